Source: an optimization exercise on an open RTL-to-GDS flow (aim: small area). Production flows keep margins and buffers that such runs may drop. Only simulation tests tie the RTL to the original design; equivalence was not proved. The runs stand in the order in which they began. Some may have run side by side, so a run need not build on the results above it, and the first need not be the original design. Some runs may be left out. An edit can pass the tests and still lose a function that they never use. The clock cells of runs 5 to 17 come from the design's own scripts or RTL, not from TritonCTS. No driver is modelled on the clock port, so clock power and skew are understated where the tree is cut down; a real chip needs a root buffer or a tree. Power is estimated from default activity; no workload was simulated.

===== run.sh =====
#!/bin/bash
# synth_recipe.tcl (not shown) runs the flow's synth.tcl, then flattens the netlist and writes it again
# the make line also repeats each setting of config.mk as NAME=value (left out here)
make -C /OpenROAD-flow-scripts/flow DESIGN_CONFIG=/design/flow/config.mk WORK_HOME=/design/flow/orfs CLKGATE_MAP_FILE= SYNTH_SCRIPT=/design/flow/synth_recipe.tcl finish

===== config.mk =====
export PLATFORM = sky130hd
export DESIGN_NAME = topmodule
export DESIGN_NICKNAME = topmodule
export VERILOG_FILES = /design/flow/design.v
export SDC_FILE = /design/flow/constraint.sdc
export NUM_CORES = 4
export LEC_CHECK = 0
export CAP_MARGIN = 20
export CORE_MARGIN = 2
export CORE_UTILIZATION = 40
export SLEW_MARGIN = 20

===== constraint.sdc =====
create_clock -name core_clock -period 10.0 [get_ports {CLK100MHZ}]
set_input_delay 2.0000 -clock core_clock [delete_from_list [all_inputs] [get_ports {CLK100MHZ}]]
set_output_delay 2.0000 -clock core_clock [all_outputs]
set_load 0.01 [all_outputs]

===== design.v =====
`timescale 1ns / 1ps
module segment7(
    input [3:0] bcd,
    output [6:0] seg
    );
    logic [6:0] cathodes;
    assign seg[6:0] = cathodes[6:0]; 
    always_comb begin
        case (bcd[3:0])
            4'd0:
                cathodes = 7'b0000001;
            4'd1:        
                cathodes = 7'b1001111;
            4'd2:       
                cathodes = 7'b0010010;
            4'd3:        
                cathodes = 7'b0000110;
            4'd4:        
                cathodes = 7'b1001100;
            4'd5:        
                cathodes = 7'b0100100;
            4'd6:        
                cathodes = 7'b0100000;
            4'd7:        
                cathodes = 7'b0001111;
            4'd8:        
                cathodes = 7'b0000000;
            4'd9:        
                cathodes = 7'b0000100;
            default :
                cathodes = 7'b1111110;  
        endcase
    end
endmodule
`timescale 1ns / 1ps
module clock_divider #(parameter d = 2)(
    input clk_in,
    input reset,
    output clk_out,
    output clk_rise      
    );
    logic next_clk, clk;
    logic [27:0] next_counter, counter;
    assign clk_out = clk;
    assign clk_rise = ( counter == (d/2 - 1) ) && ( clk == 1'b0 );
    always_ff @ (posedge clk_in) begin
        if (reset == 1'b1) begin
            clk <= 1'b0;
            counter[27:0] <= 28'b0;
        end
        else begin
            clk <= next_clk;
            counter[27:0] <= next_counter[27:0];
        end
    end
    always_comb begin
        if ( counter == (d/2 - 1) ) begin
            next_clk = ~clk;
            next_counter[27:0] = 28'b0; 
        end
        else begin
            next_clk = clk;
            next_counter[27:0] = counter[27:0] + 1;
        end
    end
endmodule
`timescale 1ns / 1ps
`timescale 1ns / 1ps
module posedge_detector ( 
    input clk,
    input reset,
    input in_signal,
    output signal_edges
    );
    logic DFF1, DFF2;
    logic in_edge;
    assign in_edge = (DFF1 & ~DFF2) ;  
    assign signal_edges = in_edge; 
    always_ff @(posedge clk) begin
        if ( reset == 1'b1) begin
            DFF1 <= 1'b0;
            DFF2 <= 1'b0;
        end
        else begin
            DFF1 <= in_signal;
            DFF2 <= DFF1;
        end
    end
endmodule
`timescale 1ns / 1ps
module debouncer #(parameter N = 11)(
    input clk,
    input reset,
    input in_btn,
    output out_btn
    );
	reg [N-1 : 0] count, next_count;	                        
	reg DFF1, DFF2, DFF3;            						    
	reg out, next_out;                                          
	wire count_flag;										    
	wire in_edge;                                               
	assign in_edge = (DFF1  ^ DFF2);		 
	assign count_flag = count[N-1];			 
	assign out_btn = out;
	always_ff @ ( posedge clk ) begin
    	if(reset ==  1'b1) begin
        	DFF1 <= 1'b0;
        	DFF2 <= 1'b0;
        	DFF3 <= 1'b0;
        end
    	else begin
    		DFF1 <= in_btn;
    		DFF2 <= DFF1;
    		DFF3 <= DFF2;
    	end
    end
    always_comb begin                           
        case ( { in_edge , count_flag } )               
            2'b00:                                       
                next_count = count + 1;
            2'b01:                                       
                next_count = count;
            default:                                     
                next_count = { {(N - 1){1'b0}}, 1'b1 };
        endcase
    end
    always_ff @ ( posedge clk ) begin            
        if (reset == 1'b1)
		    count <= { N {1'b0} };
        else
            count <= next_count;
    end
    always_comb begin
        if ( count_flag == 1'b1 )                        
            next_out = DFF3;
        else                                             
            next_out = out;
    end
    always_ff @ ( posedge clk ) begin
        if ( reset == 1'b1 )
            out <= 1'b0;
        else
            out <= next_out;
    end
endmodule
`timescale 1ns / 1ps
module mode12_24(
    input reset,                     
    input mod12_24,                  
    input [19:0] in_disp_time,       
    output led0,                     
    output [19:0] out_disp_time      
);
    logic [5:0] hour12_24;
    logic pm;
    assign out_disp_time[19:0] = {hour12_24[5:0] , in_disp_time[13:0]};
    assign led0 = pm;
    always_comb begin
        if (mod12_24 == 1'b1) begin
            case (in_disp_time[19:14])
                {2'd2, 4'd3}: begin
                    hour12_24[5:0] = {2'd1, 4'd1};
                    pm = 1'd1;
                end
                {2'd2, 4'd2}: begin
                    hour12_24[5:0] = {2'd1, 4'd0};
                    pm = 1'd1;
                end
                {2'd2, 4'd1}: begin
                    hour12_24[5:0] = {2'd0, 4'd9};
                    pm = 1'd1;
                end
                {2'd2, 4'd0}: begin
                    hour12_24[5:0] = {2'd0, 4'd8};
                    pm = 1'd1;
                end
                {2'd1, 4'd9}: begin
                    hour12_24[5:0] = {2'd0, 4'd7};
                    pm = 1'd1;
                end
                {2'd1, 4'd8}: begin
                    hour12_24[5:0] = {2'd0, 4'd6};
                    pm = 1'd1;
                end
                {2'd1, 4'd7}: begin
                    hour12_24[5:0] = {2'd0, 4'd5};
                    pm = 1'd1;
                end
                {2'd1, 4'd6}: begin
                    hour12_24[5:0] = {2'd0, 4'd4};
                    pm = 1'd1;
                end
                {2'd1, 4'd5}: begin
                    hour12_24[5:0] = {2'd0, 4'd3};
                    pm = 1'd1;
                end
                {2'd1, 4'd4}: begin
                    hour12_24[5:0] = {2'd0, 4'd2};
                    pm = 1'd1;
                end
                {2'd1, 4'd3}: begin
                    hour12_24[5:0] = {2'd0, 4'd1};
                    pm = 1'd1;
                end
                default: begin
                    hour12_24[5:0] = in_disp_time[19:14];
                    pm = 1'b0;
                 end
            endcase
        end
        else begin
            hour12_24[5:0] = in_disp_time[19:14];
            pm = 1'b0;
        end
    end 
endmodule
`timescale 1ns / 1ps
module display_ctrl(
    input clk,                     
    input reset,                   
    input [19:0] disp_time,        
    output [15:0] seg7s            
);
    logic [1:0][3:0] hours, minutes, seconds;
    logic [5:0] anode, next_anode;
    logic [6:0] cathodes;            
    logic DP;
    logic [3:0] digit;
    logic sec_clk, sec_rise;
    assign seg7s[15:0] = { cathodes[6:0], DP , anode[5:0], 2'b11 };
    assign hours[1] = {2'b00, disp_time[19:18]};
    assign hours[0] = {disp_time[17:14]};
    assign minutes[1] = {1'b0, disp_time[13:11]};
    assign minutes[0] = disp_time[10:7];
    assign seconds[1] = {1'b0, disp_time[6:4]};
    assign seconds[0] = disp_time[3:0];
    always_ff @( posedge clk ) begin
        if ( reset == 1'b1 )   
            anode[5:0] <= 6'b111110;
        else if ( sec_rise == 1'b1 )
            anode[5:0] <= next_anode[5:0];
    end
    always_comb begin
        next_anode[5:0] = {anode[4:0], anode[5]};
        case ( anode[5:0] )            
            6'b111110: begin
                digit = seconds[0];
                DP = 1'b1;
            end
            6'b111101: begin
                digit = seconds[1];
                DP = 1'b1;
            end 
            6'b111011: begin
                digit = minutes[0];
                DP = 1'b0;
            end
            6'b110111: begin
                digit = minutes[1];
                DP = 1'b1;
            end
            6'b101111: begin
                digit = hours[0];
                DP = 1'b1;
            end
            6'b011111: begin
                digit = hours[1];
                DP = 1'b1;
            end
            default: begin
                digit = 4'b1111;
                DP = 1'b0;
            end
        endcase
    end    
    segment7 bcd_to_7seg(
        .bcd(digit[3:0]),
        .seg(cathodes[6:0])
    );
    clock_divider #(.d (10)) seg7freq ( 
        .clk_in(clk),
        .reset(reset),
        .clk_out(sec_clk),
        .clk_rise(sec_rise)
    );
endmodule
`timescale 1ns / 1ps
module led_alarm(
    input clk,                
    input reset,              
    input alarm,              
    output led0_mux,          
    output [7:0] leds         
    );
    logic state, next_state;
    logic[5:0] counter;
    logic[7:0] out, shift;
    logic div_clk, div_rise;
    assign leds[7:0] = out;
    assign led0_mux = state;
    always_ff @ (posedge clk) begin
        if (reset == 1'b1)
            state <= 1'b0;
        else
            state <= next_state;    
    end
    always_ff @ (posedge clk) begin
        if (reset == 1'b1 || (div_rise == 1'b1 && state == 1'b0)) begin
            shift[7:0] <= 8'b00000001;
            counter[5:0] <= 6'b0;
        end
        else if (div_rise == 1'b1) begin
            shift[7:0] <= {shift[6:0], shift[7]};
            counter[5:0] <= counter[5:0] + 6'd1;
        end
    end
    always_comb begin
        if (alarm == 1'b1)
            next_state = 1'b1;
        else begin
            if (counter == 6'd63)
                next_state = 1'b0;
            else
                next_state = state;
        end   
        if (state == 1'b1)
            out[7:0] = shift[7:0];
        else
            out[7:0] = 8'b0;
    end
    clock_divider #(.d (100)) instance_name(
        .clk_in(clk),
        .reset(reset),
        .clk_out(div_clk),
        .clk_rise(div_rise)
    );
endmodule
`timescale 1ns / 1ps
module display(
    input clk,               
    input reset,             
    input mod12_24,          
    input alarm,             
    input [19:0] disp_time,  
    output [15:0] seg7s,     
    output [7:0] leds        
);
    logic led0_mux;
    logic [19:0] out_disp_time;
    logic out_led0, led_AM_PM;
    logic [7:0] alarm_leds;
    assign leds[7:0] = { alarm_leds[7:1], out_led0 };
    always_comb begin
        if ( led0_mux == 1'b1 )
            out_led0 = alarm_leds[0];
        else
            out_led0 = led_AM_PM;  
    end
    mode12_24 mode12_24_instance (
        .reset(reset),                   
        .mod12_24(mod12_24),             
        .in_disp_time(disp_time[19:0]),        
        .led0(led_AM_PM),                
        .out_disp_time(out_disp_time[19:0])    
    );
     display_ctrl disp_ctrl_instance (
        .clk(clk),                       
        .reset(reset),                   
        .disp_time(out_disp_time[19:0]),       
        .seg7s(seg7s)                    
    );   
    led_alarm leds_instance (
        .clk(clk),                       
        .reset(reset),                   
        .alarm(alarm),                   
        .led0_mux(led0_mux),             
        .leds(alarm_leds)                
    );    
endmodule
`timescale 1ns / 1ps
module watch(
    input clk,                       
    input reset,                     
    input [1:0] edit_btns,           
    output [19:0] current_time       
    );
    logic [19:0] clock_time, next_time;
    logic [19:0] edit_time;
    logic secs_clk;
    logic secs;
    assign current_time = clock_time;
    always_ff @ (posedge clk) begin
        if ( reset == 1'b1)
            clock_time[19:0] <= 20'd0;
        else
            clock_time[19:0] <= next_time[19:0];   
    end
    always_comb begin
        if (secs == 1'b1) begin
            if ( edit_time[3:0] == 4'd9 ) begin                      
                if ( edit_time[6:4] == 3'd5 ) begin                  
                    if ( edit_time[10:7] == 4'd9 ) begin             
                        if ( edit_time[13:11] == 3'd5 ) begin        
                            if ( edit_time[19:14] == {2'd2, 4'd3} )  
                                next_time[19:0] = 20'd0;
                            else begin                             
                                if (edit_time[17:14] == 4'd9 )       
                                    next_time[19:0] = {edit_time[19:18] + 2'd1, 18'd0};
                                else
                                    next_time[19:0] = {edit_time[19:18], edit_time[17:14] + 4'd1, 14'd0};
                            end
                        end
                        else
                            next_time[19:0] = {edit_time[19:14], edit_time[13:11] + 3'd1, 11'd0};
                    end
                    else
                        next_time[19:0] = {edit_time[19:11], edit_time[10:7] + 4'd1, 7'd0};
                end
                else
                    next_time[19:0] = {edit_time[19:7], edit_time[6:4] + 3'd1, 4'd0};
            end
            else
                next_time[19:0] = {edit_time[19:4], edit_time[3:0] + 4'd1};
        end
        else
            next_time[19:0] = edit_time[19:0];
    end
    always_comb begin    
        if ( edit_btns[1] == 1'b1 ) begin
            if ( clock_time[19:14] == {2'd2, 4'd3} )                      
                edit_time[19:14] = 6'd0;
            else begin
                if ( clock_time[17:14] == 4'd9 )                          
                    edit_time[19:14] = {clock_time[19:18] + 2'd1, 4'd0};
                else
                    edit_time[19:14] = {clock_time[19:18], clock_time[17:14] + 4'd1};
            end
        end
        else
            edit_time[19:14] = clock_time[19:14];
        if ( edit_btns[0] == 1'b1 ) begin
            if ( clock_time[13:7] == {3'd5, 4'd9} )                   
                edit_time[13:7] = 7'b0;
            else begin
                if ( clock_time[10:7] == 4'd9 )                       
                    edit_time[13:7] = {clock_time[13:11] + 3'd1, 4'd0};
                else
                    edit_time[13:7] = {clock_time[13:11], clock_time[10:7] + 4'd1};
            end
        end
        else
            edit_time[13:7] = clock_time[13:7];
        edit_time[6:0] = clock_time[6:0];
    end
    clock_divider #(.d (1000)) seconds_clk(
        .clk_in(clk),
        .reset(reset),
        .clk_out(secs_clk),
        .clk_rise()
    );
    posedge_detector instance_name (
        .clk(clk),              
        .reset(reset),            
        .in_signal(secs_clk),        
        .signal_edges(secs)      
    );
endmodule
`timescale 1ns / 1ps
module alarm(
    input clk,                       
    input reset,                     
    input [1:0] edit_btns,           
    output [19:0] alarm_time         
);
    logic [12:0] a_time, next_time;                  
    assign alarm_time = { a_time , 7'b0 };           
    always_ff @( posedge clk ) begin
        if ( reset == 1'b1 ) begin
            a_time <= 13'd1 ;
        end
        else begin
            a_time <= next_time;
        end
    end
    always_comb begin
        if (edit_btns[1] == 1'b1) begin
            if ( a_time[12:7] == {2'd2, 4'd3} )                      
                next_time[12:7] = 6'd0;
            else begin
                if ( a_time[10:7] == 4'd9 )                          
                    next_time[12:7] = {a_time[12:11] + 2'd1, 4'd0};
                else
                    next_time[12:7] = {a_time[12:11], a_time[10:7] + 4'd1};
            end
        end
        else 
            next_time[12:7] = a_time[12:7];
        if (edit_btns[0] == 1'b1) begin
            if ( a_time[6:0] == {3'd5, 4'd9} )                   
                next_time[6:0] = 7'b0;
            else begin
                if ( a_time[3:0] == 4'd9 )                       
                    next_time[6:0] = {a_time[6:4] + 3'd1, 4'd0};
                else
                    next_time[6:0] = {a_time[6:4], a_time[3:0] + 4'd1};
            end
        end
        else
            next_time[6:0] = a_time[6:0];
    end
endmodule
`timescale 1ns / 1ps
module clock_mode(
    input clk,
    input reset,
    input mode,
    input [1:0] in_edit_btns,
    input [19:0] current_time,
    input [19:0] alarm_time,
    output [1:0] clock_edit_btns,
    output [1:0] alarm_edit_btns,
    output [19:0] display_time,     
    output alarm                           
    );
    logic [1:0] edit_btns_edges;
    logic [1:0] clock_btns, alarm_btns;
    logic [19:0] display;
    logic alarm_trigger, next_trigger;
    assign clock_edit_btns = clock_btns;
    assign alarm_edit_btns = alarm_btns;
    assign display_time = display; 
    assign alarm = alarm_trigger;
    always_ff @( posedge clk )begin
        if ( reset == 1'b1 )
            alarm_trigger <= 1'b0;
        else
            alarm_trigger <= next_trigger;
    end
    always_comb begin
        if ( mode == 1'b0 ) begin            
            clock_btns[1:0] = edit_btns_edges;
            alarm_btns[1:0] = 2'b0;
            display[19:0] = current_time[19:0];
        end
        else begin                               
            clock_btns[1:0] = 2'b0;
            alarm_btns[1:0] = edit_btns_edges[1:0];
            display[19:0] = alarm_time[19:0];
        end
        if ( alarm_time[19:0] == current_time[19:0] && mode == 1'b0 )        
            next_trigger = 1'b1;
        else
            next_trigger = 1'b0;       
    end
    posedge_detector posedge_detector_left ( 
        .clk(clk),              
        .reset(reset),            
        .in_signal(in_edit_btns[1]),        
        .signal_edges(edit_btns_edges[1])      
    );
    posedge_detector posedge_detector_right ( 
        .clk(clk),              
        .reset(reset),            
        .in_signal(in_edit_btns[0]),        
        .signal_edges(edit_btns_edges[0])      
    );
endmodule
`timescale 1ns / 1ps
module reloj(
    input clk,               
    input reset,             
    input mode,              
    input [1:0] edit_btns,   
    output alarm,            
    output [19:0] disp_time  
);
    logic [1:0] clock_btns_edges, alarm_btns_edges;
    logic [19:0] current_time, alarm_time;
    watch watch_instance (
        .clk(clk),              
        .reset(reset),            
        .edit_btns(clock_btns_edges),          
        .current_time(current_time)        
    );
    clock_mode mode_instance (
        .clk(clk),              
        .reset(reset),            
        .mode(mode),             
        .in_edit_btns(edit_btns),     
        .current_time(current_time),     
        .alarm_time(alarm_time),       
        .clock_edit_btns(clock_btns_edges),  
        .alarm_edit_btns(alarm_btns_edges),  
        .display_time(disp_time),
        .alarm(alarm)               
    );
    alarm alarm_instance (
        .clk(clk),              
        .reset(reset),            
        .edit_btns(alarm_btns_edges),        
        .alarm_time(alarm_time)       
    );
endmodule
`timescale 1ns / 1ps
module topmodule(
    input CLK100MHZ,
    input CPU_RESETN,
    input [1:0]SW,
    input BTNL, BTNR,
    output CA, CB, CC, CD, CE, CF, CG, DP,
    output [7:0]AN,
    output [7:0]LED
);
    logic debouced_left, debounced_right;
    logic [19:0] disp_time;
    logic alarm_trigger;
    logic [15:0] seg7output;
    assign { CA, CB, CC, CD, CE, CF, CG, DP } =  seg7output[15:8];
    assign AN[7:0] = seg7output[7:0];
    debouncer #(.N(6)) debounce_right ( 
        .clk(CLK100MHZ),                  
        .reset(~CPU_RESETN),             
        .in_btn(BTNR),                   
        .out_btn(debounced_right)        
    );
    debouncer #(.N(6)) debounce_left (  
        .clk(CLK100MHZ),                  
        .reset(~CPU_RESETN),             
        .in_btn(BTNL),                   
        .out_btn(debouced_left)          
    );
    reloj reloj_instance (
        .clk(CLK100MHZ),                  
        .reset(~CPU_RESETN),             
        .mode(SW[1]),                    
        .edit_btns({debouced_left, debounced_right}),        
        .alarm(alarm_trigger),           
        .disp_time(disp_time)            
    );
    display display_instance (
        .clk(CLK100MHZ),                  
        .reset(~CPU_RESETN),             
        .mod12_24(SW[0]),                
        .alarm(alarm_trigger),           
        .disp_time(disp_time),           
        .seg7s(seg7output[15:0]),        
        .leds(LED[7:0])                  
    );
endmodule

==> impl_results.md, run 1 <==
- Status: timing/DRC/antenna clean
- Top-area cell type share of the netlist area: 38.1%
- Slowest-stage cell, CP: nor4_1
- # port buffers: 27
- Remaining Overflow, GRT: 0
- WL final: 17400 um
- Top Ports: 30
- Total number of vias: 6968
- Cells along the critical path: clkdlybuf4s50_1 > buf_4 > mux2_2 > or4_1 > a21oi_1 > nor4b_1 > nor4_1 > inv_1 > ha_1 > and2_1 > o21a_1 > clkdlybuf4s50_1
- Adder-cell share of the synthesized area: under 10%
- CTS tree: yes
- Sequential cell area: 0.00336 mm2
- Synth area leader: dfxtp_1
- Max transition margin: between 30% and 40%
- Iteration-0 DRC Markers: between 200 and 300
- Max Slew Vio Count: 0
- Die area: approximately 0.023 mm2
- Cell family with most CP delay: buffers and inverters
- Slew of the pin with the lowest slew margin: between 1 and 1.5 ns
- Vias in the first global route: 6409
- Resize count post-CTS: 0
- Worst-Skew Late Latency: roughly 0.43 ns
- Mapped Cells: roughly 1000
- Area contributors post-synth: dfxtp_1 (38%), xor2_1 (6.2%), nor2_1 (5.4%)
- Critical Path Sink Type: output port
- Core ar.: about 0.022 mm2
- Initial DRT Pass Iterations: 4
- CP required: 8.00 ns
- Post-layout nets: between 1000 and 1500
- DP HPWL: roughly 12000 um
- Asr flop ratio synth: 0%
- Layout cell share with drive strength beyond 1: under 10%
- Distinct cells, synth: 69
- Number of antenna violations at the first check in global routing: 0
- Vias per inst: 5.20
- Mapped cell area: ~0.009 mm2
- Worst-path maximum fanout: 14
- Synthesis-stage register bit count: ~170
- Unrepaired setup endpoints after global routing: false
- Most Frequent Cell on Critical Path: clkdlybuf4s50_1
- Clk buf depth: 2
- H-tree levels: 4
- Placed cells: ~1300
- Post-route minimum period: approximately 8.3 ns
- Leakage power: around 3.5 nW
- Num rows: between 50 and 60
- Die height: 152 um
- Wire length per cell after detailed routing: between 10 and 15 um
- Drt drc: 0
- Ys flop type: dfxtp_1
- Synth top cells by count: dfxtp_1 (168), nor2_1 (127), nand2_1 (86)
- Ys Warns: 13
- Clock buffer count from CTS: 17
- First-pass GRT wire length: approximately 31000 um
- Startpoint Class: input pin
- Clock tree sinks: roughly 170
- Largest family of logic cells by synthesized area: simple AND/OR/NAND/NOR gates
- Area occupied by multi-input gates: ~0.0052 mm2
- Area growth, synth to finish: 12.0%
- Max Freq: around 120 MHz
- All-Layer GR Usage: about 15%
- Slowest stage delay, CP: between 0.8 and 0.9 ns
- Hold Buf Count CTS: 0
- Simple-gate share of the synthesized area: 29.3%
- Worst path bufs/invs: 4
- Diode count: 0
- Sequential fraction of the synthesis area: about two fifths
- Clock Skew: approximately 0.012 ns
- Final Hold Fails: 0
- Clk slew on worst S/H paths: around 0.060 ns
- Filler Cell Count: 2180
- Starting Density: 40.5%
- Syn Area/Cell: 8.42 um2
- Die width: 152 um
- Setup bufs post-CTS: 0
- Hold Path Class: reg2reg
- Largest net degree at the start of global routing: a little under 80
- Most frequent cell after synthesis: dfxtp_1
- Mux contribution to synthesized area: under 10%
- Final setup violation count: 0
- Root Buffer: clkbuf_16
- Worst EP arrival: between 6 and 7 ns
- Final Wtd Congestion: between 0.7 and 0.8
- Worst setup path category: in2out
- Synth Area in Compound Gates: between 10 and 15%
- Antenna viol nets, final: 0
- Xor/xnor share of the synthesized area: a little over a tenth
- VDD IR max: around 0.10 mV
- PD cells: ~150 mW/mm2
- Setup_tns: 0 ns
- Post-synth EDFFs: 0
- MaxCap Viol Count: 0
- Final worst path period share: between 80% and 90%
- Fin cells: around 1300
- Final total power: between 1 and 1.5 mW
==> worst paths after layout <==
path / from / to / slack (ns) / cells past startpoint
hold reg to reg: reloj_instance.mode_instance.alarm_trigger$_SDFF_PN0_ / display_instance.leds_instance.state$_SDFFE_PN0P_ / 0.44 / 1
hold / removal: reloj_instance.mode_instance.alarm_trigger$_SDFF_PN0_ / display_instance.leds_instance.state$_SDFFE_PN0P_ / 0.44 / 1
setup / recovery: SW[1] / CG / 1.66 / 12
setup reg to reg: flop / reloj_instance.watch_instance.clock_time[17]$_SDFF_PN0_ / 7.01 / 7
==> where the power goes <==
| part | switching [mW] | total (mW) | leakage, nW | internal, mW |
|---|---|---|---|---|
| logic | 0.0453 | 0.0859 | 1.91 | 0.0406 |
| registers | 0.00865 | 0.685 | 1.36 | 0.677 |
| clock network | 0.288 | 0.668 | 0.286 | 0.380 |
| total | 0.342 | 1.44 | 3.55 | 1.10 |
==> state kept, by name, indices dropped and copies added, names as in the netlist, 6 cells and up <==
signal / count
display_instance.disp_ctrl_instance.seg7freq.counter: 28
debounce_left.count: 6
reloj_instance.alarm_instance.a_time: 13
debounce_right.count: 6
display_instance.disp_ctrl_instance.anode: 6
reloj_instance.watch_instance.clock_time: 20
reloj_instance.watch_instance.seconds_clk.counter: 28
display_instance.leds_instance.counter: 6
display_instance.leds_instance.shift: 8
display_instance.leds_instance.instance_name.counter: 28
==> routing by layer <==
metal | vias up | global-route usage [%] | share of wire [%]
met5 | - | 0 | 0
met4 | 0 | 4.72 | 1.4
met3 | 21 | 3.13 | 2.9
met2 | 85 | 23.5 | 43
met1 | 3219 | 22.1 | 52
li1 | 3643 | - | -
==> final cells by class <==
cell class	instances	area share [%]
Multi-Input combinational cell	801	52.2
Clock inverter	14	1.62
Timing Repair Buffer	31	2.99
Sequential cell	168	34.1
Clock buffer	18	4.45
Inverter	29	1.10
Tap cell	280	3.55
==> layout by cell type (no fill, tap or decap), types with 4 or more instances in the layout <==
cell,n
nand2b_1,18
xor2_1,62
o211ai_1,8
nor2b_1,24
inv_6,5
o21a_1,14
or3_1,8
nand3_1,42
and2_1,39
nor4b_1,6
o21ai_0,24
xnor2_1,43
nor3_1,31
mux2i_1,24
nand4_1,31
a22oi_1,8
and4_1,12
and3_1,16
dfxtp_1,168
a21boi_0,14
o22ai_1,4
nor2_1,127
and4b_1,4
buf_4,4
nand2_1,86
mux2_2,4
clkbuf_16,17
a21oi_1,34
inv_1,29
ha_1,29
nand4b_1,4
a21boi_1,5
nor4_1,15
nand3b_1,6
clkdlybuf4s50_1,26
nor3b_1,8
==> kinds of logic after synthesis <==
| family | after synthesis |
|---|---|
| flops | 168 |
| fa+ha+maj | 29 |
| simple gates | 493 |
| buf+inv | 79 |
| compound gates | 144 |
| xor+xnor | 105 |
| other cells | 1 |
| mux | 28 |
==> through the flow <==
step	hold WS [ns]	cell area (um2)	util, %	setup WS, ns
finish	0.443	9870	45.4	1.66
global route	0.460	9870	45.4	1.40
CTS	0.450	9860	45.3	1.65
global placement	0.425	9260	42.6	1.77
floorplan	0.418	8820	-	3.36
detailed placement	0.436	9260	42.6	1.67
==> run 2: changes to the inputs <==
==> design.v (replaced) <==
`timescale 1ns / 1ps
module topmodule(
    input CLK100MHZ,
    input CPU_RESETN,
    input [1:0]SW,
    input BTNL, BTNR,
    output CA, CB, CC, CD, CE, CF, CG, DP,
    output [7:0]AN,
    output [7:0]LED
);
    wire clk = CLK100MHZ;
    wire rst = ~CPU_RESETN;
    function automatic [3:0] inc10(input [3:0] d);    
        inc10 = (d[3] & d[0]) ? 4'd0 : d + 4'd1;
    endfunction
    function automatic [6:0] inc60(input [6:0] m);    
        if (m[3] & m[0])
            inc60 = {((m[6] & m[4]) ? 3'd0 : m[6:4] + 3'd1), 4'd0};
        else
            inc60 = {m[6:4], m[3:0] + 4'd1};
    endfunction
    function automatic [5:0] inc24(input [5:0] h);    
        if (h[5] & h[1] & h[0])                       
            inc24 = 6'd0;
        else if (h[3] & h[0])                         
            inc24 = {h[5:4] + 2'd1, 4'd0};
        else
            inc24 = {h[5:4], h[3:0] + 4'd1};
    endfunction
    logic [3:0] c0, c1, c2;
    wire c0_9 = c0[3] & c0[0];
    wire c1_9 = c1[3] & c1[0];
    always_ff @(posedge clk) begin
        if (rst) begin
            c0 <= 4'd0; c1 <= 4'd0; c2 <= 4'd0;
        end else begin
            c0 <= inc10(c0);
            if (c0_9) c1 <= inc10(c1);
            if (c0_9 & c1_9) c2 <= inc10(c2);
        end
    end
    wire scan_en = c0[2] & ~c0[1] & ~c0[0];                        
    wire led_en  = c0_9 & c1[2] & ~c1[1] & ~c1[0];                 
    wire tick    = c2[2] & c2[0] & ~c2[1] & ~c1[3] & ~c1[2] & ~c1[1] & ~c1[0]
                   & ~c0[3] & ~c0[2] & ~c0[1] & c0[0];             
    logic [1:0] d1, d2, outb, p1, p2;
    logic [5:0] cntL, cntR;
    wire [1:0] in_b = {BTNL, BTNR};
    wire [1:0] flag = {cntL[5], cntR[5]};
    wire [1:0] edg  = d1 ^ d2;
    always_ff @(posedge clk) begin
        d2 <= d1;        
        p2 <= p1;        
        if (rst) begin
            d1 <= 2'b0;
            outb <= 2'b0;
            p1 <= 2'b0;
            cntL <= 6'd0;
            cntR <= 6'd0;
        end else begin
            d1 <= in_b;
            outb <= (flag & d2) | (~flag & outb);
            p1 <= outb;
            if (edg[1]) cntL <= 6'd1; else if (!flag[1]) cntL <= cntL + 6'd1;
            if (edg[0]) cntR <= 6'd1; else if (!flag[0]) cntR <= cntR + 6'd1;
        end
    end
    wire [1:0] pulse = p1 & ~p2;           
    logic [5:0] ch, ah;                    
    logic [6:0] cm, am;                    
    logic [6:0] cs;                        
    wire amode = SW[1];
    wire [5:0] dh = amode ? ah : ch;       
    wire [6:0] dm = amode ? am : cm;
    wire [6:0] ds = amode ? 7'd0 : cs;
    wire [5:0] dh_inc = inc24(dh);         
    wire [6:0] dm_inc = inc60(dm);
    wire [5:0] ch_e = (pulse[1] & ~amode) ? dh_inc : ch;
    wire [6:0] cm_e = (pulse[0] & ~amode) ? dm_inc : cm;
    wire s59  = cs[6] & cs[4] & cs[3] & cs[0];
    wire m59  = cm_e[6] & cm_e[4] & cm_e[3] & cm_e[0];
    always_ff @(posedge clk) begin
        if (rst) begin
            cs <= 7'd0; cm <= 7'd0; ch <= 6'd0;
            am <= 7'd1; ah <= 6'd0;
        end else begin
            cs <= tick ? inc60(cs) : cs;
            cm <= (tick & s59) ? inc60(cm_e) : cm_e;
            ch <= (tick & s59 & m59) ? inc24(ch_e) : ch_e;
            if (pulse[1] & amode) ah <= dh_inc;
            if (pulse[0] & amode) am <= dm_inc;
        end
    end
    logic alarm_q;
    always_ff @(posedge clk) begin
        if (rst) alarm_q <= 1'b0;
        else     alarm_q <= ~amode & (ch == ah) & (cm == am) & (cs == 7'd0);
    end
    wire h_ge13 = dh[5] | (dh[4] & (dh[3] | (dh[1] & dh[0]) | dh[2]));
    wire pm = SW[0] & h_ge13;
    logic [5:0] hd;
    always_comb begin
        if (pm) begin
            if (dh[5])       
                hd = {1'b0, dh[1], ~dh[1], 2'b0, dh[0]};
            else             
                hd = {2'b00, dh[3:0] - 4'd2};
        end else
            hd = dh;
    end
    logic [2:0] j;
    always_ff @(posedge clk) begin
        if (rst)          j <= 3'b000;
        else if (scan_en) j <= {j[1:0], ~j[2]};
    end
    wire [5:0] sel;
    assign sel[0] = ~j[2] & ~j[0];
    assign sel[1] = j[0] & ~j[1];
    assign sel[2] = j[1] & ~j[2];
    assign sel[3] = j[2] & j[0];
    assign sel[4] = j[1] & ~j[0];
    assign sel[5] = j[2] & ~j[1];
    wire [3:0] digit = ({4{sel[0]}} & ds[3:0])
                     | ({4{sel[1]}} & {1'b0, ds[6:4]})
                     | ({4{sel[2]}} & dm[3:0])
                     | ({4{sel[3]}} & {1'b0, dm[6:4]})
                     | ({4{sel[4]}} & hd[3:0])
                     | ({4{sel[5]}} & {2'b0, hd[5:4]});
    wire b3 = digit[3], b2 = digit[2], b1 = digit[1], b0 = digit[0];
    wire sa = b3 | b1 | ~(b2 ^ b0);
    wire sb = ~b2 | ~(b1 ^ b0);
    wire sc = b2 | ~b1 | b0;
    wire sd = b3 | (~b2 & ~b0) | (b1 & ~b0) | (~b2 & b1) | (b2 & ~b1 & b0);
    wire se = (~b2 & ~b0) | (b1 & ~b0);
    wire sf = b3 | (~b1 & ~b0) | (b2 & ~b1) | (b2 & ~b0);
    wire sg = b3 | (b2 ^ b1) | (b1 & ~b0);
    assign {CA, CB, CC, CD, CE, CF, CG} = ~{sa, sb, sc, sd, se, sf, sg};
    assign DP = ~sel[2];
    assign AN = {~sel, 2'b11};
    logic lstate;
    logic [5:0] lcnt;
    always_ff @(posedge clk) begin
        if (rst) lstate <= 1'b0;
        else     lstate <= alarm_q | (lstate & ~(&lcnt));
        if (rst | (led_en & ~lstate)) lcnt <= 6'd0;
        else if (led_en)              lcnt <= lcnt + 6'd1;
    end
    wire [7:0] shift = 8'd1 << lcnt[2:0];
    assign LED[7:1] = lstate ? shift[7:1] : 7'd0;
    assign LED[0]   = lstate ? shift[0] : pm;
endmodule
==> impl_results.md, run 2 <==
- Top Ports: 30 (unchanged)
- Ys Warns: 1 (was 13)
- Die area: 0.0127 mm2 (was 0.0232 mm2)
- DP HPWL: 8280 um (was 12100 um)
- Number of antenna violations at the first check in global routing: 0 (unchanged)
- Area occupied by multi-input gates: 0.00293 mm2 (was 0.00516 mm2)
- Most common cell after layout, fill and taps aside: dfxtp_1 (unchanged)
- Synthesis-stage register bit count: 78 (was 168)
- Startpoint Class: input pin (unchanged)
- MaxCap Viol Count: 0 (unchanged)
- Layout cell share with drive strength beyond 1: 5.53% (was 5.00%)
- Metal-1 WL: 5210 um (was 9130 um)
- Drt drc: 0 (unchanged)
- Die height: 113 um (was 152 um)
- Worst-Skew Late Latency: 0.34 ns (was 0.43 ns)
- Leakage power: 2.09 nW (was 3.55 nW)
- Starting Density: 41.1% (was 40.5%)
- Max layer used: met4 (unchanged)
- H-tree levels: 3 (was 4)
- CP required: 8.00 ns (about the same)
- Vias in the first global route: 3821 (was 6409)
- Slowest-stage cell, CP: clkdlybuf4s50_1 (was nor4_1)
- Synth area leader: dfxtp_1 (unchanged)
- Num rows: 39 (was 54)
- Cell family with most CP delay: buffers and inverters (unchanged)
- First-pass GRT wire length: 18500 um (was 30600 um)
- Max transition margin: 39.5% (was 30.7%)
- Mapped cell area: 0.00472 mm2 (was 0.00882 mm2)
- Final Wtd Congestion: 0.904 (was 0.792)
- Sequential cell area: 0.00156 mm2 (was 0.00336 mm2)
- Iteration-0 DRC Markers: 221 (was 265)
- Hold Path Class: reg2reg (unchanged)
- Slew of the pin with the lowest slew margin: 0.905 ns (was 1.04 ns)
- Diode count: 0 (unchanged)
- Total number of vias: 4032 (was 6968)
- Antenna viol nets, final: 0 (unchanged)
- All-Layer GR Usage: 18.1% (was 15.4%)
- Final total power: 0.658 mW (was 1.44 mW)
- Worst-path maximum fanout: 22 (was 14)
- Slowest stage delay, CP: 0.99 ns (was 0.83 ns)
- Top-area cell type share of the netlist area: 33.1% (was 38.1%)
- Final setup violation count: 0 (unchanged)
- Mapped Cells: 577 (was 1047)
- Vias per inst: 5.45 (was 5.20)
- Ys flop type: dfxtp_1 (unchanged)
- Biggest registers after layout: am (7), cm (7), cs (7) (was display_instance.disp_ctrl_instance.seg7freq.counter (28), display_instance.leds_instance.instance_name.counter (28), reloj_instance.watch_instance.seconds_clk.counter (28))
- Post-route minimum period: 8.41 ns (was 8.34 ns)
- Setup_tns: 0 ns (unchanged)
- Die width: 113 um (was 152 um)
- Worst setup path category: in2out (unchanged)
- VDD IR max: 0.0916 mV (was 0.104 mV)
- Met2 routed WL: 4980 um (was 7550 um)
- Root Buffer: clkbuf_16 (unchanged)
- Met3 wire len: 552 um (was 509 um)
- Filler Cell Count: 1107 (was 2180)
- Worst path bufs/invs: 4 (unchanged)
- CTS tree: yes (unchanged)
- Post-layout nets: 629 (was 1083)
- Asr flop ratio synth: 0% (unchanged)
- Max Freq: 119 MHz (was 120 MHz)
- Sequential fraction of the synthesis area: 33.1% (was 38.1%)
- Final core occ: 46.7% (was 45.4%)
- Clk buf depth: 2 (unchanged)
- Clock Skew: 0.00338 ns (was 0.0116 ns)
- Clk slew on worst S/H paths: 0.06 ns (about the same)
- Area contributors post-synth: dfxtp_1 (33%), ha_1 (7.7%), nor2_1 (5.3%) (was dfxtp_1 (38%), xor2_1 (6.2%), nor2_1 (5.4%))
- Remaining Overflow, GRT: 0 (unchanged)
- Most frequent cell after synthesis: dfxtp_1 (unchanged)
- Resize count post-CTS: 0 (unchanged)
- Largest net degree at the start of global routing: 44 (was 78)
- Final Hold Fails: 0 (unchanged)
- PD cells: 123 mW/mm2 (was 146 mW/mm2)
- Area growth, synth to finish: 13.5% (was 12.0%)
- Synth top cells by count: dfxtp_1 (78), nor2_1 (66), nand2_1 (63) (was dfxtp_1 (168), nor2_1 (127), nand2_1 (86))
- Post-synth EDFFs: 0 (unchanged)
- # port buffers: 27 (unchanged)
- Clock tree sinks: 78 (was 168)
- Commonest cells after routing, fill and taps aside: dfxtp_1 (78), nor2_1 (66), nand2_1 (63), a21oi_1 (32), inv_1 (31) (was dfxtp_1 (168), nor2_1 (127), nand2_1 (86), xor2_1 (62), xnor2_1 (43))
- Core ar.: 0.0115 mm2 (was 0.0218 mm2)
- Setup bufs post-CTS: 0 (unchanged)
- WL final: 11000 um (was 17400 um)
- Unrepaired setup endpoints after global routing: false (unchanged)
- Syn Area/Cell: 8.18 um2 (was 8.42 um2)
- Max Slew Vio Count: 0 (unchanged)
- Worst EP arrival: 6.41 ns (was 6.34 ns)
- Clock buffer count from CTS: 9 (was 17)
- Wire length per cell after detailed routing: 14.8 um (was 13.0 um)
- Status: timing/DRC/antenna clean (unchanged)
- Critical Path Sink Type: output port (unchanged)
- Distinct cells, synth: 67 (was 69)
- Final worst path period share: 84.1% (was 83.4%)
- Hold Buf Count CTS: 0 (unchanged)
- Initial DRT Pass Iterations: 4 (unchanged)
- Cells along the critical path: clkdlybuf4s50_1 > mux2i_1 > inv_1 > ha_1 > o21bai_1 > and2_1 > mux2i_1 > a2111oi_1 > inv_1 > ha_1 > nor2_1 > nand2_1 > a211oi_1 > clkdlybuf4s50_1 (was clkdlybuf4s50_1 > buf_4 > mux2_2 > or4_1 > a21oi_1 > nor4b_1 > nor4_1 > inv_1 > ha_1 > and2_1 > o21a_1 > clkdlybuf4s50_1)
-- run 2: changes by cell type after synthesis, sizes merged, moves of 21 or more --
| cell | before | now |
|---|---|---|
| and2 | 39 | 15 |
| dfxtp | 168 | 78 |
| nand2 | 86 | 63 |
| nand3 | 43 | 17 |
| nand4 | 31 | 8 |
| nor2 | 127 | 66 |
| nor3 | 32 | 11 |
| xor2 | 62 | 16 |
-- run 2: worst paths after layout --
| check | startpoint | to | slack [ns] | cells after the start |
|---|---|---|---|---|
| max | SW[1] | CD | 1.59 | 14 |
| min | d1[1]$_SDFF_PN0_ | d2[1]$_DFF_P_ | 0.37 | 0 |
| max reg2reg | cm[0]$_SDFF_PN0_ | ch[4]$_SDFF_PN0_ | 7.39 | 6 |
| min reg2reg | d1[1]$_SDFF_PN0_ | d2[1]$_DFF_P_ | 0.37 | 0 |
-- run 2: routing by layer --
metal / vias to the layer above / GRT usage, %
met4: 0 / 6.83
met1: 1893 / 24.6
met3: 17 / 4.00
met5: - / 0
met2: 79 / 28.0
li1: 2043 / -
-- run 2: cell families (layout without fill, tap and decap cells) --
group                      Yosys count  in the layout  share of synthesized area, %
DFF                                 78             78                          33.1
and+or+nand+nor                    239            239                          25.2
muxes                               27             27                          5.89
buffers and inverters               57             76                          5.04
other                                1              2                        0.0795
AOI/OAI and AO/OA                  105            105                          15.4
xor gates and xnor gates            41             41                          7.61
adders and majority gates           29             29                          7.69
-- run 2: layout make-up --
cell class	instances	share of cell area, %
sequential	78	29.2
inverter	32	2.24
clock buffer	9	4.20
tap	143	3.34
multi-input combinational	443	54.6
clock inverter	5	0.981
timing repair buffer	30	5.47
-- run 2: through the flow --
step	cells	worst slack (ns)	cell area, um2	hold WS [ns]
finish	740	1.59	5360	0.368
global route	740	1.13	5360	0.376
floorplan	578	2.88	4720	0.347
detailed placement	726	1.42	5080	0.363
CTS	740	1.42	5350	0.371
global placement	726	1.55	5080	0.355
-- run 2: report_power, final --
part / leakage, nW / total [mW] / switching (mW) / internal, mW
clock network: 0.137 / 0.311 / 0.122 / 0.189
logic: 1.32 / 0.0279 / 0.0169 / 0.0110
registers: 0.631 / 0.319 / 0.00405 / 0.315
==> run 3: changes to the inputs <==
==> design.v (replaced) <==
`timescale 1ns / 1ps
module ac_timebase(
    input clk, input rst,
    output scan_en, output led_en, output tick
);
    logic [3:0] c0, c1, c2;
    wire c0_9 = c0[3] & c0[0];
    wire c1_9 = c1[3] & c1[0];
    always_ff @(posedge clk) begin
        if (rst) begin
            c0 <= 4'd0; c1 <= 4'd0; c2 <= 4'd0;
        end else begin
            c0 <= c0_9 ? 4'd0 : c0 + 4'd1;
            if (c0_9) c1 <= c1_9 ? 4'd0 : c1 + 4'd1;
            if (c0_9 & c1_9) c2 <= (c2[3] & c2[0]) ? 4'd0 : c2 + 4'd1;
        end
    end
    assign scan_en = c0[2] & ~c0[1] & ~c0[0];                        
    assign led_en  = c0_9 & c1[2] & ~c1[1] & ~c1[0];                 
    assign tick    = c2[2] & c2[0] & ~c2[1] & ~c1[3] & ~c1[2] & ~c1[1] & ~c1[0]
                     & ~c0[3] & ~c0[2] & ~c0[1] & c0[0];             
endmodule
module ac_debounce(
    input clk, input rst, input in_btn, output pulse
);
    logic d1, d2, outb, p1, p2, flag;
    logic [4:0] cnt;
    wire edg = d1 ^ d2;
    always_ff @(posedge clk) begin
        d2 <= d1;        
        p2 <= p1;        
        if (rst) begin
            d1 <= 1'b0; outb <= 1'b0; p1 <= 1'b0; flag <= 1'b0; cnt <= 5'd0;
        end else begin
            d1 <= in_btn;
            outb <= flag ? d2 : outb;
            p1 <= outb;
            flag <= ~edg & (flag | (&cnt));
            cnt <= edg ? 5'd1 : cnt + 5'd1;
        end
    end
    assign pulse = p1 & ~p2;
endmodule
module ac_time(
    input clk, input rst, input amode, input [1:0] pulse, input tick,
    output [5:0] dh, output [6:0] dm, output [6:0] ds, output logic alarm_q
);
    function automatic [6:0] cinc60(input [6:0] m, input ci);    
        logic cu;
        cu = ci & m[3] & m[0];                                   
        cinc60[3:0] = cu ? 4'd0 : m[3:0] + {3'd0, ci};
        cinc60[6:4] = (cu & m[6] & m[4]) ? 3'd0 : m[6:4] + {2'd0, cu};
    endfunction
    function automatic [5:0] cinc24(input [5:0] h, input ci);    
        logic w, cu;
        w  = ci & h[5] & h[1] & h[0];                            
        cu = ci & h[3] & h[0];                                   
        cinc24[3:0] = (cu | w) ? 4'd0 : h[3:0] + {3'd0, ci};
        cinc24[5:4] = w ? 2'd0 : h[5:4] + {1'b0, cu};
    endfunction
    logic [5:0] ch, ah;
    logic [6:0] cm, am, cs;
    assign dh = amode ? ah : ch;
    assign dm = amode ? am : cm;
    assign ds = amode ? 7'd0 : cs;
    wire [5:0] ch_e = cinc24(ch, pulse[1] & ~amode);
    wire [6:0] cm_e = cinc60(cm, pulse[0] & ~amode);
    wire s59  = cs[6] & cs[4] & cs[3] & cs[0];
    wire m59  = cm_e[6] & cm_e[4] & cm_e[3] & cm_e[0];
    always_ff @(posedge clk) begin
        if (rst) begin
            cs <= 7'd0; cm <= 7'd0; ch <= 6'd0;
            am <= 7'd1; ah <= 6'd0;
            alarm_q <= 1'b0;
        end else begin
            cs <= cinc60(cs, tick);
            cm <= cinc60(cm_e, tick & s59);
            ch <= cinc24(ch_e, tick & s59 & m59);
            ah <= cinc24(ah, pulse[1] & amode);
            am <= cinc60(am, pulse[0] & amode);
            alarm_q <= ~amode & (ch == ah) & (cm == am) & (cs == 7'd0);
        end
    end
endmodule
module ac_display(
    input clk, input rst, input scan_en, input mode12,
    input [5:0] dh, input [6:0] dm, input [6:0] ds,
    output [6:0] seg, output dp, output [5:0] an, output pm
);
    wire h_ge13 = dh[5] | (dh[4] & (dh[3] | (dh[1] & dh[0]) | dh[2]));
    assign pm = mode12 & h_ge13;
    logic [5:0] hd;
    always_comb begin
        if (pm) begin
            if (dh[5])       
                hd = {1'b0, dh[1], ~dh[1], 2'b0, dh[0]};
            else             
                hd = {2'b00, dh[3:0] - 4'd2};
        end else
            hd = dh;
    end
    logic [2:0] j;
    always_ff @(posedge clk) begin
        if (rst)          j <= 3'b000;
        else if (scan_en) j <= {j[1:0], ~j[2]};
    end
    wire [5:0] sel;
    assign sel[0] = ~j[2] & ~j[0];
    assign sel[1] = j[0] & ~j[1];
    assign sel[2] = j[1] & ~j[2];
    assign sel[3] = j[2] & j[0];
    assign sel[4] = j[1] & ~j[0];
    assign sel[5] = j[2] & ~j[1];
    wire [3:0] digit = ({4{sel[0]}} & ds[3:0])
                     | ({4{sel[1]}} & {1'b0, ds[6:4]})
                     | ({4{sel[2]}} & dm[3:0])
                     | ({4{sel[3]}} & {1'b0, dm[6:4]})
                     | ({4{sel[4]}} & hd[3:0])
                     | ({4{sel[5]}} & {2'b0, hd[5:4]});
    wire b3 = digit[3], b2 = digit[2], b1 = digit[1], b0 = digit[0];
    wire sa = b3 | b1 | ~(b2 ^ b0);
    wire sb = ~b2 | ~(b1 ^ b0);
    wire sc = b2 | ~b1 | b0;
    wire sd = b3 | (~b2 & ~b0) | (b1 & ~b0) | (~b2 & b1) | (b2 & ~b1 & b0);
    wire se = (~b2 & ~b0) | (b1 & ~b0);
    wire sf = b3 | (~b1 & ~b0) | (b2 & ~b1) | (b2 & ~b0);
    wire sg = b3 | (b2 ^ b1) | (b1 & ~b0);
    assign seg = ~{sa, sb, sc, sd, se, sf, sg};
    assign dp = ~sel[2];
    assign an = ~sel;
endmodule
module ac_led(
    input clk, input rst, input alarm, input led_en, input pm, output [7:0] led
);
    logic lstate;
    logic [5:0] lcnt;
    always_ff @(posedge clk) begin
        if (rst) lstate <= 1'b0;
        else     lstate <= alarm | (lstate & ~(&lcnt));
        if (rst | (led_en & ~lstate)) lcnt <= 6'd0;
        else if (led_en)              lcnt <= lcnt + 6'd1;
    end
    wire [7:0] shift = 8'd1 << lcnt[2:0];
    assign led[7:1] = lstate ? shift[7:1] : 7'd0;
    assign led[0]   = lstate ? shift[0] : pm;
endmodule
module topmodule(
    input CLK100MHZ,
    input CPU_RESETN,
    input [1:0]SW,
    input BTNL, BTNR,
    output CA, CB, CC, CD, CE, CF, CG, DP,
    output [7:0]AN,
    output [7:0]LED
);
    wire clk = CLK100MHZ;
    wire rst = ~CPU_RESETN;
    wire scan_en, led_en, tick, alarm_q, pm;
    wire [1:0] pulse;
    wire [5:0] dh;
    wire [6:0] dm, ds;
    wire [5:0] an;
    ac_timebase u_tb(.clk(clk), .rst(rst), .scan_en(scan_en), .led_en(led_en), .tick(tick));
    ac_debounce u_dl(.clk(clk), .rst(rst), .in_btn(BTNL), .pulse(pulse[1]));
    ac_debounce u_dr(.clk(clk), .rst(rst), .in_btn(BTNR), .pulse(pulse[0]));
    ac_time u_time(.clk(clk), .rst(rst), .amode(SW[1]), .pulse(pulse), .tick(tick),
                   .dh(dh), .dm(dm), .ds(ds), .alarm_q(alarm_q));
    ac_display u_disp(.clk(clk), .rst(rst), .scan_en(scan_en), .mode12(SW[0]),
                      .dh(dh), .dm(dm), .ds(ds),
                      .seg({CA, CB, CC, CD, CE, CF, CG}), .dp(DP), .an(an), .pm(pm));
    assign AN = {an, 2'b11};
    ac_led u_led(.clk(clk), .rst(rst), .alarm(alarm_q), .led_en(led_en), .pm(pm), .led(LED));
endmodule
==> flow/run.sh (new file) <==
#!/bin/bash
# Own layout flow: the standard flow, with three changes.
#  1. After the standard synthesis, the combinational logic between the
#     (untouched) flip-flops is re-mapped by ABC with an area-oriented script
#     (deepsyn + area mapping). Flip-flop instances, names and cell types stay
#     exactly as the standard synthesis made them.
#  2. Port buffers are the smallest buffer (buf_1) instead of clkdlybuf4s50_1.
#  3. CTS without dummy loads, with a small buffer list.
# Each tool's output goes to a log file of its own in the work folder.
set -euo pipefail
W=$(pwd)
R=$W/orfs/results/${FLOW_PLATFORM}/topmodule/base
LIB=$FLOW_HOME/platforms/sky130hd/lib/sky130_fd_sc_hd__tt_025C_1v80.lib

bash standard.sh synth > $W/log_1_synth.txt 2>&1

cp $R/1_2_yosys.v $W/synth_standard.v
DU=$(sed -n '/^export DONT_USE_CELLS/,/^$/p' $FLOW_HOME/platforms/sky130hd/config.mk \
     | grep -oE 'sky130_fd_sc_hd__[a-z0-9_]+' | sort -u | sed 's/^/-dont_use /' | tr '\n' ' ')
sed -e "s#@LIB@#$LIB#g" -e "s#@DU@#$DU#g" -e "s#@IN@#$W/synth_standard.v#g" \
    -e "s#@OUT@#$W/synth_reabc.v#g" -e "s#@SCRIPT@#$W/flow/abc_area.script#g" \
    $W/flow/reabc.ys > $W/reabc.ys
yosys -s $W/reabc.ys > $W/log_reabc.txt 2>&1
cp $W/synth_reabc.v $R/1_2_yosys.v
rm -f $R/1_synth.odb $R/1_synth.sdc

bash standard.sh \
    BUFFER_PORTS_ARGS="-buffer_cell sky130_fd_sc_hd__buf_1" \
    CTS_ARGS="${CTS_ARGS_OVERRIDE:--sink_clustering_enable -repair_clock_nets -dont_use_dummy_load -buf_list sky130_fd_sc_hd__clkbuf_8}" \
    finish > $W/log_2_layout.txt 2>&1
==> flow/abc_area.script (new file) <==
strash
&get -n
&deepsyn -T 60 -S 1
&put
strash
&get -n
&dch -f
&nf -R 1000
&put
mfs2
strash
&get -n
&dch -f
&nf -R 1000
&put
topo
==> flow/reabc.ys (new file) <==
# Re-map the combinational logic of the standard synthesis netlist.
read_liberty -ignore_miss_func @LIB@
read_verilog @IN@
hierarchy -top topmodule
# keep flip-flops and tie cells as they are
blackbox sky130_fd_sc_hd__dfxtp_* sky130_fd_sc_hd__dfrtp_* sky130_fd_sc_hd__dfstp_* sky130_fd_sc_hd__dfbbp_* sky130_fd_sc_hd__dfrbp_* sky130_fd_sc_hd__dfsbp_* sky130_fd_sc_hd__dfxbp_* sky130_fd_sc_hd__edfxtp_* sky130_fd_sc_hd__conb_1
# private names for the combinational cells, so that flattening keeps the
# standard netlist's net names
rename -hide t:sky130_fd_sc_hd__* t:sky130_fd_sc_hd__df* %d t:sky130_fd_sc_hd__conb_1 %d
flatten
opt_clean
tee -o @OUT@.stat_before.txt stat -liberty @LIB@
abc -liberty @LIB@ @DU@ -script @SCRIPT@
opt_clean -purge
splitnets
opt_clean -purge
hilomap -singleton -hicell sky130_fd_sc_hd__conb_1 HI -locell sky130_fd_sc_hd__conb_1 LO
insbuf -buf sky130_fd_sc_hd__buf_1 A X
write_verilog -noattr -nohex -nodec -selected @OUT@.tmp.v
design -reset
read_liberty -lib @LIB@
read_verilog @OUT@.tmp.v
hierarchy -check -top topmodule
tee -o @OUT@.stat_after.txt stat -liberty @LIB@
check -assert -mapped
write_verilog -noattr -nohex -nodec @OUT@
==> standard.sh (new file) <==
#!/bin/bash
# synth_recipe.tcl (not shown) runs the flow's synth.tcl, then flattens the netlist and writes it again
# the make line also repeats each setting of config.mk as NAME=value (left out here)
make -C /OpenROAD-flow-scripts/flow DESIGN_CONFIG=/design/flow/config.mk WORK_HOME=/design/flow/orfs CLKGATE_MAP_FILE= SYNTH_SCRIPT=/design/flow/synth_recipe.tcl "${@:-finish}"
removed: run.sh
==> impl_results.md, run 3 <==
- Setup_tns: 0 ns (unchanged)
- Hold WS: 0.332 ns (was 0.368 ns)
- Worst setup path category: in2out (unchanged)
- PD cells: 143 mW/mm2 (was 123 mW/mm2)
- Mapped Cells: 417 (was 577)
- Die height: 96.7 um (was 113 um)
- Num rows: 33 (was 39)
- Antenna viol nets, final: 0 (unchanged)
- CP required: 8.00 ns (about the same)
- Clock tree sinks: 78 (unchanged)
- Commonest cells after routing, fill and taps aside: dfxtp_1 (78), nor2_1 (61), nand2_1 (39), a21oi_1 (31), buf_1 (27) (was dfxtp_1 (78), nor2_1 (66), nand2_1 (63), a21oi_1 (32), inv_1 (31))
- Status: timing/DRC/antenna clean (unchanged)
- Die width: 96.7 um (was 113 um)
- Remaining Overflow, GRT: 0 (unchanged)
- Worst reg2reg startpoint: u_tb.c0[2]$_SDFF_PP0_ (was cm[0]$_SDFF_PN0_)
- Worst setup startpoint: SW[1] (unchanged)
- Worst-Skew Late Latency: 0.35 ns (was 0.34 ns)
- Clock buffer count from CTS: 9 (unchanged)
- Clk buf depth: 2 (unchanged)
- Met3 Use GR: 4.70% (was 4.00%)
- # port buffers: 27 (unchanged)
- Wire length per cell after detailed routing: 13.2 um (was 14.8 um)
- Slew of the pin with the lowest slew margin: 0.643 ns (was 0.905 ns)
- Vias per inst: 5.33 (was 5.45)
- Die area: 0.00934 mm2 (was 0.0127 mm2)
- Diode count: 0 (unchanged)
- First-pass GRT wire length: 12400 um (was 18500 um)
- Clk slew on worst S/H paths: 0.09 ns (was 0.06 ns)
- Gr busiest metal: met2 (unchanged)
- Worst Hold Launch: u_dr.p1$_SDFF_PN0_ (was d1[1]$_SDFF_PN0_)
- Final Hold Fails: 0 (unchanged)
- Largest net degree at the start of global routing: 44 (unchanged)
- Hold Buf Count CTS: 0 (unchanged)
- Startpoint Class: input pin (unchanged)
- MaxCap Viol Count: 0 (unchanged)
- Final worst path period share: 69.4% (was 84.1%)
- Met2 Use GR: 24.1% (was 28.0%)
- Routing usage on met1: 22.0% (was 24.6%)
- Worst EP arrival: 4.94 ns (was 6.41 ns)
- All-Layer GR Usage: 16.0% (was 18.1%)
- Max transition margin: 56.7% (was 39.5%)
- Critical Path Sink Type: output port (unchanged)
- Layout cell share with drive strength beyond 1: 2.43% (was 5.53%)
- Vias in the first global route: 2660 (was 3821)
- Ys Warns: 5 (was 1)
- Biggest registers after layout: u_time.am (7), u_time.cm (7), u_time.cs (7) (was am (7), cm (7), cs (7))
- CTS tree: yes (unchanged)
- Unrepaired setup endpoints after global routing: false (unchanged)
- Max Freq: 144 MHz (was 119 MHz)
- Syn Area/Cell: 8.24 um2 (was 8.18 um2)
- Area growth, synth to finish: 10.6% (was 13.5%)
- DP HPWL: 5340 um (was 8280 um)
- Root Buffer: clkbuf_8 (was clkbuf_16)
- Final core occ: 46.0% (was 46.7%)
- WL final: 7360 um (was 11000 um)
- Max Slew Vio Count: 0 (unchanged)
- Leakage power: 1.36 nW (was 2.09 nW)
- Initial DRT Pass Iterations: 5 (was 4)
- Final total power: 0.543 mW (was 0.658 mW)
- H-tree levels: 3 (unchanged)
- Mapped cell area: 0.00343 mm2 (was 0.00472 mm2)
- Top Ports: 30 (unchanged)
- Core ar.: 0.00826 mm2 (was 0.0115 mm2)
- Worst-path maximum fanout: 21 (was 22)
- Starting Density: 41.6% (was 41.1%)
- Post-layout nets: 461 (was 629)
- Post-route minimum period: 6.94 ns (was 8.41 ns)
- Total number of vias: 2972 (was 4032)
- Setup bufs post-CTS: 0 (unchanged)
- VDD IR max: 0.0595 mV (was 0.0916 mV)
- Hold Path Class: reg2reg (unchanged)
- Final setup violation count: 0 (unchanged)
- Number of antenna violations at the first check in global routing: 0 (unchanged)
- Clock Skew: 0.0282 ns (was 0.00338 ns)
- Iteration-0 DRC Markers: 181 (was 221)
- Final Wtd Congestion: 0.876 (was 0.904)
- Drt drc: 0 (unchanged)
- Most common cell after layout, fill and taps aside: dfxtp_1 (unchanged)
- Resize count post-CTS: 0 (unchanged)
run 3: report_power, final:
part | switching, mW | internal (mW)
logic | 0.0234 | 0.0156
clock network | 0.0987 | 0.0804
registers | 0.00675 | 0.318
total | 0.129 | 0.414
run 3: final timing paths:
| check | slack, ns | to | cells after the start |
|---|---|---|---|
| max | 3.06 | CA | 13 |
| max reg2reg | 6.89 | u_time.ch[5]$_SDFF_PP0_ | 15 |
| min | 0.33 | u_dr.p2$_DFF_P_ | 0 |
| min reg2reg | 0.33 | u_dr.p2$_DFF_P_ | 0 |
run 3: layout make-up:
class	count	area (um2)
fillers	814	4460
multi-input cells	314	1780
flip-flops and latches	78	1560
well taps	105	131
clock buffers	9	124
repair buffers	29	116
inverters	23	86.3
run 3: metrics by stage:
| stage | worst slack, ns | instance area (um2) | instances |
|---|---|---|---|
| after floorplan | 3.65 | 3440 | 418 |
| after global placement | 3.30 | 3670 | 549 |
| after detailed placement | 3.11 | 3670 | 549 |
| after CTS | 3.10 | 3800 | 558 |
| after global routing | 2.73 | 3800 | 558 |
| final | 3.06 | 3800 | 558 |
run 3: per-layer routing:
metal	vias up	wire length, um
met2	74	3210
li1	1534	-
met5	-	0
met3	5	446
met4	0	78
met1	1359	3620
run 3: worst max-delay path, stage by stage:
cell	delay [ns]
buf_1	0.07
buf_4	0.24
mux2i_1	0.32
nand2_1	0.08
nor4_1	0.48
and2_0	0.27
xnor2_1	0.09
a221oi_1	0.50
a21oi_1	0.14
nor2b_1	0.19
nor3b_1	0.24
nor2b_1	0.16
buf_1	0.15
==> run 4: changes to the inputs <==
==> design.v (replaced) <==
`timescale 1ns / 1ps
module ac_dig10(input [3:0] q, input ci, output [3:0] n, output co);
    assign n[0] = q[0] ^ ci;
    assign n[1] = q[1] ^ (ci & q[0] & ~q[3]);
    assign n[2] = q[2] ^ (ci & q[0] & q[1]);
    assign n[3] = q[3] ^ (ci & q[0] & (q[3] | (q[2] & q[1])));
    assign co   = ci & q[3] & q[0];
endmodule
module ac_dig6(input [2:0] q, input ci, output [2:0] n, output co);
    assign n[0] = q[0] ^ ci;
    assign n[1] = q[1] ^ (ci & q[0] & ~q[2]);
    assign n[2] = q[2] ^ (ci & q[0] & (q[1] | q[2]));
    assign co   = ci & q[2] & q[0];
endmodule
module ac_inc60(input [6:0] q, input ci, output [6:0] n, output co);
    wire cu;
    ac_dig10 u_u(.q(q[3:0]), .ci(ci), .n(n[3:0]), .co(cu));
    ac_dig6  u_t(.q(q[6:4]), .ci(cu), .n(n[6:4]), .co(co));
endmodule
module ac_inc24(input [5:0] q, input ci, output [5:0] n);
    wire w  = ci & q[5] & q[1] & q[0];               
    wire cu = ci & q[3] & q[0];                      
    assign n[0] = q[0] ^ ci;
    assign n[1] = q[1] ^ (ci & q[0] & ~q[3]);
    assign n[2] = q[2] ^ (ci & q[0] & q[1] & ~q[5]);
    assign n[3] = q[3] ^ (ci & q[0] & (q[3] | (q[2] & q[1])));
    assign n[4] = q[4] ^ cu;
    assign n[5] = (q[5] & ~w) | (cu & q[4]);
endmodule
module ac_timebase(
    input clk, input rst,
    output scan_en, output led_en, output tick
);
    logic [3:0] c0, c1, c2;
    wire [3:0] n0, n1, n2;
    wire k0, k1, k2;
    ac_dig10 u_d0(.q(c0), .ci(1'b1), .n(n0), .co(k0));
    ac_dig10 u_d1(.q(c1), .ci(k0),   .n(n1), .co(k1));
    ac_dig10 u_d2(.q(c2), .ci(k1),   .n(n2), .co(k2));
    always_ff @(posedge clk) begin
        if (rst) begin
            c0 <= 4'd0; c1 <= 4'd0; c2 <= 4'd0;
        end else begin
            c0 <= n0; c1 <= n1; c2 <= n2;
        end
    end
    assign scan_en = c0[2] & ~c0[1] & ~c0[0];                          
    assign led_en  = c0[3] & c0[0] & c1[2] & ~c1[1] & ~c1[0];          
    assign tick    = c2[2] & c2[0] & ~c2[1] & ~c1[3] & ~c1[2] & ~c1[1] & ~c1[0]
                     & ~c0[3] & ~c0[2] & ~c0[1] & c0[0];               
endmodule
module ac_debounce(
    input clk, input rst, input in_btn, output pulse
);
    logic d1, d2, outb, p1, p2, flag;
    logic [4:0] lf;
    wire edg = d1 ^ d2;
    wire last = ~lf[4] & lf[3] & lf[2] & lf[1] & lf[0];
    always_ff @(posedge clk) begin
        p2 <= p1;        
        lf <= edg ? 5'b11111 : {lf[3:0], lf[4] ^ lf[2]};
        if (rst) begin
            d1 <= 1'b0; d2 <= 1'b1; outb <= 1'b0; p1 <= 1'b0; flag <= 1'b0;
        end else begin
            d1 <= in_btn;
            d2 <= d1;
            outb <= flag ? d2 : outb;
            p1 <= outb;
            flag <= ~edg & (flag | last);
        end
    end
    assign pulse = p1 & ~p2;
endmodule
module ac_time(
    input clk, input rst, input amode, input [1:0] pulse, input tick,
    output [5:0] dh, output logic [6:0] cm, output logic [6:0] am, output logic [6:0] cs,
    output logic alarm_q
);
    logic [5:0] ch, ah;
    assign dh = amode ? ah : ch;
    wire [6:0] cs_n, cm_e, cm_n, am_n;
    wire [5:0] ch_e, ch_n, ah_n;
    wire cs_c, cm_c, x1, x2;
    ac_inc60 u_cs (.q(cs),   .ci(tick),               .n(cs_n), .co(cs_c));
    ac_inc60 u_cme(.q(cm),   .ci(pulse[0] & ~amode),  .n(cm_e), .co(x1));
    ac_inc60 u_cmn(.q(cm_e), .ci(cs_c),               .n(cm_n), .co(cm_c));
    ac_inc24 u_che(.q(ch),   .ci(pulse[1] & ~amode),  .n(ch_e));
    ac_inc24 u_chn(.q(ch_e), .ci(cm_c),               .n(ch_n));
    ac_inc60 u_am (.q(am),   .ci(pulse[0] & amode),   .n(am_n), .co(x2));
    ac_inc24 u_ah (.q(ah),   .ci(pulse[1] & amode),   .n(ah_n));
    always_ff @(posedge clk) begin
        if (rst) begin
            cs <= 7'd0; cm <= 7'd0; ch <= 6'd0;
            am <= 7'd1; ah <= 6'd0;
            alarm_q <= 1'b0;
        end else begin
            cs <= cs_n;
            cm <= cm_n;
            ch <= ch_n;
            am <= am_n;
            ah <= ah_n;
            alarm_q <= ~amode & (ch == ah) & (cm == am) & (cs == 7'd0);
        end
    end
endmodule
module ac_display(
    input clk, input rst, input scan_en, input mode12, input amode,
    input [5:0] dh, input [6:0] cm, input [6:0] am, input [6:0] cs,
    output [6:0] seg, output dp, output [5:0] an, output pm
);
    wire h_ge13 = dh[5] | (dh[4] & (dh[3] | dh[2] | (dh[1] & dh[0])));
    assign pm = mode12 & h_ge13;
    wire [5:0] hd = ~pm   ? dh :
                    dh[5] ? {1'b0, dh[1], ~dh[1], 2'b00, dh[0]} :
                            {2'b00, 1'b0, dh[3] | (dh[2] & dh[1]), ~dh[1], dh[0]};
    logic [2:0] j;
    always_ff @(posedge clk) begin
        if (rst)          j <= 3'b000;
        else if (scan_en) j <= {j[1:0], ~j[2]};
    end
    wire [5:0] sel;
    assign sel[0] = ~j[2] & ~j[0];
    assign sel[1] = j[0] & ~j[1];
    assign sel[2] = j[1] & ~j[2];
    assign sel[3] = j[2] & j[0];
    assign sel[4] = j[1] & ~j[0];
    assign sel[5] = j[2] & ~j[1];
    wire [3:0] digit = ({4{sel[0] & ~amode}} & cs[3:0])
                     | ({4{sel[1] & ~amode}} & {1'b0, cs[6:4]})
                     | ({4{sel[2] & ~amode}} & cm[3:0])
                     | ({4{sel[2] &  amode}} & am[3:0])
                     | ({4{sel[3] & ~amode}} & {1'b0, cm[6:4]})
                     | ({4{sel[3] &  amode}} & {1'b0, am[6:4]})
                     | ({4{sel[4]}} & hd[3:0])
                     | ({4{sel[5]}} & {2'b0, hd[5:4]});
    wire b3 = digit[3], b2 = digit[2], b1 = digit[1], b0 = digit[0];
    wire sa = b3 | b1 | ~(b2 ^ b0);
    wire sb = ~b2 | ~(b1 ^ b0);
    wire sc = b2 | ~b1 | b0;
    wire sd = b3 | (~b2 & ~b0) | (b1 & ~b0) | (~b2 & b1) | (b2 & ~b1 & b0);
    wire se = (~b2 & ~b0) | (b1 & ~b0);
    wire sf = b3 | (~b1 & ~b0) | (b2 & ~b1) | (b2 & ~b0);
    wire sg = b3 | (b2 ^ b1) | (b1 & ~b0);
    assign seg = ~{sa, sb, sc, sd, se, sf, sg};
    assign dp = ~sel[2];
    assign an = ~sel;
endmodule
module ac_led(
    input clk, input rst, input alarm, input led_en, input pm, output [7:0] led
);
    logic lstate;
    logic [5:0] lcnt;
    always_ff @(posedge clk) begin
        if (rst) lstate <= 1'b0;
        else     lstate <= alarm | (lstate & ~(&lcnt));
        if (rst | (led_en & ~lstate)) lcnt <= 6'd0;
        else if (led_en)              lcnt <= lcnt + 6'd1;
    end
    wire [7:0] shift = 8'd1 << lcnt[2:0];
    assign led[7:1] = lstate ? shift[7:1] : 7'd0;
    assign led[0]   = lstate ? shift[0] : pm;
endmodule
module topmodule(
    input CLK100MHZ,
    input CPU_RESETN,
    input [1:0]SW,
    input BTNL, BTNR,
    output CA, CB, CC, CD, CE, CF, CG, DP,
    output [7:0]AN,
    output [7:0]LED
);
    wire clk = CLK100MHZ;
    wire rst = ~CPU_RESETN;
    wire scan_en, led_en, tick, alarm_q, pm;
    wire [1:0] pulse;
    wire [5:0] dh;
    wire [6:0] cm, am, cs;
    wire [5:0] an;
    ac_timebase u_tb(.clk(clk), .rst(rst), .scan_en(scan_en), .led_en(led_en), .tick(tick));
    ac_debounce u_dl(.clk(clk), .rst(rst), .in_btn(BTNL), .pulse(pulse[1]));
    ac_debounce u_dr(.clk(clk), .rst(rst), .in_btn(BTNR), .pulse(pulse[0]));
    ac_time u_time(.clk(clk), .rst(rst), .amode(SW[1]), .pulse(pulse), .tick(tick),
                   .dh(dh), .cm(cm), .am(am), .cs(cs), .alarm_q(alarm_q));
    ac_display u_disp(.clk(clk), .rst(rst), .scan_en(scan_en), .mode12(SW[0]), .amode(SW[1]),
                      .dh(dh), .cm(cm), .am(am), .cs(cs),
                      .seg({CA, CB, CC, CD, CE, CF, CG}), .dp(DP), .an(an), .pm(pm));
    assign AN = {an, 2'b11};
    ac_led u_led(.clk(clk), .rst(rst), .alarm(alarm_q), .led_en(led_en), .pm(pm), .led(LED));
endmodule
==> flow/run.sh (replaced) <==
#!/bin/bash
# Own layout flow: the standard flow, with these changes.
#  1. After the standard synthesis (bash standard.sh synth, unchanged), the
#     combinational logic between the flip-flops is re-mapped by ABC with an
#     area-oriented script (deepsyn + area mapping), four seeds in parallel,
#     keeping the smallest result. Flip-flop instances, their names and cell
#     types stay exactly as the standard synthesis made them.
#  2. Port buffers are the smallest buffer (buf_1) instead of clkdlybuf4s50_1.
#  3. CTS without dummy loads, clkbuf_8 only.
# Each tool's output goes to a log file of its own in the work folder.
set -euo pipefail
W=$(pwd)
R=$W/orfs/results/${FLOW_PLATFORM}/topmodule/base
LIB=$FLOW_HOME/platforms/sky130hd/lib/sky130_fd_sc_hd__tt_025C_1v80.lib

bash standard.sh synth > $W/log_1_synth.txt 2>&1

cp $R/1_2_yosys.v $W/synth_standard.v
DU=$(sed -n '/^export DONT_USE_CELLS/,/^$/p' $FLOW_HOME/platforms/sky130hd/config.mk \
     | grep -oE 'sky130_fd_sc_hd__[a-z0-9_]+' | sort -u | sed 's/^/-dont_use /' | tr '\n' ' ')
for s in 1 2 3 4; do
  sed -e "s#SEED#$s#" $W/flow/abc_area.script > $W/abc_area_$s.script
  sed -e "s#@LIB@#$LIB#g" -e "s#@DU@#$DU#g" -e "s#@IN@#$W/synth_standard.v#g" \
      -e "s#@OUT@#$W/synth_reabc_$s.v#g" -e "s#@SCRIPT@#$W/abc_area_$s.script#g" \
      $W/flow/reabc.ys > $W/reabc_$s.ys
  yosys -s $W/reabc_$s.ys > $W/log_reabc_$s.txt 2>&1 &
done
wait
best=""; besta=""
for s in 1 2 3 4; do
  a=$(grep 'Chip area for module' $W/synth_reabc_$s.v.stat_after.txt | awk '{print $NF}')
  echo "seed $s: $a" >> $W/log_reabc_pick.txt
  if [[ -z "$best" ]] || awk -v a="$a" -v b="$besta" 'BEGIN{exit !(a < b)}'; then best=$s; besta=$a; fi
done
echo "picked seed $best ($besta)" >> $W/log_reabc_pick.txt
cp $W/synth_reabc_$best.v $R/1_2_yosys.v
rm -f $R/1_synth.odb $R/1_synth.sdc

bash standard.sh \
    BUFFER_PORTS_ARGS="-buffer_cell sky130_fd_sc_hd__buf_1" \
    CTS_ARGS="-sink_clustering_enable -repair_clock_nets -dont_use_dummy_load -buf_list sky130_fd_sc_hd__clkbuf_8" \
    finish > $W/log_2_layout.txt 2>&1
==> flow/abc_area.script (replaced) <==
strash
&get -n
&deepsyn -T 60 -S SEED
&put
strash
&get -n
&dch -f
&nf -R 1000
&put
mfs2
strash
&get -n
&dch -f
&nf -R 1000
&put
topo
==> impl_results.md, run 4 <==
- Top Ports: 30 (unchanged)
- VDD IR max: 0.0916 mV (was 0.0595 mV)
- Setup bufs post-CTS: 0 (unchanged)
- All-Layer GR Usage: 17.0% (was 16.0%)
- Iteration-0 DRC Markers: 132 (was 181)
- Final total power: 0.516 mW (was 0.543 mW)
- Worst-Skew Late Latency: 0.35 ns (about the same)
- Final worst path period share: 67.0% (was 69.4%)
- MaxCap Viol Count: 0 (unchanged)
- # port buffers: 27 (unchanged)
- Max Freq: 149 MHz (was 144 MHz)
- Fin cells: 553 (was 558)
- Mapped Cells: 413 (was 417)
- Starting Density: 41.1% (was 41.6%)
- Hold Buf Count CTS: 0 (unchanged)
- Critical Path Sink Type: output port (unchanged)
- Wire length per cell after detailed routing: 13.0 um (was 13.2 um)
- Clock tree sinks: 78 (unchanged)
- Remaining Overflow, GRT: 0 (unchanged)
- Core ar.: 0.00818 mm2 (was 0.00826 mm2)
- Biggest registers after layout: u_time.am (7), u_time.cm (7), u_time.cs (7) (unchanged)
- CP required: 8.00 ns (about the same)
- Antenna viol nets, final: 0 (unchanged)
- Ys Warns: 5 (unchanged)
- Syn Area/Cell: 8.14 um2 (was 8.24 um2)
- Diode count: 0 (unchanged)
- DP HPWL: 5270 um (was 5340 um)
- WL final: 7180 um (was 7360 um)
- Initial DRT Pass Iterations: 4 (was 5)
- Slew of the pin with the lowest slew margin: 0.975 ns (was 0.643 ns)
- Clk buf depth: 2 (unchanged)
- Hold Path Class: reg2reg (unchanged)
- Post-layout nets: 456 (was 461)
- Vias per inst: 5.32 (was 5.33)
- Clk slew on worst S/H paths: 0.09 ns (about the same)
- Number of antenna violations at the first check in global routing: 0 (unchanged)
- Most common cell after layout, fill and taps aside: dfxtp_1 (unchanged)
- Leakage power: 1.35 nW (was 1.36 nW)
- H-tree levels: 3 (unchanged)
- Worst setup path category: in2out (unchanged)
- Resize count post-CTS: 0 (unchanged)
- Die width: 95.7 um (was 96.7 um)
- Setup_tns: 0 ns (unchanged)
- Drt drc: 0 (unchanged)
- Commonest cells after routing, fill and taps aside: dfxtp_1 (78), nor2_1 (55), a21oi_1 (40), nand2_1 (37), buf_1 (27) (was dfxtp_1 (78), nor2_1 (61), nand2_1 (39), a21oi_1 (31), buf_1 (27))
- Worst EP arrival: 4.70 ns (was 4.94 ns)
- Placed cells: 544 (was 549)
- Clock buffer count from CTS: 9 (unchanged)
- Final Wtd Congestion: 0.875 (was 0.876)
- PD cells: 139 mW/mm2 (was 143 mW/mm2)
- First-pass GRT wire length: 12200 um (was 12400 um)
- Num rows: 33 (unchanged)
- Post-route minimum period: 6.70 ns (was 6.94 ns)
- Unrepaired setup endpoints after global routing: false (unchanged)
- Area growth, synth to finish: 10.6% (about the same)
- Max transition margin: 35.0% (was 56.7%)
- Layout cell share with drive strength beyond 1: 2.23% (was 2.43%)
- Worst-path maximum fanout: 20 (was 21)
- CTS tree: yes (unchanged)
- Vias in the first global route: 2660 (unchanged)
- Final Hold Fails: 0 (unchanged)
- Root Buffer: clkbuf_8 (unchanged)
- Final setup violation count: 0 (unchanged)
- Clock Skew: 0.0315 ns (was 0.0282 ns)
- Status: timing/DRC/antenna clean (unchanged)
- Largest net degree at the start of global routing: 42 (was 44)
- Mapped cell area: 0.00336 mm2 (was 0.00343 mm2)
- Die height: 95.7 um (was 96.7 um)
- Max Slew Vio Count: 0 (unchanged)
- Total number of vias: 2940 (was 2972)
- Startpoint Class: input pin (unchanged)
- Die area: 0.00916 mm2 (was 0.00934 mm2)
run 4: path summary, 6_finish.rpt:
kind	startpoint	to	slack (ns)	depth (start not counted)
setup / recovery	SW[1]	CA	3.30	11
hold reg to reg	u_dr.p1$_SDFF_PN0_	u_dr.p2$_DFF_P_	0.35	0
hold / removal	u_dr.p1$_SDFF_PN0_	u_dr.p2$_DFF_P_	0.35	0
setup reg to reg	u_tb.c0[2]$_SDFF_PN0_	u_time.ch[4]$_SDFF_PN0_	6.39	13
run 4: area by class of cell:
type                       instances  area, um2
inverter                          26       97.6
clock buffer                       9        124
multi-input combinational        307       1700
sequential                        78       1560
timing repair buffer              28        109
tap                              105        131
fill                             847       4460
run 4: power by group:
| group | internal [mW] | switching, mW |
|---|---|---|
| clock network | 0.0802 | 0.0913 |
| logic | 0.00868 | 0.0150 |
| registers | 0.316 | 0.00413 |
run 4: through the flow:
step | hold slack [ns] | setup slack [ns] | util, % | area (um2)
after floorplan | 0.324 | 4.23 | - | 3370
after global placement | 0.334 | 3.49 | 44.0 | 3600
after detailed placement | 0.338 | 3.34 | 44.0 | 3600
after CTS | 0.356 | 3.32 | 45.5 | 3720
after global routing | 0.365 | 2.94 | 45.5 | 3720
final | 0.352 | 3.30 | 45.5 | 3720
run 4: worst max-delay path: stages:
cell and delay [ns]:
buf_1 0.71, nand2_1 0.18, o22ai_1 0.25, nand2_1 0.15, xor2_1 0.18, a221oi_1 0.31, o31ai_1 0.20, a21oi_1 0.25
nor2b_1 0.23, nor4_1 0.08, buf_1 0.15
run 4: per-layer routing:
metal  routed length [um]  track usage, %
met1                 3450            22.5
met2                 3240            26.6
met3                  370            4.93
met4                  119            5.95
met5                    0               0
==> run 5: changes to the inputs <==
--- a/flow/run.sh
+++ b/flow/run.sh
@@ -6,7 +6,8 @@
 #     keeping the smallest result. Flip-flop instances, their names and cell
 #     types stay exactly as the standard synthesis made them.
 #  2. Port buffers are the smallest buffer (buf_1) instead of clkdlybuf4s50_1.
-#  3. CTS without dummy loads, clkbuf_8 only.
+#  3. Clock buffering by hand (flow/mycts.tcl): the clock port drives four
+#     clkbuf_16, each driving a k-means cluster of flip-flops.
 # Each tool's output goes to a log file of its own in the work folder.
 set -euo pipefail
 W=$(pwd)
@@ -38,5 +39,5 @@
 
 bash standard.sh \
     BUFFER_PORTS_ARGS="-buffer_cell sky130_fd_sc_hd__buf_1" \
-    CTS_ARGS="-sink_clustering_enable -repair_clock_nets -dont_use_dummy_load -buf_list sky130_fd_sc_hd__clkbuf_8" \
+    PRE_CTS_TCL="$W/flow/mycts_hook.tcl" \
     finish > $W/log_2_layout.txt 2>&1
==> flow/mycts.tcl (new file) <==
# Clock buffering for a small design: the clock port drives K clock buffers
# directly, each buffer drives one cluster of flip-flops (k-means on the
# placed flip-flop locations). Used in place of TritonCTS's tree.
proc mycts_build {K master_name} {
  set db [ord::get_db]
  set block [ord::get_db_block]
  set master [$db findMaster $master_name]
  set clk_port_net ""
  foreach bt [$block getBTerms] {
    if {[$bt getName] == "CLK100MHZ"} { set clk_port_net [$bt getNet] }
  }
  set sinks {}
  foreach it [$clk_port_net getITerms] { lappend sinks $it }
  set n [llength $sinks]
  set xs {}; set ys {}
  foreach it $sinks {
    set box [[$it getInst] getBBox]
    lappend xs [expr {([$box xMin] + [$box xMax]) / 2.0}]
    lappend ys [expr {([$box yMin] + [$box yMax]) / 2.0}]
  }
  # k-means, seeded with sinks spread along the sorted x order
  set order [lsort -real -indices $xs]
  set cx {}; set cy {}
  for {set k 0} {$k < $K} {incr k} {
    set i [lindex $order [expr {int(($k + 0.5) * $n / $K)}]]
    lappend cx [lindex $xs $i]; lappend cy [lindex $ys $i]
  }
  set asg [lrepeat $n 0]
  for {set iter 0} {$iter < 50} {incr iter} {
    for {set i 0} {$i < $n} {incr i} {
      set best 0; set bd 1e30
      for {set k 0} {$k < $K} {incr k} {
        set d [expr {abs([lindex $xs $i] - [lindex $cx $k]) + abs([lindex $ys $i] - [lindex $cy $k])}]
        if {$d < $bd} { set bd $d; set best $k }
      }
      lset asg $i $best
    }
    for {set k 0} {$k < $K} {incr k} {
      set sx 0; set sy 0; set c 0
      for {set i 0} {$i < $n} {incr i} {
        if {[lindex $asg $i] == $k} { set sx [expr {$sx + [lindex $xs $i]}]; set sy [expr {$sy + [lindex $ys $i]}]; incr c }
      }
      if {$c > 0} { lset cx $k [expr {$sx / $c}]; lset cy $k [expr {$sy / $c}] }
    }
  }
  for {set k 0} {$k < $K} {incr k} {
    set inst [odb::dbInst_create $block $master "clkbuf_my_$k"]
    set net [odb::dbNet_create $block "clknet_my_$k"]
    $net setSigType CLOCK
    [$inst findITerm A] connect $clk_port_net
    [$inst findITerm X] connect $net
    for {set i 0} {$i < $n} {incr i} {
      if {[lindex $asg $i] == $k} {
        set it [lindex $sinks $i]
        $it disconnect
        $it connect $net
      }
    }
    $inst setLocation [expr {int([lindex $cx $k])}] [expr {int([lindex $cy $k])}]
    $inst setPlacementStatus PLACED
    puts "mycts: buffer $k at [lindex $cx $k] [lindex $cy $k]"
  }
}
==> flow/mycts_hook.tcl (new file) <==
# PRE_CTS hook: the clock port drives four clkbuf_16 directly, each driving one
# k-means cluster of flip-flops; TritonCTS is then skipped.
source [file join [file dirname [info script]] mycts.tcl]
mycts_build 4 sky130_fd_sc_hd__clkbuf_16
set_propagated_clock [all_clocks]
proc clock_tree_synthesis {args} { puts "clock_tree_synthesis skipped: clock buffered by mycts" }
==> impl_results.md, run 5 <==
- Cells along the critical path: buf_1 > nand2_1 > o22ai_1 > nand2_1 > xor2_1 > a221oi_1 > o31ai_1 > a21oi_1 > nor2b_1 > nor4_1 > buf_1 (unchanged)
- Hold Path Class: reg2reg (unchanged)
- WL final: 7280 um (was 7180 um)
- Number of antenna violations at the first check in global routing: 0 (unchanged)
- Filler Cell Count: 850 (was 847)
- Hold WS: 0.351 ns (was 0.352 ns)
- Mapped cell area: 0.00336 mm2 (unchanged)
- Worst path bufs/invs: 2 (unchanged)
- PD cells: 134 mW/mm2 (was 139 mW/mm2)
- MaxCap Viol Count: 0 (unchanged)
- Final Hold Fails: 0 (unchanged)
- Sequential cell area: 0.00156 mm2 (unchanged)
- Core ar.: 0.00818 mm2 (unchanged)
- Worst-Skew Late Latency: 0.16 ns (was 0.35 ns)
- Ys Warns: 5 (unchanged)
- Max transition margin: 35.2% (was 35.0%)
- Startpoint Class: input pin (unchanged)
- Vias per inst: 5.34 (was 5.32)
- All-Layer GR Usage: 16.0% (was 17.0%)
- Slew of the pin with the lowest slew margin: 0.971 ns (was 0.975 ns)
- Clock Skew: 0.0360 ns (was 0.0315 ns)
- Final Wtd Congestion: 0.875 (unchanged)
- Drt drc: 0 (unchanged)
- Leakage power: 1.33 nW (was 1.35 nW)
- Worst-path maximum fanout: 20 (unchanged)
- Area occupied by multi-input gates: 0.00170 mm2 (unchanged)
- Syn Area/Cell: 8.14 um2 (unchanged)
- Setup bufs post-CTS: 0 (unchanged)
- # port buffers: 27 (unchanged)
- Die height: 95.7 um (unchanged)
- Unrepaired setup endpoints after global routing: false (unchanged)
- Initial DRT Pass Iterations: 4 (unchanged)
- Wire length per cell after detailed routing: 13.3 um (was 13.0 um)
- Die area: 0.00916 mm2 (unchanged)
- Biggest registers after layout: u_time.am (7), u_time.cm (7), u_time.cs (7) (unchanged)
- Area growth, synth to finish: 9.90% (was 10.6%)
- Resize count post-CTS: 0 (unchanged)
- Cell family with most CP delay: compound AO/OA/AOI/OAI gates (unchanged)
- Post-layout nets: 451 (was 456)
- Die width: 95.7 um (unchanged)
- CP required: 8.00 ns (about the same)
- DP HPWL: 5270 um (unchanged)
- Post-Place Setup Slack: 3.34 ns (unchanged)
- Starting Density: 41.1% (unchanged)
- Setup_tns: 0 ns (unchanged)
- Layout cell share with drive strength beyond 1: 1.13% (was 2.23%)
- Slowest-stage cell, CP: buf_1 (unchanged)
- Hold Buf Count CTS: 0 (unchanged)
- Max Freq: 150 MHz (was 149 MHz)
- Final setup violation count: 0 (unchanged)
- Post-route minimum period: 6.69 ns (was 6.70 ns)
- Clk slew on worst S/H paths: 0.08 ns (was 0.09 ns)
- Worst EP arrival: 4.69 ns (was 4.70 ns)
- First-pass GRT wire length: 12200 um (about the same)
- VDD IR max: 0.0949 mV (was 0.0916 mV)
- Fin worst setup slack: 3.31 ns (was 3.30 ns)
- Antenna viol nets, final: 0 (unchanged)
- Total number of vias: 2928 (was 2940)
- Critical Path Sink Type: output port (unchanged)
- Num rows: 33 (unchanged)
- Top Ports: 30 (unchanged)
- Status: timing/DRC/antenna clean (unchanged)
- Vias in the first global route: 2666 (was 2660)
- Slowest stage delay, CP: 0.70 ns (was 0.71 ns)
- Diode count: 0 (unchanged)
- Mapped Cells: 413 (unchanged)
- Most common cell after layout, fill and taps aside: dfxtp_1 (unchanged)
- Iteration-0 DRC Markers: 150 (was 132)
- Remaining Overflow, GRT: 0 (unchanged)
- Final worst path period share: 66.9% (was 67.0%)
- Largest net degree at the start of global routing: 42 (unchanged)
- Commonest cells after routing, fill and taps aside: dfxtp_1 (78), nor2_1 (55), a21oi_1 (40), nand2_1 (37), buf_1 (27) (unchanged)
- Worst setup path category: in2out (unchanged)
- Max Slew Vio Count: 0 (unchanged)
## run 5: worst paths after layout
kind,endpoint,slack (ns),start,cells after the start
setup / recovery,CA,3.31,SW[1],11
hold / removal,u_dr.p2$_DFF_P_,0.35,u_dr.p1$_SDFF_PN0_,0
hold reg to reg,u_dr.p2$_DFF_P_,0.35,u_dr.p1$_SDFF_PN0_,0
setup reg to reg,u_time.ch[4]$_SDFF_PN0_,6.34,u_tb.c0[0]$_SDFF_PN0_,13
## run 5: report_power, final
part           switching [mW]  total, mW  internal [mW]
logic                  0.0151     0.0238        0.00868
registers             0.00416      0.320          0.316
clock network          0.0773      0.150         0.0726
## run 5: metrics by stage
stage                     instance area [um2]  util (%)  cells  total power, mW
after floorplan                          3370         -    414            0.342
after global routing                     3700      45.2    548            0.513
after detailed placement                 3600      44.0    544            0.351
after CTS                                3700      45.2    548            0.498
final                                    3700      45.2    548            0.494
after global placement                   3600      44.0    544            0.351
## run 5: metal layers
metal,wire length [um],share of wire [%],vias up,global-route usage [%]
li1,-,-,1509,-
met1,3580,49,1359,22.8
met2,3270,45,51,26.7
met3,337,4.6,9,1.72
met4,93,1.3,0,2.50
met5,0,0,-,0
## run 5: area by class of cell
class | instances | area share, %
multi-input combinational | 307 | 45.9
sequential | 78 | 42.2
tap | 105 | 3.55
timing repair buffer | 28 | 2.95
buffer | 4 | 2.71
inverter | 26 | 2.64
==> run 6: changes to the inputs <==
--- a/design.v
+++ b/design.v
@@ -39,15 +39,14 @@
     ac_dig10 u_d2(.q(c2), .ci(k1),   .n(n2), .co(k2));
     always_ff @(posedge clk) begin
         if (rst) begin
-            c0 <= 4'd0; c1 <= 4'd0; c2 <= 4'd0;
+            c0 <= 4'd8; c1 <= 4'd9; c2 <= 4'd4;
         end else begin
             c0 <= n0; c1 <= n1; c2 <= n2;
         end
     end
-    assign scan_en = c0[2] & ~c0[1] & ~c0[0];                          
-    assign led_en  = c0[3] & c0[0] & c1[2] & ~c1[1] & ~c1[0];          
-    assign tick    = c2[2] & c2[0] & ~c2[1] & ~c1[3] & ~c1[2] & ~c1[1] & ~c1[0]
-                     & ~c0[3] & ~c0[2] & ~c0[1] & c0[0];               
+    assign scan_en = ~c0[2] & c0[1] & ~c0[0];                          
+    assign led_en  = c1[2] & ~c1[1] & ~c1[0] & c0[2] & c0[1] & c0[0];   
+    assign tick    = k2;                                               
 endmodule
 module ac_debounce(
     input clk, input rst, input in_btn, output pulse
@@ -55,10 +54,10 @@
     logic d1, d2, outb, p1, p2, flag;
     logic [4:0] lf;
     wire edg = d1 ^ d2;
-    wire last = ~lf[4] & lf[3] & lf[2] & lf[1] & lf[0];
+    wire last = ~lf[3] & ~lf[2] & ~lf[1] & ~lf[0];
     always_ff @(posedge clk) begin
         p2 <= p1;        
-        lf <= edg ? 5'b11111 : {lf[3:0], lf[4] ^ lf[2]};
+        lf <= edg ? 5'b00001 : {lf[3:0], lf[4] ^ lf[2]};
         if (rst) begin
             d1 <= 1'b0; d2 <= 1'b1; outb <= 1'b0; p1 <= 1'b0; flag <= 1'b0;
         end else begin
==> flow/mycts_hook.tcl (replaced) <==
# PRE_CTS hook: the clock port drives four clkbuf_16 directly, each driving one
# k-means cluster of flip-flops; TritonCTS is then skipped.
source [file join [file dirname [info script]] mycts.tcl]
mycts_build 3 sky130_fd_sc_hd__clkbuf_16
set_propagated_clock [all_clocks]
proc clock_tree_synthesis {args} { puts "clock_tree_synthesis skipped: clock buffered by mycts" }
--- a/config.mk
+++ b/config.mk
@@ -7,5 +7,5 @@
 export LEC_CHECK = 0
 export CAP_MARGIN = 20
 export CORE_MARGIN = 2
-export CORE_UTILIZATION = 40
+export CORE_UTILIZATION = 60
 export SLEW_MARGIN = 20
==> impl_results.md, run 6 <==
- Cells along the critical path: buf_1 > clkinv_1 > a2111oi_0 > nor3_1 > xnor2_1 > a31oi_1 > o31ai_1 > nand2b_1 > xnor2_1 > and2_0 > nor3b_1 > buf_1 (was buf_1 > nand2_1 > o22ai_1 > nand2_1 > xor2_1 > a221oi_1 > o31ai_1 > a21oi_1 > nor2b_1 > nor4_1 > buf_1)
- Biggest registers after layout: u_time.am (7), u_time.cm (7), u_time.cs (7) (unchanged)
- Layout cell share with drive strength beyond 1: 1.16% (was 1.13%)
- Max Slew Vio Count: 0 (unchanged)
- Capturing point of the worst reg2reg path: u_time.ch[2]$_SDFF_PN0_ (was u_time.ch[4]$_SDFF_PN0_)
- Filler Cell Count: 481 (was 850)
- Largest net degree at the start of global routing: 55 (was 42)
- Worst Hold Launch: u_dr.p1$_SDFF_PN0_ (unchanged)
- Final Hold Fails: 0 (unchanged)
- Die area: 0.00618 mm2 (was 0.00916 mm2)
- R2R depth: 11 (was 13)
- # port buffers: 27 (unchanged)
- Flop pwr share: 67.3% (was 64.8%)
- Comb pwr share: 6.3% (was 4.8%)
- Min-Delay Endpoint: u_dr.p2$_DFF_P_ (unchanged)
- Fin cells: 504 (was 548)
- Mapped Cells: 403 (was 413)
- Startpoint Class: input pin (unchanged)
- Diode count: 0 (unchanged)
- Wire length per cell after detailed routing: 14.1 um (was 13.3 um)
- Slowest-stage cell, CP: buf_1 (unchanged)
- Post-route minimum period: 7.19 ns (was 6.69 ns)
- Area growth, synth to finish: 8.02% (was 9.90%)
- Worst-path maximum fanout: 19 (was 20)
- Antenna viol nets, final: 0 (unchanged)
- Critical Path Sink Type: output port (unchanged)
- Clk slew on worst S/H paths: 0.12 ns (was 0.08 ns)
- Initial DRT Pass Iterations: 5 (was 4)
- Cell family with most CP delay: buffers and inverters (was compound AO/OA/AOI/OAI gates)
- Worst setup startpoint: SW[1] (unchanged)
- Die height: 78.6 um (was 95.7 um)
- Slowest stage delay, CP: 0.61 ns (was 0.70 ns)
- WL final: 7100 um (was 7280 um)
- Max Freq: 139 MHz (was 150 MHz)
- Worst reg2reg startpoint: u_tb.c0[0]$_SDFF_PN0_ (unchanged)
- Top Ports: 30 (unchanged)
- Resize count post-CTS: 0 (unchanged)
- Core ar.: 0.00544 mm2 (was 0.00818 mm2)
- Worst EP arrival: 5.19 ns (was 4.69 ns)
- Unrepaired setup endpoints after global routing: false (unchanged)
- Syn Area/Cell: 8.29 um2 (was 8.14 um2)
- Worst-Skew Late Latency: 0.18 ns (was 0.16 ns)
- Hold Path Depth: 0 (unchanged)
- Iteration-0 DRC Markers: 191 (was 150)
- First-pass GRT wire length: 12200 um (about the same)
- Worst R2R Setup Slack: 7.11 ns (was 6.34 ns)
- Most common cell after layout, fill and taps aside: dfxtp_1 (unchanged)
- Max transition margin: 44.7% (was 35.2%)
- Sequential cell area: 0.00156 mm2 (unchanged)
- Remaining Overflow, GRT: 0 (unchanged)
- Final setup violation count: 0 (unchanged)
- VDD IR max: 0.123 mV (was 0.0949 mV)
- Slew of the pin with the lowest slew margin: 0.829 ns (was 0.971 ns)
- Worst setup path category: in2out (unchanged)
- Worst path bufs/invs: 3 (was 2)
- Vias in the first global route: 2672 (was 2666)
- Clock share of power: 26.4% (was 30.3%)
- Commonest cells after routing, fill and taps aside: dfxtp_1 (78), a21oi_1 (42), nor2_1 (41), o21ai_0 (32), nand2_1 (28) (was dfxtp_1 (78), nor2_1 (55), a21oi_1 (40), nand2_1 (37), buf_1 (27))
- Final Wtd Congestion: 0.919 (was 0.875)
- CP required: 8.00 ns (about the same)
- Number of antenna violations at the first check in global routing: 0 (unchanged)
- Internal power: 0.388 mW (was 0.397 mW)
- Critical path depth: 12 (was 11)
- Hold Buf Count CTS: 0 (unchanged)
- Die width: 78.6 um (was 95.7 um)
- Clock Skew: 0.0444 ns (was 0.0360 ns)
- Setup_tns: 0 ns (unchanged)
- Vias per inst: 5.76 (was 5.34)
- Switching share of power: 20.4% (was 19.6%)
- Psw: 0.0993 mW (was 0.0965 mW)
- Area occupied by multi-input gates: 0.00167 mm2 (was 0.00170 mm2)
- PD cells: 135 mW/mm2 (was 134 mW/mm2)
- MaxCap Viol Count: 0 (unchanged)
- Post-layout nets: 440 (was 451)
- Final total power: 0.487 mW (was 0.494 mW)
- All-Layer GR Usage: 23.3% (was 16.0%)
- Total number of vias: 2904 (was 2928)
- DP HPWL: 5190 um (was 5270 um)
- Num rows: 27 (was 33)
- Ys Warns: 5 (unchanged)
- Drt drc: 0 (unchanged)
- Placed cells: 501 (was 544)
- Leakage power: 1.29 nW (was 1.33 nW)
- Mapped cell area: 0.00334 mm2 (was 0.00336 mm2)
- Setup bufs post-CTS: 0 (unchanged)
- Status: timing/DRC/antenna clean (unchanged)
- Hold Path Class: reg2reg (unchanged)
- Final worst path period share: 71.9% (was 66.9%)
- Starting Density: 61.4% (was 41.1%)
## run 6: cell type report
| class | count | share of cell area (%) |
|---|---|---|
| buffer | 3 | 2.08 |
| inverter | 27 | 2.81 |
| multi-input combinational | 296 | 46.3 |
| sequential | 78 | 43.3 |
| tap | 72 | 2.50 |
| timing repair buffer | 28 | 3.05 |
## run 6: worst register-to-register path, cell delays in order (launching register included)
cell and delay, ns:
dfxtp_1 0.45, and3_1 0.29, and3_1 0.30, and3_1 0.24, and2_0 0.26, nand4_1 0.24
nor3_1 0.29, a31oi_1 0.14, nand2b_1 0.23, nor2_1 0.09, o21ai_0 0.08, a31oi_1 0.18
## run 6: routing by layer
metal / GRT usage [%] / share of wire (%) / vias up
li1: - / - / 1489
met1: 32.5 / 47 / 1322
met2: 40.9 / 47 / 85
met3: 1.38 / 4.5 / 8
met4: 3.16 / 1.2 / 0
met5: 0 / 0 / -
## run 6: stage by stage
stage | hold WS [ns] | instance area, um2 | util (%) | setup WS (ns)
floorplan | 0.324 | 3340 | - | 4.01
global placement | 0.326 | 3530 | 64.9 | 3.12
detailed placement | 0.332 | 3530 | 64.9 | 2.96
CTS | 0.375 | 3610 | 66.3 | 2.91
global route | 0.390 | 3610 | 66.3 | 2.52
finish | 0.368 | 3610 | 66.3 | 2.81
## run 6: power by group through the flow
stage | combinational [mW] | sequential [mW] | clock (mW)
floorplan | 0.0206 | 0.333 | 0
global placement | 0.0296 | 0.335 | 0
detailed placement | 0.0302 | 0.335 | 0
CTS | 0.0304 | 0.328 | 0.133
global route | 0.0351 | 0.330 | 0.144
finish | 0.0305 | 0.328 | 0.129
## run 6: worst max-delay path by stage
stage	slack, ns	to
3_3_place_gp	3.12	CG
6_report	2.81	CG
2_1_floorplan	4.01	CG
3_5_place_dp	2.96	CG
5_1_grt	2.52	CG
4_1_cts	2.91	CG
==> run 7: changes to the inputs <==
==> flow/mycts_hook.tcl (replaced) <==
# PRE_CTS hook: the clock port drives four clkbuf_16 directly, each driving one
# k-means cluster of flip-flops; TritonCTS is then skipped.
source [file join [file dirname [info script]] mycts.tcl]
mycts_build 4 sky130_fd_sc_hd__clkbuf_8
set_propagated_clock [all_clocks]
proc clock_tree_synthesis {args} { puts "clock_tree_synthesis skipped: clock buffered by mycts" }
--- a/config.mk
+++ b/config.mk
@@ -8,4 +8,5 @@
 export CAP_MARGIN = 20
 export CORE_MARGIN = 2
 export CORE_UTILIZATION = 60
+export PLACE_DENSITY = 0.85
 export SLEW_MARGIN = 20
==> impl_results.md, run 7 <==
- Switching share of power: 21.3% (was 20.4%)
- Slew of the pin with the lowest slew margin: 0.905 ns (was 0.829 ns)
- Layout cell share with drive strength beyond 1: 1.16% (unchanged)
- Post-layout nets: 440 (unchanged)
- Die width: 78.6 um (unchanged)
- Setup_tns: 0 ns (unchanged)
- Max Freq: 138 MHz (was 139 MHz)
- Worst-Skew Late Latency: 0.17 ns (was 0.18 ns)
- CP required: 8.00 ns (about the same)
- Max transition margin: 39.7% (was 44.7%)
- VDD IR max: 0.116 mV (was 0.123 mV)
- Mapped cell area: 0.00334 mm2 (unchanged)
- Max Slew Vio Count: 0 (unchanged)
- Flop pwr share: 69.8% (was 67.3%)
- Biggest registers after layout: u_time.am (7), u_time.cm (7), u_time.cs (7) (unchanged)
- Syn Area/Cell: 8.29 um2 (unchanged)
- R2R depth: 11 (unchanged)
- Core ar.: 0.00544 mm2 (unchanged)
- Critical Path Sink Type: output port (unchanged)
- Comb pwr share: 6.5% (was 6.3%)
- Starting Density: 61.4% (unchanged)
- Ys Warns: 5 (unchanged)
- Diode count: 0 (unchanged)
- Vias in the first global route: 2649 (was 2672)
- All-Layer GR Usage: 24.0% (was 23.3%)
- Hold Path Class: reg2reg (unchanged)
- Clock share of power: 23.7% (was 26.4%)
- Iteration-0 DRC Markers: 239 (was 191)
- Final Wtd Congestion: 0.951 (was 0.919)
- Status: timing/DRC/antenna clean (unchanged)
- Total number of vias: 2940 (was 2904)
- Largest net degree at the start of global routing: 55 (unchanged)
- Clk slew on worst S/H paths: 0.12 ns (about the same)
- PD cells: 131 mW/mm2 (was 135 mW/mm2)
- Wire length per cell after detailed routing: 14.5 um (was 14.1 um)
- MaxCap Viol Count: 0 (unchanged)
- Met2 Use GR: 42.1% (was 40.9%)
- Cell family with most CP delay: buffers and inverters (unchanged)
- Worst-path maximum fanout: 19 (unchanged)
- Setup bufs post-CTS: 0 (unchanged)
- Commonest cells after routing, fill and taps aside: dfxtp_1 (78), a21oi_1 (42), nor2_1 (41), o21ai_0 (32), nand2_1 (28) (unchanged)
- Most common cell after layout, fill and taps aside: dfxtp_1 (unchanged)
- Worst setup startpoint: SW[1] (unchanged)
- Startpoint Class: input pin (unchanged)
- Initial DRT Pass Iterations: 7 (was 5)
- Cells along the critical path: buf_1 > clkinv_1 > a2111oi_0 > nor3_1 > xnor2_1 > a31oi_1 > o31ai_1 > nand2b_1 > xnor2_1 > and2_0 > nor3b_1 > buf_1 (unchanged)
- Drt drc: 0 (unchanged)
- Unrepaired setup endpoints after global routing: false (unchanged)
- Antenna viol nets, final: 0 (unchanged)
- Met3 Use GR: 0.920% (was 1.38%)
- Remaining Overflow, GRT: 0 (unchanged)
- Gr busiest metal: met2 (unchanged)
- # port buffers: 27 (unchanged)
- Placement Cell Area: 0.00352 mm2 (was 0.00353 mm2)
- Placed cells: 500 (was 501)
- Critical Path End: CG (unchanged)
- Worst R2R Setup Slack: 7.05 ns (was 7.11 ns)
- First-pass GRT wire length: 12300 um (was 12200 um)
- Final Hold Fails: 0 (unchanged)
- Worst setup path category: in2out (unchanged)
- Clock Skew: 0.0173 ns (was 0.0444 ns)
- DP HPWL: 5410 um (was 5190 um)
- Mapped Cells: 403 (unchanged)
- Top Ports: 30 (unchanged)
- Post-route minimum period: 7.27 ns (was 7.19 ns)
- Slowest stage delay, CP: 0.64 ns (was 0.61 ns)
- Worst path bufs/invs: 3 (unchanged)
- Number of antenna violations at the first check in global routing: 0 (unchanged)
- Num rows: 27 (unchanged)
- WL final: 7290 um (was 7100 um)
- Resize count post-CTS: 0 (unchanged)
- Final worst path period share: 72.7% (was 71.9%)
- Capturing point of the worst reg2reg path: u_time.ch[2]$_SDFF_PN0_ (unchanged)
- Fin cells: 504 (unchanged)
- Routing usage on met1: 33.1% (was 32.5%)
- Final core occ: 65.8% (was 66.3%)
- Leakage power: 1.28 nW (was 1.29 nW)
- Vias per inst: 5.83 (was 5.76)
- Critical path depth: 12 (unchanged)
- Die area: 0.00618 mm2 (unchanged)
- Worst reg2reg startpoint: u_tb.c0[0]$_SDFF_PN0_ (unchanged)
- Area growth, synth to finish: 7.19% (was 8.02%)
- Psw: 0.100 mW (was 0.0993 mW)
- Slowest-stage cell, CP: buf_1 (unchanged)
- Hold Buf Count CTS: 0 (unchanged)
- Internal power: 0.370 mW (was 0.388 mW)
- Worst EP arrival: 5.27 ns (was 5.19 ns)
- Die height: 78.6 um (unchanged)
- Final setup violation count: 0 (unchanged)
- Final Instance Area: 0.00358 mm2 (was 0.00361 mm2)
-- run 7: how the worst min path moves through the flow --
stage                       start         endpoint  slack (ns)  cells past startpoint
2_1_floorplan  u_dr.p1$_SDFF_PN0_  u_dr.p2$_DFF_P_        0.32                      0
3_3_place_gp   u_dr.p1$_SDFF_PN0_  u_dr.p2$_DFF_P_        0.33                      0
3_5_place_dp   u_dr.p1$_SDFF_PN0_  u_dr.p2$_DFF_P_        0.33                      0
4_1_cts        u_dr.p1$_SDFF_PN0_  u_dr.p2$_DFF_P_        0.36                      0
5_1_grt        u_dr.p1$_SDFF_PN0_  u_dr.p2$_DFF_P_        0.36                      0
6_report       u_dr.p1$_SDFF_PN0_  u_dr.p2$_DFF_P_        0.36                      0
-- run 7: through the flow --
step                      hold WS [ns]  setup WS (ns)  power, mW
final                            0.355           2.73      0.470
after global routing             0.361           2.46      0.491
after CTS                        0.357           2.84      0.473
after detailed placement         0.332           2.87      0.366
after global placement           0.327           3.08      0.363
after floorplan                  0.324           4.01      0.354
-- run 7: final cells by class --
class                      count  area (um2)
timing repair buffer          27         103
tap                           72        90.1
inverter                      27         101
sequential                    78        1560
buffer                         4        55.1
fill                         485        1860
multi-input combinational    296        1670
-- run 7: layer usage --
layer  wire, um  share of wire [%]  vias up
met5          0                  0        -
met4        174                2.4        0
met3        313                4.3       16
met2       3520                 48       85
met1       3280                 45     1337
li1           -                  -     1502
-- run 7: power by group through the flow --
stage / clock [mW] / combinational (mW) / sequential [mW]
2_1_floorplan: 0 / 0.0206 / 0.333
6_report: 0.111 / 0.0304 / 0.328
5_1_grt: 0.126 / 0.0351 / 0.330
3_3_place_gp: 0 / 0.0289 / 0.335
3_5_place_dp: 0 / 0.0304 / 0.335
4_1_cts: 0.114 / 0.0306 / 0.328
==> run 8: changes to the inputs <==
==> flow/run.sh (replaced) <==
#!/bin/bash
# Own layout flow: the standard flow, with these changes.
#  1. After the standard synthesis (bash standard.sh synth, unchanged), the
#     combinational logic between the flip-flops is re-mapped by ABC with an
#     area-oriented script (deepsyn + area mapping), eight seeds, keeping the
#     smallest result. Flip-flop instances, their names and cell types stay
#     exactly as the standard synthesis made them (flow/reabc.ys).
#  2. Port buffers are the smallest buffer (buf_1) instead of clkdlybuf4s50_1.
#  3. Clock buffering by hand instead of TritonCTS (flow/mycts_hook.tcl, run
#     as the CTS step's PRE_CTS_TCL hook): the clock port drives a few clock
#     buffers directly, each driving one k-means cluster of flip-flops.
# Each tool's output goes to a log file of its own in the work folder.
set -euo pipefail
W=$(pwd)
R=$W/orfs/results/${FLOW_PLATFORM}/topmodule/base
LIB=$FLOW_HOME/platforms/sky130hd/lib/sky130_fd_sc_hd__tt_025C_1v80.lib

bash standard.sh synth > $W/log_1_synth.txt 2>&1

cp $R/1_2_yosys.v $W/synth_standard.v
DU=$(sed -n '/^export DONT_USE_CELLS/,/^$/p' $FLOW_HOME/platforms/sky130hd/config.mk \
     | grep -oE 'sky130_fd_sc_hd__[a-z0-9_]+' | sort -u | sed 's/^/-dont_use /' | tr '\n' ' ')
run_seed() {
  local s=$1
  sed -e "s#SEED#$s#" $W/flow/abc_area.script > $W/abc_area_$s.script
  sed -e "s#@LIB@#$LIB#g" -e "s#@DU@#$DU#g" -e "s#@IN@#$W/synth_standard.v#g" \
      -e "s#@OUT@#$W/synth_reabc_$s.v#g" -e "s#@SCRIPT@#$W/abc_area_$s.script#g" \
      $W/flow/reabc.ys > $W/reabc_$s.ys
  yosys -s $W/reabc_$s.ys > $W/log_reabc_$s.txt 2>&1 || true
}
for s in 1 2 3 4; do run_seed $s & done; wait
for s in 5 6 7 8; do run_seed $s & done; wait
best=""; besta=""
for s in 1 2 3 4 5 6 7 8; do
  f=$W/synth_reabc_$s.v.stat_after.txt
  [[ -s $W/synth_reabc_$s.v && -s $f ]] || { echo "seed $s: failed" >> $W/log_reabc_pick.txt; continue; }
  a=$(grep 'Chip area for module' $f | awk '{print $NF}')
  echo "seed $s: $a" >> $W/log_reabc_pick.txt
  if [[ -z "$best" ]] || awk -v a="$a" -v b="$besta" 'BEGIN{exit !(a < b)}'; then best=$s; besta=$a; fi
done
if [[ -n "$best" ]]; then
  echo "picked seed $best ($besta)" >> $W/log_reabc_pick.txt
  cp $W/synth_reabc_$best.v $R/1_2_yosys.v
  rm -f $R/1_synth.odb $R/1_synth.sdc
else
  echo "no re-mapped netlist; keeping the standard one" >> $W/log_reabc_pick.txt
fi

bash standard.sh \
    BUFFER_PORTS_ARGS="-buffer_cell sky130_fd_sc_hd__buf_1" \
    PRE_CTS_TCL="$W/flow/mycts_hook.tcl" \
    finish > $W/log_2_layout.txt 2>&1
--- a/flow/mycts.tcl
+++ b/flow/mycts.tcl
@@ -61,3 +61,25 @@
     puts "mycts: buffer $k at [lindex $cx $k] [lindex $cy $k]"
   }
 }
+
+# Size each clock buffer made by mycts_build: the smallest of the given cells
+# whose flip-flop clock pins all have an estimated slew below limit_ns.
+proc mycts_size {K cells limit_ns} {
+  set db [ord::get_db]
+  set block [ord::get_db_block]
+  for {set k 0} {$k < $K} {incr k} {
+    set inst [$block findInst "clkbuf_my_$k"]
+    foreach c $cells {
+      $inst swapMaster [$db findMaster $c]
+      estimate_parasitics -placement
+      set worst 0
+      foreach pin [get_pins -of_objects [get_nets "clknet_my_$k"]] {
+        if {[get_property $pin direction] != "input"} { continue }
+        set s [get_property $pin slew_max]
+        if {$s > $worst} { set worst $s }
+      }
+      puts "mycts: clkbuf_my_$k $c worst sink slew $worst"
+      if {$worst < $limit_ns} { break }
+    }
+  }
+}
==> flow/mycts_hook.tcl (replaced) <==
source [file join [file dirname [info script]] mycts.tcl]
mycts_build 4 sky130_fd_sc_hd__clkbuf_8
set_propagated_clock [all_clocks]
mycts_size 4 {sky130_fd_sc_hd__clkbuf_4 sky130_fd_sc_hd__clkbuf_8 sky130_fd_sc_hd__clkbuf_16} 0.124
proc clock_tree_synthesis {args} { puts "clock_tree_synthesis skipped: clock buffered by mycts" }
==> impl_results.md, run 8 <==
- Top Ports: 30 (unchanged)
- Clk slew on worst S/H paths: 0.09 ns (was 0.12 ns)
- Placement Cell Area: 0.00353 mm2 (was 0.00352 mm2)
- Fin cells: 508 (was 504)
- Mapped cell area: 0.00333 mm2 (was 0.00334 mm2)
- DP HPWL: 4870 um (was 5410 um)
- Die area: 0.00617 mm2 (was 0.00618 mm2)
- Mapped Cells: 405 (was 403)
- Final Instance Area: 0.00360 mm2 (was 0.00358 mm2)
- Unrepaired setup endpoints after global routing: false (unchanged)
- Starting Density: 61.3% (was 61.4%)
- All-Layer GR Usage: 21.9% (was 24.0%)
- Slew of the pin with the lowest slew margin: 0.706 ns (was 0.905 ns)
- Slowest-stage cell, CP: a31oi_1 (was buf_1)
- Setup_tns: 0 ns (unchanged)
- Core ar.: 0.00544 mm2 (unchanged)
- Startpoint Class: input pin (unchanged)
- Slowest stage delay, CP: 0.27 ns (was 0.64 ns)
- Vias per inst: 5.67 (was 5.83)
- Total number of vias: 2880 (was 2940)
- Post-layout nets: 444 (was 440)
- Syn Area/Cell: 8.23 um2 (was 8.29 um2)
- Cells along the critical path: buf_1 > buf_4 > nand2b_1 > o22ai_1 > nand2_1 > o22ai_1 > o22ai_1 > nand3_1 > nand2_1 > a31oi_1 > a21oi_1 > nor2b_1 > nor4_1 > buf_1 (was buf_1 > clkinv_1 > a2111oi_0 > nor3_1 > xnor2_1 > a31oi_1 > o31ai_1 > nand2b_1 > xnor2_1 > and2_0 > nor3b_1 > buf_1)
- Area growth, synth to finish: 7.96% (was 7.19%)
- Iteration-0 DRC Markers: 183 (was 239)
- Vias in the first global route: 2559 (was 2649)
- Placed cells: 504 (was 500)
- Commonest cells after routing, fill and taps aside: dfxtp_1 (78), nor2_1 (51), a21oi_1 (39), nand2_1 (30) (was dfxtp_1 (78), a21oi_1 (42), nor2_1 (41), o21ai_0 (32), nand2_1 (28))
- Cell family with most CP delay: simple AND/OR/NAND/NOR gates (was buffers and inverters)
- Drt drc: 0 (unchanged)
- Worst reg2reg startpoint: u_tb.c0[0]$_SDFF_PN0_ (unchanged)
- First-pass GRT wire length: 11400 um (was 12300 um)
- Number of antenna violations at the first check in global routing: 0 (unchanged)
- Num rows: 27 (unchanged)
- Final total power: 0.481 mW (was 0.470 mW)
- Initial DRT Pass Iterations: 4 (was 7)
- Hold Buf Count CTS: 0 (unchanged)
- Worst setup startpoint: SW[1] (unchanged)
- Most Frequent Cell on Critical Path: o22ai_1
- Worst-path maximum fanout: 25 (was 19)
- Die height: 78.5 um (was 78.6 um)
- Worst path bufs/invs: 3 (unchanged)
- Max Freq: 160 MHz (was 138 MHz)
- WL final: 6810 um (was 7290 um)
- Status: timing/DRC/antenna clean (unchanged)
- Worst-Skew Late Latency: 0.17 ns (about the same)
- Most common cell after layout, fill and taps aside: dfxtp_1 (unchanged)
- MaxCap Viol Count: 0 (unchanged)
- Leakage power: 1.29 nW (was 1.28 nW)
- Final Wtd Congestion: 0.909 (was 0.951)
- Largest net degree at the start of global routing: 41 (was 55)
- VDD IR max: 0.145 mV (was 0.116 mV)
- # port buffers: 27 (unchanged)
- Filler Cell Count: 470 (was 485)
- Worst setup path category: in2out (unchanged)
- Remaining Overflow, GRT: 0 (unchanged)
- Final Hold Fails: 0 (unchanged)
- Max Slew Vio Count: 0 (unchanged)
- Hold WS: 0.352 ns (was 0.355 ns)
- Layout cell share with drive strength beyond 1: 1.38% (was 1.16%)
- Resize count post-CTS: 0 (unchanged)
- Die width: 78.5 um (was 78.6 um)
- CP required: 8.00 ns (about the same)
- Clock Skew: 0.0220 ns (was 0.0173 ns)
- Post-route minimum period: 6.26 ns (was 7.27 ns)
- Diode count: 0 (unchanged)
- Wire length per cell after detailed routing: 13.4 um (was 14.5 um)
- Final worst path period share: 62.6% (was 72.7%)
- Hold Path Class: reg2reg (unchanged)
- PD cells: 134 mW/mm2 (was 131 mW/mm2)
- Ys Warns: 5 (unchanged)
- Worst R2R Setup Slack: 6.62 ns (was 7.05 ns)
- Worst EP arrival: 4.26 ns (was 5.27 ns)
- Critical Path Sink Type: output port (unchanged)
- Critical Path End: CA (was CG)
- Final setup violation count: 0 (unchanged)
- Biggest registers after layout: u_time.am (7), u_time.cm (7), u_time.cs (7) (unchanged)
- Antenna viol nets, final: 0 (unchanged)
- R2R depth: 12 (was 11)
- Capturing point of the worst reg2reg path: u_time.ch[4]$_SDFF_PN0_ (was u_time.ch[2]$_SDFF_PN0_)
- Critical path depth: 14 (was 12)
- Max transition margin: 52.6% (was 39.7%)
- Setup bufs post-CTS: 0 (unchanged)
## run 8: report_power, final
group | switching [mW] | internal, mW
sequential | 0.00759 | 0.321
combinational | 0.0193 | 0.0127
clock | 0.0740 | 0.0462
total | 0.101 | 0.380
## run 8: worst min path at each step
stage | start | endpoint | slack (ns) | depth (start not counted)
2_1_floorplan | u_dr.p1$_SDFF_PN0_ | u_dr.p2$_DFF_P_ | 0.32 | 0
3_3_place_gp | u_dr.p1$_SDFF_PN0_ | u_dr.p2$_DFF_P_ | 0.33 | 0
4_1_cts | u_dr.p1$_SDFF_PN0_ | u_dr.p2$_DFF_P_ | 0.35 | 0
5_1_grt | u_dr.p1$_SDFF_PN0_ | u_dr.p2$_DFF_P_ | 0.37 | 0
3_5_place_dp | u_dr.p1$_SDFF_PN0_ | u_dr.p2$_DFF_P_ | 0.34 | 0
6_report | u_dr.p1$_SDFF_PN0_ | u_dr.p2$_DFF_P_ | 0.35 | 0
## run 8: layer usage
layer	up-vias	global-route usage (%)	wire length, um
met1	1302	29.8	3210
met5	-	0	0
met2	69	38.7	3150
met3	8	1.95	368
met4	0	2.81	80
li1	1501	-	-
## run 8: final cells by class
type	instances	area, um2	share of cell area (%)
inverters	23	86.3	2.40
repair buffers	29	116	3.23
flip-flops and latches	78	1560	43.4
plain buffers	4	66.3	1.84
well taps	72	90.1	2.50
multi-input cells	302	1680	46.6
## run 8: stage by stage
stage                     util (%)  setup slack (ns)
after floorplan                  -              4.30
after global placement        64.9              3.98
after detailed placement      64.9              3.81
after CTS                     66.1              3.77
after global routing          66.1              3.52
final                         66.1              3.74
==> run 9: changes to the inputs <==
--- a/flow/run.sh
+++ b/flow/run.sh
@@ -2,7 +2,7 @@
 # Own layout flow: the standard flow, with these changes.
 #  1. After the standard synthesis (bash standard.sh synth, unchanged), the
 #     combinational logic between the flip-flops is re-mapped by ABC with an
-#     area-oriented script (deepsyn + area mapping), eight seeds, keeping the
+#     area-oriented script (deepsyn + area mapping), twelve seeds, keeping the
 #     smallest result. Flip-flop instances, their names and cell types stay
 #     exactly as the standard synthesis made them (flow/reabc.ys).
 #  2. Port buffers are the smallest buffer (buf_1) instead of clkdlybuf4s50_1.
@@ -30,8 +30,9 @@
 }
 for s in 1 2 3 4; do run_seed $s & done; wait
 for s in 5 6 7 8; do run_seed $s & done; wait
+for s in 9 10 11 12; do run_seed $s & done; wait
 best=""; besta=""
-for s in 1 2 3 4 5 6 7 8; do
+for s in 1 2 3 4 5 6 7 8 9 10 11 12; do
   f=$W/synth_reabc_$s.v.stat_after.txt
   [[ -s $W/synth_reabc_$s.v && -s $f ]] || { echo "seed $s: failed" >> $W/log_reabc_pick.txt; continue; }
   a=$(grep 'Chip area for module' $f | awk '{print $NF}')
==> flow/mycts.tcl (replaced) <==
# Clock buffering by hand for a small design: the clock port drives K clock
# buffers directly, each driving one cluster of flip-flops. Used in place of
# TritonCTS's tree (see mycts_hook.tcl).

# Manhattan minimum spanning tree length of the points (idx into xs/ys).
proc mycts_mst {xs ys idx} {
  set n [llength $idx]
  if {$n < 2} { return 0.0 }
  set in [lrepeat $n 0]
  set d [lrepeat $n 1e30]
  lset d 0 0.0
  set total 0.0
  for {set step 0} {$step < $n} {incr step} {
    set best -1; set bd 1e30
    for {set i 0} {$i < $n} {incr i} {
      if {![lindex $in $i] && [lindex $d $i] < $bd} { set bd [lindex $d $i]; set best $i }
    }
    lset in $best 1
    set total [expr {$total + $bd}]
    set bx [lindex $xs [lindex $idx $best]]; set by [lindex $ys [lindex $idx $best]]
    for {set i 0} {$i < $n} {incr i} {
      if {[lindex $in $i]} { continue }
      set dd [expr {abs([lindex $xs [lindex $idx $i]] - $bx) + abs([lindex $ys [lindex $idx $i]] - $by)}]
      if {$dd < [lindex $d $i]} { lset d $i $dd }
    }
  }
  return $total
}

# k-means (Manhattan assignment) from the given initial centres; returns the
# assignment list.
proc mycts_kmeans {xs ys K cx cy} {
  set n [llength $xs]
  set asg [lrepeat $n 0]
  for {set iter 0} {$iter < 40} {incr iter} {
    for {set i 0} {$i < $n} {incr i} {
      set best 0; set bd 1e30
      for {set k 0} {$k < $K} {incr k} {
        set d [expr {abs([lindex $xs $i] - [lindex $cx $k]) + abs([lindex $ys $i] - [lindex $cy $k])}]
        if {$d < $bd} { set bd $d; set best $k }
      }
      lset asg $i $best
    }
    for {set k 0} {$k < $K} {incr k} {
      set sx 0; set sy 0; set c 0
      for {set i 0} {$i < $n} {incr i} {
        if {[lindex $asg $i] == $k} { set sx [expr {$sx + [lindex $xs $i]}]; set sy [expr {$sy + [lindex $ys $i]}]; incr c }
      }
      if {$c > 0} { lset cx $k [expr {$sx / $c}]; lset cy $k [expr {$sy / $c}] }
    }
  }
  return $asg
}

proc mycts_build {K master_name} {
  set db [ord::get_db]
  set block [ord::get_db_block]
  set dbu [$block getDbUnitsPerMicron]
  set master [$db findMaster $master_name]
  set clk_port_net ""
  foreach bt [$block getBTerms] {
    if {[$bt getName] == "CLK100MHZ"} { set clk_port_net [$bt getNet] }
  }
  set sinks {}
  foreach it [$clk_port_net getITerms] { lappend sinks $it }
  set n [llength $sinks]
  set xs {}; set ys {}
  foreach it $sinks {
    set box [[$it getInst] getBBox]
    lappend xs [expr {([$box xMin] + [$box xMax]) / 2.0 / $dbu}]
    lappend ys [expr {([$box yMin] + [$box yMax]) / 2.0 / $dbu}]
  }
  # multi-start k-means; keep the clustering whose largest cluster load
  # (pins plus an MST wire estimate) is smallest
  set best_cost 1e30; set best_asg {}
  set lcg 12345
  for {set trial 0} {$trial < 30} {incr trial} {
    set cx {}; set cy {}
    for {set k 0} {$k < $K} {incr k} {
      set lcg [expr {($lcg * 1103515245 + 12345) % 2147483648}]
      set i [expr {$lcg % $n}]
      lappend cx [lindex $xs $i]; lappend cy [lindex $ys $i]
    }
    set asg [mycts_kmeans $xs $ys $K $cx $cy]
    set worst 0.0
    for {set k 0} {$k < $K} {incr k} {
      set idx {}
      for {set i 0} {$i < $n} {incr i} { if {[lindex $asg $i] == $k} { lappend idx $i } }
      set cost [expr {[llength $idx] * 1.8 + 0.2 * [mycts_mst $xs $ys $idx]}]
      if {$cost > $worst} { set worst $cost }
    }
    if {$worst < $best_cost} { set best_cost $worst; set best_asg $asg }
  }
  puts "mycts: best clustering, largest cluster load estimate $best_cost fF"
  for {set k 0} {$k < $K} {incr k} {
    set inst [odb::dbInst_create $block $master "clkbuf_my_$k"]
    set net [odb::dbNet_create $block "clknet_my_$k"]
    $net setSigType CLOCK
    [$inst findITerm A] connect $clk_port_net
    [$inst findITerm X] connect $net
    set sx 0; set sy 0; set c 0
    for {set i 0} {$i < $n} {incr i} {
      if {[lindex $best_asg $i] == $k} {
        set it [lindex $sinks $i]
        $it disconnect
        $it connect $net
        set sx [expr {$sx + [lindex $xs $i]}]; set sy [expr {$sy + [lindex $ys $i]}]; incr c
      }
    }
    set px [expr {int($sx / $c * $dbu)}]; set py [expr {int($sy / $c * $dbu)}]
    $inst setLocation $px $py
    $inst setPlacementStatus PLACED
    puts "mycts: buffer $k drives $c flip-flops, at $px $py"
  }
}
# Size each clock buffer made by mycts_build: the smallest of the given cells
# whose flip-flop clock pins all have an estimated slew below limit_ns.
proc mycts_size {K cells limit_ns} {
  set db [ord::get_db]
  set block [ord::get_db_block]
  for {set k 0} {$k < $K} {incr k} {
    set inst [$block findInst "clkbuf_my_$k"]
    foreach c $cells {
      $inst swapMaster [$db findMaster $c]
      estimate_parasitics -placement
      set worst 0
      foreach pin [get_pins -of_objects [get_nets "clknet_my_$k"]] {
        if {[get_property $pin direction] != "input"} { continue }
        set s [get_property $pin slew_max]
        if {$s > $worst} { set worst $s }
      }
      puts "mycts: clkbuf_my_$k $c worst sink slew $worst"
      if {$worst < $limit_ns} { break }
    }
  }
}
==> flow/mycts_hook.tcl (replaced) <==
source [file join [file dirname [info script]] mycts.tcl]
mycts_build 4 sky130_fd_sc_hd__clkbuf_8
set_propagated_clock [all_clocks]
detailed_placement
mycts_size 4 {sky130_fd_sc_hd__clkbuf_4 sky130_fd_sc_hd__clkbuf_8 sky130_fd_sc_hd__clkbuf_16} 0.125
proc clock_tree_synthesis {args} { puts "clock_tree_synthesis skipped: clock buffered by mycts" }
==> impl_results.md, run 9 <==
- Status: timing/DRC/antenna clean (unchanged)
- Worst-path maximum fanout: 26 (was 25)
- Startpoint Class: input pin (unchanged)
- MaxCap Viol Count: 0 (unchanged)
- Max Slew Vio Count: 0 (unchanged)
- Diode count: 0 (unchanged)
- CP required: 8.00 ns (about the same)
- First-pass GRT wire length: 12100 um (was 11400 um)
- Area growth, synth to finish: 8.45% (was 7.96%)
- VDD IR max: 0.124 mV (was 0.145 mV)
- Post-route minimum period: 6.56 ns (was 6.26 ns)
- Iteration-0 DRC Markers: 315 (was 183)
- Flop pwr share: 66.3% (was 68.3%)
- Remaining Overflow, GRT: 0 (unchanged)
- Critical Path Sink Type: output port (unchanged)
- Wire length per cell after detailed routing: 13.6 um (was 13.4 um)
- Final setup violation count: 0 (unchanged)
- Syn Area/Cell: 8.20 um2 (was 8.23 um2)
- Psw: 0.103 mW (was 0.101 mW)
- Layout cell share with drive strength beyond 1: 1.37% (was 1.38%)
- Setup bufs post-CTS: 0 (unchanged)
- Clock share of power: 27.1% (was 25.0%)
- Worst EP arrival: 4.56 ns (was 4.26 ns)
- Vias in the first global route: 2787 (was 2559)
- Worst-Skew Late Latency: 0.17 ns (about the same)
- Mapped Cells: 406 (was 405)
- Setup_tns: 0 ns (unchanged)
- Ys Warns: 5 (unchanged)
- Comb pwr share: 6.6% (about the same)
- Max Freq: 152 MHz (was 160 MHz)
- Leakage power: 1.31 nW (was 1.29 nW)
- Clock Skew: 0.0232 ns (was 0.0220 ns)
- Most common cell after layout, fill and taps aside: dfxtp_1 (unchanged)
- # port buffers: 27 (unchanged)
- Commonest cells after routing, fill and taps aside: dfxtp_1 (78), nor2_1 (45), a21oi_1 (44), clkinv_1 (34) (was dfxtp_1 (78), nor2_1 (51), a21oi_1 (39), nand2_1 (30))
- Die area: 0.00616 mm2 (was 0.00617 mm2)
- Hold Buf Count CTS: 0 (unchanged)
- Die height: 78.5 um (about the same)
- DP HPWL: 4970 um (was 4870 um)
- Worst setup path category: in2out (unchanged)
- Max transition margin: 45.6% (was 52.6%)
- Biggest registers after layout: u_time.am (7), u_time.cm (7), u_time.cs (7) (unchanged)
- Internal power: 0.394 mW (was 0.380 mW)
- Final Wtd Congestion: 0.901 (was 0.909)
- Final total power: 0.497 mW (was 0.481 mW)
- Drt drc: 0 (unchanged)
- Num rows: 27 (unchanged)
- Starting Density: 61.2% (was 61.3%)
- Top Ports: 30 (unchanged)
- Mapped cell area: 0.00333 mm2 (about the same)
- Largest net degree at the start of global routing: 40 (was 41)
- Clk slew on worst S/H paths: 0.09 ns (about the same)
- Hold Path Class: reg2reg (unchanged)
- Slew of the pin with the lowest slew margin: 0.805 ns (was 0.706 ns)
- All-Layer GR Usage: 23.1% (was 21.9%)
- Switching share of power: 20.7% (was 21.0%)
- Final Hold Fails: 0 (unchanged)
- Total number of vias: 2994 (was 2880)
- Number of antenna violations at the first check in global routing: 0 (unchanged)
- Initial DRT Pass Iterations: 6 (was 4)
- WL final: 6920 um (was 6810 um)
- Post-layout nets: 445 (was 444)
- Resize count post-CTS: 0 (unchanged)
- Die width: 78.5 um (about the same)
- Core ar.: 0.00544 mm2 (unchanged)
- Vias per inst: 5.88 (was 5.67)
- Final worst path period share: 65.6% (was 62.6%)
- Antenna viol nets, final: 0 (unchanged)
- Unrepaired setup endpoints after global routing: false (unchanged)
- PD cells: 137 mW/mm2 (was 134 mW/mm2)
==> run 9: stage by stage <==
step,cell area [um2],cells,hold WS (ns),utilization [%],setup slack (ns)
final,3610,509,0.352,66.4,3.44
after CTS,3610,509,0.352,66.4,3.49
after global placement,3530,505,0.330,64.9,3.58
after global routing,3610,509,0.366,66.4,3.03
after detailed placement,3530,505,0.333,64.9,3.47
after floorplan,3330,407,0.324,-,4.05
==> run 9: worst max-delay path, stage by stage <==
cell and delay [ns]:
buf_1 0.07, buf_4 0.26, a2111oi_0 0.10, nor4b_1 0.74, a21oi_1 0.13, a21oi_1 0.16
o31ai_1 0.08, a31oi_1 0.28, a21oi_1 0.12, o21ai_0 0.13, and3_1 0.21, nor2b_1 0.12
buf_1 0.16
==> run 9: layout make-up <==
type,count,area [um2]
Buffer,4,82.6
Tap cell,72,90.1
Inverter,34,128
Sequential cell,78,1560
Multi-Input combinational cell,292,1630
Fill cell,450,1830
Timing Repair Buffer,29,116
==> run 9: path summary, 6_finish.rpt <==
kind | start | endpoint | slack, ns | depth (start not counted)
worst max-delay path | SW[1] | CA | 3.44 | 13
worst min-delay path | u_dr.p1$_SDFF_PN0_ | u_dr.p2$_DFF_P_ | 0.35 | 0
worst max register to register | u_tb.c0[0]$_SDFF_PN0_ | u_time.ch[3]$_SDFF_PN0_ | 6.78 | 14
worst min register to register | u_dr.p1$_SDFF_PN0_ | u_dr.p2$_DFF_P_ | 0.35 | 0
==> run 9: layer usage <==
layer  vias to the layer above  routed length [um]  global-route usage [%]
met1                      1379                3260                    31.0
met2                        98                3230                    41.8
met4                         0                 104                    2.63
met3                        10                 327                    1.72
met5                         -                   0                       0
li1                       1507                   -                       -
==> run 9: power by group through the flow <==
stage	logic [mW]	clock network (mW)	registers, mW
global placement	0.0317	0	0.336
global route	0.0375	0.148	0.331
CTS	0.0329	0.136	0.329
floorplan	0.0226	0	0.334
detailed placement	0.0326	0	0.336
finish	0.0329	0.134	0.329
==> run 10: changes to the inputs <==
--- a/design.v
+++ b/design.v
@@ -152,8 +152,8 @@
     always_ff @(posedge clk) begin
         if (rst) lstate <= 1'b0;
         else     lstate <= alarm | (lstate & ~(&lcnt));
-        if (rst | (led_en & ~lstate)) lcnt <= 6'd0;
-        else if (led_en)              lcnt <= lcnt + 6'd1;
+        if (!lstate)     lcnt <= 6'd0;
+        else if (led_en) lcnt <= lcnt + 6'd1;
     end
     wire [7:0] shift = 8'd1 << lcnt[2:0];
     assign led[7:1] = lstate ? shift[7:1] : 7'd0;
==> impl_results.md, run 10 <==
- Die height: 78.2 um (was 78.5 um)
- Clk slew on worst S/H paths: 0.09 ns (about the same)
- Top Ports: 30 (unchanged)
- Placement Cell Area: 0.00349 mm2 (was 0.00353 mm2)
- Final total power: 0.482 mW (was 0.497 mW)
- Setup bufs post-CTS: 0 (unchanged)
- Area growth, synth to finish: 7.96% (was 8.45%)
- WL final: 7240 um (was 6920 um)
- Initial DRT Pass Iterations: 5 (was 6)
- PD cells: 135 mW/mm2 (was 137 mW/mm2)
- VDD IR max: 0.124 mV (about the same)
- Wire length per cell after detailed routing: 14.5 um (was 13.6 um)
- Max Slew Vio Count: 0 (unchanged)
- Slew of the pin with the lowest slew margin: 0.925 ns (was 0.805 ns)
- Worst-Skew Late Latency: 0.17 ns (about the same)
- Final setup violation count: 0 (unchanged)
- Core ar.: 0.00541 mm2 (was 0.00544 mm2)
- Die width: 78.2 um (was 78.5 um)
- Max Freq: 145 MHz (was 152 MHz)
- Total number of vias: 2955 (was 2994)
- Switching share of power: 20.7% (about the same)
- Mapped cell area: 0.00330 mm2 (was 0.00333 mm2)
- Flop pwr share: 68.0% (was 66.3%)
- Resize count post-CTS: 0 (unchanged)
- First-pass GRT wire length: 12200 um (was 12100 um)
- Antenna viol nets, final: 0 (unchanged)
- Final Wtd Congestion: 0.949 (was 0.901)
- Sequential cell area: 0.00156 mm2 (unchanged)
- Iteration-0 DRC Markers: 271 (was 315)
- Startpoint Class: input pin (unchanged)
- MaxCap Viol Count: 0 (unchanged)
- Unrepaired setup endpoints after global routing: false (unchanged)
- Diode count: 0 (unchanged)
- Final Hold Fails: 0 (unchanged)
- Vias per inst: 5.91 (was 5.88)
- Biggest registers after layout: u_time.am (7), u_time.cm (7), u_time.cs (7) (unchanged)
- Most common cell after layout, fill and taps aside: dfxtp_1 (unchanged)
- Die area: 0.00611 mm2 (was 0.00616 mm2)
- # port buffers: 27 (unchanged)
- Critical Path Sink Type: output port (unchanged)
- Num rows: 27 (unchanged)
- Remaining Overflow, GRT: 0 (unchanged)
- Filler Cell Count: 479 (was 450)
- Vias in the first global route: 2681 (was 2787)
- Starting Density: 61.1% (was 61.2%)
- Setup_tns: 0 ns (unchanged)
- Clock Skew: 0.0254 ns (was 0.0232 ns)
- Syn Area/Cell: 8.29 um2 (was 8.20 um2)
- Final Instance Area: 0.00356 mm2 (was 0.00361 mm2)
- Mapped Cells: 398 (was 406)
- Commonest cells after routing, fill and taps aside: dfxtp_1 (78), a21oi_1 (51), o21ai_0 (38), nor2_1 (35), clkinv_1 (28) (was dfxtp_1 (78), nor2_1 (45), a21oi_1 (44), clkinv_1 (34))
- Ys Warns: 5 (unchanged)
- Hold Buf Count CTS: 0 (unchanged)
- Layout cell share with drive strength beyond 1: 1.17% (was 1.37%)
- Comb pwr share: 6.1% (was 6.6%)
- All-Layer GR Usage: 23.7% (was 23.1%)
- Area occupied by multi-input gates: 0.00163 mm2 (about the same)
- Post-route minimum period: 6.89 ns (was 6.56 ns)
- Hold Path Class: reg2reg (unchanged)
- Largest net degree at the start of global routing: 44 (was 40)
- Status: timing/DRC/antenna clean (unchanged)
- CP required: 8.00 ns (about the same)
- Clock share of power: 25.9% (was 27.1%)
- Post-layout nets: 436 (was 445)
- Max transition margin: 37.6% (was 45.6%)
- DP HPWL: 5320 um (was 4970 um)
- Final core occ: 65.9% (was 66.4%)
- Worst setup path category: in2out (unchanged)
- Drt drc: 0 (unchanged)
- Internal power: 0.383 mW (was 0.394 mW)
- Worst EP arrival: 4.89 ns (was 4.56 ns)
- Leakage power: 1.26 nW (was 1.31 nW)
- Number of antenna violations at the first check in global routing: 0 (unchanged)
- Final worst path period share: 68.9% (was 65.6%)
- Psw: 0.0996 mW (was 0.103 mW)
- Worst-path maximum fanout: 20 (was 26)
## run 10: area by class of cell
cell class / instances / area share (%)
inverter: 28 / 2.95
sequential: 78 / 43.8
buffer: 4 / 2.00
timing repair buffer: 28 / 3.05
multi-input combinational: 290 / 45.6
tap: 72 / 2.53
## run 10: path summary, 6_finish.rpt
check	from	to	slack, ns	cells after the start
worst max register to register	u_tb.c0[0]$_SDFF_PN0_	u_time.ch[2]$_SDFF_PN0_	6.48	14
worst min-delay path	u_dr.p1$_SDFF_PN0_	u_dr.p2$_DFF_P_	0.36	0
worst min register to register	u_dr.p1$_SDFF_PN0_	u_dr.p2$_DFF_P_	0.36	0
worst max-delay path	SW[1]	CA	3.11	12
## run 10: power groups by stage
stage | clock [mW] | sequential, mW | combinational [mW]
after floorplan | 0 | 0.333 | 0.0202
after global placement | 0 | 0.334 | 0.0281
after detailed placement | 0 | 0.335 | 0.0291
after CTS | 0.128 | 0.328 | 0.0293
after global routing | 0.138 | 0.330 | 0.0334
final | 0.125 | 0.328 | 0.0293
## run 10: routing by layer
| metal | GRT usage [%] | share of wire, % | up-vias |
|---|---|---|---|
| li1 | - | - | 1488 |
| met1 | 32.0 | 45 | 1359 |
| met2 | 42.6 | 47 | 93 |
| met3 | 1.72 | 5.6 | 15 |
| met4 | 4.04 | 2.5 | 0 |
| met5 | 0 | 0 | - |
## run 10: critical path, cell delays in order
cell and delay (ns):
buf_1 0.64, clkinv_1 0.45, nand2_1 0.20, o22ai_1 0.10
nand2_1 0.15, xnor2_1 0.09, a32oi_1 0.16, o311ai_0 0.32
a21oi_1 0.30, nor2b_1 0.24, nor3_1 0.07, buf_1 0.16
## run 10: stage by stage
step | hold slack (ns) | instances | worst slack (ns)
2_1_floorplan | 0.324 | 399 | 4.34
3_3_place_gp | 0.331 | 496 | 3.40
3_5_place_dp | 0.345 | 496 | 3.24
4_1_cts | 0.361 | 500 | 3.23
5_1_grt | 0.366 | 500 | 2.73
6_report | 0.361 | 500 | 3.11
==> run 11: changes to the inputs <==
==> flow/mycts.tcl (replaced) <==
# Clock buffering by hand for a small design: the clock port drives K clock
# buffers directly, each driving one cluster of flip-flops. Used in place of
# TritonCTS's tree (see mycts_hook.tcl).

# Manhattan minimum spanning tree length of the points (idx into xs/ys).
proc mycts_mst {xs ys idx} {
  set n [llength $idx]
  if {$n < 2} { return 0.0 }
  set in [lrepeat $n 0]
  set d [lrepeat $n 1e30]
  lset d 0 0.0
  set total 0.0
  for {set step 0} {$step < $n} {incr step} {
    set best -1; set bd 1e30
    for {set i 0} {$i < $n} {incr i} {
      if {![lindex $in $i] && [lindex $d $i] < $bd} { set bd [lindex $d $i]; set best $i }
    }
    lset in $best 1
    set total [expr {$total + $bd}]
    set bx [lindex $xs [lindex $idx $best]]; set by [lindex $ys [lindex $idx $best]]
    for {set i 0} {$i < $n} {incr i} {
      if {[lindex $in $i]} { continue }
      set dd [expr {abs([lindex $xs [lindex $idx $i]] - $bx) + abs([lindex $ys [lindex $idx $i]] - $by)}]
      if {$dd < [lindex $d $i]} { lset d $i $dd }
    }
  }
  return $total
}

# k-means (Manhattan assignment) from the given initial centres; returns the
# assignment list.
proc mycts_kmeans {xs ys K cx cy} {
  set n [llength $xs]
  set asg [lrepeat $n 0]
  for {set iter 0} {$iter < 40} {incr iter} {
    for {set i 0} {$i < $n} {incr i} {
      set best 0; set bd 1e30
      for {set k 0} {$k < $K} {incr k} {
        set d [expr {abs([lindex $xs $i] - [lindex $cx $k]) + abs([lindex $ys $i] - [lindex $cy $k])}]
        if {$d < $bd} { set bd $d; set best $k }
      }
      lset asg $i $best
    }
    for {set k 0} {$k < $K} {incr k} {
      set sx 0; set sy 0; set c 0
      for {set i 0} {$i < $n} {incr i} {
        if {[lindex $asg $i] == $k} { set sx [expr {$sx + [lindex $xs $i]}]; set sy [expr {$sy + [lindex $ys $i]}]; incr c }
      }
      if {$c > 0} { lset cx $k [expr {$sx / $c}]; lset cy $k [expr {$sy / $c}] }
    }
  }
  return $asg
}

# Connect sink i to clock buffer asg(i) and put each buffer at its sinks'
# centre.
proc mycts_apply {sinks xs ys K asg} {
  set block [ord::get_db_block]
  set dbu [$block getDbUnitsPerMicron]
  set n [llength $sinks]
  for {set k 0} {$k < $K} {incr k} {
    set net [$block findNet "clknet_my_$k"]
    set sx 0; set sy 0; set c 0
    for {set i 0} {$i < $n} {incr i} {
      if {[lindex $asg $i] == $k} {
        set it [lindex $sinks $i]
        if {[$it getNet] != $net} { $it disconnect; $it connect $net }
        set sx [expr {$sx + [lindex $xs $i]}]; set sy [expr {$sy + [lindex $ys $i]}]; incr c
      }
    }
    set inst [$block findInst "clkbuf_my_$k"]
    if {$c > 0} {
      $inst setLocation [expr {int($sx / $c * $dbu)}] [expr {int($sy / $c * $dbu)}]
    }
    $inst setPlacementStatus PLACED
  }
}

# Size each clock buffer: the smallest of cells whose flip-flop clock pins all
# have an estimated slew below limit_ns. Returns {total area, worst slew}.
proc mycts_size {K cells limit_ns} {
  set db [ord::get_db]
  set block [ord::get_db_block]
  set dbu [$block getDbUnitsPerMicron]
  set area 0.0; set worst_all 0.0
  for {set k 0} {$k < $K} {incr k} {
    set inst [$block findInst "clkbuf_my_$k"]
    foreach c $cells {
      set m [$db findMaster $c]
      $inst swapMaster $m
      estimate_parasitics -placement
      set worst 0
      foreach pin [get_pins -of_objects [get_nets "clknet_my_$k"]] {
        if {[get_property $pin direction] != "input"} { continue }
        set s [get_property $pin slew_max]
        if {$s > $worst} { set worst $s }
      }
      if {$worst < $limit_ns} { break }
    }
    set area [expr {$area + [$m getWidth] * [$m getHeight] / double($dbu * $dbu)}]
    if {$worst > $worst_all} { set worst_all $worst }
  }
  return [list $area $worst_all]
}

proc mycts_build {K cells limit_ns} {
  set db [ord::get_db]
  set block [ord::get_db_block]
  set dbu [$block getDbUnitsPerMicron]
  set clk_port_net ""
  foreach bt [$block getBTerms] {
    if {[$bt getName] == "CLK100MHZ"} { set clk_port_net [$bt getNet] }
  }
  set sinks {}
  foreach it [$clk_port_net getITerms] { lappend sinks $it }
  set n [llength $sinks]
  set xs {}; set ys {}
  foreach it $sinks {
    set box [[$it getInst] getBBox]
    lappend xs [expr {([$box xMin] + [$box xMax]) / 2.0 / $dbu}]
    lappend ys [expr {([$box yMin] + [$box yMax]) / 2.0 / $dbu}]
  }
  set master [$db findMaster [lindex $cells 0]]
  for {set k 0} {$k < $K} {incr k} {
    set inst [odb::dbInst_create $block $master "clkbuf_my_$k"]
    set net [odb::dbNet_create $block "clknet_my_$k"]
    $net setSigType CLOCK
    [$inst findITerm A] connect $clk_port_net
    [$inst findITerm X] connect $net
  }
  # multi-start k-means; each clustering is sized, and the one with the
  # smallest buffer area (then the smallest worst slew) is kept
  set best {}; set best_area 1e30; set best_slew 1e30
  set lcg 12345
  set seen {}
  set xorder [lsort -real -indices $xs]
  set yorder [lsort -real -indices $ys]
  for {set trial 0} {$trial < 26} {incr trial} {
    set cx {}; set cy {}
    for {set k 0} {$k < $K} {incr k} {
      if {$trial == 0} {
        set i [lindex $xorder [expr {int(($k + 0.5) * $n / $K)}]]
      } elseif {$trial == 1} {
        set i [lindex $yorder [expr {int(($k + 0.5) * $n / $K)}]]
      } else {
        set lcg [expr {($lcg * 1103515245 + 12345) % 2147483648}]
        set i [expr {($lcg >> 8) % $n}]
      }
      lappend cx [lindex $xs $i]; lappend cy [lindex $ys $i]
    }
    set asg [mycts_kmeans $xs $ys $K $cx $cy]
    set used [lsort -unique $asg]
    if {[llength $used] < $K} { continue }
    if {[lsearch -exact $seen $asg] >= 0} { continue }
    lappend seen $asg
    mycts_apply $sinks $xs $ys $K $asg
    lassign [mycts_size $K $cells $limit_ns] area slew
    puts "mycts: trial $trial buffer area $area worst slew $slew"
    if {$area < $best_area - 1e-6 || ($area < $best_area + 1e-6 && $slew < $best_slew)} {
      set best $asg; set best_area $area; set best_slew $slew
    }
  }
  mycts_apply $sinks $xs $ys $K $best
  for {set k 0} {$k < $K} {incr k} {
    set c 0
    foreach a $best { if {$a == $k} { incr c } }
    puts "mycts: buffer $k drives $c flip-flops"
  }
}
==> flow/mycts_hook.tcl (replaced) <==
source [file join [file dirname [info script]] mycts.tcl]
set mycts_cells {sky130_fd_sc_hd__clkbuf_4 sky130_fd_sc_hd__clkbuf_8 sky130_fd_sc_hd__clkbuf_16}
mycts_build 4 $mycts_cells 0.125
set_propagated_clock [all_clocks]
detailed_placement
lassign [mycts_size 4 $mycts_cells 0.125] mycts_area mycts_slew
puts "mycts: final buffer area $mycts_area, worst estimated clock slew $mycts_slew"
proc clock_tree_synthesis {args} { puts "clock_tree_synthesis skipped: clock buffered by mycts" }
==> impl_results.md, run 11 <==
- Status: timing/DRC/antenna clean (unchanged)
- Startpoint Class: input pin (unchanged)
- Total number of vias: 2931 (was 2955)
- Max Slew Vio Count: 0 (unchanged)
- Die area: 0.00611 mm2 (unchanged)
- CP required: 8.00 ns (about the same)
- Max transition margin: 41.0% (was 37.6%)
- Iteration-0 DRC Markers: 177 (was 271)
- First-pass GRT wire length: 12300 um (was 12200 um)
- Resize count post-CTS: 0 (unchanged)
- DP HPWL: 5320 um (unchanged)
- Wire length per cell after detailed routing: 14.5 um (about the same)
- VDD IR max: 0.148 mV (was 0.124 mV)
- Drt drc: 0 (unchanged)
- Biggest registers after layout: u_time.am (7), u_time.cm (7), u_time.cs (7) (unchanged)
- Area growth, synth to finish: 7.81% (was 7.96%)
- Top Ports: 30 (unchanged)
- Vias per inst: 5.86 (was 5.91)
- Final setup violation count: 0 (unchanged)
- Mapped cell area: 0.00330 mm2 (unchanged)
- Final Instance Area: 0.00356 mm2 (about the same)
- # port buffers: 27 (unchanged)
- Final Hold Fails: 0 (unchanged)
- Post-layout nets: 436 (unchanged)
- Max Freq: 146 MHz (was 145 MHz)
- Final Wtd Congestion: 0.949 (unchanged)
- Largest net degree at the start of global routing: 44 (unchanged)
- Placement Cell Area: 0.00349 mm2 (unchanged)
- Number of antenna violations at the first check in global routing: 0 (unchanged)
- Die height: 78.2 um (unchanged)
- Vias in the first global route: 2717 (was 2681)
- Critical Path Sink Type: output port (unchanged)
- Worst setup path category: in2out (unchanged)
- Leakage power: 1.25 nW (was 1.26 nW)
- MaxCap Viol Count: 0 (unchanged)
- WL final: 7250 um (was 7240 um)
- Most common cell after layout, fill and taps aside: dfxtp_1 (unchanged)
- Ys Warns: 5 (unchanged)
- Layout cell share with drive strength beyond 1: 1.17% (unchanged)
- Unrepaired setup endpoints after global routing: false (unchanged)
- Slew of the pin with the lowest slew margin: 0.873 ns (was 0.925 ns)
- Diode count: 0 (unchanged)
- Starting Density: 61.1% (unchanged)
- Antenna viol nets, final: 0 (unchanged)
- Hold Buf Count CTS: 0 (unchanged)
- Post-route minimum period: 6.87 ns (was 6.89 ns)
- Syn Area/Cell: 8.29 um2 (unchanged)
- Setup_tns: 0 ns (unchanged)
- Final core occ: 65.8% (was 65.9%)
- Worst-path maximum fanout: 20 (unchanged)
- Hold Path Class: reg2reg (unchanged)
- Num rows: 27 (unchanged)
- Final worst path period share: 68.7% (was 68.9%)
- Clk slew on worst S/H paths: 0.11 ns (was 0.09 ns)
- Setup bufs post-CTS: 0 (unchanged)
- Clock Skew: 0.0196 ns (was 0.0254 ns)
- Die width: 78.2 um (unchanged)
- Commonest cells after routing, fill and taps aside: dfxtp_1 (78), a21oi_1 (51), o21ai_0 (38), nor2_1 (35), clkinv_1 (28) (unchanged)
- Initial DRT Pass Iterations: 4 (was 5)
- PD cells: 135 mW/mm2 (about the same)
- All-Layer GR Usage: 23.9% (was 23.7%)
- Remaining Overflow, GRT: 0 (unchanged)
- Worst-Skew Late Latency: 0.16 ns (was 0.17 ns)
- Worst EP arrival: 4.87 ns (was 4.89 ns)
- Mapped Cells: 398 (unchanged)
- Core ar.: 0.00541 mm2 (unchanged)
-- run 11: layout make-up --
cell class                      count  area (um2)
Buffer                              4        66.3
Sequential cell                    78        1560
Fill cell                         475        1850
Timing Repair Buffer               28         109
Tap cell                           72        90.1
Inverter                           28         105
Multi-Input combinational cell    290        1630
-- run 11: worst max-delay path: stages --
cell      delay (ns)
buf_1           0.63
clkinv_1        0.45
nand2_1         0.20
o22ai_1         0.10
nand2_1         0.15
a21boi_0        0.12
o32ai_1         0.49
a21oi_1         0.18
nor2b_1         0.22
nor3_1          0.17
buf_1           0.17
-- run 11: where the power goes --
part	internal [mW]	total, mW	switching (mW)
Sequential	0.321	0.328	0.00749
Combinational	0.0114	0.0293	0.0178
Clock	0.0463	0.123	0.0765
Total	0.378	0.480	0.102
-- run 11: worst paths after layout --
check                        start                      end  slack, ns  cells after the start
max reg2reg  u_tb.c0[0]$_SDFF_PN0_  u_time.ch[2]$_SDFF_PN0_       6.51                     14
min             u_dr.p1$_SDFF_PN0_          u_dr.p2$_DFF_P_       0.36                      0
min reg2reg     u_dr.p1$_SDFF_PN0_          u_dr.p2$_DFF_P_       0.36                      0
max                          SW[1]                       CA       3.13                     11
-- run 11: through the flow --
stage | std cells | power, mW | setup slack, ns | hold WS [ns]
final | 500 | 0.480 | 3.13 | 0.364
after global routing | 500 | 0.498 | 2.73 | 0.369
after CTS | 500 | 0.482 | 3.23 | 0.364
after detailed placement | 496 | 0.364 | 3.24 | 0.345
after global placement | 496 | 0.363 | 3.40 | 0.331
after floorplan | 399 | 0.353 | 4.34 | 0.324
-- run 11: routing by layer --
metal,routed length (um),track usage (%),up-vias
li1,-,-,1492
met1,3350,31.8,1359
met2,3450,43.1,69
met3,307,1.61,11
met4,142,4.91,0
met5,0,0,-
==> run 12: changes to the inputs <==
--- a/flow/run.sh
+++ b/flow/run.sh
@@ -2,7 +2,7 @@
 # Own layout flow: the standard flow, with these changes.
 #  1. After the standard synthesis (bash standard.sh synth, unchanged), the
 #     combinational logic between the flip-flops is re-mapped by ABC with an
-#     area-oriented script (deepsyn + area mapping), twelve seeds, keeping the
+#     area-oriented script (deepsyn + area mapping), 24 seeds, keeping the
 #     smallest result. Flip-flop instances, their names and cell types stay
 #     exactly as the standard synthesis made them (flow/reabc.ys).
 #  2. Port buffers are the smallest buffer (buf_1) instead of clkdlybuf4s50_1.
@@ -28,11 +28,13 @@
       $W/flow/reabc.ys > $W/reabc_$s.ys
   yosys -s $W/reabc_$s.ys > $W/log_reabc_$s.txt 2>&1 || true
 }
-for s in 1 2 3 4; do run_seed $s & done; wait
-for s in 5 6 7 8; do run_seed $s & done; wait
-for s in 9 10 11 12; do run_seed $s & done; wait
+SEEDS=$(seq 1 24)
+for b in 0 1 2 3 4 5; do
+  for i in 1 2 3 4; do run_seed $((b * 4 + i)) & done
+  wait
+done
 best=""; besta=""
-for s in 1 2 3 4 5 6 7 8 9 10 11 12; do
+for s in $SEEDS; do
   f=$W/synth_reabc_$s.v.stat_after.txt
   [[ -s $W/synth_reabc_$s.v && -s $f ]] || { echo "seed $s: failed" >> $W/log_reabc_pick.txt; continue; }
   a=$(grep 'Chip area for module' $f | awk '{print $NF}')
==> impl_results.md, run 12 <==
- Diode count: 0 (unchanged)
- Vias in the first global route: 2717 (unchanged)
- Worst reg2reg startpoint: u_tb.c0[0]$_SDFF_PN0_ (unchanged)
- Mapped Cells: 398 (unchanged)
- Max Freq: 146 MHz (unchanged)
- Core ar.: 0.00541 mm2 (unchanged)
- Final worst path period share: 68.7% (unchanged)
- MaxCap Viol Count: 0 (unchanged)
- CP required: 8.00 ns (about the same)
- Min-Delay Endpoint: u_dr.p2$_DFF_P_ (unchanged)
- Remaining Overflow, GRT: 0 (unchanged)
- Largest net degree at the start of global routing: 44 (unchanged)
- Number of antenna violations at the first check in global routing: 0 (unchanged)
- Cells along the critical path: buf_1 > clkinv_1 > nand2_1 > o22ai_1 > nand2_1 > a21boi_0 > o32ai_1 > a21oi_1 > nor2b_1 > nor3_1 > buf_1 (unchanged)
- Worst-path maximum fanout: 20 (unchanged)
- # port buffers: 27 (unchanged)
- Worst R2R Setup Slack: 6.51 ns (about the same)
- Initial DRT Pass Iterations: 4 (unchanged)
- Final total power: 0.480 mW (unchanged)
- Final setup violation count: 0 (unchanged)
- Final Wtd Congestion: 0.949 (unchanged)
- Setup bufs post-CTS: 0 (unchanged)
- Num rows: 27 (unchanged)
- Post-Place Setup Slack: 3.24 ns (unchanged)
- Die area: 0.00611 mm2 (unchanged)
- Capturing point of the worst reg2reg path: u_time.ch[2]$_SDFF_PN0_ (unchanged)
- Slew of the pin with the lowest slew margin: 0.873 ns (unchanged)
- Slowest-stage cell, CP: buf_1 (unchanged)
- Hold Path Depth: 0 (unchanged)
- Final Instance Area: 0.00356 mm2 (unchanged)
- Final Hold Fails: 0 (unchanged)
- Fin cells: 500 (unchanged)
- Resize count post-CTS: 0 (unchanged)
- Clk slew on worst S/H paths: 0.11 ns (about the same)
- Max transition margin: 41.0% (unchanged)
- Ys Warns: 5 (unchanged)
- Worst setup startpoint: SW[1] (unchanged)
- Mapped cell area: 0.00330 mm2 (unchanged)
- Iteration-0 DRC Markers: 177 (unchanged)
- Most common cell after layout, fill and taps aside: dfxtp_1 (unchanged)
- Die height: 78.2 um (unchanged)
- Syn Area/Cell: 8.29 um2 (unchanged)
- Total number of vias: 2931 (unchanged)
- Drt drc: 0 (unchanged)
- Worst-Skew Late Latency: 0.16 ns (about the same)
- Die width: 78.2 um (unchanged)
- WL final: 7250 um (unchanged)
- Leakage power: 1.25 nW (unchanged)
- Clock Skew: 0.0196 ns (unchanged)
- Commonest cells after routing, fill and taps aside: dfxtp_1 (78), a21oi_1 (51), o21ai_0 (38), nor2_1 (35), clkinv_1 (28) (unchanged)
- Area growth, synth to finish: 7.81% (unchanged)
- Startpoint Class: input pin (unchanged)
- DP HPWL: 5320 um (unchanged)
- VDD IR max: 0.148 mV (unchanged)
- Hold Path Class: reg2reg (unchanged)
- Worst setup path category: in2out (unchanged)
- Placed cells: 496 (unchanged)
- Wire length per cell after detailed routing: 14.5 um (unchanged)
- Setup_tns: 0 ns (unchanged)
- First-pass GRT wire length: 12300 um (unchanged)
- Worst path bufs/invs: 3 (unchanged)
- All-Layer GR Usage: 23.9% (unchanged)
- R2R depth: 14 (unchanged)
- Starting Density: 61.1% (unchanged)
- Post-layout nets: 436 (unchanged)
- Max Slew Vio Count: 0 (unchanged)
- Layout cell share with drive strength beyond 1: 1.17% (unchanged)
- Slowest stage delay, CP: 0.63 ns (about the same)
- Post-route minimum period: 6.87 ns (unchanged)
- Placement Cell Area: 0.00349 mm2 (unchanged)
- Final core occ: 65.8% (unchanged)
- Status: timing/DRC/antenna clean (unchanged)
- Top Ports: 30 (unchanged)
- PD cells: 135 mW/mm2 (unchanged)
- Worst EP arrival: 4.87 ns (about the same)
- Fin worst setup slack: 3.13 ns (unchanged)
- Hold WS: 0.364 ns (unchanged)
- Biggest registers after layout: u_time.am (7), u_time.cm (7), u_time.cs (7) (unchanged)
- Vias per inst: 5.86 (unchanged)
- Hold Buf Count CTS: 0 (unchanged)
- Unrepaired setup endpoints after global routing: false (unchanged)
- Cell family with most CP delay: buffers and inverters (unchanged)
- Critical Path Sink Type: output port (unchanged)
- Worst Hold Launch: u_dr.p1$_SDFF_PN0_ (unchanged)
- Antenna viol nets, final: 0 (unchanged)
[run 12: worst max path at each step]
stage	end	cells after the start
final	CA	11
after global placement	CA	11
after global routing	CA	12
after floorplan	CA	10
after CTS	CA	12
after detailed placement	CA	11
[run 12: layer usage]
metal  wire length [um]  GRT usage, %
met4                142          4.91
met3                307          1.61
met5                  0             0
met2               3450          43.1
met1               3350          31.8
[run 12: cell type report]
type / count / area [um2]
buffer: 4 / 66.3
fill: 475 / 1850
inverter: 28 / 105
multi-input combinational: 290 / 1630
sequential: 78 / 1560
tap: 72 / 90.1
timing repair buffer: 28 / 109
[run 12: report_power, final]
group | switching (mW) | internal, mW
Combinational | 0.0178 | 0.0114
Clock | 0.0765 | 0.0463
Sequential | 0.00749 | 0.321
Total | 0.102 | 0.378
==> run 13: changes to the inputs <==
--- a/flow/run.sh
+++ b/flow/run.sh
@@ -2,7 +2,7 @@
 # Own layout flow: the standard flow, with these changes.
 #  1. After the standard synthesis (bash standard.sh synth, unchanged), the
 #     combinational logic between the flip-flops is re-mapped by ABC with an
-#     area-oriented script (deepsyn + area mapping), 24 seeds, keeping the
+#     area-oriented script (deepsyn + area mapping), twelve seeds, keeping the
 #     smallest result. Flip-flop instances, their names and cell types stay
 #     exactly as the standard synthesis made them (flow/reabc.ys).
 #  2. Port buffers are the smallest buffer (buf_1) instead of clkdlybuf4s50_1.
@@ -28,13 +28,11 @@
       $W/flow/reabc.ys > $W/reabc_$s.ys
   yosys -s $W/reabc_$s.ys > $W/log_reabc_$s.txt 2>&1 || true
 }
-SEEDS=$(seq 1 24)
-for b in 0 1 2 3 4 5; do
-  for i in 1 2 3 4; do run_seed $((b * 4 + i)) & done
-  wait
-done
+for s in 1 2 3 4; do run_seed $s & done; wait
+for s in 5 6 7 8; do run_seed $s & done; wait
+for s in 9 10 11 12; do run_seed $s & done; wait
 best=""; besta=""
-for s in $SEEDS; do
+for s in 1 2 3 4 5 6 7 8 9 10 11 12; do
   f=$W/synth_reabc_$s.v.stat_after.txt
   [[ -s $W/synth_reabc_$s.v && -s $f ]] || { echo "seed $s: failed" >> $W/log_reabc_pick.txt; continue; }
   a=$(grep 'Chip area for module' $f | awk '{print $NF}')
--- a/config.mk
+++ b/config.mk
@@ -8,5 +8,5 @@
 export CAP_MARGIN = 20
 export CORE_MARGIN = 2
 export CORE_UTILIZATION = 60
-export PLACE_DENSITY = 0.85
+export PLACE_DENSITY = 0.95
 export SLEW_MARGIN = 20
==> impl_results.md, run 13 <==
- Mapped cell area: 0.00331 mm2 (was 0.00330 mm2)
- Placed cells: 498 (was 496)
- Ys Warns: 5 (unchanged)
- Post-layout nets: 438 (was 436)
- Capturing point of the worst reg2reg path: u_time.ch[2]$_SDFF_PN0_ (unchanged)
- Worst reg2reg startpoint: u_tb.c0[0]$_SDFF_PN0_ (unchanged)
- Layout cell share with drive strength beyond 1: 1.16% (was 1.17%)
- First-pass GRT wire length: 12500 um (was 12300 um)
- Final worst path period share: 68.2% (was 68.7%)
- Most common cell after layout, fill and taps aside: dfxtp_1 (unchanged)
- Drt drc: 0 (unchanged)
- Vias per inst: 5.95 (was 5.86)
- Final Wtd Congestion: 0.970 (was 0.949)
- WL final: 7190 um (was 7250 um)
- Hold Path Depth: 0 (unchanged)
- Total number of vias: 2989 (was 2931)
- Core ar.: 0.00541 mm2 (unchanged)
- Die width: 78.3 um (was 78.2 um)
- Die height: 78.3 um (was 78.2 um)
- Die area: 0.00612 mm2 (was 0.00611 mm2)
- Max Slew Vio Count: 0 (unchanged)
- Antenna viol nets, final: 0 (unchanged)
- Clock Skew: 0.00554 ns (was 0.0196 ns)
- Wire length per cell after detailed routing: 14.3 um (was 14.5 um)
- Worst-Skew Late Latency: 0.17 ns (was 0.16 ns)
- Worst setup path category: in2out (unchanged)
- Leakage power: 1.29 nW (was 1.25 nW)
- Setup bufs post-CTS: 0 (unchanged)
- Hold Path Class: reg2reg (unchanged)
- Biggest registers after layout: u_time.am (7), u_time.cm (7), u_time.cs (7) (unchanged)
- Final Hold Fails: 0 (unchanged)
- Worst setup startpoint: SW[1] (unchanged)
- Worst Hold Launch: u_dr.p1$_SDFF_PN0_ (unchanged)
- Post-route minimum period: 6.82 ns (was 6.87 ns)
- Commonest cells after routing, fill and taps aside: dfxtp_1 (78), nor2_1 (45), a21oi_1 (43), nand2_1 (33), buf_1 (27) (was dfxtp_1 (78), a21oi_1 (51), o21ai_0 (38), nor2_1 (35), clkinv_1 (28))
- Starting Density: 61.2% (was 61.1%)
- Largest net degree at the start of global routing: 39 (was 44)
- Top Ports: 30 (unchanged)
- Critical Path Sink Type: output port (unchanged)
- Area growth, synth to finish: 7.45% (was 7.81%)
- Number of antenna violations at the first check in global routing: 0 (unchanged)
- Diode count: 0 (unchanged)
- Initial DRT Pass Iterations: 5 (was 4)
- PD cells: 132 mW/mm2 (was 135 mW/mm2)
- Remaining Overflow, GRT: 0 (unchanged)
- DP HPWL: 5340 um (was 5320 um)
- Mapped Cells: 400 (was 398)
- Worst EP arrival: 4.82 ns (was 4.87 ns)
- Max transition margin: 33.4% (was 41.0%)
- Fin cells: 502 (was 500)
- VDD IR max: 0.126 mV (was 0.148 mV)
- Resize count post-CTS: 0 (unchanged)
- Num rows: 27 (unchanged)
- # port buffers: 27 (unchanged)
- Iteration-0 DRC Markers: 217 (was 177)
- Setup_tns: 0 ns (unchanged)
- Worst R2R Setup Slack: 6.87 ns (was 6.51 ns)
- Worst-path maximum fanout: 24 (was 20)
- Min-Delay Endpoint: u_dr.p2$_DFF_P_ (unchanged)
- Vias in the first global route: 2869 (was 2717)
- Max Freq: 147 MHz (was 146 MHz)
- All-Layer GR Usage: 24.2% (was 23.9%)
- Status: timing/DRC/antenna clean (unchanged)
- Startpoint Class: input pin (unchanged)
- Unrepaired setup endpoints after global routing: false (unchanged)
- Slew of the pin with the lowest slew margin: 0.999 ns (was 0.873 ns)
- MaxCap Viol Count: 0 (unchanged)
- Hold Buf Count CTS: 0 (unchanged)
- Final setup violation count: 0 (unchanged)
- Clk slew on worst S/H paths: 0.11 ns (about the same)
- CP required: 8.00 ns (about the same)
- Syn Area/Cell: 8.27 um2 (was 8.29 um2)
- R2R depth: 13 (was 14)
run 13: layer usage:
metal,track usage [%],part of all wire [%],wire length [um],up-vias
met4,5.96,1.9,136,0
met3,4.02,6.5,470,17
li1,-,-,-,1484
met2,44.8,50,3580,112
met1,29.1,42,3010,1376
met5,0,0,0,-
run 13: final cells by class:
type / count / area, um2
Fill cell: 462 / 1850
Multi-Input combinational cell: 294 / 1640
Sequential cell: 78 / 1560
Timing Repair Buffer: 28 / 109
Inverter: 26 / 97.6
Tap cell: 72 / 90.1
Buffer: 4 / 55.1
run 13: worst max-delay path by stage:
| stage | slack (ns) | cells after the start | end |
|---|---|---|---|
| 2_1_floorplan | 4.22 | 9 | CA |
| 3_3_place_gp | 3.45 | 11 | CA |
| 3_5_place_dp | 3.22 | 11 | CA |
| 4_1_cts | 3.22 | 11 | CA |
| 5_1_grt | 2.87 | 11 | CA |
| 6_report | 3.18 | 11 | CA |
run 13: through the flow:
stage	utilization [%]	power (mW)	hold WS, ns	instance area [um2]	setup slack (ns)
after detailed placement	64.7	0.365	0.335	3500	3.22
after CTS	65.8	0.472	0.356	3550	3.22
after floorplan	-	0.354	0.324	3310	4.22
final	65.8	0.470	0.355	3550	3.18
after global placement	64.7	0.363	0.330	3500	3.45
after global routing	65.8	0.489	0.368	3550	2.87
run 13: where the power goes:
group	leakage (nW)	internal (mW)	switching, mW	total [mW]
registers	0.633	0.321	0.00734	0.328
logic	0.624	0.0118	0.0185	0.0303
clock network	0.0288	0.0374	0.0742	0.112
total	1.29	0.370	0.100	0.470
run 13: critical path, stage by stage:
cell and delay [ns]:
buf_1 0.72, nand2_1 0.17, o22ai_1 0.29, and3_1 0.22
o22ai_1 0.08, a32o_1 0.21, a311oi_1 0.36, a21oi_1 0.12
nor2b_1 0.19, nor4_1 0.27, buf_1 0.18
==> run 14: changes to the inputs <==
--- a/design.v
+++ b/design.v
@@ -12,20 +12,13 @@
     assign n[2] = q[2] ^ (ci & q[0] & (q[1] | q[2]));
     assign co   = ci & q[2] & q[0];
 endmodule
-module ac_inc60(input [6:0] q, input ci, output [6:0] n, output co);
-    wire cu;
-    ac_dig10 u_u(.q(q[3:0]), .ci(ci), .n(n[3:0]), .co(cu));
-    ac_dig6  u_t(.q(q[6:4]), .ci(cu), .n(n[6:4]), .co(co));
-endmodule
-module ac_inc24(input [5:0] q, input ci, output [5:0] n);
-    wire w  = ci & q[5] & q[1] & q[0];               
-    wire cu = ci & q[3] & q[0];                      
-    assign n[0] = q[0] ^ ci;
-    assign n[1] = q[1] ^ (ci & q[0] & ~q[3]);
-    assign n[2] = q[2] ^ (ci & q[0] & q[1] & ~q[5]);
-    assign n[3] = q[3] ^ (ci & q[0] & (q[3] | (q[2] & q[1])));
-    assign n[4] = q[4] ^ cu;
-    assign n[5] = (q[5] & ~w) | (cu & q[4]);
+module ac_inc60(input [5:0] q, input ci, output [5:0] n, output co);
+    assign co = ci & q[5] & q[4] & q[3] & q[1] & q[0];   
+    assign n  = co ? 6'd0 : q + {5'd0, ci};
+endmodule
+module ac_inc24(input [4:0] q, input ci, output [4:0] n);
+    wire w = ci & q[4] & q[2] & q[1] & q[0];         
+    assign n = w ? 5'd0 : q + {4'd0, ci};
 endmodule
 module ac_timebase(
     input clk, input rst,
@@ -72,13 +65,13 @@
 endmodule
 module ac_time(
     input clk, input rst, input amode, input [1:0] pulse, input tick,
-    output [5:0] dh, output logic [6:0] cm, output logic [6:0] am, output logic [6:0] cs,
+    output [4:0] dh, output logic [5:0] cm, output logic [5:0] am, output logic [5:0] cs,
     output logic alarm_q
 );
-    logic [5:0] ch, ah;
+    logic [4:0] ch, ah;
     assign dh = amode ? ah : ch;
-    wire [6:0] cs_n, cm_e, cm_n, am_n;
-    wire [5:0] ch_e, ch_n, ah_n;
+    wire [5:0] cs_n, cm_e, cm_n, am_n;
+    wire [4:0] ch_e, ch_n, ah_n;
     wire cs_c, cm_c, x1, x2;
     ac_inc60 u_cs (.q(cs),   .ci(tick),               .n(cs_n), .co(cs_c));
     ac_inc60 u_cme(.q(cm),   .ci(pulse[0] & ~amode),  .n(cm_e), .co(x1));
@@ -89,8 +82,8 @@
     ac_inc24 u_ah (.q(ah),   .ci(pulse[1] & amode),   .n(ah_n));
     always_ff @(posedge clk) begin
         if (rst) begin
-            cs <= 7'd0; cm <= 7'd0; ch <= 6'd0;
-            am <= 7'd1; ah <= 6'd0;
+            cs <= 6'd0; cm <= 6'd0; ch <= 5'd0;
+            am <= 6'd1; ah <= 5'd0;
             alarm_q <= 1'b0;
         end else begin
             cs <= cs_n;
@@ -98,20 +91,18 @@
             ch <= ch_n;
             am <= am_n;
             ah <= ah_n;
-            alarm_q <= ~amode & (ch == ah) & (cm == am) & (cs == 7'd0);
+            alarm_q <= ~amode & (ch == ah) & (cm == am) & (cs == 6'd0);
         end
     end
 endmodule
 module ac_display(
     input clk, input rst, input scan_en, input mode12, input amode,
-    input [5:0] dh, input [6:0] cm, input [6:0] am, input [6:0] cs,
+    input [4:0] dh, input [5:0] cm, input [5:0] am, input [5:0] cs,
     output [6:0] seg, output dp, output [5:0] an, output pm
 );
-    wire h_ge13 = dh[5] | (dh[4] & (dh[3] | dh[2] | (dh[1] & dh[0])));
+    wire h_ge13 = dh[4] | (dh[3] & dh[2] & (dh[1] | dh[0]));
     assign pm = mode12 & h_ge13;
-    wire [5:0] hd = ~pm   ? dh :
-                    dh[5] ? {1'b0, dh[1], ~dh[1], 2'b00, dh[0]} :
-                            {2'b00, 1'b0, dh[3] | (dh[2] & dh[1]), ~dh[1], dh[0]};
+    wire [4:0] hv = pm ? dh - 5'd12 : dh;
     logic [2:0] j;
     always_ff @(posedge clk) begin
         if (rst)          j <= 3'b000;
@@ -124,14 +115,80 @@
     assign sel[3] = j[2] & j[0];
     assign sel[4] = j[1] & ~j[0];
     assign sel[5] = j[2] & ~j[1];
-    wire [3:0] digit = ({4{sel[0] & ~amode}} & cs[3:0])
-                     | ({4{sel[1] & ~amode}} & {1'b0, cs[6:4]})
-                     | ({4{sel[2] & ~amode}} & cm[3:0])
-                     | ({4{sel[2] &  amode}} & am[3:0])
-                     | ({4{sel[3] & ~amode}} & {1'b0, cm[6:4]})
-                     | ({4{sel[3] &  amode}} & {1'b0, am[6:4]})
-                     | ({4{sel[4]}} & hd[3:0])
-                     | ({4{sel[5]}} & {2'b0, hd[5:4]});
+    wire [5:0] field = ({6{(sel[0] | sel[1]) & ~amode}} & cs)
+                     | ({6{(sel[2] | sel[3]) & ~amode}} & cm)
+                     | ({6{(sel[2] | sel[3]) &  amode}} & am)
+                     | ({6{sel[4] | sel[5]}} & {1'b0, hv});
+    logic [6:0] tu;
+    always_comb begin
+        case (field)
+            6'd0: tu = {3'd0, 4'd0};
+            6'd1: tu = {3'd0, 4'd1};
+            6'd2: tu = {3'd0, 4'd2};
+            6'd3: tu = {3'd0, 4'd3};
+            6'd4: tu = {3'd0, 4'd4};
+            6'd5: tu = {3'd0, 4'd5};
+            6'd6: tu = {3'd0, 4'd6};
+            6'd7: tu = {3'd0, 4'd7};
+            6'd8: tu = {3'd0, 4'd8};
+            6'd9: tu = {3'd0, 4'd9};
+            6'd10: tu = {3'd1, 4'd0};
+            6'd11: tu = {3'd1, 4'd1};
+            6'd12: tu = {3'd1, 4'd2};
+            6'd13: tu = {3'd1, 4'd3};
+            6'd14: tu = {3'd1, 4'd4};
+            6'd15: tu = {3'd1, 4'd5};
+            6'd16: tu = {3'd1, 4'd6};
+            6'd17: tu = {3'd1, 4'd7};
+            6'd18: tu = {3'd1, 4'd8};
+            6'd19: tu = {3'd1, 4'd9};
+            6'd20: tu = {3'd2, 4'd0};
+            6'd21: tu = {3'd2, 4'd1};
+            6'd22: tu = {3'd2, 4'd2};
+            6'd23: tu = {3'd2, 4'd3};
+            6'd24: tu = {3'd2, 4'd4};
+            6'd25: tu = {3'd2, 4'd5};
+            6'd26: tu = {3'd2, 4'd6};
+            6'd27: tu = {3'd2, 4'd7};
+            6'd28: tu = {3'd2, 4'd8};
+            6'd29: tu = {3'd2, 4'd9};
+            6'd30: tu = {3'd3, 4'd0};
+            6'd31: tu = {3'd3, 4'd1};
+            6'd32: tu = {3'd3, 4'd2};
+            6'd33: tu = {3'd3, 4'd3};
+            6'd34: tu = {3'd3, 4'd4};
+            6'd35: tu = {3'd3, 4'd5};
+            6'd36: tu = {3'd3, 4'd6};
+            6'd37: tu = {3'd3, 4'd7};
+            6'd38: tu = {3'd3, 4'd8};
+            6'd39: tu = {3'd3, 4'd9};
+            6'd40: tu = {3'd4, 4'd0};
+            6'd41: tu = {3'd4, 4'd1};
+            6'd42: tu = {3'd4, 4'd2};
+            6'd43: tu = {3'd4, 4'd3};
+            6'd44: tu = {3'd4, 4'd4};
+            6'd45: tu = {3'd4, 4'd5};
+            6'd46: tu = {3'd4, 4'd6};
+            6'd47: tu = {3'd4, 4'd7};
+            6'd48: tu = {3'd4, 4'd8};
+            6'd49: tu = {3'd4, 4'd9};
+            6'd50: tu = {3'd5, 4'd0};
+            6'd51: tu = {3'd5, 4'd1};
+            6'd52: tu = {3'd5, 4'd2};
+            6'd53: tu = {3'd5, 4'd3};
+            6'd54: tu = {3'd5, 4'd4};
+            6'd55: tu = {3'd5, 4'd5};
+            6'd56: tu = {3'd5, 4'd6};
+            6'd57: tu = {3'd5, 4'd7};
+            6'd58: tu = {3'd5, 4'd8};
+            6'd59: tu = {3'd5, 4'd9};
+            6'd60: tu = {3'd6, 4'd0};
+            6'd61: tu = {3'd6, 4'd1};
+            6'd62: tu = {3'd6, 4'd2};
+            6'd63: tu = {3'd6, 4'd3};
+        endcase
+    end
+    wire [3:0] digit = (sel[1] | sel[3] | sel[5]) ? {1'b0, tu[6:4]} : tu[3:0];
     wire b3 = digit[3], b2 = digit[2], b1 = digit[1], b0 = digit[0];
     wire sa = b3 | b1 | ~(b2 ^ b0);
     wire sb = ~b2 | ~(b1 ^ b0);
@@ -172,8 +229,8 @@
     wire rst = ~CPU_RESETN;
     wire scan_en, led_en, tick, alarm_q, pm;
     wire [1:0] pulse;
-    wire [5:0] dh;
-    wire [6:0] cm, am, cs;
+    wire [4:0] dh;
+    wire [5:0] cm, am, cs;
     wire [5:0] an;
     ac_timebase u_tb(.clk(clk), .rst(rst), .scan_en(scan_en), .led_en(led_en), .tick(tick));
     ac_debounce u_dl(.clk(clk), .rst(rst), .in_btn(BTNL), .pulse(pulse[1]));
--- a/flow/run.sh
+++ b/flow/run.sh
@@ -2,7 +2,7 @@
 # Own layout flow: the standard flow, with these changes.
 #  1. After the standard synthesis (bash standard.sh synth, unchanged), the
 #     combinational logic between the flip-flops is re-mapped by ABC with an
-#     area-oriented script (deepsyn + area mapping), twelve seeds, keeping the
+#     area-oriented script (deepsyn + area mapping), 24 seeds, keeping the
 #     smallest result. Flip-flop instances, their names and cell types stay
 #     exactly as the standard synthesis made them (flow/reabc.ys).
 #  2. Port buffers are the smallest buffer (buf_1) instead of clkdlybuf4s50_1.
@@ -28,11 +28,13 @@
       $W/flow/reabc.ys > $W/reabc_$s.ys
   yosys -s $W/reabc_$s.ys > $W/log_reabc_$s.txt 2>&1 || true
 }
-for s in 1 2 3 4; do run_seed $s & done; wait
-for s in 5 6 7 8; do run_seed $s & done; wait
-for s in 9 10 11 12; do run_seed $s & done; wait
+SEEDS=$(seq 1 24)
+for b in 0 1 2 3 4 5; do
+  for i in 1 2 3 4; do run_seed $((b * 4 + i)) & done
+  wait
+done
 best=""; besta=""
-for s in 1 2 3 4 5 6 7 8 9 10 11 12; do
+for s in $SEEDS; do
   f=$W/synth_reabc_$s.v.stat_after.txt
   [[ -s $W/synth_reabc_$s.v && -s $f ]] || { echo "seed $s: failed" >> $W/log_reabc_pick.txt; continue; }
   a=$(grep 'Chip area for module' $f | awk '{print $NF}')
==> impl_results.md, run 14 <==
- Status: timing/DRC/antenna clean (unchanged)
- Fin cells: 490 (was 502)
- Hold Path Class: reg2reg (unchanged)
- R2R depth: 13 (unchanged)
- Total number of vias: 2943 (was 2989)
- Mapped Cells: 390 (was 400)
- Post-route minimum period: 8.50 ns (was 6.82 ns)
- Ys Warns: 5 (unchanged)
- Drt drc: 0 (unchanged)
- Startpoint Class: input pin (unchanged)
- Core ar.: 0.00511 mm2 (was 0.00541 mm2)
- # port buffers: 27 (unchanged)
- Vias in the first global route: 2714 (was 2869)
- CP required: 8.00 ns (about the same)
- Setup bufs post-CTS: 0 (unchanged)
- First-pass GRT wire length: 11800 um (was 12500 um)
- Largest net degree at the start of global routing: 35 (was 39)
- Max Freq: 118 MHz (was 147 MHz)
- Resize count post-CTS: 0 (unchanged)
- Slowest-stage cell, CP: buf_1 (unchanged)
- Final Hold Fails: 0 (unchanged)
- Area growth, synth to finish: 7.68% (was 7.45%)
- VDD IR max: 0.105 mV (was 0.126 mV)
- Worst EP arrival: 6.50 ns (was 4.82 ns)
- Diode count: 0 (unchanged)
- WL final: 6760 um (was 7190 um)
- Iteration-0 DRC Markers: 271 (was 217)
- Commonest cells after routing, fill and taps aside: dfxtp_1 (73), nor2_1 (48), nand2_1 (45), a21oi_1 (33), o21ai_0 (31) (was dfxtp_1 (78), nor2_1 (45), a21oi_1 (43), nand2_1 (33), buf_1 (27))
- Most common cell after layout, fill and taps aside: dfxtp_1 (unchanged)
- Setup_tns: 0 ns (unchanged)
- Antenna viol nets, final: 0 (unchanged)
- Final Wtd Congestion: 0.982 (was 0.970)
- Final setup violation count: 0 (unchanged)
- All-Layer GR Usage: 22.9% (was 24.2%)
- Unrepaired setup endpoints after global routing: false (unchanged)
- PD cells: 129 mW/mm2 (was 132 mW/mm2)
- Wire length per cell after detailed routing: 13.8 um (was 14.3 um)
- Final worst path period share: 85.0% (was 68.2%)
- Worst-path maximum fanout: 16 (was 24)
- Die height: 76.8 um (was 78.3 um)
- Starting Density: 62.2% (was 61.2%)
- Vias per inst: 6.01 (was 5.95)
- Die width: 76.8 um (was 78.3 um)
- Worst-Skew Late Latency: 0.17 ns (about the same)
- Syn Area/Cell: 8.14 um2 (was 8.27 um2)
- Num rows: 26 (was 27)
- Leakage power: 1.30 nW (was 1.29 nW)
- Clk slew on worst S/H paths: 0.10 ns (was 0.11 ns)
- Hold Path Depth: 0 (unchanged)
- Initial DRT Pass Iterations: 5 (unchanged)
- Max transition margin: 46.4% (was 33.4%)
- Remaining Overflow, GRT: 0 (unchanged)
- Layout cell share with drive strength beyond 1: 1.19% (was 1.16%)
- MaxCap Viol Count: 0 (unchanged)
- Hold Buf Count CTS: 0 (unchanged)
- Clock Skew: 0.0140 ns (was 0.00554 ns)
- Max Slew Vio Count: 0 (unchanged)
- Placed cells: 486 (was 498)
- Cells along the critical path: buf_1 > o21ai_0 > nand2b_1 > a21oi_1 > o21ai_0 > clkinv_1 > nand2_1 > xor2_1 > a21boi_0 > nor2_1 > clkinv_1 > a21oi_1 > a21oi_1 > a31oi_1 > nor2_1 > nor3_1 > o21ai_0 > o21a_1 > o21a_1 > nor2b_1 > buf_1 (was buf_1 > nand2_1 > o22ai_1 > and3_1 > o22ai_1 > a32o_1 > a311oi_1 > a21oi_1 > nor2b_1 > nor4_1 > buf_1)
- Final total power: 0.441 mW (was 0.470 mW)
- Post-layout nets: 428 (was 438)
- Critical Path Sink Type: output port (unchanged)
- Slowest stage delay, CP: 0.59 ns (was 0.72 ns)
- Number of antenna violations at the first check in global routing: 0 (unchanged)
- DP HPWL: 5000 um (was 5340 um)
- Top Ports: 30 (unchanged)
- Mapped cell area: 0.00318 mm2 (was 0.00331 mm2)
- Slew of the pin with the lowest slew margin: 0.804 ns (was 0.999 ns)
- Worst setup path category: in2out (unchanged)
- Die area: 0.00589 mm2 (was 0.00612 mm2)
run 14: cell type report:
cell class | count | area [um2]
Buffer | 4 | 55.1
Fill cell | 415 | 1690
Inverter | 22 | 82.6
Multi-Input combinational cell | 293 | 1620
Sequential cell | 73 | 1460
Tap cell | 70 | 87.6
Timing Repair Buffer | 28 | 109
run 14: critical path: cells and delay by family:
family                    cells  cell delay [ns]
AOI/OAI and AO/OA            10             2.23
and+or+nand+nor               6             1.11
buffers and inverters         4             1.02
xor gates and xnor gates      1             0.14
run 14: power by group:
group,internal (mW),total [mW],switching [mW]
clock network,0.0372,0.106,0.0687
registers,0.301,0.308,0.00703
logic,0.0107,0.0274,0.0167
total,0.349,0.441,0.0924
run 14: through the flow:
stage          area [um2]  setup WS (ns)  utilization, %  hold slack (ns)
2_1_floorplan        3180           2.81               -            0.332
3_3_place_gp         3360           2.05            65.9            0.342
3_5_place_dp         3360           1.73            65.9            0.347
4_1_cts              3420           1.68            67.0            0.364
5_1_grt              3420           1.13            67.0            0.374
6_report             3420           1.50            67.0            0.360
run 14: path summary, 6_finish.rpt:
kind	from	end	slack, ns
worst max-delay path	SW[1]	CA	1.50
worst min register to register	u_dl.p1$_SDFF_PN0_	u_dl.p2$_DFF_P_	0.36
worst min-delay path	u_dl.p1$_SDFF_PN0_	u_dl.p2$_DFF_P_	0.36
worst max register to register	u_tb.c0[0]$_SDFF_PN0_	u_time.ch[3]$_SDFF_PP0_	6.95
run 14: routing by layer:
layer  GRT usage (%)  part of all wire [%]
met1            29.0                    42
met2            41.2                    48
met3            2.71                   7.8
met4            5.45                   2.7
met5               0                     0
==> run 15: changes to the inputs <==
--- a/design.v
+++ b/design.v
@@ -44,21 +44,21 @@
 module ac_debounce(
     input clk, input rst, input in_btn, output pulse
 );
-    logic d1, d2, outb, p1, p2, flag;
+    logic d1, d2, outb, p1, p2;
     logic [4:0] lf;
-    wire edg = d1 ^ d2;
-    wire last = ~lf[3] & ~lf[2] & ~lf[1] & ~lf[0];
+    wire edg  = d1 ^ d2;
+    wire z4   = ~lf[3] & ~lf[2] & ~lf[1] & ~lf[0];     
+    wire flag = z4 & ~lf[4];                            
     always_ff @(posedge clk) begin
         p2 <= p1;        
-        lf <= edg ? 5'b00001 : {lf[3:0], lf[4] ^ lf[2]};
+        lf <= (edg | rst) ? 5'b00001 : {lf[3:0], (lf[4] ^ lf[2]) & ~z4};
         if (rst) begin
-            d1 <= 1'b0; d2 <= 1'b1; outb <= 1'b0; p1 <= 1'b0; flag <= 1'b0;
+            d1 <= 1'b0; d2 <= 1'b1; outb <= 1'b0; p1 <= 1'b0;
         end else begin
             d1 <= in_btn;
             d2 <= d1;
             outb <= flag ? d2 : outb;
             p1 <= outb;
-            flag <= ~edg & (flag | last);
         end
     end
     assign pulse = p1 & ~p2;
==> impl_results.md, run 15 <==
- R2R depth: 13 (unchanged)
- Vias in the first global route: 2574 (was 2714)
- Final worst path period share: 80.3% (was 85.0%)
- Worst Hold Launch: u_dr.p1$_SDFF_PN0_ (was u_dl.p1$_SDFF_PN0_)
- First-pass GRT wire length: 11400 um (was 11800 um)
- Die area: 0.00582 mm2 (was 0.00589 mm2)
- Worst-Skew Late Latency: 0.16 ns (was 0.17 ns)
- Clock Skew: 0.0185 ns (was 0.0140 ns)
- Diode count: 0 (unchanged)
- PD cells: 136 mW/mm2 (was 129 mW/mm2)
- Wire length per cell after detailed routing: 13.9 um (was 13.8 um)
- Core ar.: 0.00507 mm2 (was 0.00511 mm2)
- WL final: 6700 um (was 6760 um)
- All-Layer GR Usage: 22.6% (was 22.9%)
- Hold WS: 0.365 ns (was 0.360 ns)
- Ys Warns: 5 (unchanged)
- Commonest cells after routing, fill and taps aside: dfxtp_1 (71), nor2_1 (44), a21oi_1 (38), nand2_1 (36), o21ai_0 (34) (was dfxtp_1 (73), nor2_1 (48), nand2_1 (45), a21oi_1 (33), o21ai_0 (31))
- Drt drc: 0 (unchanged)
- Die width: 76.3 um (was 76.8 um)
- Clk slew on worst S/H paths: 0.11 ns (was 0.10 ns)
- Met2 Use GR: 39.8% (was 41.2%)
- Final Hold Fails: 0 (unchanged)
- Post-route minimum period: 8.03 ns (was 8.50 ns)
- Leakage power: 1.25 nW (was 1.30 nW)
- Iteration-0 DRC Markers: 326 (was 271)
- Layout cell share with drive strength beyond 1: 1.21% (was 1.19%)
- Slew of the pin with the lowest slew margin: 0.826 ns (was 0.804 ns)
- Status: timing/DRC/antenna clean (unchanged)
- Worst setup path category: in2out (unchanged)
- Number of antenna violations at the first check in global routing: 0 (unchanged)
- MaxCap Viol Count: 0 (unchanged)
- Total number of vias: 2892 (was 2943)
- Worst R2R Setup Slack: 6.24 ns (was 6.95 ns)
- Unrepaired setup endpoints after global routing: false (unchanged)
- Worst EP arrival: 6.03 ns (was 6.50 ns)
- Filler Cell Count: 413 (was 415)
- Final Wtd Congestion: 0.966 (was 0.982)
- Critical Path Sink Type: output port (unchanged)
- Initial DRT Pass Iterations: 6 (was 5)
- Worst-path maximum fanout: 19 (was 16)
- Hold Buf Count CTS: 0 (unchanged)
- Top Ports: 30 (unchanged)
- CP required: 8.00 ns (about the same)
- Area growth, synth to finish: 7.79% (was 7.68%)
- Resize count post-CTS: 0 (unchanged)
- Max Slew Vio Count: 0 (unchanged)
- Routing usage on met1: 29.9% (was 29.0%)
- Gr busiest metal: met2 (unchanged)
- VDD IR max: 0.153 mV (was 0.105 mV)
- Max transition margin: 44.9% (was 46.4%)
- Setup bufs post-CTS: 0 (unchanged)
- Hold Path Class: reg2reg (unchanged)
- DP HPWL: 4940 um (was 5000 um)
- Syn Area/Cell: 8.18 um2 (was 8.14 um2)
- Die height: 76.3 um (was 76.8 um)
- Final core occ: 66.5% (was 67.0%)
- Vias per inst: 5.99 (was 6.01)
- Largest net degree at the start of global routing: 32 (was 35)
- Min-Delay Endpoint: u_dr.p2$_DFF_P_ (was u_dl.p2$_DFF_P_)
- Starting Density: 61.7% (was 62.2%)
- Worst reg2reg startpoint: u_tb.c0[0]$_SDFF_PN0_ (unchanged)
- # port buffers: 27 (unchanged)
- Mapped cell area: 0.00313 mm2 (was 0.00318 mm2)
- Remaining Overflow, GRT: 0 (unchanged)
- Hold Path Depth: 0 (unchanged)
- Mapped Cells: 383 (was 390)
- Setup_tns: 0 ns (unchanged)
- Final setup violation count: 0 (unchanged)
- Most common cell after layout, fill and taps aside: dfxtp_1 (unchanged)
- Startpoint Class: input pin (unchanged)
- Antenna viol nets, final: 0 (unchanged)
- Max Freq: 125 MHz (was 118 MHz)
- Num rows: 26 (unchanged)
- Capturing point of the worst reg2reg path: u_time.ch[3]$_SDFF_PP0_ (unchanged)
- Met3 Use GR: 2.37% (was 2.71%)
- Post-layout nets: 421 (was 428)
run 15: worst max path at each step:
stage / startpoint / endpoint / slack, ns
floorplan: SW[1] / CG / 3.32
global placement: SW[1] / CG / 2.54
detailed placement: SW[1] / CG / 2.11
CTS: SW[1] / CG / 2.09
global route: SW[1] / CG / 1.57
finish: SW[1] / CG / 1.97
run 15: critical path, cell delays in order:
cell	delay [ns]
buf_1	0.60
mux2i_1	0.30
nor4_1	0.34
o21ai_0	0.24
or2_0	0.27
xor2_1	0.15
a21oi_1	0.19
or2_0	0.27
nand4_1	0.13
o21ai_0	0.14
nor3b_1	0.09
a21oi_1	0.30
nor2_1	0.12
xor2_1	0.22
nand2_1	0.11
a21oi_1	0.20
nand2_1	0.09
o21ai_0	0.08
buf_1	0.17
run 15: layer usage:
layer,share of wire (%),wire length [um],up-vias
li1,-,-,1417
met1,43,2860,1311
met2,47,3170,138
met3,7.3,489,26
met4,2.7,181,0
met5,0,0,-
run 15: stage by stage:
step,power [mW],cells,worst slack (ns),area (um2)
final,0.458,483,1.97,3380
after floorplan,0.346,384,3.32,3140
after detailed placement,0.360,479,2.11,3320
after CTS,0.460,483,2.09,3380
after global routing,0.480,483,1.57,3380
after global placement,0.357,479,2.54,3320
run 15: report_power, final:
| part | leakage, nW | switching (mW) | internal, mW | total (mW) |
|---|---|---|---|---|
| clock network | 0.0288 | 0.0656 | 0.0372 | 0.103 |
| logic | 0.642 | 0.0284 | 0.0176 | 0.0460 |
| registers | 0.578 | 0.0106 | 0.299 | 0.309 |
| total | 1.25 | 0.105 | 0.354 | 0.458 |
run 15: final cells by class:
cell class / count / area (um2) / area share, %
inverter: 15 / 56.3 / 1.67
tap: 70 / 87.6 / 2.59
multi-input combinational: 295 / 1650 / 48.8
sequential: 71 / 1420 / 42.1
timing repair buffer: 28 / 109 / 3.22
buffer: 4 / 55.1 / 1.63
==> run 16: changes to the inputs <==
==> flow/abc_area.script (replaced) <==
strash
&get -n
&deepsyn -T 90 -S SEED
&put
strash
&get -n
&dch -f
&nf -R 1000
&put
mfs2
strash
&get -n
&dch -f
&nf -R 1000
&put
topo
==> impl_results.md, run 16 <==
- Post-layout nets: 415 (was 421)
- Final worst path period share: 82.3% (was 80.3%)
- MaxCap Viol Count: 0 (unchanged)
- Number of antenna violations at the first check in global routing: 0 (unchanged)
- Antenna viol nets, final: 0 (unchanged)
- Psw: 0.100 mW (was 0.105 mW)
- Diode count: 0 (unchanged)
- Resize count post-CTS: 0 (unchanged)
- Final setup violation count: 0 (unchanged)
- Hold Buf Count CTS: 0 (unchanged)
- DP HPWL: 4670 um (was 4940 um)
- Mapped Cells: 377 (was 383)
- Mapped cell area: 0.00312 mm2 (was 0.00313 mm2)
- Starting Density: 61.5% (was 61.7%)
- Worst Hold Launch: u_dr.p1$_SDFF_PN0_ (unchanged)
- Setup_tns: 0 ns (unchanged)
- Area growth, synth to finish: 8.17% (was 7.79%)
- Setup bufs post-CTS: 0 (unchanged)
- Remaining Overflow, GRT: 0 (unchanged)
- VDD IR max: 0.109 mV (was 0.153 mV)
- Layout cell share with drive strength beyond 1: 1.23% (was 1.21%)
- Unrepaired setup endpoints after global routing: false (unchanged)
- Vias in the first global route: 2632 (was 2574)
- Vias per inst: 5.94 (was 5.99)
- Hold WS: 0.353 ns (was 0.365 ns)
- Post-Place Setup Slack: 1.80 ns (was 2.11 ns)
- Worst-Skew Late Latency: 0.15 ns (was 0.16 ns)
- Hold Path Class: reg2reg (unchanged)
- Most common cell after layout, fill and taps aside: dfxtp_1 (unchanged)
- Max Slew Vio Count: 0 (unchanged)
- Leakage power: 1.24 nW (was 1.25 nW)
- Drt drc: 0 (unchanged)
- Worst EP arrival: 6.23 ns (was 6.03 ns)
- Switching share of power: 21.7% (was 22.8%)
- Total number of vias: 2834 (was 2892)
- Wire length per cell after detailed routing: 13.2 um (was 13.9 um)
- Internal power: 0.361 mW (was 0.354 mW)
- Comb pwr share: 8.6% (was 10.0%)
- WL final: 6320 um (was 6700 um)
- Fin worst setup slack: 1.77 ns (was 1.97 ns)
- Num rows: 26 (unchanged)
- Syn Area/Cell: 8.28 um2 (was 8.18 um2)
- Post-route minimum period: 8.23 ns (was 8.03 ns)
- CP required: 8.00 ns (about the same)
- Max Freq: 122 MHz (was 125 MHz)
- Top Ports: 30 (unchanged)
- Worst-path maximum fanout: 18 (was 19)
- Clk slew on worst S/H paths: 0.09 ns (was 0.11 ns)
- Initial DRT Pass Iterations: 6 (unchanged)
- Final Wtd Congestion: 0.854 (was 0.966)
- Final Instance Area: 0.00338 mm2 (about the same)
- Iteration-0 DRC Markers: 281 (was 326)
- Startpoint Class: input pin (unchanged)
- Max transition margin: 48.3% (was 44.9%)
- Worst setup path category: in2out (unchanged)
- Clock share of power: 24.4% (was 22.4%)
- Placement Cell Area: 0.00331 mm2 (was 0.00332 mm2)
- Slew of the pin with the lowest slew margin: 0.776 ns (was 0.826 ns)
- Critical Path Sink Type: output port (unchanged)
- PD cells: 136 mW/mm2 (about the same)
- Core ar.: 0.00507 mm2 (unchanged)
- Largest net degree at the start of global routing: 32 (unchanged)
- Commonest cells after routing, fill and taps aside: dfxtp_1 (71), nor2_1 (44), nand2_1 (36), a21oi_1 (34), o21ai_0 (28) (was dfxtp_1 (71), nor2_1 (44), a21oi_1 (38), nand2_1 (36), o21ai_0 (34))
- Die height: 76.1 um (was 76.3 um)
- # port buffers: 27 (unchanged)
- Status: timing/DRC/antenna clean (unchanged)
- Worst reg2reg startpoint: u_tb.c0[0]$_SDFF_PN0_ (unchanged)
- Clock Skew: 0.00553 ns (was 0.0185 ns)
- Flop pwr share: 67.1% (was 67.5%)
- Worst setup startpoint: SW[1] (unchanged)
- Final Hold Fails: 0 (unchanged)
- Ys Warns: 5 (unchanged)
- First-pass GRT wire length: 10900 um (was 11400 um)
- Die area: 0.00580 mm2 (was 0.00582 mm2)
- Die width: 76.1 um (was 76.3 um)
- All-Layer GR Usage: 21.5% (was 22.6%)
==> run 16: final timing paths <==
kind | endpoint | slack, ns | cells past startpoint
setup / recovery | CD | 1.77 | 19
hold / removal | u_dr.p2$_DFF_P_ | 0.35 | 0
setup reg to reg | u_time.ch[3]$_SDFF_PP0_ | 6.49 | 14
hold reg to reg | u_dr.p2$_DFF_P_ | 0.35 | 0
==> run 16: layer usage <==
metal  global-route usage, %  vias up  routed length [um]
li1                        -     1398                   -
met1                    26.2     1300                2710
met2                    39.9      109                3040
met3                    2.37       27                 399
met4                    6.55        0                 172
met5                       0        -                   0
==> run 16: power groups by stage <==
stage | clock [mW] | combinational [mW] | sequential [mW]
after detailed placement | 0 | 0.0388 | 0.315
after floorplan | 0 | 0.0295 | 0.313
after CTS | 0.115 | 0.0393 | 0.309
after global placement | 0 | 0.0370 | 0.315
after global routing | 0.125 | 0.0448 | 0.312
final | 0.112 | 0.0395 | 0.309
==> run 16: area by class of cell <==
class,instances,area [um2]
fill,418,1700
multi-input combinational,290,1640
sequential,71,1420
timing repair buffer,28,109
tap,70,87.6
buffer,4,66.3
inverter,14,52.6
==> run 16: stage by stage <==
stage	power, mW	instances	utilization (%)
floorplan	0.342	378	-
global placement	0.352	473	65.3
detailed placement	0.354	473	65.3
CTS	0.463	477	66.6
global route	0.481	477	66.6
finish	0.461	477	66.6
==> run 16: critical path, stage by stage <==
cell and delay [ns]:
buf_1 0.57, mux2i_1 0.37, or2_0 0.22, nor2_1 0.07, o21ai_0 0.42, xor2_1 0.13, a21oi_1 0.20, and2_0 0.35
nand2b_1 0.10, o221ai_1 0.09, o21ai_0 0.18, xnor2_1 0.16, o22ai_1 0.28, a21o_1 0.16, a21oi_1 0.09, or3_1 0.34
a21boi_0 0.22, nand2b_1 0.13, buf_1 0.15
==> run 17: changes to the inputs <==
--- a/flow/mycts.tcl
+++ b/flow/mycts.tcl
@@ -103,6 +103,36 @@
   return [list $area $worst_all]
 }
 
+# k-means with at most cap sinks per cluster (greedy assignment by distance).
+proc mycts_kmeans_cap {xs ys K cx cy cap} {
+  set n [llength $xs]
+  set asg [lrepeat $n 0]
+  for {set iter 0} {$iter < 30} {incr iter} {
+    set pairs {}
+    for {set i 0} {$i < $n} {incr i} {
+      for {set k 0} {$k < $K} {incr k} {
+        lappend pairs [list [expr {abs([lindex $xs $i] - [lindex $cx $k]) + abs([lindex $ys $i] - [lindex $cy $k])}] $i $k]
+      }
+    }
+    set pairs [lsort -real -index 0 $pairs]
+    set done [lrepeat $n 0]
+    set cnt [lrepeat $K 0]
+    foreach p $pairs {
+      lassign $p d i k
+      if {[lindex $done $i] || [lindex $cnt $k] >= $cap} { continue }
+      lset asg $i $k; lset done $i 1; lset cnt $k [expr {[lindex $cnt $k] + 1}]
+    }
+    for {set k 0} {$k < $K} {incr k} {
+      set sx 0; set sy 0; set c 0
+      for {set i 0} {$i < $n} {incr i} {
+        if {[lindex $asg $i] == $k} { set sx [expr {$sx + [lindex $xs $i]}]; set sy [expr {$sy + [lindex $ys $i]}]; incr c }
+      }
+      if {$c > 0} { lset cx $k [expr {$sx / $c}]; lset cy $k [expr {$sy / $c}] }
+    }
+  }
+  return $asg
+}
+
 proc mycts_build {K cells limit_ns} {
   set db [ord::get_db]
   set block [ord::get_db_block]
@@ -135,12 +165,12 @@
   set seen {}
   set xorder [lsort -real -indices $xs]
   set yorder [lsort -real -indices $ys]
-  for {set trial 0} {$trial < 26} {incr trial} {
+  for {set trial 0} {$trial < 40} {incr trial} {
     set cx {}; set cy {}
     for {set k 0} {$k < $K} {incr k} {
-      if {$trial == 0} {
+      if {$trial <= 1} {
         set i [lindex $xorder [expr {int(($k + 0.5) * $n / $K)}]]
-      } elseif {$trial == 1} {
+      } elseif {$trial <= 3} {
         set i [lindex $yorder [expr {int(($k + 0.5) * $n / $K)}]]
       } else {
         set lcg [expr {($lcg * 1103515245 + 12345) % 2147483648}]
@@ -148,7 +178,12 @@
       }
       lappend cx [lindex $xs $i]; lappend cy [lindex $ys $i]
     }
-    set asg [mycts_kmeans $xs $ys $K $cx $cy]
+    # even trials: plain k-means; odd trials: at most ceil(n/K) + 1 per cluster
+    if {$trial % 2 == 0} {
+      set asg [mycts_kmeans $xs $ys $K $cx $cy]
+    } else {
+      set asg [mycts_kmeans_cap $xs $ys $K $cx $cy [expr {($n + $K - 1) / $K + 1}]]
+    }
     set used [lsort -unique $asg]
     if {[llength $used] < $K} { continue }
     if {[lsearch -exact $seen $asg] >= 0} { continue }
==> impl_results.md, run 17 <==
- Status: timing/DRC/antenna clean (unchanged)
- Hold WS: 0.356 ns (was 0.353 ns)
- Antenna viol nets, final: 0 (unchanged)
- Commonest cells after routing, fill and taps aside: dfxtp_1 (71), nor2_1 (44), nand2_1 (36), a21oi_1 (34), o21ai_0 (28) (unchanged)
- Worst R2R Setup Slack: 6.50 ns (was 6.49 ns)
- Final total power: 0.457 mW (was 0.461 mW)
- All-Layer GR Usage: 21.6% (was 21.5%)
- Total number of vias: 2839 (was 2834)
- Critical Path Sink Type: output port (unchanged)
- VDD IR max: 0.102 mV (was 0.109 mV)
- Worst EP arrival: 6.25 ns (was 6.23 ns)
- Max Slew Vio Count: 0 (unchanged)
- Unrepaired setup endpoints after global routing: false (unchanged)
- Hold Buf Count CTS: 0 (unchanged)
- PD cells: 136 mW/mm2 (about the same)
- Filler Cell Count: 420 (was 418)
- First-pass GRT wire length: 11000 um (was 10900 um)
- Syn Area/Cell: 8.28 um2 (unchanged)
- Most common cell after layout, fill and taps aside: dfxtp_1 (unchanged)
- Final Wtd Congestion: 0.854 (unchanged)
- # port buffers: 27 (unchanged)
- Remaining Overflow, GRT: 0 (unchanged)
- Hold Path Class: reg2reg (unchanged)
- Max transition margin: 47.5% (was 48.3%)
- Post-layout nets: 415 (unchanged)
- Leakage power: 1.23 nW (was 1.24 nW)
- Area growth, synth to finish: 7.81% (was 8.17%)
- DP HPWL: 4670 um (unchanged)
- Iteration-0 DRC Markers: 292 (was 281)
- Final setup violation count: 0 (unchanged)
- Resize count post-CTS: 0 (unchanged)
- Final worst path period share: 82.5% (was 82.3%)
- Largest net degree at the start of global routing: 32 (unchanged)
- Core ar.: 0.00507 mm2 (unchanged)
- Final Instance Area: 0.00337 mm2 (was 0.00338 mm2)
- Drt drc: 0 (unchanged)
- Starting Density: 61.5% (unchanged)
- Num rows: 26 (unchanged)
- Post-route minimum period: 8.25 ns (was 8.23 ns)
- Diode count: 0 (unchanged)
- Layout cell share with drive strength beyond 1: 1.23% (unchanged)
- Clk slew on worst S/H paths: 0.10 ns (was 0.09 ns)
- Die height: 76.1 um (unchanged)
- MaxCap Viol Count: 0 (unchanged)
- Max Freq: 121 MHz (was 122 MHz)
- Startpoint Class: input pin (unchanged)
- Worst setup path category: in2out (unchanged)
- Vias per inst: 5.95 (was 5.94)
- Setup bufs post-CTS: 0 (unchanged)
- Placement Cell Area: 0.00331 mm2 (unchanged)
- Initial DRT Pass Iterations: 5 (was 6)
- Number of antenna violations at the first check in global routing: 0 (unchanged)
- Die area: 0.00580 mm2 (unchanged)
- Clock Skew: 0.0128 ns (was 0.00553 ns)
- Wire length per cell after detailed routing: 13.3 um (was 13.2 um)
- Die width: 76.1 um (unchanged)
- Ys Warns: 5 (unchanged)
- CP required: 8.00 ns (about the same)
- Vias in the first global route: 2654 (was 2632)
- Final Hold Fails: 0 (unchanged)
- Worst-path maximum fanout: 18 (unchanged)
- Slew of the pin with the lowest slew margin: 0.788 ns (was 0.776 ns)
- Mapped Cells: 377 (unchanged)
- Top Ports: 30 (unchanged)
- WL final: 6360 um (was 6320 um)
- Worst-Skew Late Latency: 0.17 ns (was 0.15 ns)
- Setup_tns: 0 ns (unchanged)
- Mapped cell area: 0.00312 mm2 (unchanged)
-- run 17: worst max-delay path: stages --
cell	delay [ns]
buf_1	0.58
mux2i_1	0.37
or2_0	0.22
nor2_1	0.06
o21ai_0	0.43
xor2_1	0.13
a21oi_1	0.20
and2_0	0.35
nand2b_1	0.10
o221ai_1	0.09
o21ai_0	0.18
xnor2_1	0.16
o22ai_1	0.28
a21o_1	0.16
a21oi_1	0.09
or3_1	0.34
a21boi_0	0.22
nand2b_1	0.13
buf_1	0.15
-- run 17: metrics by stage --
step / setup WS (ns) / cells / util (%)
6_report: 1.75 / 477 / 66.3
4_1_cts: 1.79 / 477 / 66.3
3_5_place_dp: 1.80 / 473 / 65.3
2_1_floorplan: 2.83 / 378 / -
5_1_grt: 1.38 / 477 / 66.3
3_3_place_gp: 2.09 / 473 / 65.3
-- run 17: report_power, final --
| group | total, mW | internal (mW) | leakage (nW) | switching (mW) |
|---|---|---|---|---|
| registers | 0.309 | 0.299 | 0.578 | 0.0103 |
| clock network | 0.109 | 0.0373 | 0.0288 | 0.0712 |
| logic | 0.0393 | 0.0160 | 0.627 | 0.0233 |
-- run 17: final cells by class --
class / instances / area [um2] / share of cell area (%)
Inverter: 14 / 52.6 / 1.56
Multi-Input combinational cell: 290 / 1640 / 48.8
Sequential cell: 71 / 1420 / 42.2
Tap cell: 70 / 87.6 / 2.60
Timing Repair Buffer: 28 / 109 / 3.23
Buffer: 4 / 55.1 / 1.64
-- run 17: path summary, 6_finish.rpt --
path | start | end | depth (start not counted)
max | SW[1] | CD | 19
max reg2reg | u_tb.c0[0]$_SDFF_PN0_ | u_time.ch[3]$_SDFF_PP0_ | 14
min | u_dr.p1$_SDFF_PN0_ | u_dr.p2$_DFF_P_ | 0
min reg2reg | u_dr.p1$_SDFF_PN0_ | u_dr.p2$_DFF_P_ | 0
-- run 17: per-layer routing --
metal | vias to the layer above | track usage (%) | wire length [um]
met3 | 26 | 2.37 | 387
met1 | 1303 | 26.8 | 2760
met5 | - | 0 | 0
li1 | 1403 | - | -
met2 | 107 | 39.5 | 3050
met4 | 0 | 6.73 | 160

==> re-timing with driven ports <==
Ports are ideal in the flow. The routed layouts listed here were re-timed in OpenROAD. Step 1, drivers: a clkbuf_16 drives CLK100MHZ and a buf_2 each remaining input, both assumed. Step 2 moves the port delays by t, midway between the first and last clock arrival at a register: inputs arrive t later, outputs are due t later. That takes back most of the time a late clock gives input paths. Slacks: no drivers / after step 1 / after step 2; pairs: no drivers / after step 1.
| run | t (ns) | slack for setup (ns) | latest minus earliest clock arrival (ns) | slew at the worst register clock pin (ns) | worst slew at a driven data input, ns |
|---|---|---|---|---|---|
| run 1 | 0.468 | 1.659 / 1.634 / 1.634 | 0.014 / 0.014 | 0.07 / 0.07 | 0.03 |
| run 2 | 0.371 | 1.587 / 1.544 / 1.544 | 0.003 / 0.003 | 0.06 / 0.06 | 0.04 |
| run 3 | 0.365 | 3.060 / 3.037 / 3.037 | 0.029 / 0.029 | 0.09 / 0.09 | 0.03 |
| run 4 | 0.366 | 3.301 / 3.275 / 3.275 | 0.033 / 0.032 | 0.09 / 0.09 | 0.03 |
| run 5 | 0.227 | 3.312 / 3.285 / 3.285 | 0.036 / 0.036 | 0.10 / 0.10 | 0.03 |
| run 6 | 0.218 | 2.806 / 2.762 / 2.762 | 0.044 / 0.045 | 0.12 / 0.12 | 0.04 |
| run 7 | 0.225 | 2.728 / 2.699 / 2.699 | 0.018 / 0.019 | 0.12 / 0.12 | 0.03 |
| run 8 | 0.221 | 3.740 / 3.721 / 3.721 | 0.022 / 0.022 | 0.11 / 0.11 | 0.03 |
| run 9 | 0.226 | 3.437 / 3.415 / 3.415 | 0.024 / 0.024 | 0.11 / 0.11 | 0.03 |
| run 10 | 0.225 | 3.107 / 3.080 / 3.080 | 0.026 / 0.026 | 0.12 / 0.12 | 0.03 |
| run 11 | 0.218 | 3.129 / 3.101 / 3.101 | 0.020 / 0.020 | 0.11 / 0.11 | 0.03 |
| run 12 | 0.218 | 3.129 / 3.101 / 3.101 | 0.020 / 0.020 | 0.11 / 0.11 | 0.03 |
| run 13 | 0.222 | 3.183 / 3.143 / 3.143 | 0.005 / 0.005 | 0.11 / 0.11 | 0.04 |
| run 14 | 0.216 | 1.499 / 1.468 / 1.468 | 0.015 / 0.015 | 0.11 / 0.11 | 0.03 |
| run 15 | 0.209 | 1.972 / 1.941 / 1.941 | 0.019 / 0.019 | 0.11 / 0.11 | 0.03 |
| run 16 | 0.209 | 1.770 / 1.744 / 1.744 | 0.006 / 0.006 | 0.09 / 0.09 | 0.03 |
| run 17 | 0.213 | 1.751 / 1.725 / 1.725 | 0.013 / 0.013 | 0.11 / 0.11 | 0.03 |
After both steps every run listed still meets setup and hold. For run 6, which loses most, drivers alone change the setup slack by -0.044 ns; drivers and shift together by -0.044 ns.
